Context: an optimization exercise on an open-source flow, tuned for small area, a short achievable clock period and few clock cycles per item. The choices shown serve that exercise and are no tape-out recipe. At most, simulation tests tie the RTL to the original design; equivalence was not proved. Order is by start time. A run may have started before the one above it ended, and the first run may already hold edits. Some runs may be left out. An edit can pass the tests and still lose a function that they never use. Only the layout flow was run in runs 1 to 4, 9, 10, 12, 15 to 18 and 21; the RTL was not checked for function there. Power and IR drop assume default switching activity.

==> design/flow/run.sh <==
#!/bin/bash
# synth_recipe.tcl (not shown) runs the flow's synth.tcl, then flattens the netlist and writes it again
# the make line also repeats each setting of config.mk as NAME=value (left out here)
make -C /OpenROAD-flow-scripts/flow DESIGN_CONFIG=/design/flow/config.mk WORK_HOME=/design/flow/orfs CLKGATE_MAP_FILE= SYNTH_SCRIPT=/design/flow/synth_recipe.tcl finish
==> design/flow/config.mk <==
export PLATFORM = sky130hd
export DESIGN_NAME = prince_top
export DESIGN_NICKNAME = prince_top
export VERILOG_FILES = /design/flow/design.v
export SDC_FILE = /design/flow/constraint.sdc
export NUM_CORES = 4
export LEC_CHECK = 0
export CAP_MARGIN = 20
export CORE_MARGIN = 2
export CORE_UTILIZATION = 25
export SETUP_SLACK_MARGIN = 0.4
export SLEW_MARGIN = 20
==> design/flow/constraint.sdc <==
create_clock -name core_clock -period 6.5 [get_ports {clk}]
set_input_delay 1.3000 -clock core_clock [delete_from_list [all_inputs] [get_ports {clk}]]
set_output_delay 1.3000 -clock core_clock [all_outputs]
set_load 0.01 [all_outputs]
==> design/flow/design.v <==
module Share_1_A1(
	input wire [3:0] data_in,
	output wire [3:0] data_out
);
assign data_out[3] = 1'b1 ^ data_in[3] ^ data_in[1];
assign data_out[2] = 1'b1 ^ data_in[2];
assign data_out[1] = data_in[1] ^ data_in[0];
assign data_out[0] = data_in[1];
endmodule 
module Affine_1(
	input wire [3:0] x1,	 
	input wire [3:0] x2,
	input wire [3:0] x3,
	output wire [3:0] y1,	 
	output wire [3:0] y2, 
	output wire [3:0] y3 
);
Share_1_A1 i_share_1_A1 (x1, y1);
Share_1_A1 i_share_2_A1 (x2, y2);
Share_1_A1 i_share_3_A1 (x3, y3);
endmodule 
module Share_1_A2(
	input wire [3:0] data_in,
	output wire [3:0] data_out
);
assign data_out[3]   = data_in[3] ^ data_in[1] ^ data_in[0];
assign data_out[2] = 1'b1 ^ data_in[3] ^ data_in[1];
assign data_out[1] = 1'b1 ^ data_in[2] ^ data_in[1] ^ data_in[0];
assign data_out[0] = data_in[3] ^ data_in[2] ^ data_in[1] ^ data_in[0];
endmodule 
module Affine_2(
	input wire [3:0] x1,	 
	input wire [3:0] x2,
	input wire [3:0] x3,
	output wire [3:0] y1,	 
	output wire [3:0] y2,
	output wire [3:0] y3
);
Share_1_A2 i_share_1_A2 (x1, y1);
Share_1_A2 i_share_2_A2 (x2, y2);
Share_1_A2 i_share_3_A2 (x3, y3);
endmodule 
module Share_1_A3(
	input wire [3:0] data_in,
	output wire [3:0] data_out
);
assign data_out[3]   = data_in[0];
assign data_out[2] = data_in[1];
assign data_out[1] = data_in[2];
assign data_out[0] = data_in[3];
endmodule 
module Affine_3(
	input wire [3:0] x1,	 
	input wire [3:0] x2,
	input wire [3:0] x3,
	output wire [3:0] y1,	 
	output wire [3:0] y2,
	output wire [3:0] y3
);
Share_1_A3 i_share_1_A3 (x1, y1);
Share_1_A3 i_share_2_A3 (x2, y2);
Share_1_A3 i_share_3_A3 (x3, y3);
endmodule 
module Share_1_A4(
	input wire [3:0] data_in,
	output wire [3:0] data_out
);
assign data_out[3]   = 1'b1 ^ data_in[3] ^ data_in[2] ^ data_in[1] ^ data_in[0];
assign data_out[2] = data_in[3];
assign data_out[1] = 1'b1 ^ data_in[3] ^ data_in[1] ^ data_in[0];
assign data_out[0] = data_in[0];
endmodule 
module Affine_4(
	input wire [3:0] x1,	 
	input wire [3:0] x2,
	input wire [3:0] x3,
	output wire [3:0] y1,	 
	output wire [3:0] y2,
	output wire [3:0] y3
);
Share_1_A4 i_share_1_A4 (x1, y1);
Share_1_A4 i_share_2_A4 (x2, y2);
Share_1_A4 i_share_3_A4 (x3, y3);
endmodule 
module Share_1_A5(
	input wire [3:0] data_in,
	output wire [3:0] data_out
);
assign data_out[3] = 1'b1 ^ data_in[2];
assign data_out[2] = data_in[3] ^ data_in[1];
assign data_out[1] = 1'b1 ^ data_in[2] ^ data_in[0];
assign data_out[0] = 1'b1 ^ data_in[1] ^ data_in[0];
endmodule 
module Affine_5(
	input wire [3:0] x1,	 
	input wire [3:0] x2,
	input wire [3:0] x3,
	output wire [3:0] y1,	 
	output wire [3:0] y2,
	output wire [3:0] y3
);
Share_1_A5 i_share_1_A5 (x1, y1);
Share_1_A5 i_share_2_A5 (x2, y2);
Share_1_A5 i_share_3_A5 (x3, y3);
endmodule 
module Share_1_A6(
	input wire [3:0] data_in,
	output wire [3:0] data_out
);
assign data_out[3]   = 1'b1 ^ (data_in[3] ^ data_in[0]);
assign data_out[2] = data_in[2];
assign data_out[1] = data_in[0];
assign data_out[0] = 1'b1 ^ data_in[1];
endmodule 
module Affine_6(
	input wire [3:0] x1,	 
	input wire [3:0] x2,
	input wire [3:0] x3,
	output wire [3:0] y1,	 
	output wire [3:0] y2,
	output wire [3:0] y3
);
Share_1_A6 i_share_1_A6 (x1, y1);
Share_1_A6 i_share_2_A6 (x2, y2);
Share_1_A6 i_share_3_A6 (x3, y3);
endmodule 
module Share_1_Q294(
	input wire [3:0] data_in_i,
	input wire [3:0] data_in_i_plus_1,
	output wire [3:0] data_out
);
assign data_out[3] = data_in_i[3];
assign data_out[2] = data_in_i[2];
assign data_out[1] = data_in_i[1] ^ (data_in_i[3]&data_in_i[2]) ^ (data_in_i[3]&data_in_i_plus_1[2]) ^ (data_in_i_plus_1[3]&data_in_i[2]);
assign data_out[0] = data_in_i[0] ^ (data_in_i[3]&data_in_i[1]) ^ (data_in_i[3]&data_in_i_plus_1[1]) ^ (data_in_i_plus_1[3]&data_in_i[1]);
endmodule 
module Quadratic_294(
	input wire [3:0] x1,	 
	input wire [3:0] x2,
	input wire [3:0] x3,
	output wire [3:0] y1,	 
	output wire [3:0] y2,
	output wire [3:0] y3
);
Share_1_Q294 i_share_1_Q294 (x1, x2, y1);
Share_1_Q294 i_share_2_Q294 (x2, x3, y2);
Share_1_Q294 i_share_3_Q294 (x3, x1, y3);
endmodule 
module linear_m(
  input [63:0] data_in,
  output wire [63:0] data_out
);
assign data_out[63:60] = data_in[63:60];
assign data_out[59:56] = data_in[43:40];
assign data_out[55:52] = data_in[23:20];
assign data_out[51:48] = data_in[3:0];
assign data_out[47:44] = data_in[47:44];
assign data_out[43:40] = data_in[27:24];
assign data_out[39:36] = data_in[7:4];
assign data_out[35:32] = data_in[51:48];
assign data_out[31:28] = data_in[31:28];
assign data_out[27:24] = data_in[11:8];
assign data_out[23:20] = data_in[55:52];
assign data_out[19:16] = data_in[35:32];
assign data_out[15:12] = data_in[15:12];
assign data_out[11:8] = data_in[59:56];
assign data_out[7:4] = data_in[39:36];
assign data_out[3:0] = data_in[19:16];
endmodule
module linear_mprime(
  input [63:0] data_in,
  output wire [63:0] data_out
);
assign data_out[63] = data_in[59] ^ data_in[55] ^ data_in[51];
assign data_out[62] = data_in[62] ^ data_in[54] ^ data_in[50];
assign data_out[61] = data_in[61] ^ data_in[57] ^ data_in[49];
assign data_out[60] = data_in[60] ^ data_in[56] ^ data_in[52];
assign data_out[59] = data_in[63] ^ data_in[59] ^ data_in[55];
assign data_out[58] = data_in[58] ^ data_in[54] ^ data_in[50];
assign data_out[57] = data_in[61] ^ data_in[53] ^ data_in[49];
assign data_out[56] = data_in[60] ^ data_in[56] ^ data_in[48];
assign data_out[55] = data_in[63] ^ data_in[59] ^ data_in[51];
assign data_out[54] = data_in[62] ^ data_in[58] ^ data_in[54];
assign data_out[53] = data_in[57] ^ data_in[53] ^ data_in[49];
assign data_out[52] = data_in[60] ^ data_in[52] ^ data_in[48];
assign data_out[51] = data_in[63] ^ data_in[55] ^ data_in[51];
assign data_out[50] = data_in[62] ^ data_in[58] ^ data_in[50];
assign data_out[49] = data_in[61] ^ data_in[57] ^ data_in[53];
assign data_out[48] = data_in[56] ^ data_in[52] ^ data_in[48];
assign data_out[47] = data_in[47] ^ data_in[43] ^ data_in[39];
assign data_out[46] = data_in[42] ^ data_in[38] ^ data_in[34];
assign data_out[45] = data_in[45] ^ data_in[37] ^ data_in[33];
assign data_out[44] = data_in[44] ^ data_in[40] ^ data_in[32];
assign data_out[43] = data_in[47] ^ data_in[43] ^ data_in[35];
assign data_out[42] = data_in[46] ^ data_in[42] ^ data_in[38];
assign data_out[41] = data_in[41] ^ data_in[37] ^ data_in[33];
assign data_out[40] = data_in[44] ^ data_in[36] ^ data_in[32];
assign data_out[39] = data_in[47] ^ data_in[39] ^ data_in[35];
assign data_out[38] = data_in[46] ^ data_in[42] ^ data_in[34];
assign data_out[37] = data_in[45] ^ data_in[41] ^ data_in[37];
assign data_out[36] = data_in[40] ^ data_in[36] ^ data_in[32];
assign data_out[35] = data_in[43] ^ data_in[39] ^ data_in[35];
assign data_out[34] = data_in[46] ^ data_in[38] ^ data_in[34];
assign data_out[33] = data_in[45] ^ data_in[41] ^ data_in[33];
assign data_out[32] = data_in[44] ^ data_in[40] ^ data_in[36];
assign data_out[31] = data_in[31] ^ data_in[27] ^ data_in[23];
assign data_out[30] = data_in[26] ^ data_in[22] ^ data_in[18];
assign data_out[29] = data_in[29] ^ data_in[21] ^ data_in[17];
assign data_out[28] = data_in[28] ^ data_in[24] ^ data_in[16];
assign data_out[27] = data_in[31] ^ data_in[27] ^ data_in[19];
assign data_out[26] = data_in[30] ^ data_in[26] ^ data_in[22];
assign data_out[25] = data_in[25] ^ data_in[21] ^ data_in[17];
assign data_out[24] = data_in[28] ^ data_in[20] ^ data_in[16];
assign data_out[23] = data_in[31] ^ data_in[23] ^ data_in[19];
assign data_out[22] = data_in[30] ^ data_in[26] ^ data_in[18];
assign data_out[21] = data_in[29] ^ data_in[25] ^ data_in[21];
assign data_out[20] = data_in[24] ^ data_in[20] ^ data_in[16];
assign data_out[19] = data_in[27] ^ data_in[23] ^ data_in[19];
assign data_out[18] = data_in[30] ^ data_in[22] ^ data_in[18];
assign data_out[17] = data_in[29] ^ data_in[25] ^ data_in[17];
assign data_out[16] = data_in[28] ^ data_in[24] ^ data_in[20];
assign data_out[15] = data_in[11] ^ data_in[7] ^ data_in[3];
assign data_out[14] = data_in[14] ^ data_in[6] ^ data_in[2];
assign data_out[13] = data_in[13] ^ data_in[9] ^ data_in[1];
assign data_out[12] = data_in[12] ^ data_in[8] ^ data_in[4];
assign data_out[11] = data_in[15] ^ data_in[11] ^ data_in[7];
assign data_out[10] = data_in[10] ^ data_in[6] ^ data_in[2];
assign data_out[9] = data_in[13] ^ data_in[5] ^ data_in[1];
assign data_out[8] = data_in[12] ^ data_in[8] ^ data_in[0];
assign data_out[7] = data_in[15] ^ data_in[11] ^ data_in[3];
assign data_out[6] = data_in[14] ^ data_in[10] ^ data_in[6];
assign data_out[5] = data_in[9] ^ data_in[5] ^ data_in[1];
assign data_out[4] = data_in[12] ^ data_in[4] ^ data_in[0];
assign data_out[3] = data_in[15] ^ data_in[7] ^ data_in[3];
assign data_out[2] = data_in[14] ^ data_in[10] ^ data_in[2];
assign data_out[1] = data_in[13] ^ data_in[9] ^ data_in[5];
assign data_out[0] = data_in[8] ^ data_in[4] ^ data_in[0];
endmodule
module linear_m_inv (
  input [63:0] data_in,
  output wire [63:0] data_out
);
assign data_out[63:60] = data_in[63:60];
assign data_out[59:56] = data_in[11:8];
assign data_out[55:52] = data_in[23:20];
assign data_out[51:48] = data_in[35:32];
assign data_out[47:44] = data_in[47:44];
assign data_out[43:40] = data_in[59:56];
assign data_out[39:36] = data_in[7:4];
assign data_out[35:32] = data_in[19:16];
assign data_out[31:28] = data_in[31:28];
assign data_out[27:24] = data_in[43:40];
assign data_out[23:20] = data_in[55:52];
assign data_out[19:16] = data_in[3:0];
assign data_out[15:12] = data_in[15:12];
assign data_out[11:8] = data_in[27:24];
assign data_out[7:4] = data_in[39:36];
assign data_out[3:0] = data_in[51:48];
endmodule
module prince_core_data (
    input       [191:0] data_in      ,
    input       [  5:0] counter      ,
    input       [191:0] key_1        ,
    output wire [191:0] o_from_Abox_5,
    output wire [191:0] o_from_Q294
);
    localparam SBOX_NUMBER = 16;
    genvar j;
    wire [64-1:0] rcs_0 ;
    wire [64-1:0] rcs_1 ;
    wire [64-1:0] rcs_2 ;
    wire [64-1:0] rcs_3 ;
    wire [64-1:0] rcs_4 ;
    wire [64-1:0] rcs_5 ;
    wire [64-1:0] rcs_6 ;
    wire [64-1:0] rcs_7 ;
    wire [64-1:0] rcs_8 ;
    wire [64-1:0] rcs_9 ;
    wire [64-1:0] rcs_10;
    wire [64-1:0] rcs_11;
    assign rcs_0  = 64'h0000000000000000;
    assign rcs_1  = 64'h13198A2E03707344;
    assign rcs_2  = 64'hA4093822299F31D0;
    assign rcs_3  = 64'h082EFA98EC4E6C89;
    assign rcs_4  = 64'h452821E638D01377;
    assign rcs_5  = 64'hBE5466CF34E90C6C;
    assign rcs_6  = 64'h7EF84F78FD955CB1;
    assign rcs_7  = 64'h85840851F1AC43AA;
    assign rcs_8  = 64'hC882D32F25323C54;
    assign rcs_9  = 64'h64A51195E0E3610D;
    assign rcs_10 = 64'hD3B5A399CA0C2399;
    assign rcs_11 = 64'hC0AC29B7C97C50DD;
    reg [191:0] alpha ;
    reg [191:0] beta  ;
    reg [191:0] gamma ;
    reg [191:0] delta ;
    reg [191:0] rcs_k1;  
    wire [191:0] to_A4;
    wire [191:0] to_A6;
    wire [191:0] from_Abox_1;
    wire [191:0] from_Abox_2;
    wire [191:0] from_Abox_3;
    wire [191:0] from_Abox_4;
    wire [191:0] from_Abox_5;
    wire [191:0] from_Abox_6;
    wire [191:0] from_M     ;
    wire [191:0] to_M       ;
    wire [191:0] from_SR    ;
    wire [191:0] to_SR      ;
    wire [191:0] from_Q294  ;
    always @(*) begin: alpha_mux
        if (counter == 6'h4 || counter == 6'h7 || counter == 6'hA || counter == 6'hD || counter == 6'h10 || counter == 6'h13)
            alpha = from_Abox_1;
        else if (counter == 6'h16 || counter == 6'h19 || counter == 6'h1C || counter == 6'h1F || counter == 6'h22 || counter == 6'h25)
            alpha = from_Abox_5;
        else
            alpha = data_in;
    end
    always @(*) begin: beta_mux
        if ((counter == 6'h4 || counter == 6'h7 || counter == 6'hA || counter == 6'hD || counter == 6'h10) ||
				(counter == 6'd12 || counter == 6'd34))
            beta = from_M;
        else if (counter == 6'd1 || counter == 6'd3 || counter == 6'd15 || counter == 6'd33)
            beta = alpha;
		  else 
				beta = alpha;
    end
    assign to_A4 = rcs_k1 ^ beta;
    always @(*) begin: round_constant
        if (counter >= 6'd1 && counter < 6'd4)
            rcs_k1 <= {{64{1'b0}}, {64{1'b0}}, rcs_0} ^ key_1;
        else if (counter >= 6'd4 && counter < 6'd7)
            rcs_k1 <= {{64{1'b0}}, {64{1'b0}}, rcs_1} ^ key_1;
        else if (counter >= 6'd7 && counter < 6'd10)
            rcs_k1 <= {{64{1'b0}}, {64{1'b0}}, rcs_2} ^ key_1;
        else if (counter >= 6'd10 && counter < 6'd13)
            rcs_k1 <= {{64{1'b0}}, {64{1'b0}}, rcs_3} ^ key_1;
        else if (counter >= 6'd13 && counter < 6'd16)
            rcs_k1 <= {{64{1'b0}}, {64{1'b0}}, rcs_4} ^ key_1;
        else if (counter >= 6'd16 && counter < 6'd19)
            rcs_k1 <= {{64{1'b0}}, {64{1'b0}}, rcs_5} ^ key_1;
        else if (counter >= 6'd22 && counter < 6'd25)
            rcs_k1 <= {{64{1'b0}}, {64{1'b0}}, rcs_6} ^ key_1;
        else if (counter >= 6'd25 && counter < 6'd28)
            rcs_k1 <= {{64{1'b0}}, {64{1'b0}}, rcs_7} ^ key_1;
        else if (counter >= 6'd28 && counter < 6'd31)
            rcs_k1 <= {{64{1'b0}}, {64{1'b0}}, rcs_8} ^ key_1;
        else if (counter >= 6'd31 && counter < 6'd34)
            rcs_k1 <= {{64{1'b0}}, {64{1'b0}}, rcs_9} ^ key_1;
        else if (counter >= 6'd34 && counter < 6'd37)
            rcs_k1 <= {{64{1'b0}}, {64{1'b0}}, rcs_10} ^ key_1;
        else if (counter == 6'd37)
            rcs_k1 <= {{64{1'b0}}, {64{1'b0}}, rcs_11} ^ key_1;
        else
            rcs_k1 <= {{64{1'b0}}, {64{1'b0}}, rcs_0};
    end
    generate
        for (j = 0 ; j <= (SBOX_NUMBER-1) ; j = j + 1) begin: A1_box
            Affine_1 A1 (
                .x1(data_in[191 - 4*j : 191 - 4*j - 3]),
                .x2(data_in[191 - 4*j - 64 : 191 - 4*j - 3 - 64]),
                .x3(data_in[191 - 4*j - 128 : 191 - 4*j - 3 - 128]),
                .y1(from_Abox_1[191 - 4*j : 191 - 4*j - 3]),
                .y2(from_Abox_1[191 - 4*j - 64 : 191 - 4*j - 3 - 64]),
                .y3(from_Abox_1[191 - 4*j - 128 : 191 - 4*j - 3 - 128])
            );
        end
    endgenerate
    generate
        for (j = 0 ; j <= (SBOX_NUMBER-1) ; j = j + 1) begin: A5_box
            Affine_5 A5 (
                .x1(data_in[191 - 4*j : 191 - 4*j - 3]),
                .x2(data_in[191 - 4*j - 64 : 191 - 4*j - 3 - 64]),
                .x3(data_in[191 - 4*j - 128 : 191 - 4*j - 3 - 128]),
                .y1(from_Abox_5[191 - 4*j : 191 - 4*j - 3]),
                .y2(from_Abox_5[191 - 4*j - 64 : 191 - 4*j - 3 - 64]),
                .y3(from_Abox_5[191 - 4*j - 128 : 191 - 4*j - 3 - 128])
            );
        end
    endgenerate
    generate
        for (j = 0 ; j <= (SBOX_NUMBER-1) ; j = j + 1) begin: A4_box
            Affine_4 A4 (
                .x1(to_A4[191 - 4*j : 191 - 4*j - 3]),
                .x2(to_A4[191 - 4*j - 64 : 191 - 4*j - 3 - 64]),
                .x3(to_A4[191 - 4*j - 128 : 191 - 4*j - 3 - 128]),
                .y1(from_Abox_4[191 - 4*j : 191 - 4*j - 3]),
                .y2(from_Abox_4[191 - 4*j - 64 : 191 - 4*j - 3 - 64]),
                .y3(from_Abox_4[191 - 4*j - 128 : 191 - 4*j - 3 - 128])
            );
        end
    endgenerate
    generate
        for (j = 0 ; j <= (SBOX_NUMBER-1) ; j = j + 1) begin: A3_box
            Affine_3 A3 (
                .x1(alpha[191 - 4*j : 191 - 4*j - 3]),
                .x2(alpha[191 - 4*j - 64 : 191 - 4*j - 3 - 64]),
                .x3(alpha[191 - 4*j - 128 : 191 - 4*j - 3 - 128]),
                .y1(from_Abox_3[191 - 4*j : 191 - 4*j - 3]),
                .y2(from_Abox_3[191 - 4*j - 64 : 191 - 4*j - 3 - 64]),
                .y3(from_Abox_3[191 - 4*j - 128 : 191 - 4*j - 3 - 128])
            );
        end
    endgenerate
    generate
        for (j = 0 ; j <= (SBOX_NUMBER-1) ; j = j + 1) begin: A2_box
            Affine_2 A2 (
                .x1(alpha[191 - 4*j : 191 - 4*j - 3]),
                .x2(alpha[191 - 4*j - 64 : 191 - 4*j - 3 - 64]),
                .x3(alpha[191 - 4*j - 128 : 191 - 4*j - 3 - 128]),
                .y1(from_Abox_2[191 - 4*j : 191 - 4*j - 3]),
                .y2(from_Abox_2[191 - 4*j - 64 : 191 - 4*j - 3 - 64]),
                .y3(from_Abox_2[191 - 4*j - 128 : 191 - 4*j - 3 - 128])
            );
        end
    endgenerate
    generate
        for (j = 0 ; j <= (SBOX_NUMBER-1) ; j = j + 1) begin: A6_box
            Affine_6 A6 (
                .x1(to_A6[191 - 4*j : 191 - 4*j - 3]),
                .x2(to_A6[191 - 4*j - 64 : 191 - 4*j - 3 - 64]),
                .x3(to_A6[191 - 4*j - 128 : 191 - 4*j - 3 - 128]),
                .y1(from_Abox_6[191 - 4*j : 191 - 4*j - 3]),
                .y2(from_Abox_6[191 - 4*j - 64 : 191 - 4*j - 3 - 64]),
                .y3(from_Abox_6[191 - 4*j - 128 : 191 - 4*j - 3 - 128])
            );
        end
    endgenerate
    always @(*) begin: delta_mux
        if (counter == 6'd1 || counter == 6'd4 || counter == 6'd7 || counter == 6'd10 || counter == 6'd13 || counter == 6'd16)
            delta = from_Abox_4;
        else if ((counter == 6'd2 || counter == 6'd5 || counter == 6'd8 || counter == 6'd11 || counter == 6'd14 || counter == 6'd17) ||
            (counter == 6'd20 || counter == 6'd23 || counter == 6'd26 || counter == 6'd29 || counter == 6'd32 || counter == 6'd35))
        delta = from_Abox_3;
        else if ((counter == 6'd3 || counter == 6'd6 || counter == 6'd9 || counter == 6'd12 || counter == 6'd15 || counter == 6'd18) ||
            (counter == 6'd21 || counter == 6'd24 || counter == 6'd27 || counter == 6'd30 || counter == 6'd33 || counter == 6'd36))
        delta = from_Abox_2;
        else if (counter == 6'd19 || counter == 6'd22 || counter == 6'd25 || counter == 6'd28 || counter == 6'd31 || counter == 6'd34)
            delta = from_Abox_6;
        else
            delta = from_Abox_6;
    end
    always @(*) begin: gamma_mux
        if (counter == 6'd19 || counter == 6'd4 || counter == 6'd15 || counter == 6'd16 || counter == 6'd33)
            gamma = alpha;
        else if ((counter == 6'd22 || counter == 6'd25 || counter == 6'd28 || counter == 6'd31 || counter == 6'd34) ||
					(counter == 6'd3 || counter == 6'd12 || counter == 6'd13))
            gamma = from_SR;
		  else 
				gamma = alpha;
    end
    generate
        for (j = 0 ; j < 3; j = j + 1) begin: linear_mprime_inverse_box
            linear_mprime i_linear_mprime_inverse (
                .data_in (gamma[191 - 64*j : 191 - 64*j - 63]),
                .data_out(to_A6[191 - 64*j : 191 - 64*j - 63])
            );
        end
    endgenerate
    generate
        for (j = 0 ; j < 3; j = j + 1) begin: linear_mprime_box
            linear_mprime i_linear_mprime (
                .data_in(alpha[191 - 64*j : 191 - 64*j - 63]),
                .data_out(to_M[191 - 64*j : 191 - 64*j - 63])
            );
        end
    endgenerate
    generate
        for (j = 0 ; j < 3; j = j + 1) begin: linear_m_box
            linear_m i_linear_m (
                .data_in (to_M[191 - 64*j : 191 - 64*j - 63]),
                .data_out(from_M[191 - 64*j : 191 - 64*j - 63])
            );
        end
    endgenerate
    assign to_SR = alpha ^ rcs_k1;
    generate
        for (j = 0 ; j < 3; j = j + 1) begin: linear_m_inv_box
            linear_m_inv i_linear_m_inv (
                .data_in (to_SR[191 - 64*j : 191 - 64*j - 63]  ),
                .data_out(from_SR[191 - 64*j : 191 - 64*j - 63])
            );
        end
    endgenerate
    generate
        for (j = 0 ; j <= (SBOX_NUMBER-1) ; j = j + 1) begin: Q294_box
            Quadratic_294 Q294(
                .x1(delta[191 - 4*j : 191 - 4*j - 3]),
                .x2(delta[191 - 4*j - 64 : 191 - 4*j - 3 - 64]),
                .x3(delta[191 - 4*j - 128 : 191 - 4*j - 3 - 128]),
                .y1(from_Q294[191 - 4*j : 191 - 4*j - 3]),
                .y2(from_Q294[191 - 4*j - 64 : 191 - 4*j - 3 - 64]),
                .y3(from_Q294[191 - 4*j - 128 : 191 - 4*j - 3 - 128])
            );
        end
    endgenerate
    assign o_from_Abox_5 = from_Abox_5 ^ {{64{1'b0}}, {64{1'b0}}, rcs_11} ^ key_1;
    assign o_from_Q294   = from_Q294;
endmodule 
module prince_top (
    input  wire         clk       ,
    input  wire         reset     ,
    input  wire         start     ,
    input  wire [191:0] plaintext ,
    input  wire [383:0] key       ,
    output reg          done      ,
    output wire [191:0] ciphertext
);
    wire [191:0] k0_start         ;
    wire [191:0] k0_end           ;
    wire [191:0] k1               ;
    reg  [  5:0] counter          ;  
    reg  [191:0] shared_state     ;
    wire [191:0] o_from_Abox_5    ;
    wire [191:0] o_from_Q294      ;
	reg 		 clk_en;
    wire [191:0] in_core;
    assign k0_start = {key[383:320], key[255:192], key[127:64]};
    assign k0_end   = {{key[320],key[383:322],(key[321] ^ key[383])},
        {key[192],key[255:194],(key[193] ^ key[255])},
        {key[64],key[127:66],(key[65] ^ key[127])}};	 
    assign k1 = {key[319:256], key[191:128], key[63:0]};	 
    assign ciphertext = k0_end ^ o_from_Abox_5;
    assign in_core = (counter == 1) ? (plaintext ^ k0_start): shared_state;
    prince_core_data d_prince_core (
        .data_in      (in_core      ),
        .counter      (counter      ),
        .key_1        (k1           ),
        .o_from_Abox_5(o_from_Abox_5),
        .o_from_Q294  (o_from_Q294  )
    );
    reg [1:0]  state                  ;
    localparam STATE_IDLE = 2'h0      ;
    localparam STATE_ENC  = 2'h1      ;
    localparam STATE_DONE = 2'h2      ;
    always @(posedge clk) begin
        if (reset) begin
            state   <= STATE_IDLE;
            done    <= 1'b0;
            clk_en  <= 1'b0;
            counter <= 6'b0;
        end else begin
            case (state)
                STATE_IDLE : begin
                    done    <= 1'b0;
                    clk_en  <= 1'b0;
                    counter <= 6'b0;
                    if (start) begin
                        state   <= STATE_ENC;
                        counter <= counter + 1;
                        clk_en  <= 1'b1;
                    end
                end
                STATE_ENC : begin
                    if (counter == 36) begin
                        state   <= STATE_DONE;
                        clk_en  <= 1'b0;
                        counter <= counter;
                    end else begin
                        counter <= counter + 1;
                        clk_en  <= 1'b1;
                    end
                end
                STATE_DONE : begin
                    done   <= 1'b1;
                    clk_en <= 1'b0;
                    state  <= STATE_IDLE;
                end
            endcase
        end
    end
    always @(posedge clk) begin
        if (clk_en)
            shared_state <= o_from_Q294;
        else
            shared_state <= shared_state;
    end
endmodule 
==> results.cfg, run 1 <==
[final_layout]
seqCellArea_sq_um = 5973
drive_above_1_share = 0.2478
n_fill_cell = 23100
mostFrequentLayoutCells = 1754 x buf_4, 1349 x xnor2_1, 770 x xor2_1, 770 x clkdlybuf4s50_1, 701 x a21oi_1
multi_input_area_sq_um = 47200
post-route-util = 0.3714
finalInstanceArea_sq_um = 82730
num-nets-final = 10010
area_growth_pct = 47.52
final_common_cell = buf_4

[drt]
first_iter_violations = 10370
detail_route.vias_per_cell = 5.677
drc_errors = 0
avgRoutedWirePerCell_um = 35.68
ant_nets = 0
wirelength_um = 444200
dr_total_vias = 70690
drtPass1Iterations = 8

[worst_setup_path]
cp_data_required_time_ns = 5.20
path_max_fanout = 10
crit_path_end_kind = primary output
regToRegStartpoint = counter[5]$_SDFFE_PP0P_
rr_worst_depth = 21
critPathArrivalTime_ns = 4.73
criticalPathCategory = reg -> out
regToRegSetupSlack_ns = 0.50
worst_setup_path_start_kind = register
reg2reg_to = shared_state[152]$_DFFE_PP_

[yosys]
synthMuxAreaShare = 0.06336
synth_top_cell_by_area = xnor2_1
ys_types = 140
ys_ff_latch = 202
synth_compound_area_frac = 0.2237
synth_xor_area_frac = 0.3758
synth_fa_ha_area_frac = 0.002008
ys.flop_type = edfxtp_1
async_flop_share = 0
synth-simple-area-share = 0.1710
synthesis.instances = 7226
synth_top_family_by_area = XOR/XNOR gates
syn_avg_cell_area_sq_um = 7.761
synth-edff-count = 192
syn_area_sq_um = 56080
synth_nets = 7814
ys_top_cells_by_area = xnor2_1 21%, xor2_1 12%, edfxtp_1 10%, a21oi_1 6.3%, mux2i_1 5.0%
synth-seq-area-share = 0.1064
yosysTopAreaCellShare = 0.2108
ys_warn_count = 2

[floorplanning]
dieArea_sq_um = 228100
dieWidth_um = 477.6
io_pins = 772
coreArea_sq_um = 222700
rows = 173
die_h_um = 477.6
start_util = 0.2518

[clock_tree]
cts_buffer_depth = 3
cts_tree = yes
clockRootBuffer = clkbuf_16
clkSlewWorstSetupHoldPaths_ns = 0.07
numCtsBuffers = 34
cts_sinks = 202
cts_hold_buf = 0
clk_latency_ns = 0.66
htreeDepth = 2

[timing]
rsz0062_at_grt = true
hold_viol = 0
finalCriticalPeriod_ns = 6.034
tightest_slew_ns = 1.194
fin_setup_tns_ns = 0
fin_crit_sh = 0.9283
skew_ns = 0.04549
max_freq_ghz = 0.1657
setup_viol = 0
timing.final.ws_setup_ns = 0.4660
drv_slew = 0
slew_headroom = 0.2013

[min_path]
min_path_cells = 2
hold_class = reg -> reg
min_to = done$_SDFFE_PP0P_
worst_hold_startpoint = done$_SDFFE_PP0P_

[run_status]
status = finished clean

[placement]
io_buffers = 771
place_congestion = 1.073
dp_slack_ns = -0.1342
dpl.hpwl_um = 375900
dpl_cell_area_sq_um = 81350

[flow_run]
drv_cap = 0

[global_routing]
met3_usage = 0.1040
met2_usage = 0.5101
track_usage = 0.3707
gr-usage-met1 = 0.4993
antenna_found_initial = 69
overflow = 0
grt_pass1_wl_um = 581600
grt-busiest-layer = met2
grt_pass1_vias = 65050
grt_max_degree = 69
-- worst max path at each step --
stage | depth (start not counted) | startpoint | end
finish | 10 | counter[1]$_SDFFE_PP0P_ | ciphertext[91]
global route | 26 | counter[1]$_SDFFE_PP0P_ | shared_state[92]$_DFFE_PP_
CTS | 25 | counter[0]$_SDFFE_PP0P_ | shared_state[32]$_DFFE_PP_
detailed placement | 20 | key[69] | shared_state[32]$_DFFE_PP_
global placement | 20 | key[69] | shared_state[32]$_DFFE_PP_
floorplan | 21 | counter[1]$_SDFFE_PP0P_ | shared_state[44]$_DFFE_PP_
-- critical path, stage by stage, from the launching register on --
cell and delay (ns):
dfxtp_1 0.30, inv_1 0.11, ha_1 0.30, or3b_4 0.57
nor2_8 0.23, buf_4 0.29, buf_4 0.31, mux2i_1 0.14
buf_4 0.17, xnor2_1 0.85, clkdlybuf4s50_1 0.79
-- stage by stage --
step           cells  hold WS (ns)
2_1_floorplan   7226        0.4643
3_3_place_gp   12360        0.4665
3_5_place_dp   12360        0.4804
4_1_cts        12420        0.4965
5_1_grt        12430        0.5358
6_report       12450        0.4884
-- metal layers --
| metal | up-vias | wire, um | part of all wire |
|---|---|---|---|
| met4 | 56 | 33860 | 0.076 |
| met3 | 928 | 53350 | 0.12 |
| met2 | 4928 | 172900 | 0.39 |
| li1 | 30020 | - | - |
| met1 | 34770 | 183800 | 0.41 |
| met5 | - | 378 | 0.00085 |
-- Yosys cell counts (64+ instances only) --
| cell | instances |
|---|---|
| clkbuf_1 | 149 |
| nand2_1 | 598 |
| nand3_1 | 164 |
| nor3_1 | 213 |
| xnor3_1 | 87 |
| a21oi_1 | 701 |
| buf_2 | 222 |
| o21ai_1 | 71 |
| edfxtp_1 | 192 |
| nor2_1 | 520 |
| xor2_1 | 773 |
| xnor2_1 | 1350 |
| o21ai_0 | 311 |
| nand4_1 | 64 |
| mux2i_1 | 282 |
-- flip-flops by register name, summed over array words and instances (netlist names) --
name and flops:
clk_en 1, shared_state 192, done 1, state 2, counter 6
-- timing repair --
action,in CTS,in global routing
setup endpoints to repair,40,38
buffers inserted,0,1
pin swaps,1,3
gates resized for setup,7,22
-- area by class of cell --
type / instances / area share
Multi-Input combinational cell: 6414 / 0.5705
Timing Repair Buffer: 2696 / 0.2938
Antenna cell: 32 / 0.0009679
Inverter: 74 / 0.003357
Tap cell: 2975 / 0.04499
Clock inverter: 23 / 0.003766
Sequential cell: 202 / 0.07220
Clock buffer: 36 / 0.01037
-- cells by family after synthesis --
| logic type | Yosys count |
|---|---|
| simple gates | 1990 |
| buf+inv | 610 |
| compound gates | 1833 |
| flops | 202 |
| fa+ha+maj | 9 |
| xor+xnor | 2237 |
| mux | 345 |
Power of run 1 is not shown: default switching activity piles up to over one toggle a cycle in this logic, so the estimate is an artifact.
==> inputs of run 2 (changes only) <==
==> design/flow/design.v (replaced) <==
module Share_1_A1(
	input wire [3:0] data_in,
	output wire [3:0] data_out
);
assign data_out[3] = 1'b1 ^ data_in[3] ^ data_in[1];
assign data_out[2] = 1'b1 ^ data_in[2];
assign data_out[1] = data_in[1] ^ data_in[0];
assign data_out[0] = data_in[1];
endmodule 
module Affine_1(
	input wire [3:0] x1,	 
	input wire [3:0] x2,
	input wire [3:0] x3,
	output wire [3:0] y1,	 
	output wire [3:0] y2, 
	output wire [3:0] y3 
);
Share_1_A1 i_share_1_A1 (x1, y1);
Share_1_A1 i_share_2_A1 (x2, y2);
Share_1_A1 i_share_3_A1 (x3, y3);
endmodule 
module Share_1_A2(
	input wire [3:0] data_in,
	output wire [3:0] data_out
);
assign data_out[3]   = data_in[3] ^ data_in[1] ^ data_in[0];
assign data_out[2] = 1'b1 ^ data_in[3] ^ data_in[1];
assign data_out[1] = 1'b1 ^ data_in[2] ^ data_in[1] ^ data_in[0];
assign data_out[0] = data_in[3] ^ data_in[2] ^ data_in[1] ^ data_in[0];
endmodule 
module Affine_2(
	input wire [3:0] x1,	 
	input wire [3:0] x2,
	input wire [3:0] x3,
	output wire [3:0] y1,	 
	output wire [3:0] y2,
	output wire [3:0] y3
);
Share_1_A2 i_share_1_A2 (x1, y1);
Share_1_A2 i_share_2_A2 (x2, y2);
Share_1_A2 i_share_3_A2 (x3, y3);
endmodule 
module Share_1_A3(
	input wire [3:0] data_in,
	output wire [3:0] data_out
);
assign data_out[3]   = data_in[0];
assign data_out[2] = data_in[1];
assign data_out[1] = data_in[2];
assign data_out[0] = data_in[3];
endmodule 
module Affine_3(
	input wire [3:0] x1,	 
	input wire [3:0] x2,
	input wire [3:0] x3,
	output wire [3:0] y1,	 
	output wire [3:0] y2,
	output wire [3:0] y3
);
Share_1_A3 i_share_1_A3 (x1, y1);
Share_1_A3 i_share_2_A3 (x2, y2);
Share_1_A3 i_share_3_A3 (x3, y3);
endmodule 
module Share_1_A4(
	input wire [3:0] data_in,
	output wire [3:0] data_out
);
assign data_out[3]   = 1'b1 ^ data_in[3] ^ data_in[2] ^ data_in[1] ^ data_in[0];
assign data_out[2] = data_in[3];
assign data_out[1] = 1'b1 ^ data_in[3] ^ data_in[1] ^ data_in[0];
assign data_out[0] = data_in[0];
endmodule 
module Affine_4(
	input wire [3:0] x1,	 
	input wire [3:0] x2,
	input wire [3:0] x3,
	output wire [3:0] y1,	 
	output wire [3:0] y2,
	output wire [3:0] y3
);
Share_1_A4 i_share_1_A4 (x1, y1);
Share_1_A4 i_share_2_A4 (x2, y2);
Share_1_A4 i_share_3_A4 (x3, y3);
endmodule 
module Share_1_A5(
	input wire [3:0] data_in,
	output wire [3:0] data_out
);
assign data_out[3] = 1'b1 ^ data_in[2];
assign data_out[2] = data_in[3] ^ data_in[1];
assign data_out[1] = 1'b1 ^ data_in[2] ^ data_in[0];
assign data_out[0] = 1'b1 ^ data_in[1] ^ data_in[0];
endmodule 
module Affine_5(
	input wire [3:0] x1,	 
	input wire [3:0] x2,
	input wire [3:0] x3,
	output wire [3:0] y1,	 
	output wire [3:0] y2,
	output wire [3:0] y3
);
Share_1_A5 i_share_1_A5 (x1, y1);
Share_1_A5 i_share_2_A5 (x2, y2);
Share_1_A5 i_share_3_A5 (x3, y3);
endmodule 
module Share_1_A6(
	input wire [3:0] data_in,
	output wire [3:0] data_out
);
assign data_out[3]   = 1'b1 ^ (data_in[3] ^ data_in[0]);
assign data_out[2] = data_in[2];
assign data_out[1] = data_in[0];
assign data_out[0] = 1'b1 ^ data_in[1];
endmodule 
module Affine_6(
	input wire [3:0] x1,	 
	input wire [3:0] x2,
	input wire [3:0] x3,
	output wire [3:0] y1,	 
	output wire [3:0] y2,
	output wire [3:0] y3
);
Share_1_A6 i_share_1_A6 (x1, y1);
Share_1_A6 i_share_2_A6 (x2, y2);
Share_1_A6 i_share_3_A6 (x3, y3);
endmodule 
module Share_1_Q294(
	input wire [3:0] data_in_i,
	input wire [3:0] data_in_i_plus_1,
	output wire [3:0] data_out
);
assign data_out[3] = data_in_i[3];
assign data_out[2] = data_in_i[2];
assign data_out[1] = data_in_i[1] ^ (data_in_i[3]&data_in_i[2]) ^ (data_in_i[3]&data_in_i_plus_1[2]) ^ (data_in_i_plus_1[3]&data_in_i[2]);
assign data_out[0] = data_in_i[0] ^ (data_in_i[3]&data_in_i[1]) ^ (data_in_i[3]&data_in_i_plus_1[1]) ^ (data_in_i_plus_1[3]&data_in_i[1]);
endmodule 
module Quadratic_294(
	input wire [3:0] x1,	 
	input wire [3:0] x2,
	input wire [3:0] x3,
	output wire [3:0] y1,	 
	output wire [3:0] y2,
	output wire [3:0] y3
);
Share_1_Q294 i_share_1_Q294 (x1, x2, y1);
Share_1_Q294 i_share_2_Q294 (x2, x3, y2);
Share_1_Q294 i_share_3_Q294 (x3, x1, y3);
endmodule 
module linear_m(
  input [63:0] data_in,
  output wire [63:0] data_out
);
assign data_out[63:60] = data_in[63:60];
assign data_out[59:56] = data_in[43:40];
assign data_out[55:52] = data_in[23:20];
assign data_out[51:48] = data_in[3:0];
assign data_out[47:44] = data_in[47:44];
assign data_out[43:40] = data_in[27:24];
assign data_out[39:36] = data_in[7:4];
assign data_out[35:32] = data_in[51:48];
assign data_out[31:28] = data_in[31:28];
assign data_out[27:24] = data_in[11:8];
assign data_out[23:20] = data_in[55:52];
assign data_out[19:16] = data_in[35:32];
assign data_out[15:12] = data_in[15:12];
assign data_out[11:8] = data_in[59:56];
assign data_out[7:4] = data_in[39:36];
assign data_out[3:0] = data_in[19:16];
endmodule
module linear_mprime(
  input [63:0] data_in,
  output wire [63:0] data_out
);
assign data_out[63] = data_in[59] ^ data_in[55] ^ data_in[51];
assign data_out[62] = data_in[62] ^ data_in[54] ^ data_in[50];
assign data_out[61] = data_in[61] ^ data_in[57] ^ data_in[49];
assign data_out[60] = data_in[60] ^ data_in[56] ^ data_in[52];
assign data_out[59] = data_in[63] ^ data_in[59] ^ data_in[55];
assign data_out[58] = data_in[58] ^ data_in[54] ^ data_in[50];
assign data_out[57] = data_in[61] ^ data_in[53] ^ data_in[49];
assign data_out[56] = data_in[60] ^ data_in[56] ^ data_in[48];
assign data_out[55] = data_in[63] ^ data_in[59] ^ data_in[51];
assign data_out[54] = data_in[62] ^ data_in[58] ^ data_in[54];
assign data_out[53] = data_in[57] ^ data_in[53] ^ data_in[49];
assign data_out[52] = data_in[60] ^ data_in[52] ^ data_in[48];
assign data_out[51] = data_in[63] ^ data_in[55] ^ data_in[51];
assign data_out[50] = data_in[62] ^ data_in[58] ^ data_in[50];
assign data_out[49] = data_in[61] ^ data_in[57] ^ data_in[53];
assign data_out[48] = data_in[56] ^ data_in[52] ^ data_in[48];
assign data_out[47] = data_in[47] ^ data_in[43] ^ data_in[39];
assign data_out[46] = data_in[42] ^ data_in[38] ^ data_in[34];
assign data_out[45] = data_in[45] ^ data_in[37] ^ data_in[33];
assign data_out[44] = data_in[44] ^ data_in[40] ^ data_in[32];
assign data_out[43] = data_in[47] ^ data_in[43] ^ data_in[35];
assign data_out[42] = data_in[46] ^ data_in[42] ^ data_in[38];
assign data_out[41] = data_in[41] ^ data_in[37] ^ data_in[33];
assign data_out[40] = data_in[44] ^ data_in[36] ^ data_in[32];
assign data_out[39] = data_in[47] ^ data_in[39] ^ data_in[35];
assign data_out[38] = data_in[46] ^ data_in[42] ^ data_in[34];
assign data_out[37] = data_in[45] ^ data_in[41] ^ data_in[37];
assign data_out[36] = data_in[40] ^ data_in[36] ^ data_in[32];
assign data_out[35] = data_in[43] ^ data_in[39] ^ data_in[35];
assign data_out[34] = data_in[46] ^ data_in[38] ^ data_in[34];
assign data_out[33] = data_in[45] ^ data_in[41] ^ data_in[33];
assign data_out[32] = data_in[44] ^ data_in[40] ^ data_in[36];
assign data_out[31] = data_in[31] ^ data_in[27] ^ data_in[23];
assign data_out[30] = data_in[26] ^ data_in[22] ^ data_in[18];
assign data_out[29] = data_in[29] ^ data_in[21] ^ data_in[17];
assign data_out[28] = data_in[28] ^ data_in[24] ^ data_in[16];
assign data_out[27] = data_in[31] ^ data_in[27] ^ data_in[19];
assign data_out[26] = data_in[30] ^ data_in[26] ^ data_in[22];
assign data_out[25] = data_in[25] ^ data_in[21] ^ data_in[17];
assign data_out[24] = data_in[28] ^ data_in[20] ^ data_in[16];
assign data_out[23] = data_in[31] ^ data_in[23] ^ data_in[19];
assign data_out[22] = data_in[30] ^ data_in[26] ^ data_in[18];
assign data_out[21] = data_in[29] ^ data_in[25] ^ data_in[21];
assign data_out[20] = data_in[24] ^ data_in[20] ^ data_in[16];
assign data_out[19] = data_in[27] ^ data_in[23] ^ data_in[19];
assign data_out[18] = data_in[30] ^ data_in[22] ^ data_in[18];
assign data_out[17] = data_in[29] ^ data_in[25] ^ data_in[17];
assign data_out[16] = data_in[28] ^ data_in[24] ^ data_in[20];
assign data_out[15] = data_in[11] ^ data_in[7] ^ data_in[3];
assign data_out[14] = data_in[14] ^ data_in[6] ^ data_in[2];
assign data_out[13] = data_in[13] ^ data_in[9] ^ data_in[1];
assign data_out[12] = data_in[12] ^ data_in[8] ^ data_in[4];
assign data_out[11] = data_in[15] ^ data_in[11] ^ data_in[7];
assign data_out[10] = data_in[10] ^ data_in[6] ^ data_in[2];
assign data_out[9] = data_in[13] ^ data_in[5] ^ data_in[1];
assign data_out[8] = data_in[12] ^ data_in[8] ^ data_in[0];
assign data_out[7] = data_in[15] ^ data_in[11] ^ data_in[3];
assign data_out[6] = data_in[14] ^ data_in[10] ^ data_in[6];
assign data_out[5] = data_in[9] ^ data_in[5] ^ data_in[1];
assign data_out[4] = data_in[12] ^ data_in[4] ^ data_in[0];
assign data_out[3] = data_in[15] ^ data_in[7] ^ data_in[3];
assign data_out[2] = data_in[14] ^ data_in[10] ^ data_in[2];
assign data_out[1] = data_in[13] ^ data_in[9] ^ data_in[5];
assign data_out[0] = data_in[8] ^ data_in[4] ^ data_in[0];
endmodule
module linear_m_inv (
  input [63:0] data_in,
  output wire [63:0] data_out
);
assign data_out[63:60] = data_in[63:60];
assign data_out[59:56] = data_in[11:8];
assign data_out[55:52] = data_in[23:20];
assign data_out[51:48] = data_in[35:32];
assign data_out[47:44] = data_in[47:44];
assign data_out[43:40] = data_in[59:56];
assign data_out[39:36] = data_in[7:4];
assign data_out[35:32] = data_in[19:16];
assign data_out[31:28] = data_in[31:28];
assign data_out[27:24] = data_in[43:40];
assign data_out[23:20] = data_in[55:52];
assign data_out[19:16] = data_in[3:0];
assign data_out[15:12] = data_in[15:12];
assign data_out[11:8] = data_in[27:24];
assign data_out[7:4] = data_in[39:36];
assign data_out[3:0] = data_in[51:48];
endmodule
module prince_core_data (
    input  wire [191:0] state   ,
    input  wire [191:0] pt      ,
    input  wire [383:0] key     ,
    input  wire         s_i     ,
    input  wire         s_a3    ,
    input  wire         s_a2    ,
    input  wire         s_d     ,
    input  wire         s_e     ,
    input  wire         s_f     ,
    input  wire         s_o     ,
    input  wire [ 63:0] rc      ,
    output wire [191:0] nxt
);
    localparam SBOX_NUMBER = 16;
    genvar j;
    wire [191:0] k0 = {key[383:320], key[255:192], key[127:64]};
    wire [191:0] k1 = {key[319:256], key[191:128], key[63:0]};
    wire [191:0] k0_end = {{key[320],key[383:322],(key[321] ^ key[383])},
        {key[192],key[255:194],(key[193] ^ key[255])},
        {key[64],key[127:66],(key[65] ^ key[127])}};
    wire [191:0] rck1 = {128'b0, rc} ^ k1;
    wire [191:0] q, a1, a2, a3, a5, f_in, f_sr, t, m, m_sr, d_in, d_out, e_out;
    generate
        for (j = 0; j < SBOX_NUMBER; j = j + 1) begin: nib
            Quadratic_294 Q (
                .x1(state[191-4*j -: 4]), .x2(state[127-4*j -: 4]), .x3(state[63-4*j -: 4]),
                .y1(q[191-4*j -: 4]), .y2(q[127-4*j -: 4]), .y3(q[63-4*j -: 4]));
            Affine_1 A1 (
                .x1(q[191-4*j -: 4]), .x2(q[127-4*j -: 4]), .x3(q[63-4*j -: 4]),
                .y1(a1[191-4*j -: 4]), .y2(a1[127-4*j -: 4]), .y3(a1[63-4*j -: 4]));
            Affine_2 A2 (
                .x1(q[191-4*j -: 4]), .x2(q[127-4*j -: 4]), .x3(q[63-4*j -: 4]),
                .y1(a2[191-4*j -: 4]), .y2(a2[127-4*j -: 4]), .y3(a2[63-4*j -: 4]));
            Affine_3 A3 (
                .x1(q[191-4*j -: 4]), .x2(q[127-4*j -: 4]), .x3(q[63-4*j -: 4]),
                .y1(a3[191-4*j -: 4]), .y2(a3[127-4*j -: 4]), .y3(a3[63-4*j -: 4]));
            Affine_5 A5 (
                .x1(q[191-4*j -: 4]), .x2(q[127-4*j -: 4]), .x3(q[63-4*j -: 4]),
                .y1(a5[191-4*j -: 4]), .y2(a5[127-4*j -: 4]), .y3(a5[63-4*j -: 4]));
            Affine_4 A4 (
                .x1(d_in[191-4*j -: 4]), .x2(d_in[127-4*j -: 4]), .x3(d_in[63-4*j -: 4]),
                .y1(d_out[191-4*j -: 4]), .y2(d_out[127-4*j -: 4]), .y3(d_out[63-4*j -: 4]));
            Affine_6 A6 (
                .x1(m[191-4*j -: 4]), .x2(m[127-4*j -: 4]), .x3(m[63-4*j -: 4]),
                .y1(e_out[191-4*j -: 4]), .y2(e_out[127-4*j -: 4]), .y3(e_out[63-4*j -: 4]));
        end
        for (j = 0; j < 3; j = j + 1) begin: sh
            linear_m_inv  SRI (.data_in(f_in[191-64*j -: 64]), .data_out(f_sr[191-64*j -: 64]));
            linear_mprime MP  (.data_in(t[191-64*j -: 64]), .data_out(m[191-64*j -: 64]));
            linear_m      SR  (.data_in(m[191-64*j -: 64]), .data_out(m_sr[191-64*j -: 64]));
        end
    endgenerate
    assign f_in = a5 ^ rck1;
    assign t    = ({192{s_d | s_e}} & a1) | ({192{s_f}} & f_sr);
    assign d_in = (({192{s_d}} & m_sr) ^ ({192{s_i}} & (pt ^ k0))) ^ rck1;
    assign nxt = ({192{s_a3}} & a3) | ({192{s_a2}} & a2) |
                 ({192{s_d | s_i}} & d_out) | ({192{s_e | s_f}} & e_out) |
                 ({192{s_o}} & (f_in ^ k0_end));
endmodule
module prince_top (
    input  wire         clk       ,
    input  wire         reset     ,
    input  wire         start     ,
    input  wire [191:0] plaintext ,
    input  wire [383:0] key       ,
    output reg          done      ,
    output wire [191:0] ciphertext
);
    reg  [191:0] shared_state;
    reg          busy;
    reg  [  2:0] pos;     
    reg  [  3:0] layer;   
    wire [191:0] nxt;
    wire [ 63:0] rc;
    assign rc = !busy ? 64'h0 :
                (layer == 4'd0) ? 64'h13198A2E03707344 :
                (layer == 4'd1) ? 64'hA4093822299F31D0 :
                (layer == 4'd2) ? 64'h082EFA98EC4E6C89 :
                (layer == 4'd3) ? 64'h452821E638D01377 :
                (layer == 4'd4) ? 64'hBE5466CF34E90C6C :
                (layer == 4'd6) ? 64'h7EF84F78FD955CB1 :
                (layer == 4'd7) ? 64'h85840851F1AC43AA :
                (layer == 4'd8) ? 64'hC882D32F25323C54 :
                (layer == 4'd9) ? 64'h64A51195E0E3610D :
                (layer == 4'd10) ? 64'hD3B5A399CA0C2399 :
                (layer == 4'd11) ? 64'hC0AC29B7C97C50DD :
                64'h0;
    wire s_x = busy & pos[2];
    prince_core_data d_prince_core (
        .state(shared_state),
        .pt   (plaintext   ),
        .key  (key         ),
        .s_i  (~busy       ),
        .s_a3 (busy & pos[0]),
        .s_a2 (busy & pos[1]),
        .s_d  (s_x & (layer < 4'd5)),
        .s_e  (s_x & (layer == 4'd5)),
        .s_f  (s_x & (layer > 4'd5) & (layer < 4'd11)),
        .s_o  (s_x & (layer == 4'd11)),
        .rc   (rc          ),
        .nxt  (nxt         )
    );
    assign ciphertext = shared_state;
    wire last = pos[2] && (layer == 4'd11);
    always @(posedge clk) begin
        shared_state <= nxt;
    end
    always @(posedge clk) begin
        if (reset) begin
            busy  <= 1'b0;
            done  <= 1'b0;
            pos   <= 3'b001;
            layer <= 4'd0;
        end else begin
            done <= busy && last;
            if (!busy) begin
                busy  <= start;
                pos   <= 3'b001;
                layer <= 4'd0;
            end else begin
                pos <= {pos[1:0], pos[2]};
                if (pos[2])
                    layer <= layer + 4'd1;
                if (last)
                    busy <= 1'b0;
            end
        end
    end
endmodule
==> run 2 against run 1 <==
Effect of this change: die area down 25%; worst hold slack better by 0.10 ns; non-clock buffer count decreased by 1753; utilization is 5.0 points lower; first-iteration DRC count down 43%; worst setup slack gained 0.49 ns; global-route usage decreased by 6.7 points; clock-buffer cell count up 11; critical path type is now reg -> reg; highest routed layer unchanged.
==> results.cfg, run 2 <==
[yosys]
synth_compound_area_frac = 0.2321
ys_ff_latch = 201
ys_top_cells_by_area = xnor2_1 24%, xor2_1 13%, dfxtp_1 9.6%, xnor3_1 4.8%, o21ai_0 4.3%
ys.flop_type = dfxtp_1
async_flop_share = 0
synth_xor_area_frac = 0.4429
ys_warn_count = 1
synth.most_common_cell = xnor2_1
synth_nets = 6124
synth-edff-count = 0
synthesis.instances = 5492
synth-seq-area-share = 0.09570
syn_area_sq_um = 42050
syn_avg_cell_area_sq_um = 7.656
synth_common_cells = 1145 x xnor2_1, 627 x xor2_1, 474 x nand2_1
synth-simple-area-share = 0.1474
synthMuxAreaShare = 0.02702
synth_fa_ha_area_frac = 0.01577
synth_top_cell_by_area = xnor2_1
yosysTopAreaCellShare = 0.2385
ys_types = 102
synth_top_family_by_area = XOR/XNOR gates

[worst_setup_path]
critPathTopFamily = compound AO/OA/AOI/OAI gates
rr_worst_depth = 15
crit_path_end_kind = register
worst_path_largest_cell_delay_ns = 0.80
crit_path_top_delay_cell = ha_1
worst_setup_path_start_kind = register
reg2reg_to = shared_state[19]$_DFF_P_
critPathArrivalTime_ns = 6.02
cp_cell_sequence = inv_1 -> ha_1 -> nor3b_1 -> o2bb2ai_1 -> nand2_1 -> xnor2_1 -> xor2_1 -> o21ai_1 -> a221oi_1 -> xor2_1 -> mux2i_1 -> xnor2_2 -> o21a_1 -> a2111oi_0 -> nand3_1
cp_data_required_time_ns = 6.98
path_buf_inv = 1
path_common_cell = xor2_1
regToRegStartpoint = layer[0]$_SDFFE_PP0P_
cp.depth = 15
endpoint = shared_state[19]$_DFF_P_
critPathLaunch = layer[0]$_SDFFE_PP0P_
criticalPathCategory = reg -> reg
path_max_fanout = 27
regToRegSetupSlack_ns = 0.95

[drt]
ant_nets = 0
dr_total_vias = 47380
avgRoutedWirePerCell_um = 32.76
detail_route.vias_per_cell = 5.677
first_iter_violations = 5906
drtPass1Iterations = 9
drc_errors = 0
wirelength_um = 273500

[flow_run]
drv_cap = 0

[clock_tree]
clkSlewWorstSetupHoldPaths_ns = 0.06
cts_buffer_depth = 3
cts_resized = 0
cts_tree = yes
clk_latency_ns = 0.64
clockRootBuffer = clkbuf_16
cts_hold_buf = 0
htreeDepth = 2
post_cts_buffers = 0
cts_sinks = 201
numCtsBuffers = 35

[timing]
setup_viol = 0
rsz0062_at_grt = false
drv_slew = 0
max_freq_ghz = 0.1803
finalCriticalPeriod_ns = 5.546
fin_setup_tns_ns = 0
fin_crit_sh = 0.8532
hold_viol = 0
slew_headroom = 0.2117
skew_ns = 0.04302
tightest_slew_ns = 1.182

[final_layout]
mostFrequentLayoutCells = 1144 x xnor2_1, 771 x clkdlybuf4s50_1, 627 x xor2_1, 470 x nand2_1, 441 x nor2_1
largest_register_ff_count = 192
final_common_cell = xnor2_1
num-nets-final = 6735
top_register = shared_state
drive_above_1_share = 0.06286
area_growth_pct = 27.80
largestRegisters = shared_state: 192 flops, layer: 4 flops, pos: 3 flops

[min_path]
hold_class = reg -> reg

[placement]
io_buffers = 771
place_congestion = 1.032
dpl.hpwl_um = 219300

[floorplanning]
dieWidth_um = 414.1
die_h_um = 414.1
coreArea_sq_um = 167000
start_util = 0.2517
rows = 150
dieArea_sq_um = 171500
io_pins = 772

[global_routing]
grt_pass1_vias = 45080
track_usage = 0.3034
grt_pass1_wl_um = 367900
grt_max_degree = 91
overflow = 0
antenna_found_initial = 30

[run_status]
status = finished clean
-- run 2: stage by stage --
stage	util	instance area, sq um	setup slack, ns	hold WS, ns	cells
after floorplan	-	42050	2.287	0.5332	5492
after global placement	0.3148	52580	1.037	0.5668	8270
after detailed placement	0.3148	52590	1.059	0.5850	8270
after CTS	0.3214	53690	1.030	0.5934	8329
after global routing	0.3217	53730	0.5834	0.6312	8345
final	0.3217	53730	0.9539	0.5918	8346
-- run 2: how the worst min path moves through the flow --
stage / startpoint / to / slack (ns) / cells past startpoint
6_report: layer[1]$_SDFFE_PP0P_ / layer[1]$_SDFFE_PP0P_ / 0.59 / 2
5_1_grt: busy$_SDFF_PP0_ / busy$_SDFF_PP0_ / 0.63 / 2
4_1_cts: layer[1]$_SDFFE_PP0P_ / layer[1]$_SDFFE_PP0P_ / 0.59 / 2
3_5_place_dp: busy$_SDFF_PP0_ / busy$_SDFF_PP0_ / 0.59 / 2
3_3_place_gp: layer[1]$_SDFFE_PP0P_ / layer[1]$_SDFFE_PP0P_ / 0.57 / 2
2_1_floorplan: layer[1]$_SDFFE_PP0P_ / layer[1]$_SDFFE_PP0P_ / 0.53 / 2
-- run 2: final cells by class --
class                           instances  area [sq um]
Clock buffer                           47         991.0
Tap cell                             2204          2758
Sequential cell                       201          4030
Multi-Input combinational cell       4888         36490
Antenna cell                           17         42.54
Inverter                               34         130.1
Fill cell                           17920        113300
Timing Repair Buffer                  943          9184
Clock inverter                         12         110.1
-- run 2: cell families after synthesis --
family,Yosys count
compound gates,1446
xor+xnor,1913
fa+ha+maj,53
buf+inv,403
flops,201
mux,107
simple gates,1369
-- run 2: per-layer routing --
metal,up-vias,GRT usage,part of all wire
li1,20610,-,-
met1,22950,0.3387,0.35
met2,3057,0.4988,0.46
met3,763,0.04594,0.081
met4,10,0.2771,0.11
met5,-,0,0.00021
-- run 2: tightest hold or removal path, cell delays in order, from the launching register on --
cell,delay [ns]
dfxtp_1,0.35
mux2i_1,0.14
nor2_1,0.06
Power of run 2 is not shown: the default activity estimate is doubtful for this run.
==> inputs of run 3 (changes only) <==
--- a/design/flow/design.v
+++ b/design/flow/design.v
@@ -263,12 +263,13 @@
     input  wire [383:0] key     ,
     input  wire         s_i     ,
-    input  wire         s_a3    ,
-    input  wire         s_a2    ,
-    input  wire         s_d     ,
-    input  wire         s_e     ,
+    input  wire         s_p0    ,
+    input  wire         s_p1    ,
+    input  wire         s_de    ,
     input  wire         s_f     ,
-    input  wire         s_o     ,
+    input  wire         s_d     ,
+    input  wire         s_ef    ,
     input  wire [ 63:0] rc      ,
-    output wire [191:0] nxt
+    output wire [191:0] nxt     ,
+    output wire [191:0] ct
 );
     localparam SBOX_NUMBER = 16;
@@ -280,41 +281,67 @@
         {key[64],key[127:66],(key[65] ^ key[127])}};
     wire [191:0] rck1 = {128'b0, rc} ^ k1;
-    wire [191:0] q, a1, a2, a3, a5, f_in, f_sr, t, m, m_sr, d_in, d_out, e_out;
+    wire [191:0] h, p0, p1, u1, u5, w, w_sr, t, m, m_sr, v, d, e;
     generate
         for (j = 0; j < SBOX_NUMBER; j = j + 1) begin: nib
             Quadratic_294 Q (
                 .x1(state[191-4*j -: 4]), .x2(state[127-4*j -: 4]), .x3(state[63-4*j -: 4]),
-                .y1(q[191-4*j -: 4]), .y2(q[127-4*j -: 4]), .y3(q[63-4*j -: 4]));
-            Affine_1 A1 (
-                .x1(q[191-4*j -: 4]), .x2(q[127-4*j -: 4]), .x3(q[63-4*j -: 4]),
-                .y1(a1[191-4*j -: 4]), .y2(a1[127-4*j -: 4]), .y3(a1[63-4*j -: 4]));
-            Affine_2 A2 (
-                .x1(q[191-4*j -: 4]), .x2(q[127-4*j -: 4]), .x3(q[63-4*j -: 4]),
-                .y1(a2[191-4*j -: 4]), .y2(a2[127-4*j -: 4]), .y3(a2[63-4*j -: 4]));
-            Affine_3 A3 (
-                .x1(q[191-4*j -: 4]), .x2(q[127-4*j -: 4]), .x3(q[63-4*j -: 4]),
-                .y1(a3[191-4*j -: 4]), .y2(a3[127-4*j -: 4]), .y3(a3[63-4*j -: 4]));
-            Affine_5 A5 (
-                .x1(q[191-4*j -: 4]), .x2(q[127-4*j -: 4]), .x3(q[63-4*j -: 4]),
-                .y1(a5[191-4*j -: 4]), .y2(a5[127-4*j -: 4]), .y3(a5[63-4*j -: 4]));
-            Affine_4 A4 (
-                .x1(d_in[191-4*j -: 4]), .x2(d_in[127-4*j -: 4]), .x3(d_in[63-4*j -: 4]),
-                .y1(d_out[191-4*j -: 4]), .y2(d_out[127-4*j -: 4]), .y3(d_out[63-4*j -: 4]));
-            Affine_6 A6 (
-                .x1(m[191-4*j -: 4]), .x2(m[127-4*j -: 4]), .x3(m[63-4*j -: 4]),
-                .y1(e_out[191-4*j -: 4]), .y2(e_out[127-4*j -: 4]), .y3(e_out[63-4*j -: 4]));
+                .y1(h[191-4*j -: 4]), .y2(h[127-4*j -: 4]), .y3(h[63-4*j -: 4]));
+        end
+        for (j = 0; j < 3*SBOX_NUMBER; j = j + 1) begin: nsh
+            nib_p0 P0 (.x(h[4*j +: 4]), .y(p0[4*j +: 4]));
+            nib_p1 P1 (.x(h[4*j +: 4]), .y(p1[4*j +: 4]));
+            nib_u1 U1 (.x(h[4*j +: 4]), .y(u1[4*j +: 4]));
+            nib_u5 U5 (.x(h[4*j +: 4]), .y(u5[4*j +: 4]));
+            nib_d4 D4 (.x(v[4*j +: 4]), .y(d[4*j +: 4]));
+            nib_e6 E6 (.x(m[4*j +: 4]), .y(e[4*j +: 4]));
         end
         for (j = 0; j < 3; j = j + 1) begin: sh
-            linear_m_inv  SRI (.data_in(f_in[191-64*j -: 64]), .data_out(f_sr[191-64*j -: 64]));
+            linear_m_inv  SRI (.data_in(w[191-64*j -: 64]), .data_out(w_sr[191-64*j -: 64]));
             linear_mprime MP  (.data_in(t[191-64*j -: 64]), .data_out(m[191-64*j -: 64]));
             linear_m      SR  (.data_in(m[191-64*j -: 64]), .data_out(m_sr[191-64*j -: 64]));
         end
     endgenerate
-    assign f_in = a5 ^ rck1;
-    assign t    = ({192{s_d | s_e}} & a1) | ({192{s_f}} & f_sr);
-    assign d_in = (({192{s_d}} & m_sr) ^ ({192{s_i}} & (pt ^ k0))) ^ rck1;
-    assign nxt = ({192{s_a3}} & a3) | ({192{s_a2}} & a2) |
-                 ({192{s_d | s_i}} & d_out) | ({192{s_e | s_f}} & e_out) |
-                 ({192{s_o}} & (f_in ^ k0_end));
+    assign w  = u5 ^ rck1;
+    assign ct = w ^ k0_end;
+    assign t  = ({192{s_de}} & u1) | ({192{s_f}} & w_sr);
+    assign v  = m_sr ^ ({192{s_i}} & (pt ^ k0)) ^ rck1;
+    assign nxt = ({192{s_p0}} & p0) | ({192{s_p1}} & p1) |
+                 ({192{s_d}} & d) | ({192{s_ef}} & e);
+endmodule
+module nib_p0 (input wire [3:0] x, output wire [3:0] y);
+    assign y[3] = x[3] ^ x[0];
+    assign y[2] = x[1] ^ x[0];
+    assign y[1] = x[2];
+    assign y[0] = x[3];
+endmodule
+module nib_p1 (input wire [3:0] x, output wire [3:0] y);
+    assign y[3] = x[1] ^ x[0];
+    assign y[2] = ~(x[1]);
+    assign y[1] = x[2] ^ x[0];
+    assign y[0] = ~(x[3]);
+endmodule
+module nib_u1 (input wire [3:0] x, output wire [3:0] y);
+    assign y[3] = ~(x[3] ^ x[2] ^ x[1]);
+    assign y[2] = ~(x[2]);
+    assign y[1] = x[0];
+    assign y[0] = x[2] ^ x[1];
+endmodule
+module nib_u5 (input wire [3:0] x, output wire [3:0] y);
+    assign y[3] = ~(x[2]);
+    assign y[2] = x[3] ^ x[2] ^ x[1];
+    assign y[1] = ~(x[1] ^ x[0]);
+    assign y[0] = ~(x[0]);
+endmodule
+module nib_d4 (input wire [3:0] x, output wire [3:0] y);
+    assign y[3] = ~(x[3] ^ x[2] ^ x[1] ^ x[0]);
+    assign y[2] = x[3];
+    assign y[1] = x[2];
+    assign y[0] = x[0];
+endmodule
+module nib_e6 (input wire [3:0] x, output wire [3:0] y);
+    assign y[3] = ~(x[3] ^ x[0]);
+    assign y[2] = x[2];
+    assign y[1] = ~(x[3]);
+    assign y[0] = ~(x[1]);
 endmodule
 module prince_top (
@@ -329,22 +356,24 @@
     reg  [191:0] shared_state;
     reg          busy;
-    reg  [  2:0] pos;     
-    reg  [  3:0] layer;   
+    reg  [  2:0] pos;      
+    reg  [ 11:0] layer;    
+    reg          s_p0, s_p1, s_de, s_f, s_d, s_ef;
     wire [191:0] nxt;
     wire [ 63:0] rc;
-    assign rc = !busy ? 64'h0 :
-                (layer == 4'd0) ? 64'h13198A2E03707344 :
-                (layer == 4'd1) ? 64'hA4093822299F31D0 :
-                (layer == 4'd2) ? 64'h082EFA98EC4E6C89 :
-                (layer == 4'd3) ? 64'h452821E638D01377 :
-                (layer == 4'd4) ? 64'hBE5466CF34E90C6C :
-                (layer == 4'd6) ? 64'h7EF84F78FD955CB1 :
-                (layer == 4'd7) ? 64'h85840851F1AC43AA :
-                (layer == 4'd8) ? 64'hC882D32F25323C54 :
-                (layer == 4'd9) ? 64'h64A51195E0E3610D :
-                (layer == 4'd10) ? 64'hD3B5A399CA0C2399 :
-                (layer == 4'd11) ? 64'hC0AC29B7C97C50DD :
-                64'h0;
-    wire s_x = busy & pos[2];
+    localparam [64*12-1:0] RCS = {
+        64'hC0AC29B7C97C50DD, 64'hD3B5A399CA0C2399, 64'h64A51195E0E3610D,
+        64'hC882D32F25323C54, 64'h85840851F1AC43AA, 64'h7EF84F78FD955CB1,
+        64'h0000000000000000, 64'hBE5466CF34E90C6C, 64'h452821E638D01377,
+        64'h082EFA98EC4E6C89, 64'hA4093822299F31D0, 64'h13198A2E03707344};
+    genvar b, l;
+    generate
+        for (b = 0; b < 64; b = b + 1) begin: rcb
+            wire [11:0] sel;
+            for (l = 0; l < 12; l = l + 1) begin: rcl
+                assign sel[l] = RCS[64*l + b] & layer[l];
+            end
+            assign rc[b] = |sel;
+        end
+    endgenerate
     prince_core_data d_prince_core (
         .state(shared_state),
@@ -352,18 +381,23 @@
         .key  (key         ),
         .s_i  (~busy       ),
-        .s_a3 (busy & pos[0]),
-        .s_a2 (busy & pos[1]),
-        .s_d  (s_x & (layer < 4'd5)),
-        .s_e  (s_x & (layer == 4'd5)),
-        .s_f  (s_x & (layer > 4'd5) & (layer < 4'd11)),
-        .s_o  (s_x & (layer == 4'd11)),
+        .s_p0 (s_p0        ),
+        .s_p1 (s_p1        ),
+        .s_de (s_de        ),
+        .s_f  (s_f         ),
+        .s_d  (s_d         ),
+        .s_ef (s_ef        ),
         .rc   (rc          ),
-        .nxt  (nxt         )
+        .nxt  (nxt         ),
+        .ct   (ciphertext  )
     );
-    assign ciphertext = shared_state;
-    wire last = pos[2] && (layer == 4'd11);
     always @(posedge clk) begin
         shared_state <= nxt;
     end
+    wire        last    = busy & pos[2] & layer[11];
+    wire        busy_n  = busy ? ~last : start;
+    wire [ 2:0] pos_n   = busy ? {pos[1:0], pos[2]} : 3'b001;
+    wire [11:0] layer_n = ~busy  ? {11'b0, start} :
+                          last   ? 12'b0 :
+                          pos[2] ? {layer[10:0], 1'b0} : layer;
     always @(posedge clk) begin
         if (reset) begin
@@ -371,18 +405,22 @@
             done  <= 1'b0;
             pos   <= 3'b001;
-            layer <= 4'd0;
+            layer <= 12'b0;
+            s_p0  <= 1'b0;
+            s_p1  <= 1'b0;
+            s_de  <= 1'b0;
+            s_f   <= 1'b0;
+            s_d   <= 1'b1;
+            s_ef  <= 1'b0;
         end else begin
-            done <= busy && last;
-            if (!busy) begin
-                busy  <= start;
-                pos   <= 3'b001;
-                layer <= 4'd0;
-            end else begin
-                pos <= {pos[1:0], pos[2]};
-                if (pos[2])
-                    layer <= layer + 4'd1;
-                if (last)
-                    busy <= 1'b0;
-            end
+            busy  <= busy_n;
+            done  <= busy & pos[1] & layer[11];
+            pos   <= pos_n;
+            layer <= layer_n;
+            s_p0  <= busy_n & pos_n[0];
+            s_p1  <= busy_n & pos_n[1];
+            s_de  <= busy_n & pos_n[2] & (|layer_n[5:0]);
+            s_f   <= busy_n & pos_n[2] & (|layer_n[11:6]);
+            s_d   <= ~busy_n | (pos_n[2] & (|layer_n[4:0]));
+            s_ef  <= busy_n & pos_n[2] & (|layer_n[10:5]);
         end
     end
==> run 3 against run 2 <==
Effect of this change: still clean on timing, DRC and antenna; wire length shrank 21%; cell count is 15% lower; fmax decreased by 1.1%; die area shrank 9.2%; clock-buffer cell count grew 1; sequential share of layout area is 1.3 points higher; via count decreased by 22%; synthesized cell count is 19% lower; worst hold slack got worse by 0.14 ns; sequential cell count up 14; first-iteration DRC count decreased by 20%; worst setup slack worse by 0.061 ns; highest routed layer unchanged.
==> results.cfg, run 3 <==
[final_layout]
seqCellArea_sq_um = 4330
n_fill_cell = 16010
largestRegisters = shared_state: 192 flops, layer: 12 flops, pos: 3 flops
area_growth_pct = 28.41
multi_input_area_sq_um = 32230
mostFrequentLayoutCells = 1147 x xnor2_1, 771 x clkdlybuf4s50_1, 473 x xor2_1, 291 x nor2_1, 261 x nand2_1
drive_above_1_share = 0.04511
num-nets-final = 5635
largest_register_ff_count = 192
top_register = shared_state
final_common_cell = xnor2_1

[floorplanning]
start_util = 0.2513
rows = 143
die_h_um = 394.6
dieWidth_um = 394.6
coreArea_sq_um = 151700
dieArea_sq_um = 155700
io_pins = 772

[placement]
dpl.hpwl_um = 179500
io_buffers = 771
place_congestion = 0.9892

[yosys]
ys_top_cells_by_area = xnor2_1 26%, xnor3_1 13%, dfxtp_1 11%, xor2_1 11%, a21oi_1 2.9%
ys_types = 97
synth_top_cell_by_area = xnor2_1
ys.flop_type = dfxtp_1
ys_warn_count = 1
syn_area_sq_um = 38140
syn_avg_cell_area_sq_um = 8.608
yosysTopAreaCellShare = 0.2643
synth_nets = 5057
synth-edff-count = 0
synth-seq-area-share = 0.1129
async_flop_share = 0
synth_common_cells = 1151 x xnor2_1, 474 x xor2_1, 291 x nor2_1
ys_ff_latch = 215
synth.most_common_cell = xnor2_1
synthesis.instances = 4430

[timing]
setup_viol = 0
skew_ns = 0.03100
drv_slew = 0
fin_setup_tns_ns = 0
hold_viol = 0
slew_headroom = 0.2064
max_freq_ghz = 0.1783
rsz0062_at_grt = false
tightest_slew_ns = 1.185
fin_crit_sh = 0.8627
finalCriticalPeriod_ns = 5.607

[clock_tree]
numCtsBuffers = 34
cts_sinks = 215
htreeDepth = 2
cts_hold_buf = 0
post_cts_buffers = 0
clk_latency_ns = 0.58
clkSlewWorstSetupHoldPaths_ns = 0.06
cts_buffer_depth = 3
cts_tree = yes
clockRootBuffer = clkbuf_16
cts_resized = 0

[global_routing]
track_usage = 0.2652
overflow = 0
antenna_found_initial = 34
grt_pass1_wl_um = 291700
grt_max_degree = 167
grt_pass1_vias = 35980

[worst_setup_path]
path_max_fanout = 8
worst_setup_path_start_kind = register
critPathArrivalTime_ns = 4.31
criticalPathCategory = reg -> out
cp_data_required_time_ns = 5.20
crit_path_end_kind = primary output

[drt]
drc_errors = 0
wirelength_um = 215800
avgRoutedWirePerCell_um = 30.53
ant_nets = 0
drtPass1Iterations = 9
first_iter_violations = 4745
dr_total_vias = 37110
detail_route.vias_per_cell = 5.249

[min_path]
hold_class = reg -> reg

[flow_run]
drv_cap = 0

[run_status]
status = finished clean
-- run 3: cell count changes in the layout (fill, tap and decap cells not counted), sizes merged, moves of 88 or more --
| cell | change |
|---|---|
| o22ai | -88 |
| o221ai | -101 |
| buf | -98 |
| xor2 | -150 |
| xnor3 | +126 |
| o21ai | -221 |
| nand2 | -213 |
| nor2 | -154 |
-- run 3: per-stage QoR --
step	setup WS (ns)	cell area [sq um]	instances	hold WS [ns]	util
after floorplan	2.634	38140	4430	0.4210	-
after global placement	1.010	47840	7002	0.4293	0.3153
after detailed placement	1.359	47860	7002	0.4386	0.3155
after CTS	0.9611	48940	7062	0.4556	0.3226
after global routing	0.7837	48960	7065	0.4573	0.3227
final	0.8926	48970	7070	0.4522	0.3228
-- run 3: final timing paths --
| check | from | to | slack, ns | cells after the start |
|---|---|---|---|---|
| setup reg to reg | shared_state[34]$_DFF_P_ | shared_state[35]$_DFF_P_ | 1.65 | 10 |
| setup / recovery | shared_state[178]$_DFF_P_ | ciphertext[177] | 0.89 | 7 |
| hold / removal | pos[0]$_SDFF_PP1_ | pos[1]$_SDFF_PP0_ | 0.45 | 1 |
| hold reg to reg | pos[0]$_SDFF_PP1_ | pos[1]$_SDFF_PP0_ | 0.45 | 1 |
-- run 3: critical path: stages (launching register included) --
cell and delay [ns]:
dfxtp_1 0.68, ha_1 0.25, xor2_1 0.22, xor3_2 0.55
xnor3_1 0.43, xnor2_1 0.73, xor2_1 0.27, clkdlybuf4s50_1 0.58
-- run 3: kinds of logic (layout without fill, tap and decap cells) --
| family | count (synthesis) | after routing | synth area share |
|---|---|---|---|
| adders and majority gates | 48 | 48 | 0.01575 |
| xor gates and xnor gates | 1885 | 1885 | 0.5266 |
| muxes | 59 | 59 | 0.01667 |
| and+or+nand+nor | 898 | 898 | 0.1139 |
| DFF | 215 | 215 | 0.1129 |
| buffers and inverters | 417 | 1019 | 0.04311 |
| AOI/OAI and AO/OA | 908 | 908 | 0.1711 |
| other | 0 | 8 | 0 |
-- run 3: metal layers --
| metal | wire [um] | GRT usage |
|---|---|---|
| met3 | 20630 | 0.05421 |
| met1 | 84790 | 0.3345 |
| met5 | 172 | 0 |
| met4 | 11340 | 0.1187 |
| met2 | 98890 | 0.4341 |
-- run 3: cell type report --
| type | count | share of cell area |
|---|---|---|
| Antenna cell | 8 | 0.0004088 |
| Clock buffer | 48 | 0.01970 |
| Clock inverter | 12 | 0.002325 |
| Inverter | 114 | 0.008841 |
| Multi-Input combinational cell | 3798 | 0.6582 |
| Sequential cell | 215 | 0.08843 |
| Tap cell | 2030 | 0.05187 |
| Timing Repair Buffer | 845 | 0.1702 |
Power of run 3 is not shown: the default activity estimate is doubtful for this run.
==> inputs of run 4 (changes only) <==
--- a/design/flow/config.mk
+++ b/design/flow/config.mk
@@ -8,5 +8,5 @@
 export CAP_MARGIN = 20
 export CORE_MARGIN = 2
-export CORE_UTILIZATION = 25
+export CORE_UTILIZATION = 55
 export SETUP_SLACK_MARGIN = 0.4
 export SLEW_MARGIN = 20
==> run 4 against run 3 <==
Effect of this change: utilization increased by 36 points; still clean on timing, DRC and antenna; critical endpoint is now ciphertext[25]; die area fell by 54%; wire length decreased by 23%; worst setup slack gained 0.17 ns; final area decreased by 3.7%; sequential cell count unchanged; non-clock buffer count down 39; clock skew fell by 0.0082 ns.
==> results.cfg, run 4 <==
[clock_tree]
clkSlewWorstSetupHoldPaths_ns = 0.06
post_cts_buffers = 0
htreeDepth = 1
cts_hold_buf = 0
cts_buffer_depth = 3
clk_latency_ns = 0.60
clockRootBuffer = clkbuf_16
numCtsBuffers = 30
cts_sinks = 215
cts_tree = yes
cts_resized = 0

[final_layout]
stdcell_count = 5926
drive_above_1_share = 0.03528
largest_register_ff_count = 192
largestRegisters = shared_state: 192 flops, layer: 12 flops, pos: 3 flops
top_register = shared_state
final_common_cell = xnor2_1
mostFrequentLayoutCells = 1151 x xnor2_1, 771 x clkdlybuf4s50_1, 474 x xor2_1, 291 x nor2_1, 261 x nand2_1
num-nets-final = 5592
area_growth_pct = 23.69

[yosys]
synth.most_common_cell = xnor2_1
synth-seq-area-share = 0.1129
ys_ff_latch = 215
ys_types = 97
synthesis.instances = 4430
synth-edff-count = 0
yosysTopAreaCellShare = 0.2643
async_flop_share = 0
synth_top_cell_by_area = xnor2_1
ys_warn_count = 1
ys_top_cells_by_area = xnor2_1 26%, xnor3_1 13%, dfxtp_1 11%, xor2_1 11%, a21oi_1 2.9%
syn_avg_cell_area_sq_um = 8.608
synth_common_cells = 1151 x xnor2_1, 474 x xor2_1, 291 x nor2_1
synth_nets = 5057
ys.flop_type = dfxtp_1
syn_area_sq_um = 38140

[global_routing]
grt_max_degree = 161
antenna_found_initial = 12
grt_pass1_vias = 35360
overflow = 0
grt_pass1_wl_um = 236700
track_usage = 0.4498
met2_usage = 0.7111
gr-usage-met1 = 0.5598
met3_usage = 0.09388
grt-busiest-layer = met2

[run_status]
status = finished clean

[floorplanning]
rows = 96
start_util = 0.5560
die_h_um = 267.3
coreArea_sq_um = 68590
dieArea_sq_um = 71460
dieWidth_um = 267.3
io_pins = 772

[drt]
wirelength_um = 167100
drtPass1Iterations = 10
first_iter_violations = 5979
drc_errors = 0
dr_total_vias = 37210
avgRoutedWirePerCell_um = 28.20
detail_route.vias_per_cell = 6.278
ant_nets = 0

[timing]
fin_crit_sh = 0.8360
drv_slew = 0
fin_setup_tns_ns = 0
rsz0062_at_grt = false
max_freq_ghz = 0.1840
hold_viol = 0
tightest_slew_ns = 1.193
finalCriticalPeriod_ns = 5.434
slew_headroom = 0.1979
setup_viol = 0
skew_ns = 0.02283

[placement]
dpl.hpwl_um = 134100
place_congestion = 1.029
place_inst = 5864
io_buffers = 771

[worst_setup_path]
regToRegSetupSlack_ns = 1.68
cp_cell_sequence = ha_1 -> xnor2_1 -> xnor3_1 -> xnor3_1 -> xnor2_1 -> xor2_1 -> clkdlybuf4s50_1
cp_data_required_time_ns = 5.20
path_max_fanout = 11
reg2reg_to = shared_state[35]$_DFF_P_
criticalPathCategory = reg -> out
worst_setup_path_start_kind = register
crit_path_end_kind = primary output
critPathArrivalTime_ns = 4.13
rr_worst_depth = 11
crit_path_top_delay_cell = dfxtp_1
regToRegStartpoint = shared_state[10]$_DFF_P_
worst_path_largest_cell_delay_ns = 1.00

[min_path]
worst_hold_startpoint = pos[0]$_SDFF_PP1_
min_path_cells = 1
min_to = pos[1]$_SDFF_PP0_
hold_class = reg -> reg

[flow_run]
drv_cap = 0
==> run 4: how the worst max path moves through the flow <==
stage                                   start                  endpoint
finish               shared_state[26]$_DFF_P_            ciphertext[25]
global route         shared_state[31]$_DFF_P_            ciphertext[30]
CTS                 shared_state[130]$_DFF_P_           ciphertext[129]
detailed placement                    key[33]            ciphertext[33]
global placement                      key[33]            ciphertext[33]
floorplan                              key[8]  shared_state[35]$_DFF_P_
==> run 4: kinds of logic after synthesis <==
family,count (synthesis),share of synthesized area
XOR/XNOR,1885,0.5266
AO/OA/AOI/OAI,908,0.1711
AND/OR/NAND/NOR,898,0.1139
buffers and inverters,417,0.04311
flip-flops,215,0.1129
multiplexers,59,0.01667
adder cells (fa/ha/maj),48,0.01575
==> run 4: per-stage QoR <==
step	util	hold slack (ns)	setup WS (ns)	instance area (sq um)
after floorplan	-	0.4210	2.634	38140
after global placement	0.6730	0.4294	1.436	46160
after detailed placement	0.6730	0.4412	1.490	46160
after CTS	0.6875	0.4551	1.148	47150
after global routing	0.6877	0.4800	1.026	47170
final	0.6877	0.4573	1.066	47170
==> run 4: per-layer routing <==
metal / vias up / routed length [um]
li1: 16370 / -
met1: 17410 / 60580
met2: 2855 / 74410
met3: 565 / 20030
met4: 6 / 12080
met5: - / 27
==> run 4: area by class of cell <==
class,instances,area [sq um]
multi-input combinational,3798,32190
fill,5831,21420
timing repair buffer,806,8043
sequential,215,4330
tap,931,1165
clock buffer,42,827.0
inverter,114,431.7
clock inverter,13,167.7
antenna,7,17.52
==> run 4: worst max-delay path, delay by kind of cell, from the launching register on <==
family	cells	cell delay (ns)
buffers and inverters	1	0.57
XOR/XNOR	5	1.65
adder cells (fa/ha/maj)	1	0.34
flip-flops	1	1.00
Power of run 4 is not shown: the default activity estimate is doubtful for this run.
==> inputs of run 5 (changes only) <==
--- a/design/flow/design.v
+++ b/design/flow/design.v
@@ -269,4 +269,5 @@
     input  wire         s_d     ,
     input  wire         s_ef    ,
+    input  wire         s_o     ,
     input  wire [ 63:0] rc      ,
     output wire [191:0] nxt     ,
@@ -307,5 +308,5 @@
     assign v  = m_sr ^ ({192{s_i}} & (pt ^ k0)) ^ rck1;
     assign nxt = ({192{s_p0}} & p0) | ({192{s_p1}} & p1) |
-                 ({192{s_d}} & d) | ({192{s_ef}} & e);
+                 ({192{s_d}} & d) | ({192{s_ef}} & e) | ({192{s_o}} & ct);
 endmodule
 module nib_p0 (input wire [3:0] x, output wire [3:0] y);
@@ -358,5 +359,5 @@
     reg  [  2:0] pos;      
     reg  [ 11:0] layer;    
-    reg          s_p0, s_p1, s_de, s_f, s_d, s_ef;
+    reg          s_p0, s_p1, s_de, s_f, s_d, s_ef, s_o;
     wire [191:0] nxt;
     wire [ 63:0] rc;
@@ -387,8 +388,10 @@
         .s_d  (s_d         ),
         .s_ef (s_ef        ),
+        .s_o  (s_o         ),
         .rc   (rc          ),
         .nxt  (nxt         ),
-        .ct   (ciphertext  )
+        .ct   (            )
     );
+    assign ciphertext = shared_state;
     always @(posedge clk) begin
         shared_state <= nxt;
@@ -412,7 +415,8 @@
             s_d   <= 1'b1;
             s_ef  <= 1'b0;
+            s_o   <= 1'b0;
         end else begin
             busy  <= busy_n;
-            done  <= busy & pos[1] & layer[11];
+            done  <= last;
             pos   <= pos_n;
             layer <= layer_n;
@@ -423,4 +427,5 @@
             s_d   <= ~busy_n | (pos_n[2] & (|layer_n[4:0]));
             s_ef  <= busy_n & pos_n[2] & (|layer_n[10:5]);
+            s_o   <= busy_n & pos_n[2] & layer_n[11];
         end
     end
==> run 5 against run 4 <==
Effect of this change: still clean; clock-buffer cell count shrank 3; worst setup slack gained 0.42 ns; first-iteration DRC count grew 9.6%; utilization shrank 0.64 points; register-to-register slack lost 0.19 ns; wire length grew 11%; sequential share of layout area shrank 0.24 points; global-route usage grew 2.7 points; die area grew 4.2%; clock skew shrank 0.0028 ns.
==> results.cfg, run 5 <==
[clock_tree]
cts_resized = 0
cts_sinks = 216
clockRootBuffer = clkbuf_16
cts_buffer_depth = 3
cts_tree = yes
htreeDepth = 1
cts_hold_buf = 0
clk_latency_ns = 0.63
numCtsBuffers = 31
post_cts_buffers = 0
clkSlewWorstSetupHoldPaths_ns = 0.06

[placement]
io_buffers = 771
place_inst = 6050
dpl.hpwl_um = 146400
place_congestion = 1.066
dp_slack_ns = 1.739

[worst_setup_path]
path_buf_inv = 0
crit_path_top_delay_cell = o21ai_0
worst_setup_path_start_kind = register
rr_worst_depth = 11
crit_path_end_kind = register
cp.depth = 11
regToRegSetupSlack_ns = 1.49
cp_data_required_time_ns = 6.95
path_max_fanout = 14
reg2reg_to = shared_state[183]$_DFF_P_
endpoint = shared_state[183]$_DFF_P_
regToRegStartpoint = shared_state[151]$_DFF_P_
critPathArrivalTime_ns = 5.47
critPathTopFamily = XOR/XNOR gates
criticalPathCategory = reg -> reg
critPathLaunch = shared_state[151]$_DFF_P_
worst_path_largest_cell_delay_ns = 0.90
cp_cell_sequence = ha_1 -> xor2_1 -> xor3_2 -> xnor2_1 -> o21ai_0 -> xnor2_1 -> xnor3_1 -> xnor2_1 -> xnor3_1 -> xnor2_1 -> o221ai_1
path_common_cell = xnor2_1

[floorplanning]
coreArea_sq_um = 71490
dieArea_sq_um = 74490
dieWidth_um = 272.9
start_util = 0.5564
rows = 98
die_h_um = 272.9
io_pins = 772

[drt]
drc_errors = 0
first_iter_violations = 6553
ant_nets = 0
drtPass1Iterations = 10
dr_total_vias = 39830
wirelength_um = 185400
detail_route.vias_per_cell = 6.521
avgRoutedWirePerCell_um = 30.35

[run_status]
status = finished clean

[timing]
max_freq_ghz = 0.1995
fin_crit_sh = 0.7712
fin_setup_tns_ns = 0
drv_slew = 0
hold_viol = 0
timing.final.ws_setup_ns = 1.488
skew_ns = 0.02003
setup_viol = 0
tightest_slew_ns = 1.163
slew_headroom = 0.2162
rsz0062_at_grt = false
finalCriticalPeriod_ns = 5.012

[pwr]
ir_drop_v = 0.0003840
power.leakage_nw = 19.13
power-per-cell-area_nw_per_um2 = 574.8
p_seq_frac = 0.146
pwr-share-clk = 0.067
p_int_mw = 13.37
power_switching_mw = 14.63
combPwrFrac = 0.787
p_sw_frac = 0.5226

[yosys]
synth_top_cell_by_area = xnor2_1
async_flop_share = 0
synth_common_cells = 1250 x xnor2_1, 480 x xor2_1, 371 x nand2_1
syn_avg_cell_area_sq_um = 8.595
ys_ff_latch = 216
synthesis.instances = 4628
synth-seq-area-share = 0.1087
yosysTopAreaCellShare = 0.2752
synth.most_common_cell = xnor2_1
ys_warn_count = 1
ys_top_cells_by_area = xnor2_1 28%, dfxtp_1 11%, xor2_1 11%, xnor3_1 9.6%, nand2_1 3.5%
synth_nets = 5255
synth-edff-count = 0
ys_types = 91
ys.flop_type = dfxtp_1
syn_area_sq_um = 39780

[global_routing]
grt_max_degree = 136
grt_pass1_wl_um = 260200
antenna_found_initial = 12
grt_pass1_vias = 37740
track_usage = 0.4763
overflow = 0

[final_layout]
largestRegisters = shared_state: 192 flops, layer: 12 flops, pos: 3 flops
drive_above_1_share = 0.04541
stdcell_count = 6108
final_common_cell = xnor2_1
mostFrequentLayoutCells = 1250 x xnor2_1, 771 x clkdlybuf4s50_1, 480 x xor2_1, 371 x nand2_1, 300 x nor2_1
num-nets-final = 5760
largest_register_ff_count = 192
n_fill_cell = 6148
post-route-util = 0.6814
top_register = shared_state
area_growth_pct = 22.46

[flow_run]
drv_cap = 0

[min_path]
hold_class = reg -> reg
-- run 5: area by class of cell --
| cell class | instances | area [sq um] | share of cell area |
|---|---|---|---|
| well taps | 950 | 1189 | 0.02440 |
| inverters | 66 | 251.5 | 0.005163 |
| clock buffers | 39 | 855.8 | 0.01757 |
| multi-input cells | 3996 | 33730 | 0.6925 |
| clock inverters | 14 | 176.4 | 0.003622 |
| flip-flops and latches | 216 | 4354 | 0.08939 |
| diodes | 5 | 12.51 | 0.0002569 |
| repair buffers | 822 | 8138 | 0.1671 |
-- run 5: logic make-up after synthesis --
kind of cell	Yosys count	synth area share
flip-flops	216	0.1087
AND/OR/NAND/NOR	1031	0.1235
XOR/XNOR	1990	0.5246
AO/OA/AOI/OAI	870	0.1698
multiplexers	57	0.01488
adder cells (fa/ha/maj)	48	0.01510
buffers and inverters	416	0.04344
-- run 5: power by group through the flow --
stage	combinational [mW]	clock, mW	sequential (mW)
after floorplan	16.6	0	2.58
after global placement	21.1	0	3.90
after detailed placement	21.4	0	3.92
after CTS	21.5	1.84	3.90
after global routing	23.2	1.89	4.08
final	22.0	1.87	4.09
-- run 5: how the worst min path moves through the flow --
stage	endpoint	from	depth (start not counted)
after global placement	pos[1]$_SDFF_PP0_	pos[0]$_SDFF_PP1_	1
after floorplan	pos[1]$_SDFF_PP0_	pos[0]$_SDFF_PP1_	1
after global routing	pos[1]$_SDFF_PP0_	pos[0]$_SDFF_PP1_	1
final	pos[1]$_SDFF_PP0_	pos[0]$_SDFF_PP1_	1
after CTS	pos[1]$_SDFF_PP0_	pos[0]$_SDFF_PP1_	1
after detailed placement	pos[1]$_SDFF_PP0_	pos[0]$_SDFF_PP1_	1
-- run 5: routing by layer --
layer	track usage	up-vias	wire, um
met5	0	-	76
met3	0.1062	706	23340
met2	0.7361	3125	80360
li1	-	17120	-
met1	0.5811	18870	65040
met4	0.3525	12	16570
-- run 5: metrics by stage --
step	total power, mW	hold slack (ns)	cell area, sq um
after detailed placement	25.29	0.4330	47660
after CTS	27.26	0.4475	48700
after floorplan	19.21	0.4210	39780
after global placement	24.97	0.4272	47660
after global routing	29.20	0.4688	48710
final	28.00	0.4444	48710
Testbench counts for the RTL of run 5, summed over its fixed seeds: cycles 7,296, items 192.
==> inputs of run 6 (changes only) <==
--- a/design/flow/config.mk
+++ b/design/flow/config.mk
@@ -9,4 +9,4 @@
 export CORE_MARGIN = 2
 export CORE_UTILIZATION = 55
-export SETUP_SLACK_MARGIN = 0.4
+export SETUP_SLACK_MARGIN = 2.5
 export SLEW_MARGIN = 20
==> run 6 against run 5 <==
Effect of this change: clock power hardly changed; combinational power increased by 4%; utilization increased by 2.0 points; synthesized area unchanged; clock skew shrank 0.0029 ns; final area is 2.9% higher; largest cell class unchanged; synthesized cell count unchanged; critical endpoint is now shared_state[11]$_DFF_P_.
==> results.cfg, run 6 <==
[final_layout]
mostFrequentLayoutCells = 1201 x xnor2_1, 771 x clkdlybuf4s50_1, 451 x xor2_1, 371 x nand2_1, 295 x nor2_1
largestRegisters = shared_state: 192 flops, layer: 12 flops, pos: 3 flops
n_fill_cell = 5951
top_register = shared_state
area_growth_pct = 26.00
final_common_cell = xnor2_1
post-route-util = 0.7011
largest_register_ff_count = 192
drive_above_1_share = 0.09791
num-nets-final = 5785

[clock_tree]
cts_buffer_depth = 3
numCtsBuffers = 31
cts_tree = yes
clk_latency_ns = 0.63
clkSlewWorstSetupHoldPaths_ns = 0.06
cts_hold_buf = 0
clockRootBuffer = clkbuf_16
htreeDepth = 1
cts_sinks = 216

[pwr]
power-per-cell-area_nw_per_um2 = 578.0
power.leakage_nw = 19.65
pwr-share-clk = 0.065
p_sw_frac = 0.5198
combPwrFrac = 0.789
p_int_mw = 13.91
power_switching_mw = 15.06
ir_drop_v = 0.0004445
p_seq_frac = 0.146

[yosys]
synth_nets = 5255
syn_area_sq_um = 39780
synth-seq-area-share = 0.1087
ys_top_cells_by_area = xnor2_1 28%, dfxtp_1 11%, xor2_1 11%, xnor3_1 9.6%, nand2_1 3.5%
async_flop_share = 0
synth.most_common_cell = xnor2_1
synthesis.instances = 4628
ys_ff_latch = 216
ys_warn_count = 1
yosysTopAreaCellShare = 0.2752
synth_common_cells = 1250 x xnor2_1, 480 x xor2_1, 371 x nand2_1
ys.flop_type = dfxtp_1
synth_top_cell_by_area = xnor2_1
syn_avg_cell_area_sq_um = 8.595
synth-edff-count = 0
ys_types = 91

[worst_setup_path]
criticalPathCategory = reg -> reg
cp_data_required_time_ns = 7.03
path_max_fanout = 9
cp_cell_sequence = ha_1 -> xor2_1 -> xnor3_1 -> xnor3_1 -> xnor2_1 -> a22o_1 -> xnor3_1 -> xnor3_1 -> xnor3_1 -> o221ai_1
crit_path_top_delay_cell = dfxtp_2
critPathArrivalTime_ns = 4.51
crit_path_end_kind = register
worst_path_largest_cell_delay_ns = 0.57
path_common_cell = xnor3_1
worst_setup_path_start_kind = register

[timing]
slew_headroom = 0.3436
finalCriticalPeriod_ns = 3.987
skew_ns = 0.01708
drv_slew = 0
max_freq_ghz = 0.2508
setup_viol = 0
fin_crit_sh = 0.6133
fin_setup_tns_ns = 0
hold_viol = 0
tightest_slew_ns = 0.9845
rsz0062_at_grt = true

[drt]
avgRoutedWirePerCell_um = 30.51
first_iter_violations = 6598
detail_route.vias_per_cell = 6.532
drtPass1Iterations = 10
wirelength_um = 187300
dr_total_vias = 40100
ant_nets = 0
drc_errors = 0

[floorplanning]
die_h_um = 272.9
io_pins = 772
dieWidth_um = 272.9
coreArea_sq_um = 71490
dieArea_sq_um = 74490
rows = 98
start_util = 0.5564

[min_path]
hold_class = reg -> reg

[placement]
io_buffers = 771
dpl.hpwl_um = 146400
place_congestion = 1.066

[global_routing]
grt_max_degree = 136
track_usage = 0.4781
overflow = 0
antenna_found_initial = 14
grt_pass1_vias = 37860
grt_pass1_wl_um = 261200

[flow_run]
drv_cap = 0

[run_status]
status = finished clean
[run 6: path summary, 6_finish.rpt]
path / cells past startpoint / from / to / slack, ns
hold reg to reg: 1 / pos[0]$_SDFF_PP1_ / pos[1]$_SDFF_PP0_ / 0.45
hold / removal: 1 / pos[0]$_SDFF_PP1_ / pos[1]$_SDFF_PP0_ / 0.45
setup / recovery: 10 / shared_state[34]$_DFF_P_ / shared_state[11]$_DFF_P_ / 2.51
setup reg to reg: 10 / shared_state[34]$_DFF_P_ / shared_state[11]$_DFF_P_ / 2.51
[run 6: cells by family (layout without fill, tap and decap cells)]
group           count (synthesis)  count (layout)  share of synthesized area
xor+xnor                     1990            1990                     0.5246
buf+inv                       416             966                    0.04344
mux                            57              57                    0.01488
compound gates                870             870                     0.1698
other cells                     0              11                          0
simple gates                 1031            1031                     0.1235
fa+ha+maj                      48              48                    0.01510
flops                         216             216                     0.1087
[run 6: worst max-delay path, delay by kind of cell, from the launching register on]
kind | cells | cell delay [ns]
adder cells (fa/ha/maj) | 1 | 0.23
flip-flops | 1 | 0.57
XOR/XNOR | 7 | 2.56
AO/OA/AOI/OAI | 2 | 0.52
[run 6: per-stage QoR]
step	power, mW	worst slack (ns)	cell area [sq um]	hold WS (ns)	std cells
finish	28.97	2.513	50120	0.4450	6139
CTS	27.54	2.457	49150	0.4475	6112
global placement	24.97	1.794	47660	0.4272	6050
floorplan	19.21	2.598	39780	0.4210	4628
global route	30.16	2.465	50100	0.4693	6132
detailed placement	25.29	1.739	47660	0.4330	6050
[run 6: power groups by stage]
stage | Combinational (mW) | Sequential, mW | Clock [mW]
6_report | 22.9 | 4.23 | 1.87
5_1_grt | 24.0 | 4.22 | 1.89
4_1_cts | 21.7 | 3.96 | 1.84
3_5_place_dp | 21.4 | 3.92 | 0
3_3_place_gp | 21.1 | 3.90 | 0
2_1_floorplan | 16.6 | 2.58 | 0
[run 6: repair_timing]
| item | CTS | global route |
|---|---|---|
| gates resized for setup | 123 | 171 |
| buffers inserted | 9 | 16 |
| setup endpoints to repair | 52 | 46 |
| hold endpoints to repair | 0 | 0 |
| pin swaps | 5 | 12 |
[run 6: routing by layer]
| layer | vias up | wire length [um] | GRT usage |
|---|---|---|---|
| li1 | 17140 | - | - |
| met1 | 18980 | 64840 | 0.5819 |
| met2 | 3231 | 80840 | 0.7362 |
| met3 | 744 | 24020 | 0.1061 |
| met4 | 8 | 17570 | 0.3647 |
| met5 | - | 56 | 0 |
[run 6: cell type report]
cell class | count | area [sq um] | share of cell area
clock buffers | 39 | 855.8 | 0.01708
multi-input cells | 3996 | 34690 | 0.6922
inverters | 66 | 257.7 | 0.005143
well taps | 950 | 1189 | 0.02372
clock inverters | 14 | 176.4 | 0.003520
flip-flops and latches | 216 | 4554 | 0.09087
diodes | 11 | 27.53 | 0.0005492
repair buffers | 847 | 8366 | 0.1669
==> inputs of run 7 (changes only) <==
--- a/design/flow/config.mk
+++ b/design/flow/config.mk
@@ -9,4 +9,4 @@
 export CORE_MARGIN = 2
 export CORE_UTILIZATION = 55
-export SETUP_SLACK_MARGIN = 2.5
+export SETUP_SLACK_MARGIN = 3.5
 export SLEW_MARGIN = 20
==> run 7 against run 6 <==
Effect of this change: the flow now stops in global routing; synthesized area did not move; synthesized cell count did not move.
==> results.cfg, run 7 <==
[yosys]
ys.flop_type = dfxtp_1
yosysTopAreaCellShare = 0.2752
synth_common_cells = 1250 x xnor2_1, 480 x xor2_1, 371 x nand2_1
synth-edff-count = 0
syn_area_sq_um = 39780
async_flop_share = 0
ys_warn_count = 1
synthesis.instances = 4628
synth-seq-area-share = 0.1087
synth_top_cell_by_area = xnor2_1
ys_top_cells_by_area = xnor2_1 28%, dfxtp_1 11%, xor2_1 11%, xnor3_1 9.6%, nand2_1 3.5%
ys_types = 91
synth.most_common_cell = xnor2_1
ys_ff_latch = 216
syn_avg_cell_area_sq_um = 8.595
synth_nets = 5255

[run_status]
firstError = [ERROR GRT-0232] Routing congestion too high. Check the congestion heatmap in the GUI.
haltStage = global routing
status = did not finish

[global_routing]
grt_max_degree = 129
overflow = 1168
track_usage = 0.9130

[floorplanning]
die_h_um = 272.9
dieWidth_um = 272.9
start_util = 0.5564
rows = 98
io_pins = 772

[placement]
place_congestion = 1.052
dpl.hpwl_um = 145600
io_buffers = 771

[clock_tree]
htreeDepth = 1
cts_hold_buf = 0
numCtsBuffers = 31
clockRootBuffer = clkbuf_16
cts_buffer_depth = 3
cts_sinks = 216

[timing]
worst-ep-kind = register data pin
postGrtWorstEndpoint = shared_state[171]$_DFF_P_/D
run 7: logic make-up after synthesis:
kind of cell | Yosys count | synth area share
and+or+nand+nor | 1031 | 0.1235
AOI/OAI and AO/OA | 870 | 0.1698
xor gates and xnor gates | 1990 | 0.5246
muxes | 57 | 0.01488
adders and majority gates | 48 | 0.01510
DFF | 216 | 0.1087
buffers and inverters | 416 | 0.04344
run 7: worst min path at each step:
stage	from	end	slack, ns
2_1_floorplan	pos[0]$_SDFF_PP1_	pos[1]$_SDFF_PP0_	0.42
3_3_place_gp	pos[0]$_SDFF_PP1_	pos[1]$_SDFF_PP0_	0.43
3_5_place_dp	pos[0]$_SDFF_PP1_	pos[1]$_SDFF_PP0_	0.44
4_1_cts	pos[0]$_SDFF_PP1_	pos[1]$_SDFF_PP0_	0.45
run 7: what timing repair did:
action,4_1_cts
cloned,4
setup endpoints to repair,364
resized for setup,1434
buffers inserted,737
pin swaps,539
run 7: routing by layer:
metal  track usage  GRT overflow
met4        0.9748           430
met2         1.029           652
met5        0.5809             2
met3        0.8360            47
met1        0.8702            37
run 7: per-stage QoR:
| step | hold WS, ns | worst slack, ns | instances | utilization | area (sq um) |
|---|---|---|---|---|---|
| after floorplan | 0.4210 | 2.922 | 4628 | - | 41430 |
| after global placement | 0.4347 | 2.035 | 6041 | 0.6874 | 49140 |
| after detailed placement | 0.4401 | 2.038 | 6041 | 0.6874 | 49140 |
| after CTS | 0.4511 | 3.051 | 6836 | 0.8682 | 62070 |
==> inputs of run 8 (changes only) <==
==> design/flow/flow/run.sh (new file) <==
#!/bin/bash
# Standard ORFS layout with two changes:
#  - synthesis maps the logic with flow/area.abc, an area-oriented ABC script,
#    in place of ORFS's speed script (everything else in the standard
#    synthesis, synth_recipe.tcl, is unchanged, so the registers are the same);
#  - the port buffers that buffer_ports inserts are the smallest plain buffer
#    (repair may still resize them).
set -euo pipefail
work=$(pwd)
{
  echo "proc abc {args} {"
  echo "  set i [lsearch -exact \$args -script]"
  echo "  if {\$i >= 0} { lset args [expr {\$i + 1}] $work/flow/area.abc }"
  echo "  yosys abc {*}\$args"
  echo "}"
  cat synth_recipe.tcl
} > own_synth.tcl
export BUFFER_PORTS_ARGS="-buffer_cell sky130_fd_sc_hd__buf_1"
bash standard.sh SYNTH_SCRIPT="$work/own_synth.tcl" finish > standard_flow.log 2>&1
==> design/flow/flow/area.abc (new file) <==
&get -n
&st
&dch
&nf
&put
==> design/flow/standard.sh (new file) <==
#!/bin/bash
# synth_recipe.tcl (not shown) runs the flow's synth.tcl, then flattens the netlist and writes it again
# the make line also repeats each setting of config.mk as NAME=value (left out here)
make -C /OpenROAD-flow-scripts/flow DESIGN_CONFIG=/design/flow/config.mk WORK_HOME=/design/flow/orfs CLKGATE_MAP_FILE= SYNTH_SCRIPT=/design/flow/synth_recipe.tcl "${@:-finish}"
--- a/design/flow/config.mk
+++ b/design/flow/config.mk
@@ -9,4 +9,4 @@
 export CORE_MARGIN = 2
 export CORE_UTILIZATION = 55
-export SETUP_SLACK_MARGIN = 3.5
+export SETUP_SLACK_MARGIN = 2.5
 export SLEW_MARGIN = 20
removed: design/flow/run.sh
==> run 8 against run 7 <==
Effect of this change: the run now finishes clean; synthesized cell count down 18%; synthesized area down 15%.
==> results.cfg, run 8 <==
[run_status]
status = finished clean

[global_routing]
grt_pass1_wl_um = 225900
grt_max_degree = 132
track_usage = 0.4893
overflow = 0
antenna_found_initial = 21
grt_pass1_vias = 33080

[final_layout]
mostFrequentLayoutCells = 843 x xnor2_1, 771 x buf_1, 414 x xor2_1, 401 x o21ai_0, 356 x nand2_1
final_common_cell = xnor2_1
largestRegisters = shared_state: 192 flops, layer: 12 flops, pos: 3 flops
area_growth_pct = 18.35
num-nets-final = 5247
largest_register_ff_count = 192
top_register = shared_state
drive_above_1_share = 0.05944
post-route-util = 0.6617

[worst_setup_path]
regToRegSetupSlack_ns = 2.43
critPathTopFamily = XOR/XNOR gates
criticalPathCategory = reg -> reg
path_common_cell = xnor2_1
cp.depth = 10
worst_path_largest_cell_delay_ns = 0.58
reg2reg_to = shared_state[47]$_DFF_P_
cp_data_required_time_ns = 6.99
regToRegStartpoint = layer[0]$_SDFF_PP0_
path_max_fanout = 13
crit_path_end_kind = register
crit_path_top_delay_cell = or4_1
path_buf_inv = 0
worst_setup_path_start_kind = register
cp_cell_sequence = or4_1 -> or3_1 -> xor2_1 -> xnor2_1 -> a2bb2oi_2 -> xnor3_1 -> xnor2_1 -> xnor2_1 -> xnor3_1 -> o21ai_0
critPathArrivalTime_ns = 4.56
rr_worst_depth = 10

[yosys]
synth_nets = 4403
ys_top_cells_by_area = xnor2_1 22%, xnor3_1 14%, dfxtp_1 13%, xor2_1 11%, o21ai_0 6.0%
ys.flop_type = dfxtp_1
synth-seq-area-share = 0.1277
ys_types = 53
ys_ff_latch = 216
syn_avg_cell_area_sq_um = 8.971
ys_warn_count = 1
yosysTopAreaCellShare = 0.2239
async_flop_share = 0
synth_common_cells = 866 x xnor2_1, 435 x xor2_1, 403 x o21ai_0
synthesis.instances = 3776
synth.most_common_cell = xnor2_1
synth_top_cell_by_area = xnor2_1
synth-edff-count = 0
syn_area_sq_um = 33870

[pwr]
power-per-cell-area_nw_per_um2 = 603.2
ir_drop_v = 0.0003340
power.leakage_nw = 15.91

[clock_tree]
clk_latency_ns = 0.57
cts_buffer_depth = 3
clkSlewWorstSetupHoldPaths_ns = 0.06
htreeDepth = 2
clockRootBuffer = clkbuf_16
cts_sinks = 216
cts_tree = yes
numCtsBuffers = 34
cts_hold_buf = 0

[min_path]
min_to = pos[1]$_SDFF_PP0_
hold_class = reg -> reg
min_path_cells = 2
worst_hold_startpoint = pos[0]$_SDFF_PP1_

[placement]
dpl.hpwl_um = 126500
place_congestion = 1.074
dp_slack_ns = 2.030
io_buffers = 771

[timing]
drv_slew = 0
setup_viol = 0
max_freq_ghz = 0.2454
hold_viol = 0
rsz0062_at_grt = true
tightest_slew_ns = 1.153
fin_setup_tns_ns = 0
fin_crit_sh = 0.6269
timing.final.ws_setup_ns = 2.425
finalCriticalPeriod_ns = 4.075
slew_headroom = 0.2316
skew_ns = 0.02268

[floorplanning]
coreArea_sq_um = 60580
rows = 90
dieArea_sq_um = 63590
io_pins = 772
die_h_um = 252.2
dieWidth_um = 252.2
start_util = 0.5591

[drt]
drtPass1Iterations = 8
first_iter_violations = 4953
drc_errors = 0
detail_route.vias_per_cell = 6.527
wirelength_um = 162000
dr_total_vias = 35520
ant_nets = 0
avgRoutedWirePerCell_um = 29.77

[flow_run]
drv_cap = 0
==> run 8: cell count changes after synthesis, sizes merged, moves of 46 or more <==
cell and change:
a21oi +214, a221oi +49, a222oi -65, buf -134, clkbuf -216, inv -63
nor2 -169, nor2b -46, o21ai +267, xnor2 -408, xor2 -58
==> run 8: stage by stage <==
stage | total power, mW | hold WS, ns | instance area [sq um] | cells
3_5_place_dp | 21.03 | 0.4485 | 38070 | 5361
2_1_floorplan | 16.83 | 0.4261 | 33890 | 3776
6_report | 24.18 | 0.4519 | 40090 | 5442
5_1_grt | 25.33 | 0.4901 | 40070 | 5435
3_3_place_gp | 20.93 | 0.4399 | 38070 | 5361
4_1_cts | 23.33 | 0.4570 | 39510 | 5422
==> run 8: timing repair <==
item / in CTS / in global routing
buffers inserted: 2 / 3
pin swaps: 1 / 3
setup endpoints to repair: 35 / 54
resized for setup: 56 / 126
==> run 8: kinds of logic after synthesis <==
kind of cell / share of synthesized area
compound gates: 0.2306
xor+xnor: 0.5333
fa+ha+maj: 0.01773
buf+inv: 0.003768
flops: 0.1277
mux: 0.007461
simple gates: 0.07953
==> run 8: worst max-delay path by stage <==
stage	slack [ns]	endpoint	start
floorplan	2.76	shared_state[27]$_DFF_P_	key[26]
finish	2.43	shared_state[47]$_DFF_P_	layer[0]$_SDFF_PP0_
global route	2.39	shared_state[47]$_DFF_P_	shared_state[6]$_DFF_P_
global placement	2.13	shared_state[27]$_DFF_P_	key[26]
detailed placement	2.03	shared_state[27]$_DFF_P_	key[26]
CTS	2.39	shared_state[27]$_DFF_P_	shared_state[27]$_DFF_P_
==> run 8: layout make-up <==
| type | count | area (sq um) |
|---|---|---|
| inverter | 34 | 148.9 |
| timing repair buffer | 808 | 3209 |
| sequential | 216 | 4439 |
| fill | 5435 | 20490 |
| antenna | 17 | 42.54 |
| tap | 782 | 978.4 |
| multi-input combinational | 3526 | 30130 |
| clock buffer | 49 | 1011 |
| clock inverter | 10 | 131.4 |
==> run 8: worst register-to-register path: cells and delay by family (launching register included) <==
family / cells / cell delay (ns)
XOR/XNOR: 6 / 1.95
AND/OR/NAND/NOR: 2 / 0.96
AO/OA/AOI/OAI: 2 / 0.60
flip-flops: 1 / 0.49
==> run 8: power by group <==
group	leakage (nW)	total [mW]	switching [mW]	internal [mW]
clock network	0.561	2.01	0.807	1.20
registers	1.82	3.71	1.79	1.92
logic	13.5	18.5	9.48	8.99
==> run 8: routing by layer <==
layer	global-route usage	part of all wire	wire, um	vias to the layer above
met5	0	0.00040	65	-
met4	0.3817	0.090	14640	10
met3	0.1130	0.13	21150	620
met2	0.7388	0.43	69850	2821
met1	0.6040	0.35	56330	16530
li1	-	-	-	15550
==> inputs of run 9 (changes only) <==
--- a/design/flow/design.v
+++ b/design/flow/design.v
@@ -281,5 +281,5 @@
         {key[192],key[255:194],(key[193] ^ key[255])},
         {key[64],key[127:66],(key[65] ^ key[127])}};
-    wire [191:0] rck1 = {128'b0, rc} ^ k1;
+    wire [191:0] kk = k1 ^ {128'b0, rc} ^ ({192{s_i}} & (pt ^ k0)) ^ ({192{s_o}} & k0_end);
     wire [191:0] h, p0, p1, u1, u5, w, w_sr, t, m, m_sr, v, d, e;
     generate
@@ -303,10 +303,10 @@
         end
     endgenerate
-    assign w  = u5 ^ rck1;
-    assign ct = w ^ k0_end;
+    assign w  = u5 ^ kk;
+    assign ct = w;
     assign t  = ({192{s_de}} & u1) | ({192{s_f}} & w_sr);
-    assign v  = m_sr ^ ({192{s_i}} & (pt ^ k0)) ^ rck1;
+    assign v  = m_sr ^ kk;
     assign nxt = ({192{s_p0}} & p0) | ({192{s_p1}} & p1) |
-                 ({192{s_d}} & d) | ({192{s_ef}} & e) | ({192{s_o}} & ct);
+                 ({192{s_d}} & d) | ({192{s_ef}} & e);
 endmodule
 module nib_p0 (input wire [3:0] x, output wire [3:0] y);
@@ -391,7 +391,6 @@
         .rc   (rc          ),
         .nxt  (nxt         ),
-        .ct   (            )
+        .ct   (ciphertext  )
     );
-    assign ciphertext = shared_state;
     always @(posedge clk) begin
         shared_state <= nxt;
@@ -418,5 +417,5 @@
         end else begin
             busy  <= busy_n;
-            done  <= last;
+            done  <= busy & pos[1] & layer[11];
             pos   <= pos_n;
             layer <= layer_n;
==> run 9 against run 8 <==
Effect of this change: critical path depth is 4 lower; non-clock buffer count grew 82; first-iteration DRC count grew 6.8%; synthesized cell count grew 0.82%; wire length down 8.3%; cell count grew 1.9%; via count fell by 3.1%; clock skew is 0.0028 ns lower; register-to-register slack better by 0.09 ns; sequential cell count stayed put.
==> results.cfg, run 9 <==
[yosys]
ys.flop_type = dfxtp_1
ys_types = 49
syn_area_sq_um = 32890
synth_common_cells = 1025 x xnor2_1, 518 x nand2_1, 413 x xor2_1
async_flop_share = 0
synth_top_cell_by_area = xnor2_1
synthMuxAreaShare = 0.003423
synth_fa_ha_area_frac = 0.01826
synth-seq-area-share = 0.1315
yosysTopAreaCellShare = 0.2729
ys_top_cells_by_area = xnor2_1 27%, dfxtp_1 13%, xnor3_1 13%, xor2_1 11%, nand2_1 5.9%
ys_warn_count = 1
synthesis.instances = 3807
synth_xor_area_frac = 0.5361
synth_top_family_by_area = XOR/XNOR gates
synth-edff-count = 0
syn_avg_cell_area_sq_um = 8.640
ys_ff_latch = 216
synth.most_common_cell = xnor2_1
synth_compound_area_frac = 0.2033
synth-simple-area-share = 0.1034
synth_nets = 4434

[clock_tree]
clk_latency_ns = 0.59
cts_sinks = 216
cts_hold_buf = 0
cts_tree = yes
cts_buffer_depth = 3
htreeDepth = 1
clockRootBuffer = clkbuf_16
numCtsBuffers = 29
clkSlewWorstSetupHoldPaths_ns = 0.06

[floorplanning]
dieWidth_um = 248.6
rows = 89
io_pins = 772
die_h_um = 248.6
start_util = 0.5573
dieArea_sq_um = 61780
coreArea_sq_um = 59020

[flow_run]
drv_cap = 0

[timing]
setup_viol = 0
skew_ns = 0.01989
fin_crit_sh = 0.6383
finalCriticalPeriod_ns = 4.149
slew_headroom = 0.2217
max_freq_ghz = 0.2410
fin_setup_tns_ns = 0
drv_slew = 0
rsz0062_at_grt = true
tightest_slew_ns = 1.168
whs_ns = 0.4526
hold_viol = 0

[worst_setup_path]
worst_setup_path_start_kind = register
path_max_fanout = 6
crit_path_end_kind = primary output
critPathArrivalTime_ns = 2.85
criticalPathCategory = reg -> out
cp_data_required_time_ns = 5.20

[final_layout]
final_common_cell = xnor2_1
num-nets-final = 5355
area_growth_pct = 25.63
largestRegisters = shared_state: 192 flops, layer: 12 flops, pos: 3 flops
drive_above_1_share = 0.1368
finalInstanceArea_sq_um = 41320
top_register = shared_state
mostFrequentLayoutCells = 917 x xnor2_1, 715 x buf_1, 517 x nand2_1, 350 x xor2_1, 316 x o21ai_0
largest_register_ff_count = 192

[global_routing]
grt_pass1_vias = 31740
overflow = 0
antenna_found_initial = 24
grt_max_degree = 119
track_usage = 0.4493
grt_pass1_wl_um = 209700

[drt]
dr_total_vias = 34400
detail_route.vias_per_cell = 6.207
wirelength_um = 148600
drtPass1Iterations = 8
first_iter_violations = 5290
ant_nets = 0
avgRoutedWirePerCell_um = 26.81
drc_errors = 0

[placement]
io_buffers = 771
dpl_cell_area_sq_um = 37130
place_congestion = 1.009
dpl.hpwl_um = 113800

[run_status]
status = finished clean

[min_path]
hold_class = reg -> reg
run 9: cell count changes after synthesis, moves of 27 or more:
cell	change
nor2_1	-33
xor3_1	-42
o2111ai_1	+27
a21oi_1	-31
nor2b_1	+54
o21ai_0	-75
xnor2_1	+159
xnor3_1	-28
o211ai_1	-33
nand2_1	+162
a222oi_1	+35
a221oi_1	-57
a2bb2oi_1	-58
run 9: logic make-up (layout without fill, tap and decap cells):
group                    after synthesis  in the layout
multiplexers                          11             11
buffers and inverters                 36            979
other                                  0             20
adder cells (fa/ha/maj)               48             48
XOR/XNOR                            1660           1660
AO/OA/AOI/OAI                       1044           1044
AND/OR/NAND/NOR                      792            792
flip-flops                           216            216
run 9: through the flow:
step | setup WS [ns] | instances | util
floorplan | 2.511 | 3807 | -
global placement | 1.764 | 5381 | 0.6290
detailed placement | 1.765 | 5381 | 0.6291
CTS | 2.349 | 5481 | 0.6749
global route | 2.323 | 5543 | 0.7002
finish | 2.351 | 5543 | 0.7002
run 9: critical path, stage by stage (launching register included):
cell and delay, ns:
dfxtp_4 0.36, or4_4 0.61, or4_4 0.47, o211a_1 0.15, or3_4 0.37, and2_4 0.17, buf_6 0.12
run 9: timing repair:
action | CTS | global route
buffers inserted | 45 | 40
gates resized for setup | 339 | 230
pin swaps | 45 | 60
setup endpoints to repair | 259 | 143
gates cloned | 2 | 2
run 9: final timing paths:
| path | from | to | slack [ns] | depth (start not counted) |
|---|---|---|---|---|
| setup / recovery | layer[8]$_SDFF_PP0_ | ciphertext[2] | 2.35 | 6 |
| hold / removal | pos[0]$_SDFF_PP1_ | pos[1]$_SDFF_PP0_ | 0.45 | 2 |
| setup reg to reg | shared_state[6]$_DFF_P_ | shared_state[19]$_DFF_P_ | 2.52 | 12 |
| hold reg to reg | pos[0]$_SDFF_PP1_ | pos[1]$_SDFF_PP0_ | 0.45 | 2 |
run 9: final cells by class:
cell class / count / area, sq um
timing repair buffer: 890 / 4244
antenna: 20 / 50.05
sequential: 216 / 4543
fill: 5079 / 17690
inverter: 36 / 136.4
tap: 773 / 967.2
multi-input combinational: 3555 / 30430
clock inverter: 17 / 191.4
clock buffer: 36 / 762.0
run 9: metal layers:
layer  wire, um  GRT usage  up-vias
met4      12430     0.3126        6
met3      15370    0.06113      461
met2      65730     0.7053     2443
met1      55040     0.5722    16050
li1           -          -    15450
met5         34          0        -
Power of run 9 is not shown: the default activity estimate is doubtful for this run.
==> inputs of run 10 (changes only) <==
--- a/design/flow/design.v
+++ b/design/flow/design.v
@@ -269,5 +269,4 @@
     input  wire         s_d     ,
     input  wire         s_ef    ,
-    input  wire         s_o     ,
     input  wire [ 63:0] rc      ,
     output wire [191:0] nxt     ,
@@ -281,5 +280,5 @@
         {key[192],key[255:194],(key[193] ^ key[255])},
         {key[64],key[127:66],(key[65] ^ key[127])}};
-    wire [191:0] kk = k1 ^ {128'b0, rc} ^ ({192{s_i}} & (pt ^ k0)) ^ ({192{s_o}} & k0_end);
+    wire [191:0] rck1 = {128'b0, rc} ^ k1;
     wire [191:0] h, p0, p1, u1, u5, w, w_sr, t, m, m_sr, v, d, e;
     generate
@@ -303,8 +302,8 @@
         end
     endgenerate
-    assign w  = u5 ^ kk;
-    assign ct = w;
+    assign w  = u5 ^ rck1;
+    assign ct = w ^ k0_end;
     assign t  = ({192{s_de}} & u1) | ({192{s_f}} & w_sr);
-    assign v  = m_sr ^ kk;
+    assign v  = m_sr ^ ({192{s_i}} & (pt ^ k0)) ^ rck1;
     assign nxt = ({192{s_p0}} & p0) | ({192{s_p1}} & p1) |
                  ({192{s_d}} & d) | ({192{s_ef}} & e);
@@ -359,5 +358,5 @@
     reg  [  2:0] pos;      
     reg  [ 11:0] layer;    
-    reg          s_p0, s_p1, s_de, s_f, s_d, s_ef, s_o;
+    reg          s_p0, s_p1, s_de, s_f, s_d, s_ef;
     wire [191:0] nxt;
     wire [ 63:0] rc;
@@ -388,5 +387,4 @@
         .s_d  (s_d         ),
         .s_ef (s_ef        ),
-        .s_o  (s_o         ),
         .rc   (rc          ),
         .nxt  (nxt         ),
@@ -414,5 +412,4 @@
             s_d   <= 1'b1;
             s_ef  <= 1'b0;
-            s_o   <= 1'b0;
         end else begin
             busy  <= busy_n;
@@ -426,5 +423,4 @@
             s_d   <= ~busy_n | (pos_n[2] & (|layer_n[4:0]));
             s_ef  <= busy_n & pos_n[2] & (|layer_n[10:5]);
-            s_o   <= busy_n & pos_n[2] & layer_n[11];
         end
     end
==> run 10 against run 9 <==
Effect of this change: sequential cell count shrank 1; non-clock buffer count grew 15; cell count shrank 3.3%; critical path type is now in -> out.
==> results.cfg, run 10 <==
[run_status]
status = finished clean

[flow_run]
drv_cap = 0

[drt]
drtPass1Iterations = 9
wirelength_um = 149700
dr_total_vias = 33460
avgRoutedWirePerCell_um = 27.91
ant_nets = 0
detail_route.vias_per_cell = 6.240
first_iter_violations = 4401
drc_errors = 0

[placement]
dpl.hpwl_um = 116500
dp_slack_ns = 1.909
place_congestion = 1.041
io_buffers = 771
place_inst = 5201

[final_layout]
mostFrequentLayoutCells = 799 x xnor2_1, 758 x buf_1, 487 x xor2_1, 343 x o21ai_0, 340 x nand2_1
post-route-util = 0.6819
num-nets-final = 5185
largest_register_ff_count = 192
seqCellArea_sq_um = 4574
stdcell_count = 5362
top_register = shared_state
drive_above_1_share = 0.1175
final_common_cell = xnor2_1
n_fill_cell = 5119
area_growth_pct = 22.71
multi_input_area_sq_um = 29470
largestRegisters = shared_state: 192 flops, layer: 12 flops, pos: 3 flops

[worst_setup_path]
path_buf_inv = 2
path_common_cell = buf_1
critPathTopFamily = XOR/XNOR gates
cp_data_required_time_ns = 5.20
worst_setup_path_start_kind = input port
cp_cell_sequence = buf_1 -> xnor2_1 -> xor2_1 -> buf_1
path_max_fanout = 2
regToRegSetupSlack_ns = 2.47
worst_path_largest_cell_delay_ns = 0.66
criticalPathCategory = in -> out
critPathArrivalTime_ns = 2.79
crit_path_top_delay_cell = xnor2_1
crit_path_end_kind = primary output

[min_path]
hold_class = reg -> reg

[floorplanning]
start_util = 0.5557
dieArea_sq_um = 61480
io_pins = 772
dieWidth_um = 248.0
coreArea_sq_um = 58910
rows = 89
die_h_um = 248.0

[global_routing]
grt_max_degree = 105
overflow = 0
met3_usage = 0.1002
antenna_found_initial = 12
gr-usage-met1 = 0.5882
grt-busiest-layer = met2
met2_usage = 0.6915
grt_pass1_wl_um = 206600
grt_pass1_vias = 30760
track_usage = 0.4648

[clock_tree]
cts_tree = yes
clk_latency_ns = 0.60
numCtsBuffers = 29
clkSlewWorstSetupHoldPaths_ns = 0.06
cts_hold_buf = 0
cts_sinks = 215
clockRootBuffer = clkbuf_16
cts_buffer_depth = 3
htreeDepth = 1

[yosys]
synth-seq-area-share = 0.1315
async_flop_share = 0
syn_area_sq_um = 32730
synth_nets = 4249
ys_ff_latch = 215
ys_top_cells_by_area = xnor2_1 23%, xnor3_1 15%, xor2_1 14%, dfxtp_1 13%, o21ai_0 5.4%
ys_types = 48
synthesis.instances = 3622
synth-edff-count = 0
syn_avg_cell_area_sq_um = 9.038
ys.flop_type = dfxtp_1
synth_common_cells = 844 x xnor2_1, 530 x xor2_1, 351 x o21ai_0
ys_warn_count = 1
synth.most_common_cell = xnor2_1
synth_top_cell_by_area = xnor2_1
yosysTopAreaCellShare = 0.2258

[timing]
finalCriticalPeriod_ns = 4.093
timing.final.ws_setup_ns = 2.407
tightest_slew_ns = 1.171
fin_crit_sh = 0.6297
hold_viol = 0
drv_slew = 0
slew_headroom = 0.2193
setup_viol = 0
fin_setup_tns_ns = 0
max_freq_ghz = 0.2443
skew_ns = 0.01498
rsz0062_at_grt = true
## run 10: cell types whose count changed after synthesis, sizes merged, moves of 23 or more
cell	change
a2bb2oi	+53
a22oi	-27
a21oi	+23
xor2	+117
o21ai	+23
xnor2	-181
xor3	+31
nor2b	-52
nand2	-172
a222oi	-44
## run 10: worst paths after layout
check / start / end / depth (start not counted)
max reg2reg: layer[11]$_SDFF_PP0_ / shared_state[3]$_DFF_P_ / 10
min: pos[0]$_SDFF_PP1_ / pos[1]$_SDFF_PP0_ / 2
max: key[267] / ciphertext[139] / 4
min reg2reg: pos[0]$_SDFF_PP1_ / pos[1]$_SDFF_PP0_ / 2
## run 10: per-stage QoR
stage	hold WS (ns)	instance area [sq um]
2_1_floorplan	0.4261	32750
3_3_place_gp	0.4403	36910
3_5_place_dp	0.4396	36910
4_1_cts	0.4487	39130
5_1_grt	0.4760	40160
6_report	0.4470	40170
## run 10: kinds of logic (layout without fill, tap and decap cells)
| group | count (synthesis) | in the layout | synth area share |
|---|---|---|---|
| AO/OA/AOI/OAI | 1096 | 1096 | 0.2104 |
| XOR/XNOR | 1649 | 1649 | 0.5592 |
| adder cells (fa/ha/maj) | 48 | 48 | 0.01835 |
| buffers and inverters | 40 | 998 | 0.004587 |
| flip-flops | 215 | 215 | 0.1315 |
| multiplexers | 11 | 11 | 0.003440 |
| other | 0 | 9 | 0 |
| AND/OR/NAND/NOR | 563 | 563 | 0.07247 |
## run 10: what timing repair did
item | 4_1_cts | 5_1_grt
cloned | 0 | 0
resized for setup | 302 | 125
pin swaps | 51 | 47
setup endpoints to repair | 178 | 107
buffers inserted | 37 | 62
## run 10: layout make-up
cell class,instances,area share
Antenna cell,9,0.0005607
Clock buffer,33,0.01844
Clock inverter,20,0.007258
Inverter,40,0.004018
Multi-Input combinational cell,3367,0.7337
Sequential cell,215,0.1139
Tap cell,773,0.02408
Timing Repair Buffer,905,0.09806
## run 10: per-layer routing
layer  vias up  wire [um]
met4        10      13370
met1     15530      54030
met3       544      18290
met2      2448      63910
li1      14930          -
met5         -         64
## run 10: worst reg2reg max path, stage by stage, from the launching register on
cell and delay (ns):
dfxtp_4 0.39, or4_4 0.55, or3_4 0.42, xnor3_2 0.30, buf_4 0.17, a22oi_1 0.45
xnor2_1 0.22, xnor2_1 0.68, xnor2_1 0.25, xnor3_1 0.38, o21ai_0 0.14
Power of run 10 is not shown: the default activity estimate is doubtful for this run.
==> inputs of run 11 (changes only) <==
--- a/design/flow/design.v
+++ b/design/flow/design.v
@@ -269,4 +269,5 @@
     input  wire         s_d     ,
     input  wire         s_ef    ,
+    input  wire         s_o     ,
     input  wire [ 63:0] rc      ,
     output wire [191:0] nxt     ,
@@ -307,5 +308,5 @@
     assign v  = m_sr ^ ({192{s_i}} & (pt ^ k0)) ^ rck1;
     assign nxt = ({192{s_p0}} & p0) | ({192{s_p1}} & p1) |
-                 ({192{s_d}} & d) | ({192{s_ef}} & e);
+                 ({192{s_d}} & d) | ({192{s_ef}} & e) | ({192{s_o}} & ct);
 endmodule
 module nib_p0 (input wire [3:0] x, output wire [3:0] y);
@@ -358,5 +359,5 @@
     reg  [  2:0] pos;      
     reg  [ 11:0] layer;    
-    reg          s_p0, s_p1, s_de, s_f, s_d, s_ef;
+    reg          s_p0, s_p1, s_de, s_f, s_d, s_ef, s_o;
     wire [191:0] nxt;
     wire [ 63:0] rc;
@@ -387,8 +388,10 @@
         .s_d  (s_d         ),
         .s_ef (s_ef        ),
+        .s_o  (s_o         ),
         .rc   (rc          ),
         .nxt  (nxt         ),
-        .ct   (ciphertext  )
+        .ct   (            )
     );
+    assign ciphertext = shared_state;
     always @(posedge clk) begin
         shared_state <= nxt;
@@ -412,7 +415,8 @@
             s_d   <= 1'b1;
             s_ef  <= 1'b0;
+            s_o   <= 1'b0;
         end else begin
             busy  <= busy_n;
-            done  <= busy & pos[1] & layer[11];
+            done  <= last;
             pos   <= pos_n;
             layer <= layer_n;
@@ -423,4 +427,5 @@
             s_d   <= ~busy_n | (pos_n[2] & (|layer_n[4:0]));
             s_ef  <= busy_n & pos_n[2] & (|layer_n[10:5]);
+            s_o   <= busy_n & pos_n[2] & layer_n[11];
         end
     end
--- a/design/flow/config.mk
+++ b/design/flow/config.mk
@@ -9,4 +9,4 @@
 export CORE_MARGIN = 2
 export CORE_UTILIZATION = 55
-export SETUP_SLACK_MARGIN = 2.5
+export SETUP_SLACK_MARGIN = 3.0
 export SLEW_MARGIN = 20
==> run 11 against run 10 <==
Effect of this change: die area rose by 3.4%; clock-buffer cell count rose by 11; non-clock buffer count rose by 79; fmax rose by 14%; final area rose by 9.0%; cell count rose by 4.6%; worst setup slack improved by 0.50 ns; sequential cell count rose by 1; highest routed layer unchanged.
==> results.cfg, run 11 <==
[floorplanning]
coreArea_sq_um = 60580
die_h_um = 252.2
rows = 90
dieArea_sq_um = 63590
dieWidth_um = 252.2
io_pins = 772
start_util = 0.5591

[yosys]
ys_types = 53
async_flop_share = 0
ys_top_cells_by_area = xnor2_1 22%, xnor3_1 14%, dfxtp_1 13%, xor2_1 11%, o21ai_0 6.0%
synth_common_cells = 866 x xnor2_1, 435 x xor2_1, 403 x o21ai_0
synth.most_common_cell = xnor2_1
ys.flop_type = dfxtp_1
ys_warn_count = 1
yosysTopAreaCellShare = 0.2239
synth-seq-area-share = 0.1277
synth_top_cell_by_area = xnor2_1
synthesis.instances = 3776
syn_area_sq_um = 33870
ys_ff_latch = 216
syn_avg_cell_area_sq_um = 8.971
synth-edff-count = 0
synth_nets = 4403

[final_layout]
drive_above_1_share = 0.1700
area_growth_pct = 29.29
mostFrequentLayoutCells = 771 x buf_1, 761 x xnor2_1, 396 x o21ai_0, 373 x xor2_1, 355 x nand2_1
largestRegisters = shared_state: 192 flops, layer: 12 flops, pos: 3 flops
finalInstanceArea_sq_um = 43800
stdcell_count = 5609
top_register = shared_state
largest_register_ff_count = 192
final_common_cell = buf_1
n_fill_cell = 4910
num-nets-final = 5420
post-route-util = 0.7229

[worst_setup_path]
critPathArrivalTime_ns = 4.12
crit_path_end_kind = register
worst_path_largest_cell_delay_ns = 0.62
criticalPathCategory = reg -> reg
worst_setup_path_start_kind = register
cp_cell_sequence = or4_1 -> or3_4 -> xor2_4 -> xnor2_1 -> a2bb2oi_2 -> xnor3_1 -> xnor2_1 -> xnor2_1 -> xnor3_1 -> o21ai_0
crit_path_top_delay_cell = or4_1
path_common_cell = xnor2_1
rr_worst_depth = 10
cp_data_required_time_ns = 7.03
path_max_fanout = 12

[pwr]
p_seq_frac = 0.145
ir_drop_v = 0.0003557
p_sw_frac = 0.4998
power_mw = 26.80
p_int_mw = 13.41
combPwrFrac = 0.788
power.leakage_nw = 17.48
power_switching_mw = 13.40
pwr-share-clk = 0.067
power-per-cell-area_nw_per_um2 = 612.0

[clock_tree]
clockRootBuffer = clkbuf_16
numCtsBuffers = 31
cts_sinks = 216
cts_tree = yes
cts_hold_buf = 0
cts_buffer_depth = 3
clkSlewWorstSetupHoldPaths_ns = 0.06
clk_latency_ns = 0.63
htreeDepth = 1

[drt]
first_iter_violations = 5455
dr_total_vias = 37280
detail_route.vias_per_cell = 6.647
ant_nets = 0
drtPass1Iterations = 10
avgRoutedWirePerCell_um = 30.61
wirelength_um = 171700
drc_errors = 0

[min_path]
min_path_cells = 2
hold_class = reg -> reg

[timing]
whs_ns = 0.4514
hold_viol = 0
timing.final.ws_setup_ns = 2.908
finalCriticalPeriod_ns = 3.592
fin_crit_sh = 0.5526
skew_ns = 0.02433
drv_slew = 0
slew_headroom = 0.2253
fin_setup_tns_ns = 0
rsz0062_at_grt = true
setup_viol = 0
max_freq_ghz = 0.2784
tightest_slew_ns = 1.150

[placement]
dp_slack_ns = 2.016
place_congestion = 1.092
dpl.hpwl_um = 128600
dpl_cell_area_sq_um = 38210
io_buffers = 771
place_inst = 5363

[run_status]
status = finished clean

[global_routing]
track_usage = 0.5133
antenna_found_initial = 7
grt_pass1_vias = 34740
grt_max_degree = 119
overflow = 0
grt_pass1_wl_um = 237700

[flow_run]
drv_cap = 0
run 11: cell count changes after synthesis, moves of 11 or more:
| cell | previous run | this run |
|---|---|---|
| a221oi_1 | 28 | 71 |
| mux2i_1 | 9 | 23 |
| nand3_1 | 11 | 43 |
| nor2_1 | 114 | 132 |
| o2111ai_1 | 27 | 1 |
| o211ai_1 | 44 | 69 |
| o21ai_0 | 351 | 403 |
| o22ai_1 | 17 | 6 |
| xnor2_1 | 844 | 866 |
| xor2_1 | 530 | 435 |
| xor3_1 | 63 | 74 |
run 11: power groups by stage:
stage | Sequential, mW | Clock, mW | Combinational, mW
3_3_place_gp | 3.51 | 0 | 17.5
3_5_place_dp | 3.53 | 0 | 17.6
2_1_floorplan | 3.06 | 0 | 13.8
5_1_grt | 3.90 | 1.83 | 22.2
4_1_cts | 3.67 | 1.77 | 19.2
6_report | 3.90 | 1.79 | 21.1
run 11: routing by layer:
metal / track usage / part of all wire / vias up / wire [um]
met1: 0.6247 / 0.34 / 17230 / 57590
met4: 0.4516 / 0.11 / 2 / 19580
met3: 0.1303 / 0.14 / 882 / 23500
li1: - / - / 15870 / -
met2: 0.7534 / 0.41 / 3295 / 71010
met5: 0 / 0.000082 / - / 14
run 11: final cells by class:
| type | instances | area (sq um) | area share |
|---|---|---|---|
| clock inverter | 13 | 97.59 | 0.002228 |
| inverter | 34 | 148.9 | 0.003400 |
| sequential | 216 | 4742 | 0.1083 |
| clock buffer | 44 | 914.6 | 0.02088 |
| multi-input combinational | 3526 | 32280 | 0.7370 |
| tap | 782 | 978.4 | 0.02234 |
| timing repair buffer | 984 | 4613 | 0.1053 |
| antenna | 10 | 25.02 | 0.0005714 |
run 11: final timing paths:
path	from	endpoint	slack, ns
min reg2reg	pos[0]$_SDFF_PP1_	s_p1$_SDFF_PP0_	0.45
max reg2reg	layer[1]$_SDFF_PP0_	shared_state[47]$_DFF_P_	2.91
max	layer[1]$_SDFF_PP0_	shared_state[47]$_DFF_P_	2.91
min	pos[0]$_SDFF_PP1_	s_p1$_SDFF_PP0_	0.45
run 11: cell families (layout without fill, tap and decap cells):
family                     after synthesis  count (layout)  synth area share
buffers and inverters                   34            1075          0.003768
other                                    0              10                 0
DFF                                    216             216            0.1277
and+or+nand+nor                        630             630           0.07953
AOI/OAI and AO/OA                     1230            1230            0.2306
xor gates and xnor gates              1593            1593            0.5333
adders and majority gates               48              48           0.01773
muxes                                   25              25          0.007461
run 11: worst max-delay path, delay by kind of cell, from the launching register on:
kind	cells	cell delay, ns
compound gates	2	0.44
xor+xnor	6	1.59
simple gates	2	1.06
flops	1	0.41
run 11: timing repair:
action | 4_1_cts | 5_1_grt
resized for setup | 491 | 205
setup endpoints to repair | 157 | 64
buffers inserted | 79 | 100
pin swaps | 78 | 83
Testbench counts for the RTL of run 11, summed over its fixed seeds: cycles 7,296, items 192.
==> inputs of run 12 (changes only) <==
--- a/design/flow/design.v
+++ b/design/flow/design.v
@@ -362,4 +362,10 @@
     wire [191:0] nxt;
     wire [ 63:0] rc;
+    wire        last    = busy & pos[2] & layer[11];
+    wire        busy_n  = busy ? ~last : start;
+    wire [ 2:0] pos_n   = busy ? {pos[1:0], pos[2]} : 3'b001;
+    wire [11:0] layer_n = ~busy  ? {11'b0, start} :
+                          last   ? 12'b0 :
+                          pos[2] ? {layer[10:0], 1'b0} : layer;
     localparam [64*12-1:0] RCS = {
         64'hC0AC29B7C97C50DD, 64'hD3B5A399CA0C2399, 64'h64A51195E0E3610D,
@@ -367,4 +373,6 @@
         64'h0000000000000000, 64'hBE5466CF34E90C6C, 64'h452821E638D01377,
         64'h082EFA98EC4E6C89, 64'hA4093822299F31D0, 64'h13198A2E03707344};
+    reg  [63:0] rc_r;
+    wire [63:0] rc_n;
     genvar b, l;
     generate
@@ -372,9 +380,10 @@
             wire [11:0] sel;
             for (l = 0; l < 12; l = l + 1) begin: rcl
-                assign sel[l] = RCS[64*l + b] & layer[l];
+                assign sel[l] = RCS[64*l + b] & layer_n[l];
             end
-            assign rc[b] = |sel;
+            assign rc_n[b] = |sel;
         end
     endgenerate
+    assign rc = rc_r;
     prince_core_data d_prince_core (
         .state(shared_state),
@@ -397,10 +406,4 @@
         shared_state <= nxt;
     end
-    wire        last    = busy & pos[2] & layer[11];
-    wire        busy_n  = busy ? ~last : start;
-    wire [ 2:0] pos_n   = busy ? {pos[1:0], pos[2]} : 3'b001;
-    wire [11:0] layer_n = ~busy  ? {11'b0, start} :
-                          last   ? 12'b0 :
-                          pos[2] ? {layer[10:0], 1'b0} : layer;
     always @(posedge clk) begin
         if (reset) begin
@@ -416,4 +419,5 @@
             s_ef  <= 1'b0;
             s_o   <= 1'b0;
+            rc_r  <= 64'b0;
         end else begin
             busy  <= busy_n;
@@ -428,4 +432,5 @@
             s_ef  <= busy_n & pos_n[2] & (|layer_n[10:5]);
             s_o   <= busy_n & pos_n[2] & layer_n[11];
+            rc_r  <= rc_n;
         end
     end
--- a/design/flow/config.mk
+++ b/design/flow/config.mk
@@ -9,4 +9,4 @@
 export CORE_MARGIN = 2
 export CORE_UTILIZATION = 55
-export SETUP_SLACK_MARGIN = 3.0
+export SETUP_SLACK_MARGIN = 2.5
 export SLEW_MARGIN = 20
==> run 12 against run 11 <==
Effect of this change: final area decreased by 6.5%; clock power rose by 26%; largest cell class unchanged; synthesized cell count grew 0.11%; wire length down 5.1%; worst setup slack got worse by 0.49 ns; critical path type unchanged; still clean on timing, DRC and antenna; highest routed layer unchanged; first-iteration DRC count increased by 4.3%.
==> results.cfg, run 12 <==
[run_status]
status = finished clean

[yosys]
async_flop_share = 0
syn_area_sq_um = 34690
ys.flop_type = dfxtp_1
ys_top_cells_by_area = xnor2_1 23%, xnor3_1 16%, dfxtp_1 15%, xor2_1 11%, o21ai_0 5.2%
synth-seq-area-share = 0.1471
synthMuxAreaShare = 0.01410
synth_top_cell_by_area = xnor2_1
synth_fa_ha_area_frac = 0.01731
synth_common_cells = 907 x xnor2_1, 420 x xor2_1, 362 x o21ai_0
ys_ff_latch = 255
synth-edff-count = 0
synthesis.instances = 3780
synth-simple-area-share = 0.06524
ys_types = 43
syn_avg_cell_area_sq_um = 9.178
synth_xor_area_frac = 0.5306
synth_nets = 4407
synth.most_common_cell = xnor2_1
ys_warn_count = 1
synth_compound_area_frac = 0.2184
synth_top_family_by_area = XOR/XNOR gates
yosysTopAreaCellShare = 0.2290

[drt]
dr_total_vias = 35690
avgRoutedWirePerCell_um = 29.55
first_iter_violations = 5688
drc_errors = 0
drtPass1Iterations = 15
ant_nets = 0
wirelength_um = 162900
detail_route.vias_per_cell = 6.475

[worst_setup_path]
regToRegSetupSlack_ns = 2.42
path_buf_inv = 0
worst_path_largest_cell_delay_ns = 0.66
cp_data_required_time_ns = 6.95
critPathArrivalTime_ns = 4.53
rr_worst_depth = 11
criticalPathCategory = reg -> reg
worst_setup_path_start_kind = register
path_max_fanout = 8
cp_cell_sequence = ha_1 -> xnor2_1 -> xnor3_1 -> xnor2_1 -> a22oi_1 -> xnor3_1 -> xor2_1 -> xor3_1 -> xor3_1 -> nand2_1 -> nand4_1
crit_path_top_delay_cell = dfxtp_1
regToRegStartpoint = shared_state[63]$_DFF_P_
critPathTopFamily = XOR/XNOR gates
critPathLaunch = shared_state[63]$_DFF_P_
reg2reg_to = shared_state[23]$_DFF_P_
crit_path_end_kind = register

[clock_tree]
cts_hold_buf = 0
htreeDepth = 2
clockRootBuffer = clkbuf_16
cts_sinks = 255
clk_latency_ns = 0.58
numCtsBuffers = 35
clkSlewWorstSetupHoldPaths_ns = 0.06
cts_buffer_depth = 3
cts_tree = yes

[pwr]
power-per-cell-area_nw_per_um2 = 605.5
power.leakage_nw = 16.21
ir_drop_v = 0.0004707

[final_layout]
mostFrequentLayoutCells = 888 x xnor2_1, 770 x buf_1, 401 x xor2_1, 359 x o21ai_0, 336 x nand2_1
finalInstanceArea_sq_um = 40940
drive_above_1_share = 0.05322
num-nets-final = 5244
top_register = shared_state
area_growth_pct = 18.01
n_fill_cell = 5633
largest_register_ff_count = 192
seqCellArea_sq_um = 5200
final_common_cell = xnor2_1
largestRegisters = shared_state: 192 flops, rc_r: 39 flops, layer: 12 flops
multi_input_area_sq_um = 29920

[timing]
finalCriticalPeriod_ns = 4.077
drv_slew = 0
hold_viol = 0
slew_headroom = 0.1230
rsz0062_at_grt = true
tightest_slew_ns = 1.315
setup_viol = 0
fin_setup_tns_ns = 0
max_freq_ghz = 0.2453
fin_crit_sh = 0.6273
skew_ns = 0.02014

[global_routing]
antenna_found_initial = 28
grt_pass1_wl_um = 223200
overflow = 0
grt_max_degree = 192
grt_pass1_vias = 32420
track_usage = 0.4776

[floorplanning]
rows = 92
io_pins = 772
dieArea_sq_um = 65100
start_util = 0.5530
coreArea_sq_um = 62740
dieWidth_um = 255.2
die_h_um = 255.2

[min_path]
min_path_cells = 2
worst_hold_startpoint = pos[0]$_SDFF_PP1_
hold_class = reg -> reg
min_to = s_p1$_SDFF_PP0_

[placement]
place_congestion = 1.040
dpl_cell_area_sq_um = 38930
io_buffers = 771
dpl.hpwl_um = 127000

[flow_run]
drv_cap = 0
==> run 12: cell count changes in the layout (fill, tap and decap cells not counted), sizes merged, moves of 29 or more <==
| cell | previous run | this run |
|---|---|---|
| buf | 984 | 799 |
| o21ai | 403 | 362 |
| xnor2 | 866 | 907 |
| dfxtp | 216 | 255 |
| a222oi | 56 | 90 |
| clkinv | 42 | 71 |
==> run 12: cell type report <==
cell class,instances,share of cell area
multi-input cells,3458,0.7308
flip-flops and latches,255,0.1270
repair buffers,800,0.07735
well taps,846,0.02586
clock buffers,46,0.02466
inverters,67,0.006571
clock inverters,15,0.006235
diodes,24,0.001467
==> run 12: timing repair <==
action | in CTS | in global routing
setup endpoints to repair | 34 | 51
resized for setup | 40 | 115
endpoints found under the hold margin | 0 | 0
gates cloned | 0 | 0
setup buffers | 0 | 2
pin swaps | 0 | 2
==> run 12: where the power goes <==
group | internal (mW) | leakage [nW] | switching, mW
Sequential | 2.14 | 2.14 | 1.69
Combinational | 9.13 | 13.4 | 9.59
Clock | 1.37 | 0.619 | 0.876
Total | 12.6 | 16.2 | 12.2
==> run 12: worst max path at each step <==
stage	to	cells after the start
after floorplan	shared_state[23]$_DFF_P_	8
after global placement	shared_state[23]$_DFF_P_	10
after detailed placement	shared_state[23]$_DFF_P_	10
after CTS	shared_state[23]$_DFF_P_	11
after global routing	shared_state[143]$_DFF_P_	11
final	shared_state[23]$_DFF_P_	11
==> run 12: cells by family (layout without fill, tap and decap cells) <==
logic type	after synthesis	count (layout)
XOR/XNOR	1625	1625
multiplexers	46	46
flip-flops	255	255
other	0	24
buffers and inverters	67	928
AND/OR/NAND/NOR	550	550
AO/OA/AOI/OAI	1189	1189
adder cells (fa/ha/maj)	48	48
==> run 12: per-layer routing <==
layer	routed length, um	vias to the layer above	track usage
li1	-	15470	-
met1	60940	16860	0.6229
met2	69190	2793	0.7142
met3	22140	545	0.1365
met4	10470	13	0.2573
met5	118	-	0
==> run 12: through the flow <==
step                      worst slack [ns]  hold WS [ns]  utilization  instances  total power, mW
after floorplan                      2.379        0.4261            -       3780            17.31
after global placement               2.023        0.4344       0.6206       5424            21.48
after detailed placement             1.969        0.4415       0.6206       5424            21.58
after CTS                            2.367        0.4494       0.6433       5485            23.99
after global routing                 2.353        0.4712       0.6524       5507            25.93
final                                2.423        0.4475       0.6526       5511            24.79
==> run 12: worst reg2reg max path: stages (launching register included) <==
cell and delay, ns:
dfxtp_1 0.66, ha_1 0.26, xnor2_1 0.12, xnor3_1 0.57, xnor2_1 0.19, a22oi_1 0.46
xnor3_1 0.43, xor2_1 0.28, xor3_1 0.47, xor3_1 0.35, nand2_1 0.08, nand4_1 0.08
==> inputs of run 13 (changes only) <==
--- a/design/flow/design.v
+++ b/design/flow/design.v
@@ -269,5 +269,4 @@
     input  wire         s_d     ,
     input  wire         s_ef    ,
-    input  wire         s_o     ,
     input  wire [ 63:0] rc      ,
     output wire [191:0] nxt     ,
@@ -308,5 +307,5 @@
     assign v  = m_sr ^ ({192{s_i}} & (pt ^ k0)) ^ rck1;
     assign nxt = ({192{s_p0}} & p0) | ({192{s_p1}} & p1) |
-                 ({192{s_d}} & d) | ({192{s_ef}} & e) | ({192{s_o}} & ct);
+                 ({192{s_d}} & d) | ({192{s_ef}} & e);
 endmodule
 module nib_p0 (input wire [3:0] x, output wire [3:0] y);
@@ -359,5 +358,5 @@
     reg  [  2:0] pos;      
     reg  [ 11:0] layer;    
-    reg          s_p0, s_p1, s_de, s_f, s_d, s_ef, s_o;
+    reg          s_p0, s_p1, s_de, s_f, s_d, s_ef;
     wire [191:0] nxt;
     wire [ 63:0] rc;
@@ -397,10 +396,8 @@
         .s_d  (s_d         ),
         .s_ef (s_ef        ),
-        .s_o  (s_o         ),
         .rc   (rc          ),
         .nxt  (nxt         ),
-        .ct   (            )
+        .ct   (ciphertext  )
     );
-    assign ciphertext = shared_state;
     always @(posedge clk) begin
         shared_state <= nxt;
@@ -418,9 +415,8 @@
             s_d   <= 1'b1;
             s_ef  <= 1'b0;
-            s_o   <= 1'b0;
             rc_r  <= 64'b0;
         end else begin
             busy  <= busy_n;
-            done  <= last;
+            done  <= busy & pos[1] & layer[11];
             pos   <= pos_n;
             layer <= layer_n;
@@ -431,5 +427,4 @@
             s_d   <= ~busy_n | (pos_n[2] & (|layer_n[4:0]));
             s_ef  <= busy_n & pos_n[2] & (|layer_n[10:5]);
-            s_o   <= busy_n & pos_n[2] & layer_n[11];
             rc_r  <= rc_n;
         end
--- a/design/flow/config.mk
+++ b/design/flow/config.mk
@@ -9,4 +9,4 @@
 export CORE_MARGIN = 2
 export CORE_UTILIZATION = 55
-export SETUP_SLACK_MARGIN = 2.5
+export SETUP_SLACK_MARGIN = 3.0
 export SLEW_MARGIN = 20
==> run 13 against run 12 <==
Effect of this change: the layout now fails its checks (capacitance limit, slew limit); utilization up 19 points; clock skew up 0.0074 ns; global-route usage up 3.8 points; first-iteration DRC count up 12%; synthesized area down 3.7%; synthesized cell count down 3.7%; critical endpoint is now ciphertext[186].
==> results.cfg, run 13 <==
[drt]
drtPass1Iterations = 9
drc_errors = 0
ant_nets = 0
detail_route.vias_per_cell = 6.569
first_iter_violations = 6374
wirelength_um = 180400
avgRoutedWirePerCell_um = 30.44
dr_total_vias = 38930

[yosys]
synth_common_cells = 885 x xnor2_1, 533 x xor2_1, 357 x nand2_1
synth_xor_area_frac = 0.5598
synth-seq-area-share = 0.1521
synth_compound_area_frac = 0.2035
async_flop_share = 0
synth-simple-area-share = 0.05904
synth.most_common_cell = xnor2_1
syn_avg_cell_area_sq_um = 9.184
synthMuxAreaShare = 0.003519
ys_warn_count = 1
yosysTopAreaCellShare = 0.2319
synth_fa_ha_area_frac = 0.01797
syn_area_sq_um = 33420
ys_top_cells_by_area = xnor2_1 23%, dfxtp_1 15%, xnor3_1 15%, xor2_1 14%, a21oi_1 5.1%
synth_nets = 4266
ys_types = 38
ys.flop_type = dfxtp_1
synth-edff-count = 0
synth_top_family_by_area = XOR/XNOR gates
ys_ff_latch = 254
synth_top_cell_by_area = xnor2_1
synthesis.instances = 3639

[global_routing]
antenna_found_initial = 9
grt_max_degree = 77
overflow = 0
grt_pass1_vias = 35550
track_usage = 0.5154
grt_pass1_wl_um = 237300

[worst_setup_path]
critPathArrivalTime_ns = 2.57
cp_data_required_time_ns = 5.20
worst_setup_path_start_kind = register
criticalPathCategory = reg -> out
crit_path_end_kind = primary output
path_max_fanout = 3

[timing]
skew_ns = 0.02752
hold_viol = 0
rsz0062_at_grt = true
max_freq_ghz = 0.2587
fin_setup_tns_ns = 0
setup_viol = 0
drv_slew = 2
finalCriticalPeriod_ns = 3.865
tightest_slew_ns = 1.598
slew_headroom = -0.07691
fin_crit_sh = 0.5946

[run_status]
so_faults = capacitance limit, slew limit
status = complete, but fails checks

[final_layout]
largest_register_ff_count = 192
largestRegisters = shared_state: 192 flops, rc_r: 39 flops, layer: 12 flops
n_fill_cell = 3481
mostFrequentLayoutCells = 653 x xnor2_1, 563 x buf_4, 558 x buf_1, 411 x xor2_1, 299 x nand2_1
top_register = shared_state
final_common_cell = xnor2_1
area_growth_pct = 51.83
num-nets-final = 5734
drive_above_1_share = 0.3622

[clock_tree]
htreeDepth = 2
clockRootBuffer = clkbuf_16
cts_sinks = 254
cts_tree = yes
clk_latency_ns = 0.59
clkSlewWorstSetupHoldPaths_ns = 0.06
numCtsBuffers = 36
cts_buffer_depth = 3

[floorplanning]
start_util = 0.5547
rows = 90
dieArea_sq_um = 62750
coreArea_sq_um = 60250
die_h_um = 250.5
dieWidth_um = 250.5
io_pins = 772

[min_path]
hold_class = reg -> reg

[placement]
io_buffers = 771
place_congestion = 1.071
dpl.hpwl_um = 119100

[flow_run]
drv_cap = 1
==> run 13: cell count changes after synthesis, sizes merged, moves of 27 or more <==
cell and change:
clkinv -32, a222oi -46, xor2 +113, a221oi -35, o21ai -34, nand3 -27
==> run 13: through the flow <==
stage	instance area [sq um]	worst slack [ns]	std cells	utilization	hold WS, ns
after floorplan	33590	2.798	3639	-	0.4249
after global placement	37650	2.127	5214	0.6249	0.4408
after detailed placement	37650	2.129	5214	0.6249	0.4492
after CTS	47460	2.705	5765	0.7878	0.4765
after global routing	50730	2.634	5920	0.8420	0.5084
final	50740	2.635	5926	0.8423	0.4873
==> run 13: cells by family (layout without fill, tap and decap cells) <==
family,count (synthesis),in the layout
adders and majority gates,48,48
and+or+nand+nor,507,507
xor gates and xnor gates,1694,1694
other,0,12
AOI/OAI and AO/OA,1090,1090
DFF,254,254
muxes,11,11
buffers and inverters,35,1528
==> run 13: path summary, 6_finish.rpt <==
| path | from | endpoint | slack, ns | depth (start not counted) |
|---|---|---|---|---|
| worst max-delay path | shared_state[186]$_DFF_P_ | ciphertext[186] | 2.63 | 6 |
| worst min-delay path | pos[1]$_SDFF_PP0_ | s_d$_SDFF_PP1_ | 0.49 | 2 |
| worst max register to register | shared_state[35]$_DFF_P_ | shared_state[19]$_DFF_P_ | 2.70 | 12 |
| worst min register to register | pos[1]$_SDFF_PP0_ | s_d$_SDFF_PP1_ | 0.49 | 2 |
==> run 13: layout make-up <==
class | count | area [sq um] | area share
multi-input cells | 3350 | 33770 | 0.6655
repair buffers | 1430 | 9045 | 0.1782
flip-flops and latches | 254 | 5634 | 0.1110
clock buffers | 59 | 1079 | 0.02125
well taps | 782 | 978.4 | 0.01928
inverters | 35 | 180.2 | 0.003551
diodes | 12 | 30.03 | 0.0005918
clock inverters | 4 | 27.53 | 0.0005425
==> run 13: critical path: stages (launching register included) <==
cell and delay (ns):
dfxtp_4 0.36, ha_4 0.16, xnor2_2 0.15, xnor3_2 0.34
xor3_2 0.48, xor2_4 0.33, buf_6 0.16
==> run 13: repair_timing <==
item,CTS,global route
endpoints found under the setup margin,290,226
pin swaps,345,201
hold buffers,0,0
gates resized for setup,1239,424
buffers inserted,487,149
gates cloned,1,0
==> run 13: layer usage <==
layer,GRT usage,wire length (um)
met5,0,0
met2,0.7794,75170
met3,0.1204,25530
met1,0.6313,59330
met4,0.4133,20330
Testbench counts for the RTL of run 13, summed over its fixed seeds: cycles 7,104, items 192.
Power of run 13 is not shown: the default activity estimate is doubtful for this run.
==> inputs of run 14 (changes only) <==
--- a/design/flow/config.mk
+++ b/design/flow/config.mk
@@ -9,4 +9,4 @@
 export CORE_MARGIN = 2
 export CORE_UTILIZATION = 55
-export SETUP_SLACK_MARGIN = 3.0
+export SETUP_SLACK_MARGIN = 2.5
 export SLEW_MARGIN = 20
==> run 14 against run 13 <==
Effect of this change: now clean on timing, DRC and antenna; clock skew grew 0.0038 ns; critical path depth is the same; global-route usage decreased by 5.6 points; sequential share of layout area increased by 2.1 points; cell count fell by 10%; synthesized area unchanged; synthesized cell count stayed put; first-iteration DRC count decreased by 27%; die area unchanged; utilization fell by 18 points; sequential cell count unchanged; worst hold slack lost 0.034 ns; critical path type unchanged; highest routed layer is now met5.
==> results.cfg, run 14 <==
[drt]
wirelength_um = 150100
first_iter_violations = 4655
dr_total_vias = 33010
drtPass1Iterations = 10
drc_errors = 0
detail_route.vias_per_cell = 6.195
avgRoutedWirePerCell_um = 28.17
ant_nets = 0

[clock_tree]
numCtsBuffers = 36
cts_buffer_depth = 3
clockRootBuffer = clkbuf_16
cts_tree = yes
clk_latency_ns = 0.58
htreeDepth = 2
clkSlewWorstSetupHoldPaths_ns = 0.06
cts_sinks = 254

[min_path]
hold_class = reg -> reg

[final_layout]
drive_above_1_share = 0.08572
num-nets-final = 5138
top_register = shared_state
final_common_cell = xnor2_1
mostFrequentLayoutCells = 852 x xnor2_1, 769 x buf_1, 495 x xor2_1, 357 x nand2_1, 327 x a21oi_1
largestRegisters = shared_state: 192 flops, rc_r: 39 flops, layer: 12 flops
post-route-util = 0.6658
largest_register_ff_count = 192
area_growth_pct = 20.02

[worst_setup_path]
cp_data_required_time_ns = 5.20
criticalPathCategory = reg -> out
worst_setup_path_start_kind = register
path_max_fanout = 6
critPathArrivalTime_ns = 2.70
crit_path_end_kind = primary output

[timing]
hold_viol = 0
finalCriticalPeriod_ns = 4.005
tightest_slew_ns = 1.068
slew_headroom = 0.2880
drv_slew = 0
max_freq_ghz = 0.2497
fin_crit_sh = 0.6161
rsz0062_at_grt = true
fin_setup_tns_ns = 0
setup_viol = 0
skew_ns = 0.03131

[global_routing]
grt_pass1_wl_um = 211100
track_usage = 0.4598
grt_max_degree = 118
overflow = 0
grt_pass1_vias = 31100
antenna_found_initial = 9

[placement]
dpl.hpwl_um = 118300
io_buffers = 771
place_congestion = 1.064

[run_status]
status = finished clean

[yosys]
ys_ff_latch = 254
syn_avg_cell_area_sq_um = 9.184
async_flop_share = 0
synth-seq-area-share = 0.1521
synth-edff-count = 0
ys_types = 38
synth_common_cells = 885 x xnor2_1, 533 x xor2_1, 357 x nand2_1
synth_top_cell_by_area = xnor2_1
ys.flop_type = dfxtp_1
synth_nets = 4266
synth.most_common_cell = xnor2_1
ys_top_cells_by_area = xnor2_1 23%, dfxtp_1 15%, xnor3_1 15%, xor2_1 14%, a21oi_1 5.1%
yosysTopAreaCellShare = 0.2319
ys_warn_count = 1
synthesis.instances = 3639
syn_area_sq_um = 33420

[floorplanning]
die_h_um = 250.5
start_util = 0.5547
coreArea_sq_um = 60250
dieArea_sq_um = 62750
io_pins = 772
rows = 90
dieWidth_um = 250.5

[flow_run]
drv_cap = 0
==> run 14: cell counts after synthesis <==
No cell type changed its count.
==> run 14: timing repair <==
item                                    CTS  global route
hold endpoints to repair                  0             0
endpoints found under the setup margin  132            66
pin swaps                                27            41
buffers inserted                          6            34
resized for setup                       232            65
hold buffers                              0             0
==> run 14: logic make-up (layout without fill, tap and decap cells) <==
| logic type | Yosys count | after routing | synth area share |
|---|---|---|---|
| simple gates | 507 | 507 | 0.05904 |
| flops | 254 | 254 | 0.1521 |
| xor+xnor | 1694 | 1694 | 0.5598 |
| buf+inv | 35 | 934 | 0.003931 |
| other cells | 0 | 8 | 0 |
| compound gates | 1090 | 1090 | 0.2035 |
| fa+ha+maj | 48 | 48 | 0.01797 |
| mux | 11 | 11 | 0.003519 |
==> run 14: area by class of cell <==
type                            count  area, sq um
Antenna cell                        8        20.02
Sequential cell                   254         5309
Multi-Input combinational cell   3350        28960
Tap cell                          782        978.4
Inverter                           35        137.6
Timing Repair Buffer              834         3438
Clock buffer                       52         1085
Fill cell                        5284        20130
Clock inverter                     13        183.9
==> run 14: per-layer routing <==
metal | global-route usage | vias to the layer above | part of all wire | routed length (um)
met2 | 0.7064 | 2407 | 0.44 | 65400
met1 | 0.5918 | 15380 | 0.37 | 55620
met4 | 0.3059 | 4 | 0.079 | 11900
li1 | - | 14770 | - | -
met5 | 0 | - | 0.00015 | 22
met3 | 0.08480 | 448 | 0.11 | 17160
==> run 14: stage by stage <==
stage	hold WS, ns	instances	instance area, sq um	worst slack, ns
after global placement	0.4349	5215	37550	1.971
after CTS	0.4474	5286	39570	2.501
final	0.4535	5328	40110	2.495
after floorplan	0.4249	3639	33440	2.397
after global routing	0.4934	5324	40100	2.479
after detailed placement	0.4363	5215	37550	1.942
==> run 14: worst max-delay path, cell delays in order, from the launching register on <==
cell and delay, ns:
dfxtp_1 0.55, a21boi_0 0.15, o21ai_1 0.24, xor2_2 0.41
xnor3_1 0.33, xor2_1 0.27, buf_1 0.18
==> run 14: path summary, 6_finish.rpt <==
check,from,end,slack (ns),cells after the start
max,shared_state[41]$_DFF_P_,ciphertext[105],2.50,6
min,pos[0]$_SDFF_PP1_,s_p1$_SDFF_PP0_,0.45,2
min reg2reg,pos[0]$_SDFF_PP1_,s_p1$_SDFF_PP0_,0.45,2
max reg2reg,s_de$_SDFF_PP0_,shared_state[19]$_DFF_P_,2.56,9
Power of run 14 is not shown: the default activity estimate is doubtful for this run.
==> inputs of run 15 (changes only) <==
--- a/design/flow/design.v
+++ b/design/flow/design.v
@@ -262,11 +262,11 @@
     input  wire [191:0] pt      ,
     input  wire [383:0] key     ,
-    input  wire         s_i     ,
-    input  wire         s_p0    ,
-    input  wire         s_p1    ,
-    input  wire         s_de    ,
-    input  wire         s_f     ,
-    input  wire         s_d     ,
-    input  wire         s_ef    ,
+    input  wire [  2:0] s_i     ,  
+    input  wire [  2:0] s_p0    ,  
+    input  wire [  2:0] s_p1    ,  
+    input  wire [  2:0] s_de    ,  
+    input  wire [  2:0] s_f     ,  
+    input  wire [  2:0] s_d     ,  
+    input  wire [  2:0] s_ef    ,  
     input  wire [ 63:0] rc      ,
     output wire [191:0] nxt     ,
@@ -304,8 +304,8 @@
     assign w  = u5 ^ rck1;
     assign ct = w ^ k0_end;
-    assign t  = ({192{s_de}} & u1) | ({192{s_f}} & w_sr);
-    assign v  = m_sr ^ ({192{s_i}} & (pt ^ k0)) ^ rck1;
-    assign nxt = ({192{s_p0}} & p0) | ({192{s_p1}} & p1) |
-                 ({192{s_d}} & d) | ({192{s_ef}} & e);
+    assign t  = ({{64{s_de[2]}}, {64{s_de[1]}}, {64{s_de[0]}}} & u1) | ({{64{s_f[2]}}, {64{s_f[1]}}, {64{s_f[0]}}} & w_sr);
+    assign v  = m_sr ^ ({{64{s_i[2]}}, {64{s_i[1]}}, {64{s_i[0]}}} & (pt ^ k0)) ^ rck1;
+    assign nxt = ({{64{s_p0[2]}}, {64{s_p0[1]}}, {64{s_p0[0]}}} & p0) | ({{64{s_p1[2]}}, {64{s_p1[1]}}, {64{s_p1[0]}}} & p1) |
+                 ({{64{s_d[2]}}, {64{s_d[1]}}, {64{s_d[0]}}} & d) | ({{64{s_ef[2]}}, {64{s_ef[1]}}, {64{s_ef[0]}}} & e);
 endmodule
 module nib_p0 (input wire [3:0] x, output wire [3:0] y);
@@ -358,5 +358,5 @@
     reg  [  2:0] pos;      
     reg  [ 11:0] layer;    
-    reg          s_p0, s_p1, s_de, s_f, s_d, s_ef;
+    reg  [  2:0] s_i, s_p0, s_p1, s_de, s_f, s_d, s_ef;
     wire [191:0] nxt;
     wire [ 63:0] rc;
@@ -389,5 +389,5 @@
         .pt   (plaintext   ),
         .key  (key         ),
-        .s_i  (~busy       ),
+        .s_i  (s_i         ),
         .s_p0 (s_p0        ),
         .s_p1 (s_p1        ),
@@ -409,10 +409,11 @@
             pos   <= 3'b001;
             layer <= 12'b0;
-            s_p0  <= 1'b0;
-            s_p1  <= 1'b0;
-            s_de  <= 1'b0;
-            s_f   <= 1'b0;
-            s_d   <= 1'b1;
-            s_ef  <= 1'b0;
+            s_i   <= 3'b111;
+            s_p0  <= 3'b000;
+            s_p1  <= 3'b000;
+            s_de  <= 3'b000;
+            s_f   <= 3'b000;
+            s_d   <= 3'b111;
+            s_ef  <= 3'b000;
             rc_r  <= 64'b0;
         end else begin
@@ -421,10 +422,15 @@
             pos   <= pos_n;
             layer <= layer_n;
-            s_p0  <= busy_n & pos_n[0];
-            s_p1  <= busy_n & pos_n[1];
-            s_de  <= busy_n & pos_n[2] & (|layer_n[5:0]);
-            s_f   <= busy_n & pos_n[2] & (|layer_n[11:6]);
-            s_d   <= ~busy_n | (pos_n[2] & (|layer_n[4:0]));
-            s_ef  <= busy_n & pos_n[2] & (|layer_n[10:5]);
+            s_i   <= {~busy_n, ~(|layer_n), ~busy_n & pos_n[0]};
+            s_p0  <= {busy_n & pos_n[0], (|layer_n) & pos_n[0], busy_n & ~pos_n[1] & ~pos_n[2]};
+            s_p1  <= {busy_n & pos_n[1], (|layer_n) & pos_n[1], busy_n & ~pos_n[0] & ~pos_n[2]};
+            s_de  <= {busy_n & pos_n[2] & (|layer_n[5:0]), pos_n[2] & (|layer_n[5:0]),
+                      busy_n & pos_n[2] & ~(|layer_n[11:6])};
+            s_f   <= {busy_n & pos_n[2] & (|layer_n[11:6]), pos_n[2] & (|layer_n[11:6]),
+                      busy_n & pos_n[2] & ~(|layer_n[5:0])};
+            s_d   <= {~busy_n | (pos_n[2] & (|layer_n[4:0])), ~(|layer_n) | (pos_n[2] & (|layer_n[4:0])),
+                      ~busy_n | (~pos_n[0] & ~pos_n[1] & (|layer_n[4:0]))};
+            s_ef  <= {busy_n & pos_n[2] & (|layer_n[10:5]), pos_n[2] & (|layer_n[10:5]),
+                      busy_n & ~pos_n[0] & ~pos_n[1] & (|layer_n[10:5])};
             rc_r  <= rc_n;
         end
==> design/flow/flow/area.abc (replaced) <==
&get -n
&st
&dch -f
&nf -R 1000
&put
==> run 15 against run 14 <==
Effect of this change: clock-buffer cell count is 3 higher; critical path type unchanged; sequential share of layout area is 0.72 points higher; first-iteration DRC count is 13% higher; final area is 0.19% higher.
==> results.cfg, run 15 <==
[timing]
fin_setup_tns_ns = 0
rsz0062_at_grt = true
tightest_slew_ns = 1.105
drv_slew = 0
slew_headroom = 0.2587
setup_viol = 0
max_freq_ghz = 0.2443
finalCriticalPeriod_ns = 4.094
skew_ns = 0.03013
fin_crit_sh = 0.6298
whs_ns = 0.4561
hold_viol = 0

[global_routing]
grt_pass1_vias = 31730
grt_pass1_wl_um = 207000
track_usage = 0.4690
grt_max_degree = 65
antenna_found_initial = 4
overflow = 0

[yosys]
synth-edff-count = 0
synth-seq-area-share = 0.1732
ys.flop_type = dfxtp_1
synth_compound_area_frac = 0.2000
synth_fa_ha_area_frac = 0.01932
yosysTopAreaCellShare = 0.3304
ys_top_cells_by_area = xnor2_1 33%, xor2_1 19%, dfxtp_1 17%, o21ai_0 5.7%, a21oi_1 5.2%
syn_area_sq_um = 31090
synth-simple-area-share = 0.06551
synthesis.instances = 3736
async_flop_share = 0
synth_top_family_by_area = XOR/XNOR gates
synth.most_common_cell = xnor2_1
synth_common_cells = 1173 x xnor2_1, 668 x xor2_1, 354 x o21ai_0
ys_ff_latch = 269
synth_nets = 4363
ys_types = 35
synth_xor_area_frac = 0.5222
ys_warn_count = 1
synthMuxAreaShare = 0.01505
syn_avg_cell_area_sq_um = 8.322
synth_top_cell_by_area = xnor2_1

[min_path]
hold_class = reg -> reg

[drt]
detail_route.vias_per_cell = 6.160
first_iter_violations = 5237
drtPass1Iterations = 10
drc_errors = 0
ant_nets = 0
wirelength_um = 146700
avgRoutedWirePerCell_um = 26.66
dr_total_vias = 33890

[final_layout]
top_register = shared_state
largest_register_ff_count = 192
area_growth_pct = 29.26
num-nets-final = 5343
drive_above_1_share = 0.1398
final_common_cell = xnor2_1
largestRegisters = shared_state: 192 flops, rc_r: 39 flops, layer: 12 flops
mostFrequentLayoutCells = 993 x xnor2_1, 755 x buf_1, 576 x xor2_1, 350 x o21ai_0

[worst_setup_path]
crit_path_end_kind = primary output
endpoint = ciphertext[45]
rr_worst_depth = 14
cp_cell_sequence = o21ai_0 -> a21oi_1 -> xor2_2 -> xor2_2 -> xnor2_2 -> xnor2_1 -> buf_2
reg2reg_to = shared_state[7]$_DFF_P_
regToRegSetupSlack_ns = 2.55
worst_path_largest_cell_delay_ns = 0.63
path_common_cell = xor2_2
critPathLaunch = shared_state[173]$_DFF_P_
cp_data_required_time_ns = 5.20
crit_path_top_delay_cell = dfxtp_1
path_max_fanout = 6
regToRegStartpoint = shared_state[38]$_DFF_P_
criticalPathCategory = reg -> out
critPathArrivalTime_ns = 2.79
worst_setup_path_start_kind = register

[clock_tree]
clockRootBuffer = clkbuf_16
cts_tree = yes
clkSlewWorstSetupHoldPaths_ns = 0.06
clk_latency_ns = 0.58
htreeDepth = 2
cts_buffer_depth = 3
cts_sinks = 269
numCtsBuffers = 37
cts_hold_buf = 0

[floorplanning]
coreArea_sq_um = 56170
start_util = 0.5536
dieWidth_um = 241.8
io_pins = 772
rows = 87
die_h_um = 241.8
dieArea_sq_um = 58450

[placement]
io_buffers = 771
place_congestion = 1.046
dpl.hpwl_um = 114200

[flow_run]
drv_cap = 0

[run_status]
status = finished clean
[run 15: cell count changes in the layout (fill, tap and decap cells not counted), moves of 63 or more]
cell,before,now
a22oi_1,128,65
buf_4,58,165
xor2_1,495,576
xnor3_1,160,5
xnor2_2,33,157
xnor2_1,852,993
[run 15: timing repair]
item	in CTS	in global routing
resized for setup	303	189
buffers inserted	65	71
pin swaps	62	67
endpoints found under the setup margin	149	108
[run 15: per-layer routing]
layer | global-route usage | routed length (um) | vias up
li1 | - | - | 14850
met1 | 0.5946 | 53680 | 15880
met2 | 0.7364 | 64860 | 2619
met3 | 0.08302 | 16910 | 540
met4 | 0.2990 | 11220 | 0
met5 | 0 | 0 | -
[run 15: critical path, delay by kind of cell (launching register included)]
kind / cells / cell delay, ns
xor gates and xnor gates: 4 / 1.02
DFF: 1 / 0.63
AOI/OAI and AO/OA: 2 / 0.43
buffers and inverters: 1 / 0.15
[run 15: final cells by class]
| cell class | instances | area [sq um] |
|---|---|---|
| multi-input cells | 3428 | 28080 |
| flip-flops and latches | 269 | 5609 |
| fillers | 4704 | 15980 |
| diodes | 3 | 7.507 |
| repair buffers | 941 | 4235 |
| clock buffers | 55 | 1094 |
| well taps | 756 | 945.9 |
| inverters | 39 | 146.4 |
| clock inverters | 10 | 67.56 |
[run 15: cells by family (layout without fill, tap and decap cells)]
kind of cell               Yosys count  after routing
muxes                               43             43
xor gates and xnor gates          1846           1846
buffers and inverters               39           1045
DFF                                269            269
AOI/OAI and AO/OA                 1002           1002
and+or+nand+nor                    489            489
adders and majority gates           48             48
other                                0              3
[run 15: per-stage QoR]
step / instance area (sq um) / std cells / util / setup slack, ns
after floorplan: 31090 / 3736 / - / 2.917
after global placement: 35210 / 5297 / 0.6268 / 1.772
after detailed placement: 35210 / 5297 / 0.6268 / 1.841
after CTS: 38500 / 5427 / 0.6855 / 2.428
after global routing: 40190 / 5501 / 0.7155 / 2.337
final: 40190 / 5501 / 0.7155 / 2.406
[run 15: worst min-delay path by stage]
stage | to | slack, ns | startpoint | depth (start not counted)
floorplan | s_p1[0]$_SDFF_PP0_ | 0.41 | pos[1]$_SDFF_PP0_ | 1
global placement | s_p1[0]$_SDFF_PP0_ | 0.44 | pos[1]$_SDFF_PP0_ | 1
detailed placement | s_p1[0]$_SDFF_PP0_ | 0.43 | pos[1]$_SDFF_PP0_ | 1
CTS | s_p1[0]$_SDFF_PP0_ | 0.45 | pos[1]$_SDFF_PP0_ | 1
global route | s_p1[0]$_SDFF_PP0_ | 0.46 | pos[1]$_SDFF_PP0_ | 1
finish | s_p1[0]$_SDFF_PP0_ | 0.46 | pos[1]$_SDFF_PP0_ | 1
Power of run 15 is not shown: the default activity estimate is doubtful for this run.
==> inputs of run 16 (changes only) <==
--- a/design/flow/design.v
+++ b/design/flow/design.v
@@ -269,4 +269,5 @@
     input  wire [  2:0] s_d     ,  
     input  wire [  2:0] s_ef    ,  
+    input  wire [  2:0] s_o     ,  
     input  wire [ 63:0] rc      ,
     output wire [191:0] nxt     ,
@@ -307,5 +308,5 @@
     assign v  = m_sr ^ ({{64{s_i[2]}}, {64{s_i[1]}}, {64{s_i[0]}}} & (pt ^ k0)) ^ rck1;
     assign nxt = ({{64{s_p0[2]}}, {64{s_p0[1]}}, {64{s_p0[0]}}} & p0) | ({{64{s_p1[2]}}, {64{s_p1[1]}}, {64{s_p1[0]}}} & p1) |
-                 ({{64{s_d[2]}}, {64{s_d[1]}}, {64{s_d[0]}}} & d) | ({{64{s_ef[2]}}, {64{s_ef[1]}}, {64{s_ef[0]}}} & e);
+                 ({{64{s_d[2]}}, {64{s_d[1]}}, {64{s_d[0]}}} & d) | ({{64{s_ef[2]}}, {64{s_ef[1]}}, {64{s_ef[0]}}} & e) | ({{64{s_o[2]}}, {64{s_o[1]}}, {64{s_o[0]}}} & ct);
 endmodule
 module nib_p0 (input wire [3:0] x, output wire [3:0] y);
@@ -358,5 +359,5 @@
     reg  [  2:0] pos;      
     reg  [ 11:0] layer;    
-    reg  [  2:0] s_i, s_p0, s_p1, s_de, s_f, s_d, s_ef;
+    reg  [  2:0] s_i, s_p0, s_p1, s_de, s_f, s_d, s_ef, s_o;
     wire [191:0] nxt;
     wire [ 63:0] rc;
@@ -396,8 +397,10 @@
         .s_d  (s_d         ),
         .s_ef (s_ef        ),
+        .s_o  (s_o         ),
         .rc   (rc          ),
         .nxt  (nxt         ),
-        .ct   (ciphertext  )
+        .ct   (            )
     );
+    assign ciphertext = shared_state;
     always @(posedge clk) begin
         shared_state <= nxt;
@@ -416,8 +419,9 @@
             s_d   <= 3'b111;
             s_ef  <= 3'b000;
+            s_o   <= 3'b000;
             rc_r  <= 64'b0;
         end else begin
             busy  <= busy_n;
-            done  <= busy & pos[1] & layer[11];
+            done  <= last;
             pos   <= pos_n;
             layer <= layer_n;
@@ -433,4 +437,6 @@
             s_ef  <= {busy_n & pos_n[2] & (|layer_n[10:5]), pos_n[2] & (|layer_n[10:5]),
                       busy_n & ~pos_n[0] & ~pos_n[1] & (|layer_n[10:5])};
+            s_o   <= {busy_n & pos_n[2] & layer_n[11], pos_n[2] & layer_n[11],
+                      busy_n & ~pos_n[0] & ~pos_n[1] & layer_n[11]};
             rc_r  <= rc_n;
         end
--- a/design/flow/config.mk
+++ b/design/flow/config.mk
@@ -9,4 +9,4 @@
 export CORE_MARGIN = 2
 export CORE_UTILIZATION = 55
-export SETUP_SLACK_MARGIN = 2.5
+export SETUP_SLACK_MARGIN = 3.0
 export SLEW_MARGIN = 20
==> run 16 against run 15 <==
Effect of this change: still clean; fmax rose by 13%; sequential share of layout area fell by 0.78 points; via count increased by 9.7%; final area is 10% higher; utilization up 5.1 points; synthesized cell count increased by 3.9%; critical path type is now reg -> reg; critical endpoint is now shared_state[11]$_DFF_P_; highest routed layer is now met5.
==> results.cfg, run 16 <==
[worst_setup_path]
path_common_cell = xnor2_1
crit_path_end_kind = register
criticalPathCategory = reg -> reg
cp_data_required_time_ns = 6.96
endpoint = shared_state[11]$_DFF_P_
crit_path_top_delay_cell = dfxtp_4
cp_cell_sequence = ha_4 -> xnor2_1 -> xnor2_1 -> buf_4 -> xnor2_4 -> xnor2_4 -> o21ai_4 -> xor2_4 -> xnor2_4 -> xnor2_2 -> xnor2_1 -> xor2_1 -> xnor2_1 -> a222oi_1 -> nand3_1
critPathLaunch = shared_state[58]$_DFF_P_
worst_setup_path_start_kind = register
regToRegStartpoint = shared_state[58]$_DFF_P_
reg2reg_to = shared_state[11]$_DFF_P_
regToRegSetupSlack_ns = 2.89
path_max_fanout = 8
critPathArrivalTime_ns = 4.06
rr_worst_depth = 15
worst_path_largest_cell_delay_ns = 0.41

[final_layout]
num-nets-final = 5591
finalInstanceArea_sq_um = 44310
seqCellArea_sq_um = 5837
multi_input_area_sq_um = 31150
largestRegisters = shared_state: 192 flops, rc_r: 39 flops, layer: 12 flops
drive_above_1_share = 0.2043
largest_register_ff_count = 192
area_growth_pct = 37.61
mostFrequentLayoutCells = 855 x xnor2_1, 770 x buf_1, 665 x xor2_1, 609 x nand2_1, 266 x xnor2_2
top_register = shared_state
n_fill_cell = 4288
final_common_cell = xnor2_1
post-route-util = 0.7665

[clock_tree]
cts_hold_buf = 0
numCtsBuffers = 38
clk_latency_ns = 0.60
cts_buffer_depth = 3
clkSlewWorstSetupHoldPaths_ns = 0.06
htreeDepth = 2
cts_tree = yes
cts_sinks = 272
clockRootBuffer = clkbuf_16

[placement]
dpl.hpwl_um = 125700
io_buffers = 771
dpl_cell_area_sq_um = 36420
dp_slack_ns = 2.124
place_congestion = 1.080

[yosys]
ys_ff_latch = 272
synth_top_cell_by_area = xnor2_1
synthesis.instances = 3881
synth-seq-area-share = 0.1691
yosysTopAreaCellShare = 0.3142
synth_nets = 4508
syn_area_sq_um = 32200
syn_avg_cell_area_sq_um = 8.296
ys_top_cells_by_area = xnor2_1 31%, xor2_1 21%, dfxtp_1 17%, nand2_1 7.1%, a222oi_1 3.4%
async_flop_share = 0
ys_types = 39
ys.flop_type = dfxtp_1
synth.most_common_cell = xnor2_1
synth-edff-count = 0
ys_warn_count = 1
synth_common_cells = 1155 x xnor2_1, 790 x xor2_1, 613 x nand2_1

[floorplanning]
io_pins = 772
dieArea_sq_um = 60490
start_util = 0.5570
die_h_um = 245.9
dieWidth_um = 245.9
coreArea_sq_um = 57810
rows = 88

[flow_run]
drv_cap = 0

[global_routing]
grt_pass1_vias = 33700
grt_max_degree = 65
grt_pass1_wl_um = 228400
overflow = 0
track_usage = 0.5144
antenna_found_initial = 12

[timing]
slew_headroom = 0.2640
fin_crit_sh = 0.5552
setup_viol = 0
tightest_slew_ns = 1.097
rsz0062_at_grt = true
max_freq_ghz = 0.2771
timing.final.ws_setup_ns = 2.891
finalCriticalPeriod_ns = 3.609
drv_slew = 0
fin_setup_tns_ns = 0
skew_ns = 0.02777
hold_viol = 0

[drt]
wirelength_um = 169500
drc_errors = 0
ant_nets = 0
avgRoutedWirePerCell_um = 29.39
detail_route.vias_per_cell = 6.446
drtPass1Iterations = 13
first_iter_violations = 6622
dr_total_vias = 37170

[min_path]
min_path_cells = 1
hold_class = reg -> reg

[run_status]
status = finished clean
[run 16: changes by cell type in the layout (fill, tap and decap cells not counted), moves of 89 or more]
cell	previous run	this run
a21oi_1	321	96
xor2_1	576	665
xnor2_2	157	266
nand2_1	321	609
o21ai_0	350	120
buf_4	165	264
xnor2_1	993	855
[run 16: critical path: cells and delay by family, from the launching register on]
| family | cells | cell delay, ns |
|---|---|---|
| xor+xnor | 10 | 1.92 |
| compound gates | 2 | 0.64 |
| flops | 1 | 0.41 |
| fa+ha+maj | 1 | 0.19 |
| buf+inv | 1 | 0.17 |
| simple gates | 1 | 0.14 |
[run 16: final cells by class]
| type | count | area share |
|---|---|---|
| Multi-Input combinational cell | 3587 | 0.7030 |
| Sequential cell | 272 | 0.1317 |
| Timing Repair Buffer | 1043 | 0.1125 |
| Clock buffer | 51 | 0.02395 |
| Tap cell | 765 | 0.02160 |
| Clock inverter | 17 | 0.004716 |
| Inverter | 22 | 0.002005 |
| Antenna cell | 9 | 0.0005083 |
[run 16: stage by stage]
stage | instances | hold WS, ns
global route | 5763 | 0.4699
CTS | 5582 | 0.4334
finish | 5766 | 0.4465
floorplan | 3881 | 0.4132
global placement | 5456 | 0.4257
detailed placement | 5456 | 0.4254
[run 16: what timing repair did]
action                                  in CTS  in global routing
resized for setup                          406                440
endpoints found under the hold margin        0                  0
endpoints found under the setup margin     117                 65
buffers inserted                            58                175
cloned                                       0                  0
pin swaps                                   79                209
[run 16: worst min-delay path by stage]
stage                      startpoint                  to  slack, ns
CTS                 pos[1]$_SDFF_PP0_  s_p1[0]$_SDFF_PP0_       0.43
finish              pos[1]$_SDFF_PP0_  s_p1[0]$_SDFF_PP0_       0.45
global route        pos[1]$_SDFF_PP0_  s_p1[0]$_SDFF_PP0_       0.47
detailed placement  pos[1]$_SDFF_PP0_  s_p1[0]$_SDFF_PP0_       0.43
floorplan           pos[1]$_SDFF_PP0_  s_p1[0]$_SDFF_PP0_       0.41
global placement    pos[1]$_SDFF_PP0_  s_p1[0]$_SDFF_PP0_       0.43
[run 16: layer usage]
layer	global-route usage	vias to the layer above	share of wire
li1	-	15520	-
met1	0.6376	17320	0.34
met2	0.7616	3489	0.42
met3	0.1372	836	0.15
met4	0.3834	8	0.091
met5	0	-	0.00029
[run 16: cell families (layout without fill, tap and decap cells)]
logic type,count (synthesis),count (layout),share of synthesized area
buf+inv,22,1133,0.002565
compound gates,715,715,0.1601
xor+xnor,1947,1947,0.5305
fa+ha+maj,48,48,0.01865
flops,272,272,0.1691
mux,45,45,0.01453
simple gates,832,832,0.1045
other cells,0,9,0
Power of run 16 is not shown: the default activity estimate is doubtful for this run.
==> inputs of run 17 (changes only) <==
==> design/flow/design.v: back to that of run 12 <==
==> design/flow/flow/area.abc (replaced) <==
&get -n
&st
&dch
&nf
&put
==> run 17 against run 16 <==
Effect of this change: sequential cell count fell by 17; utilization fell by 5.6 points; cell count fell by 1.5%; largest cell class unchanged; final area rose by 0.65%; sequential share of layout area fell by 0.95 points; register-to-register slack improved by 0.02 ns; synthesized area rose by 7.8%; first-iteration DRC count fell by 6.6%; non-clock buffer count fell by 90.
==> results.cfg, run 17 <==
[clock_tree]
cts_hold_buf = 0
cts_tree = yes
clockRootBuffer = clkbuf_16
numCtsBuffers = 38
htreeDepth = 2
clk_latency_ns = 0.60
cts_sinks = 255
cts_buffer_depth = 3
clkSlewWorstSetupHoldPaths_ns = 0.06

[timing]
slew_headroom = 0.1792
max_freq_ghz = 0.2786
drv_slew = 0
finalCriticalPeriod_ns = 3.589
whs_ns = 0.4607
skew_ns = 0.03620
fin_setup_tns_ns = 0
setup_viol = 0
tightest_slew_ns = 1.218
fin_crit_sh = 0.5522
hold_viol = 0
rsz0062_at_grt = true

[placement]
io_buffers = 771
place_congestion = 1.057
dpl.hpwl_um = 129800

[worst_setup_path]
worst_setup_path_start_kind = register
cp_cell_sequence = a21oi_1 -> xnor2_2 -> xnor2_1 -> a22oi_1 -> xor2_1 -> xor2_1 -> xnor2_1 -> a221o_1 -> a21o_1
path_max_fanout = 7
crit_path_end_kind = register
crit_path_top_delay_cell = dfxtp_1
critPathArrivalTime_ns = 4.05
path_buf_inv = 0
criticalPathCategory = reg -> reg
critPathTopFamily = XOR/XNOR gates
regToRegStartpoint = shared_state[89]$_DFF_P_
critPathLaunch = shared_state[89]$_DFF_P_
worst_path_largest_cell_delay_ns = 0.60
cp_data_required_time_ns = 6.96

[floorplanning]
dieWidth_um = 255.2
die_h_um = 255.2
start_util = 0.5530
io_pins = 772
rows = 92
dieArea_sq_um = 65100
coreArea_sq_um = 62740

[global_routing]
grt_pass1_wl_um = 234300
grt_pass1_vias = 33350
overflow = 0
antenna_found_initial = 27
track_usage = 0.5025
grt_max_degree = 192

[drt]
detail_route.vias_per_cell = 6.555
dr_total_vias = 37250
first_iter_violations = 6182
avgRoutedWirePerCell_um = 30.54
ant_nets = 0
drtPass1Iterations = 11
drc_errors = 0
wirelength_um = 173500

[yosys]
synth_top_cell_by_area = xnor2_1
syn_area_sq_um = 34690
synthesis.instances = 3780
synth_nets = 4407
ys_warn_count = 1
ys_types = 43
async_flop_share = 0
synth-seq-area-share = 0.1471
yosysTopAreaCellShare = 0.2290
ys_top_cells_by_area = xnor2_1 23%, xnor3_1 16%, dfxtp_1 15%, xor2_1 11%, o21ai_0 5.2%
ys_ff_latch = 255
ys.flop_type = dfxtp_1
syn_avg_cell_area_sq_um = 9.178
synth-edff-count = 0
synth_common_cells = 907 x xnor2_1, 420 x xor2_1, 362 x o21ai_0
synth.most_common_cell = xnor2_1

[final_layout]
drive_above_1_share = 0.1657
post-route-util = 0.7109
seqCellArea_sq_um = 5453
multi_input_area_sq_um = 32080
largest_register_ff_count = 192
final_common_cell = xnor2_1
largestRegisters = shared_state: 192 flops, rc_r: 39 flops, layer: 12 flops
num-nets-final = 5401
n_fill_cell = 5091
area_growth_pct = 28.55
mostFrequentLayoutCells = 782 x xnor2_1, 770 x buf_1, 362 x xor2_1, 351 x o21ai_0, 336 x nand2_1
top_register = shared_state

[flow_run]
drv_cap = 0

[pwr]
ir_drop_v = 0.0003902
power.leakage_nw = 17.76
power-per-cell-area_nw_per_um2 = 612.2

[min_path]
worst_hold_startpoint = pos[0]$_SDFF_PP1_
hold_class = reg -> reg

[run_status]
status = finished clean
==> run 17: cell types whose count changed after synthesis, sizes merged, moves of 18 or more <==
cell	previous run	this run
xor2	790	420
nand2	613	336
xnor2	1155	907
xnor3	2	240
a21oi	114	339
o21ai	148	362
xor3	0	58
clkinv	22	67
nor2	90	124
a22o	53	20
nand3	62	29
a221oi	42	60
a222oi	108	90
==> run 17: kinds of logic after synthesis <==
family                     share of synthesized area
AOI/OAI and AO/OA                             0.2184
muxes                                        0.01410
DFF                                           0.1471
xor gates and xnor gates                      0.5306
adders and majority gates                    0.01731
and+or+nand+nor                              0.06524
buffers and inverters                       0.007249
==> run 17: timing repair <==
action,4_1_cts,5_1_grt
resized for setup,436,222
endpoints found under the setup margin,147,61
cloned,0,1
pin swaps,47,110
setup buffers,38,117
==> run 17: cell type report <==
| type | instances | share of cell area |
|---|---|---|
| repair inverters | 1 | 0.0002525 |
| clock buffers | 54 | 0.02472 |
| clock inverters | 16 | 0.004124 |
| well taps | 846 | 0.02374 |
| flip-flops and latches | 255 | 0.1223 |
| inverters | 67 | 0.006257 |
| diodes | 32 | 0.001796 |
| repair buffers | 953 | 0.09758 |
| multi-input cells | 3458 | 0.7193 |
==> run 17: metrics by stage <==
stage | cells | total power [mW] | worst slack [ns] | cell area, sq um
global placement | 5424 | 21.62 | 1.975 | 39010
global route | 5674 | 28.34 | 2.899 | 44580
CTS | 5532 | 25.18 | 2.886 | 42390
floorplan | 3780 | 17.33 | 2.518 | 34790
finish | 5682 | 27.30 | 2.911 | 44600
detailed placement | 5424 | 21.72 | 1.944 | 39010
==> run 17: worst paths after layout <==
| kind | end | slack [ns] | depth (start not counted) |
|---|---|---|---|
| max | shared_state[143]$_DFF_P_ | 2.91 | 9 |
| min | s_p1$_SDFF_PP0_ | 0.46 | 2 |
| max reg2reg | shared_state[143]$_DFF_P_ | 2.91 | 9 |
| min reg2reg | s_p1$_SDFF_PP0_ | 0.46 | 2 |
==> run 17: tightest hold or removal path: stages, from the launching register on <==
cell,delay [ns]
dfxtp_1,0.30
nand2_1,0.08
nor3_1,0.05
==> run 17: power breakdown <==
group	internal [mW]	total (mW)	switching [mW]
Sequential	2.29	4.14	1.85
Combinational	10.2	20.9	10.7
Clock	1.31	2.23	0.926
==> run 17: metal layers <==
metal / wire, um / track usage
met3: 24420 / 0.1331
met1: 62170 / 0.6485
met2: 72850 / 0.7318
met5: 130 / 0.01203
met4: 13940 / 0.3475
==> inputs of run 18 (changes only) <==
--- a/design/flow/design.v
+++ b/design/flow/design.v
@@ -269,5 +269,4 @@
     input  wire         s_d     ,
     input  wire         s_ef    ,
-    input  wire         s_o     ,
     input  wire [ 63:0] rc      ,
     output wire [191:0] nxt     ,
@@ -304,9 +303,9 @@
     endgenerate
     assign w  = u5 ^ rck1;
-    assign ct = w ^ k0_end;
+    assign ct = u5 ^ (rck1 ^ k0_end);
     assign t  = ({192{s_de}} & u1) | ({192{s_f}} & w_sr);
     assign v  = m_sr ^ ({192{s_i}} & (pt ^ k0)) ^ rck1;
     assign nxt = ({192{s_p0}} & p0) | ({192{s_p1}} & p1) |
-                 ({192{s_d}} & d) | ({192{s_ef}} & e) | ({192{s_o}} & ct);
+                 ({192{s_d}} & d) | ({192{s_ef}} & e);
 endmodule
 module nib_p0 (input wire [3:0] x, output wire [3:0] y);
@@ -359,5 +358,5 @@
     reg  [  2:0] pos;      
     reg  [ 11:0] layer;    
-    reg          s_p0, s_p1, s_de, s_f, s_d, s_ef, s_o;
+    reg          s_p0, s_p1, s_de, s_f, s_d, s_ef;
     wire [191:0] nxt;
     wire [ 63:0] rc;
@@ -397,10 +396,8 @@
         .s_d  (s_d         ),
         .s_ef (s_ef        ),
-        .s_o  (s_o         ),
         .rc   (rc          ),
         .nxt  (nxt         ),
-        .ct   (            )
+        .ct   (ciphertext  )
     );
-    assign ciphertext = shared_state;
     always @(posedge clk) begin
         shared_state <= nxt;
@@ -418,9 +415,8 @@
             s_d   <= 1'b1;
             s_ef  <= 1'b0;
-            s_o   <= 1'b0;
             rc_r  <= 64'b0;
         end else begin
             busy  <= busy_n;
-            done  <= last;
+            done  <= busy & pos[1] & layer[11];
             pos   <= pos_n;
             layer <= layer_n;
@@ -431,5 +427,4 @@
             s_d   <= ~busy_n | (pos_n[2] & (|layer_n[4:0]));
             s_ef  <= busy_n & pos_n[2] & (|layer_n[10:5]);
-            s_o   <= busy_n & pos_n[2] & layer_n[11];
             rc_r  <= rc_n;
         end
--- a/design/flow/config.mk
+++ b/design/flow/config.mk
@@ -9,4 +9,4 @@
 export CORE_MARGIN = 2
 export CORE_UTILIZATION = 55
-export SETUP_SLACK_MARGIN = 3.0
+export SETUP_SLACK_MARGIN = 2.5
 export SLEW_MARGIN = 20
==> run 18 against run 17 <==
Effect of this change: register-to-register slack worse by 0.40 ns; sequential cell count decreased by 1; critical endpoint is now ciphertext[139]; fmax is 11% lower; wire length is 13% lower; via count is 11% lower; worst setup slack lost 0.44 ns; worst hold slack better by 0.0016 ns; synthesized cell count decreased by 3.4%; sequential share of layout area up 0.97 points.
==> results.cfg, run 18 <==
[run_status]
status = finished clean

[worst_setup_path]
crit_path_top_delay_cell = xor2_1
criticalPathCategory = in -> out
path_common_cell = buf_1
worst_setup_path_start_kind = input port
crit_path_end_kind = primary output
critPathArrivalTime_ns = 2.73
path_max_fanout = 2
cp_cell_sequence = buf_1 -> xnor2_1 -> xor2_1 -> buf_1
worst_path_largest_cell_delay_ns = 0.58
cp_data_required_time_ns = 5.20

[yosys]
async_flop_share = 0
synth-seq-area-share = 0.1517
ys_warn_count = 1
syn_avg_cell_area_sq_um = 9.178
synth-edff-count = 0
ys_ff_latch = 254
synth_nets = 4280
synthesis.instances = 3653
ys_types = 41
synth.most_common_cell = xnor2_1
synth_common_cells = 904 x xnor2_1, 510 x xor2_1, 362 x nand2_1
synth_top_cell_by_area = xnor2_1
yosysTopAreaCellShare = 0.2361
ys_top_cells_by_area = xnor2_1 24%, dfxtp_1 15%, xnor3_1 15%, xor2_1 13%, o21ai_0 5.0%
ys.flop_type = dfxtp_1
syn_area_sq_um = 33530

[timing]
max_freq_ghz = 0.2484
fin_setup_tns_ns = 0
finalCriticalPeriod_ns = 4.026
slew_headroom = 0.1997
drv_slew = 0
hold_viol = 0
fin_crit_sh = 0.6195
tightest_slew_ns = 1.201
setup_viol = 0
skew_ns = 0.01796
rsz0062_at_grt = true

[global_routing]
grt_pass1_wl_um = 211600
met2_usage = 0.7110
antenna_found_initial = 16
gr-usage-met1 = 0.5920
grt_max_degree = 144
track_usage = 0.4604
grt-busiest-layer = met2
met3_usage = 0.09060
grt_pass1_vias = 30870
overflow = 0

[clock_tree]
numCtsBuffers = 34
clk_latency_ns = 0.57
htreeDepth = 2
cts_hold_buf = 0
clkSlewWorstSetupHoldPaths_ns = 0.06
cts_sinks = 254
cts_buffer_depth = 3
clockRootBuffer = clkbuf_16
cts_tree = yes

[floorplanning]
io_pins = 772
die_h_um = 250.9
dieWidth_um = 250.9
coreArea_sq_um = 60360
rows = 90
start_util = 0.5555
dieArea_sq_um = 62950

[min_path]
hold_class = reg -> reg

[drt]
first_iter_violations = 4803
dr_total_vias = 33250
avgRoutedWirePerCell_um = 28.13
wirelength_um = 150500
ant_nets = 0
drc_errors = 0
detail_route.vias_per_cell = 6.214
drtPass1Iterations = 7

[flow_run]
drv_cap = 0

[placement]
dpl.hpwl_um = 118200
place_congestion = 1.006
io_buffers = 771

[final_layout]
drive_above_1_share = 0.08337
area_growth_pct = 19.41
top_register = shared_state
largest_register_ff_count = 192
largestRegisters = shared_state: 192 flops, rc_r: 39 flops, layer: 12 flops
final_common_cell = xnor2_1
num-nets-final = 5159
mostFrequentLayoutCells = 858 x xnor2_1, 769 x buf_1, 487 x xor2_1, 362 x nand2_1, 329 x o21ai_0
run 18: worst max-delay path, delay by kind of cell:
| kind | cells | cell delay (ns) |
|---|---|---|
| xor+xnor | 2 | 0.81 |
| buf+inv | 2 | 0.61 |
run 18: per-layer routing:
| layer | share of wire | wire [um] |
|---|---|---|
| met5 | 0.00041 | 62 |
| met4 | 0.077 | 11610 |
| met3 | 0.11 | 17170 |
| met2 | 0.44 | 65620 |
| met1 | 0.37 | 56030 |
run 18: logic make-up after synthesis:
logic type / Yosys count / synth area share
buf+inv: 43 / 0.004814
compound gates: 1085 / 0.2027
simple gates: 519 / 0.05978
mux: 9 / 0.002873
flops: 254 / 0.1517
xor+xnor: 1695 / 0.5602
fa+ha+maj: 48 / 0.01791
run 18: path summary, 6_finish.rpt:
path,cells past startpoint,to,startpoint,slack [ns]
setup / recovery,4,ciphertext[139],key[267],2.47
hold / removal,2,pos[1]$_SDFF_PP0_,pos[0]$_SDFF_PP1_,0.46
setup reg to reg,9,shared_state[83]$_DFF_P_,s_de$_SDFF_PP0_,2.51
hold reg to reg,2,pos[1]$_SDFF_PP0_,pos[0]$_SDFF_PP1_,0.46
run 18: layout make-up:
class	count	area, sq um
multi-input combinational	3356	28920
fill	5349	20320
sequential	254	5285
timing repair buffer	843	3478
clock buffer	51	1069
tap	782	978.4
inverter	43	168.9
clock inverter	11	105.1
antenna	11	27.53
run 18: stage by stage:
step	hold slack [ns]	utilization	cells	worst slack [ns]	cell area, sq um
after floorplan	0.4249	-	3653	2.654	33550
after global placement	0.4341	0.6233	5227	2.016	37620
after detailed placement	0.4386	0.6233	5227	2.024	37620
after CTS	0.4486	0.6554	5307	2.348	39560
after global routing	0.4844	0.6631	5347	2.471	40030
final	0.4623	0.6633	5351	2.474	40040
run 18: what timing repair did:
action / 4_1_cts / 5_1_grt
gates resized for setup: 219 / 46
endpoints found under the setup margin: 140 / 70
pin swaps: 33 / 35
buffers inserted: 18 / 33
Power of run 18 is not shown: the default activity estimate is doubtful for this run.
==> inputs of run 19 (changes only) <==
==> design/flow/design.v: back to that of run 5 <==
--- a/design/flow/config.mk
+++ b/design/flow/config.mk
@@ -8,5 +8,5 @@
 export CAP_MARGIN = 20
 export CORE_MARGIN = 2
-export CORE_UTILIZATION = 55
-export SETUP_SLACK_MARGIN = 2.5
+export CORE_UTILIZATION = 45
+export SETUP_SLACK_MARGIN = 3.3
 export SLEW_MARGIN = 20
==> run 19 against run 18 <==
Effect of this change: critical endpoint is now shared_state[27]$_DFF_P_; cell count grew 17%; still clean on timing, DRC and antenna; largest cell class unchanged; sequential share of layout area decreased by 3.8 points; global-route usage about the same; critical path depth rose by 6; utilization grew 2.6 points; wire length grew 27%; clock-buffer cell count grew 3; die area is 23% higher; clock skew is 0.0066 ns higher; worst hold slack worse by 0.0061 ns; register-to-register slack better by 0.59 ns.
==> results.cfg, run 19 <==
[final_layout]
final_common_cell = buf_1
top_register = shared_state
drive_above_1_share = 0.3143
seqCellArea_sq_um = 4813
multi_input_area_sq_um = 35250
largest_register_ff_count = 192
area_growth_pct = 51.51
num-nets-final = 5903
finalInstanceArea_sq_um = 51320
mostFrequentLayoutCells = 764 x buf_1, 620 x xnor2_1, 614 x buf_4, 376 x o21ai_0, 352 x nand2_1
largestRegisters = shared_state: 192 flops, layer: 12 flops, pos: 3 flops
n_fill_cell = 5968

[drt]
ant_nets = 0
avgRoutedWirePerCell_um = 30.50
first_iter_violations = 5187
dr_total_vias = 39540
detail_route.vias_per_cell = 6.291
wirelength_um = 191700
drc_errors = 0
drtPass1Iterations = 10

[global_routing]
overflow = 0
track_usage = 0.4606
grt_max_degree = 103
grt_pass1_wl_um = 257900
antenna_found_initial = 22
grt_pass1_vias = 36170

[clock_tree]
numCtsBuffers = 34
clkSlewWorstSetupHoldPaths_ns = 0.06
cts_hold_buf = 0
clk_latency_ns = 0.57
cts_buffer_depth = 3
htreeDepth = 2
cts_sinks = 216
cts_tree = yes
clockRootBuffer = clkbuf_16

[pwr]
power-per-cell-area_nw_per_um2 = 619.9
power.leakage_nw = 21.15
ir_drop_v = 0.0002714
power_mw = 31.81

[timing]
fin_setup_tns_ns = 0
finalCriticalPeriod_ns = 3.405
slew_headroom = 0.2113
setup_viol = 0
fin_crit_sh = 0.5238
rsz0062_at_grt = true
tightest_slew_ns = 1.183
hold_viol = 0
skew_ns = 0.02455
max_freq_ghz = 0.2937
drv_slew = 0

[placement]
dpl_cell_area_sq_um = 39130
place_congestion = 1.022
io_buffers = 771
dpl.hpwl_um = 137700

[yosys]
syn_area_sq_um = 33870
synth.most_common_cell = xnor2_1
synth_top_cell_by_area = xnor2_1
ys_types = 53
syn_avg_cell_area_sq_um = 8.971
synth_nets = 4403
synth-edff-count = 0
async_flop_share = 0
ys_warn_count = 1
ys_top_cells_by_area = xnor2_1 22%, xnor3_1 14%, dfxtp_1 13%, xor2_1 11%, o21ai_0 6.0%
ys.flop_type = dfxtp_1
yosysTopAreaCellShare = 0.2239
synth-seq-area-share = 0.1277
synth_common_cells = 866 x xnor2_1, 435 x xor2_1, 403 x o21ai_0
ys_ff_latch = 216
synthesis.instances = 3776

[worst_setup_path]
critPathArrivalTime_ns = 3.86
crit_path_end_kind = register
cp_data_required_time_ns = 6.95
worst_setup_path_start_kind = register
path_max_fanout = 5
criticalPathCategory = reg -> reg

[floorplanning]
io_pins = 772
dieArea_sq_um = 77480
start_util = 0.4550
die_h_um = 278.4
rows = 100
dieWidth_um = 278.4
coreArea_sq_um = 74450

[flow_run]
drv_cap = 0

[min_path]
hold_class = reg -> reg

[run_status]
status = finished clean
-- run 19: changes by cell type after synthesis, sizes merged, moves of 14 or more --
cell / before / now
xor2: 510 / 435
o21ai: 333 / 403
nand3: 3 / 43
a221oi: 32 / 71
dfxtp: 254 / 216
xnor2: 904 / 866
o2111ai: 32 / 1
mux2i: 4 / 23
xor3: 56 / 74
o211ai: 53 / 69
a22oi: 128 / 114
and2: 4 / 18
-- run 19: final timing paths --
check,startpoint,slack [ns],to,cells after the start
setup / recovery,shared_state[48]$_DFF_P_,3.10,shared_state[27]$_DFF_P_,10
hold / removal,pos[1]$_SDFF_PP0_,0.46,pos[2]$_SDFF_PP0_,2
setup reg to reg,shared_state[48]$_DFF_P_,3.10,shared_state[27]$_DFF_P_,10
hold reg to reg,pos[1]$_SDFF_PP0_,0.46,pos[2]$_SDFF_PP0_,2
-- run 19: critical path: stages (launching register included) --
cell and delay [ns]:
dfxtp_1 0.43, and3b_1 0.21, or4_1 0.53, and2_4 0.24, xor3_2 0.45, a2bb2oi_4 0.24
xnor2_2 0.12, xnor2_2 0.29, xnor3_1 0.47, xnor2_1 0.14, a21o_1 0.18
-- run 19: where the power goes --
group | leakage (nW) | switching (mW) | internal (mW) | total (mW)
Clock | 0.550 | 0.825 | 1.14 | 1.96
Sequential | 1.87 | 1.58 | 2.10 | 3.68
Combinational | 18.7 | 12.6 | 13.6 | 26.2
-- run 19: timing repair --
item,CTS,global route
gates cloned,2,1
pin swaps,285,294
buffers inserted,326,337
endpoints found under the setup margin,186,87
gates resized for setup,715,346
-- run 19: logic make-up after synthesis --
family | share of synthesized area
adder cells (fa/ha/maj) | 0.01773
flip-flops | 0.1277
XOR/XNOR | 0.5333
multiplexers | 0.007461
buffers and inverters | 0.003768
AND/OR/NAND/NOR | 0.07953
AO/OA/AOI/OAI | 0.2306
-- run 19: metrics by stage --
stage	setup WS (ns)	std cells	util	hold WS [ns]
2_1_floorplan	3.100	3776	-	0.4261
3_3_place_gp	1.807	5543	0.5255	0.4444
3_5_place_dp	1.860	5543	0.5255	0.4468
5_1_grt	3.032	6280	0.6892	0.4721
6_report	3.096	6285	0.6894	0.4562
4_1_cts	3.140	5931	0.6261	0.4554
-- run 19: metal layers --
layer | global-route usage | part of all wire
met5 | 0 | 0.00048
met4 | 0.3545 | 0.096
met3 | 0.09856 | 0.12
met2 | 0.7088 | 0.43
met1 | 0.5635 | 0.35
-- run 19: cell type report --
class	count	share of cell area
well taps	969	0.02362
flip-flops and latches	216	0.09379
repair buffers	1463	0.1694
repair inverters	1	0.0005851
clock buffers	54	0.02104
multi-input cells	3526	0.6868
diodes	16	0.0007802
inverters	34	0.003364
clock inverters	6	0.0006339
Testbench counts for the RTL of run 19, summed over its fixed seeds: cycles 7,296, items 192.
==> inputs of run 20 (changes only) <==
==> design/flow/design.v: back to that of run 13 <==
--- a/design/flow/config.mk
+++ b/design/flow/config.mk
@@ -8,5 +8,5 @@
 export CAP_MARGIN = 20
 export CORE_MARGIN = 2
-export CORE_UTILIZATION = 45
-export SETUP_SLACK_MARGIN = 3.3
+export CORE_UTILIZATION = 62
+export SETUP_SLACK_MARGIN = 2.5
 export SLEW_MARGIN = 20
==> run 20 against run 19 <==
Effect of this change: global-route usage grew 4.8 points; critical path depth is 4 lower; still clean on timing, DRC and antenna; fmax shrank 17%; utilization increased by 5.4 points; first-iteration DRC count down 2.4%; wire length is 23% lower; die area decreased by 28%; via count is 14% lower; synthesized cell count fell by 3.6%.
==> results.cfg, run 20 <==
[worst_setup_path]
critPathArrivalTime_ns = 2.80
path_max_fanout = 6
worst_path_largest_cell_delay_ns = 0.61
crit_path_top_delay_cell = dfxtp_1
regToRegStartpoint = shared_state[114]$_DFF_P_
cp_cell_sequence = o21ai_0 -> a21oi_1 -> xnor2_2 -> xnor2_1 -> xor2_1 -> buf_1
cp_data_required_time_ns = 5.20
crit_path_end_kind = primary output
path_buf_inv = 1
critPathLaunch = shared_state[5]$_DFF_P_
criticalPathCategory = reg -> out
worst_setup_path_start_kind = register
critPathTopFamily = XOR/XNOR gates

[final_layout]
n_fill_cell = 4219
final_common_cell = xnor2_1
top_register = shared_state
num-nets-final = 5142
area_growth_pct = 19.26
drive_above_1_share = 0.08306
largest_register_ff_count = 192
mostFrequentLayoutCells = 851 x xnor2_1, 768 x buf_1, 502 x xor2_1, 357 x nand2_1
largestRegisters = shared_state: 192 flops, rc_r: 39 flops, layer: 12 flops
post-route-util = 0.7436

[timing]
timing.final.ws_setup_ns = 2.399
slew_headroom = 0.2112
tightest_slew_ns = 1.183
drv_slew = 0
setup_viol = 0
hold_viol = 0
fin_crit_sh = 0.6309
rsz0062_at_grt = true
finalCriticalPeriod_ns = 4.101
skew_ns = 0.03923
fin_setup_tns_ns = 0
max_freq_ghz = 0.2438

[yosys]
async_flop_share = 0
synth-seq-area-share = 0.1521
synthesis.instances = 3639
ys_top_cells_by_area = xnor2_1 23%, dfxtp_1 15%, xnor3_1 15%, xor2_1 14%, a21oi_1 5.1%
synth.most_common_cell = xnor2_1
ys.flop_type = dfxtp_1
yosysTopAreaCellShare = 0.2319
synth_top_cell_by_area = xnor2_1
ys_types = 38
synth_nets = 4266
synth-edff-count = 0
syn_avg_cell_area_sq_um = 9.184
ys_warn_count = 1
syn_area_sq_um = 33420
synth_common_cells = 885 x xnor2_1, 533 x xor2_1, 357 x nand2_1
ys_ff_latch = 254

[clock_tree]
htreeDepth = 2
cts_tree = yes
cts_sinks = 254
cts_buffer_depth = 3
clkSlewWorstSetupHoldPaths_ns = 0.06
clockRootBuffer = clkbuf_16
clk_latency_ns = 0.59
numCtsBuffers = 35

[drt]
avgRoutedWirePerCell_um = 28.21
dr_total_vias = 34020
detail_route.vias_per_cell = 6.480
wirelength_um = 148100
drtPass1Iterations = 10
first_iter_violations = 5065
ant_nets = 0
drc_errors = 0

[global_routing]
grt_max_degree = 131
overflow = 0
antenna_found_initial = 17
grt_pass1_vias = 31740
grt_pass1_wl_um = 208500
track_usage = 0.5087

[floorplanning]
start_util = 0.6235
coreArea_sq_um = 53600
rows = 85
dieWidth_um = 236.2
die_h_um = 236.2
dieArea_sq_um = 55780
io_pins = 772

[min_path]
worst_hold_startpoint = pos[0]$_SDFF_PP1_
hold_class = reg -> reg

[placement]
dpl.hpwl_um = 115100
io_buffers = 771
dp_slack_ns = 2.050
place_congestion = 1.103

[run_status]
status = finished clean

[flow_run]
drv_cap = 0
==> run 20: cell count changes in the layout (fill, tap and decap cells not counted), moves of 48 or more <==
cell,previous run,this run
buf_4,614,65
a2bb2oi_1,1,51
dfxtp_1,59,150
xor2_1,328,502
dfxtp_4,117,27
xnor2_1,620,851
a2bb2oi_4,48,0
xor2_2,80,29
a22oi_1,37,131
xnor2_2,204,34
o21ai_0,376,326
a22oi_2,77,0
==> run 20: repair_timing <==
| action | in CTS | in global routing |
|---|---|---|
| setup buffers | 4 | 43 |
| hold buffers | 0 | 0 |
| gates resized for setup | 214 | 51 |
| pin swaps | 26 | 36 |
| endpoints found under the setup margin | 122 | 69 |
==> run 20: path summary, 6_finish.rpt <==
path	to	slack [ns]	depth (start not counted)
worst min-delay path	s_p1$_SDFF_PP0_	0.45	2
worst min register to register	s_p1$_SDFF_PP0_	0.45	2
worst max register to register	shared_state[115]$_DFF_P_	2.50	11
worst max-delay path	ciphertext[4]	2.40	6
==> run 20: layer usage <==
layer  vias to the layer above  global-route usage  wire length (um)
met4                        10              0.3999             14370
met3                       633              0.1100             19160
met5                         -                   0                67
li1                      14780                   -                 -
met2                      2789              0.7663             62700
met1                     15810              0.6345             51750
==> run 20: through the flow <==
stage / hold WS [ns] / cell area [sq um] / std cells
4_1_cts: 0.4493 / 39240 / 5192
6_report: 0.4516 / 39860 / 5249
2_1_floorplan: 0.4249 / 33440 / 3639
3_3_place_gp: 0.4323 / 37400 / 5127
3_5_place_dp: 0.4375 / 37400 / 5127
5_1_grt: 0.4794 / 39850 / 5245
==> run 20: layout make-up <==
class	instances	area, sq um	area share
Sequential cell	254	5283	0.1325
Clock buffer	48	1026	0.02574
Timing Repair Buffer	839	3437	0.08623
Inverter	35	137.6	0.003453
Clock inverter	13	211.5	0.005305
Multi-Input combinational cell	3350	28860	0.7240
Tap cell	696	870.8	0.02185
Antenna cell	14	35.03	0.0008790
==> run 20: worst register-to-register path, stage by stage (launching register included) <==
cell       delay (ns)
dfxtp_2          0.40
ha_1             0.24
xnor2_1          0.22
xnor3_2          0.41
xor3_1           0.32
a2bb2oi_1        0.49
xnor2_1          0.24
xor2_1           0.52
xnor2_1          0.26
xnor3_1          0.42
xnor2_1          0.20
o21ai_0          0.10
==> run 20: kinds of logic after synthesis <==
group / after synthesis / share of synthesized area
muxes: 11 / 0.003519
DFF: 254 / 0.1521
xor gates and xnor gates: 1694 / 0.5598
buffers and inverters: 35 / 0.003931
AOI/OAI and AO/OA: 1090 / 0.2035
adders and majority gates: 48 / 0.01797
and+or+nand+nor: 507 / 0.05904
Testbench counts for the RTL of run 20, summed over its fixed seeds: cycles 7,104, items 192.
Power of run 20 is not shown: the default activity estimate is doubtful for this run.
==> inputs of run 21 (changes only) <==
==> design/flow/design.v: back to that of run 15 <==
--- a/design/flow/config.mk
+++ b/design/flow/config.mk
@@ -8,5 +8,5 @@
 export CAP_MARGIN = 20
 export CORE_MARGIN = 2
-export CORE_UTILIZATION = 62
+export CORE_UTILIZATION = 55
 export SETUP_SLACK_MARGIN = 2.5
 export SLEW_MARGIN = 20
==> run 21 against run 20 <==
Effect of this change: worst hold slack improved by 0.0022 ns; worst setup slack improved by 0.086 ns; sequential cell count rose by 15; register-to-register slack improved by 0.07 ns; sequential share of layout area rose by 0.55 points; utilization fell by 7.8 points; wire length rose by 1.9%; non-clock buffer count rose by 19; critical path type is now in -> out; largest cell class unchanged.
==> results.cfg, run 21 <==
[run_status]
status = finished clean

[yosys]
synth_nets = 4312
ys_warn_count = 1
syn_area_sq_um = 34130
synth_top_family_by_area = XOR/XNOR gates
synth-simple-area-share = 0.06880
ys_types = 42
synth_compound_area_frac = 0.1832
ys_top_cells_by_area = xnor2_1 23%, dfxtp_1 16%, xor2_1 14%, xnor3_1 14%, xor3_1 4.9%
synth_xor_area_frac = 0.5613
syn_avg_cell_area_sq_um = 9.263
synth-edff-count = 0
synth.most_common_cell = xnor2_1
async_flop_share = 0
synth_common_cells = 903 x xnor2_1, 562 x xor2_1, 375 x nand2_1
ys.flop_type = dfxtp_1
ys_ff_latch = 269
synth_top_cell_by_area = xnor2_1
yosysTopAreaCellShare = 0.2317
synthesis.instances = 3685
synthMuxAreaShare = 0.007075
synth_fa_ha_area_frac = 0.01759
synth-seq-area-share = 0.1578

[worst_setup_path]
worst_setup_path_start_kind = input port
path_max_fanout = 2
criticalPathCategory = in -> out
critPathArrivalTime_ns = 2.72
cp_data_required_time_ns = 5.20
crit_path_end_kind = primary output

[timing]
max_freq_ghz = 0.2490
finalCriticalPeriod_ns = 4.015
tightest_slew_ns = 1.022
skew_ns = 0.03014
fin_crit_sh = 0.6177
slew_headroom = 0.3147
fin_setup_tns_ns = 0
rsz0062_at_grt = true
setup_viol = 0
hold_viol = 0
drv_slew = 0

[placement]
dpl.hpwl_um = 120600
io_buffers = 771
place_congestion = 1.017

[floorplanning]
rows = 91
start_util = 0.5552
dieArea_sq_um = 64070
io_pins = 772
dieWidth_um = 253.1
die_h_um = 253.1
coreArea_sq_um = 61480

[final_layout]
top_register = shared_state
drive_above_1_share = 0.08941
area_growth_pct = 19.96
largest_register_ff_count = 192
n_fill_cell = 5454
final_common_cell = xnor2_1
mostFrequentLayoutCells = 876 x xnor2_1, 767 x buf_1, 524 x xor2_1, 375 x nand2_1, 304 x a21oi_1
num-nets-final = 5208
largestRegisters = shared_state: 192 flops, rc_r: 39 flops, layer: 12 flops

[global_routing]
grt_pass1_vias = 31180
track_usage = 0.4524
grt_max_degree = 65
grt_pass1_wl_um = 210300
overflow = 0
antenna_found_initial = 4

[clock_tree]
cts_sinks = 269
cts_buffer_depth = 3
cts_tree = yes
clk_latency_ns = 0.58
numCtsBuffers = 36
clockRootBuffer = clkbuf_16
clkSlewWorstSetupHoldPaths_ns = 0.07
cts_hold_buf = 0
htreeDepth = 2

[drt]
detail_route.vias_per_cell = 6.176
wirelength_um = 150900
drc_errors = 0
avgRoutedWirePerCell_um = 27.94
first_iter_violations = 4481
dr_total_vias = 33370
ant_nets = 0
drtPass1Iterations = 8

[flow_run]
drv_cap = 0

[min_path]
hold_class = reg -> reg
## run 21: cell types whose count changed after synthesis, moves of 18 or more
cell and change:
xnor2_1 +18, a22oi_1 -19, xor2_1 +29, nand2_1 +18, nor2b_1 +42, a21oi_1 -24, o21ai_0 -35
## run 21: final cells by class
type | instances | area [sq um] | share of cell area
antenna | 4 | 10.01 | 0.0002445
tap | 790 | 988.4 | 0.02414
sequential | 269 | 5652 | 0.1380
clock buffer | 43 | 989.7 | 0.02417
clock inverter | 22 | 281.5 | 0.006875
multi-input combinational | 3377 | 29310 | 0.7159
timing repair buffer | 858 | 3565 | 0.08706
inverter | 39 | 146.4 | 0.003575
## run 21: final timing paths
| path | from | endpoint | slack, ns | cells after the start |
|---|---|---|---|---|
| worst max-delay path | key[256] | ciphertext[128] | 2.48 | 4 |
| worst max register to register | shared_state[22]$_DFF_P_ | shared_state[23]$_DFF_P_ | 2.57 | 10 |
| worst min-delay path | pos[1]$_SDFF_PP0_ | s_p1[0]$_SDFF_PP0_ | 0.45 | 1 |
| worst min register to register | pos[1]$_SDFF_PP0_ | s_p1[0]$_SDFF_PP0_ | 0.45 | 1 |
## run 21: critical path: stages
cell	delay (ns)
buf_1	0.24
xor3_1	0.64
xnor2_1	0.32
buf_1	0.21
## run 21: per-layer routing
layer | GRT usage | wire length, um
met2 | 0.7082 | 67580
met1 | 0.5743 | 56450
met4 | 0.2852 | 10850
met3 | 0.08645 | 16050
met5 | 0 | 0
## run 21: per-stage QoR
step	hold slack (ns)	setup WS, ns	utilization	std cells	area (sq um)
detailed placement	0.4345	1.842	0.6231	5283	38310
global route	0.4502	2.478	0.6660	5402	40950
floorplan	0.4132	2.673	-	3685	34130
global placement	0.4262	1.775	0.6231	5283	38310
finish	0.4539	2.485	0.6660	5402	40950
CTS	0.4435	2.439	0.6563	5362	40360
## run 21: logic make-up after synthesis
kind of cell,count (synthesis)
and+or+nand+nor,569
adders and majority gates,48
buffers and inverters,39
DFF,269
xor gates and xnor gates,1742
AOI/OAI and AO/OA,996
muxes,22
## run 21: timing repair
item / in CTS / in global routing
setup buffers: 14 / 36
setup endpoints to repair: 144 / 64
pin swaps: 33 / 24
gates resized for setup: 246 / 65
Power of run 21 is not shown: the default activity estimate is doubtful for this run.
==> inputs of run 22 (changes only) <==
==> design/flow/design.v: back to that of run 13 <==
--- a/design/flow/config.mk
+++ b/design/flow/config.mk
@@ -9,4 +9,4 @@
 export CORE_MARGIN = 2
 export CORE_UTILIZATION = 55
-export SETUP_SLACK_MARGIN = 2.5
+export SETUP_SLACK_MARGIN = 2.2
 export SLEW_MARGIN = 20
==> run 22 against run 21 <==
Effect of this change: fmax fell by 6.9%; clock skew is 0.011 ns lower; synthesized cell count fell by 1.2%; register-to-register slack got worse by 0.38 ns; final area shrank 4.6%; via count fell by 1.4%; critical path type is now reg -> reg.
==> results.cfg, run 22 <==
[worst_setup_path]
worst_path_largest_cell_delay_ns = 0.70
path_common_cell = xnor2_1
path_buf_inv = 0
cp_data_required_time_ns = 6.91
critPathTopFamily = XOR/XNOR gates
worst_setup_path_start_kind = register
criticalPathCategory = reg -> reg
critPathArrivalTime_ns = 4.72
crit_path_top_delay_cell = a22oi_1
crit_path_end_kind = register
cp_cell_sequence = ha_1 -> xnor2_1 -> xnor3_1 -> xnor2_1 -> a22oi_1 -> xnor3_1 -> xnor2_1 -> xnor2_1 -> xnor3_1 -> xor2_1 -> o21ai_0
path_max_fanout = 8

[final_layout]
mostFrequentLayoutCells = 870 x xnor2_1, 770 x buf_1, 521 x xor2_1, 357 x nand2_1, 339 x a21oi_1
n_fill_cell = 5397
multi_input_area_sq_um = 28430
largestRegisters = shared_state: 192 flops, rc_r: 39 flops, layer: 12 flops
drive_above_1_share = 0.03956
area_growth_pct = 16.86
num-nets-final = 5099
seqCellArea_sq_um = 5175
post-route-util = 0.6483
largest_register_ff_count = 192
final_common_cell = xnor2_1
top_register = shared_state

[drt]
wirelength_um = 148500
ant_nets = 0
dr_total_vias = 32910
detail_route.vias_per_cell = 6.221
avgRoutedWirePerCell_um = 28.08
drtPass1Iterations = 12
drc_errors = 0
first_iter_violations = 4422

[timing]
slew_headroom = 0.2895
fin_crit_sh = 0.6635
tightest_slew_ns = 1.055
skew_ns = 0.01885
finalCriticalPeriod_ns = 4.313
rsz0062_at_grt = true
hold_viol = 0
drv_slew = 0
max_freq_ghz = 0.2319
fin_setup_tns_ns = 0
setup_viol = 0

[floorplanning]
coreArea_sq_um = 60250
start_util = 0.5547
dieArea_sq_um = 62750
io_pins = 772
rows = 90
die_h_um = 250.5
dieWidth_um = 250.5

[clock_tree]
numCtsBuffers = 36
clk_latency_ns = 0.58
htreeDepth = 2
cts_buffer_depth = 3
cts_tree = yes
clockRootBuffer = clkbuf_16
clkSlewWorstSetupHoldPaths_ns = 0.06
cts_sinks = 254

[yosys]
syn_area_sq_um = 33420
async_flop_share = 0
synth-edff-count = 0
synth_nets = 4266
synth_common_cells = 885 x xnor2_1, 533 x xor2_1, 357 x nand2_1
synthesis.instances = 3639
ys_warn_count = 1
synth-seq-area-share = 0.1521
ys_ff_latch = 254
synth.most_common_cell = xnor2_1
syn_avg_cell_area_sq_um = 9.184
ys.flop_type = dfxtp_1
ys_top_cells_by_area = xnor2_1 23%, dfxtp_1 15%, xnor3_1 15%, xor2_1 14%, a21oi_1 5.1%
ys_types = 38
synth_top_cell_by_area = xnor2_1
yosysTopAreaCellShare = 0.2319

[placement]
io_buffers = 771
place_congestion = 1.033
dpl.hpwl_um = 118000

[global_routing]
grt_pass1_wl_um = 208900
overflow = 0
grt_max_degree = 204
track_usage = 0.4537
grt_pass1_vias = 31070
antenna_found_initial = 13

[flow_run]
drv_cap = 0

[run_status]
status = finished clean

[min_path]
hold_class = reg -> reg
[run 22: cell families (layout without fill, tap and decap cells)]
logic type / count (synthesis) / count (layout) / share of synthesized area
AOI/OAI and AO/OA: 1090 / 1090 / 0.2035
xor gates and xnor gates: 1694 / 1694 / 0.5598
adders and majority gates: 48 / 48 / 0.01797
buffers and inverters: 35 / 895 / 0.003931
DFF: 254 / 254 / 0.1521
muxes: 11 / 11 / 0.003519
other: 0 / 9 / 0
and+or+nand+nor: 507 / 507 / 0.05904
[run 22: repair_timing]
| item | in CTS | in global routing |
|---|---|---|
| pin swaps | 0 | 2 |
| hold buffers | 0 | 0 |
| resized for setup | 22 | 65 |
| setup endpoints to repair | 18 | 50 |
| setup buffers | 0 | 2 |
[run 22: worst min-delay path: cells and delay by family, from the launching register on]
| family | cells | cell delay (ns) |
|---|---|---|
| flops | 1 | 0.29 |
| simple gates | 2 | 0.12 |
[run 22: stage by stage]
| stage | area (sq um) | hold WS [ns] | cells | worst slack (ns) |
|---|---|---|---|---|
| floorplan | 33440 | 0.4249 | 3639 | 2.220 |
| global placement | 37520 | 0.4314 | 5214 | 1.813 |
| detailed placement | 37520 | 0.4411 | 5214 | 1.873 |
| CTS | 38800 | 0.4464 | 5279 | 2.088 |
| global route | 39040 | 0.4859 | 5286 | 2.170 |
| finish | 39060 | 0.4490 | 5290 | 2.187 |
[run 22: path summary, 6_finish.rpt]
check	from	end	slack [ns]	cells after the start
worst max-delay path	shared_state[35]$_DFF_P_	shared_state[19]$_DFF_P_	2.19	11
worst min-delay path	pos[0]$_SDFF_PP1_	s_p1$_SDFF_PP0_	0.45	2
worst max register to register	shared_state[35]$_DFF_P_	shared_state[19]$_DFF_P_	2.19	11
worst min register to register	pos[0]$_SDFF_PP1_	s_p1$_SDFF_PP0_	0.45	2
[run 22: area by class of cell]
type | count | share of cell area
flip-flops and latches | 254 | 0.1325
repair buffers | 795 | 0.07939
clock inverters | 10 | 0.002819
multi-input cells | 3350 | 0.7279
diodes | 9 | 0.0005767
clock buffers | 55 | 0.02800
well taps | 782 | 0.02505
inverters | 35 | 0.003716
[run 22: per-layer routing]
layer	up-vias	share of wire	GRT usage
met2	2400	0.43	0.6944
met5	-	0.00030	0
li1	14720	-	-
met4	6	0.081	0.3121
met1	15320	0.37	0.5796
met3	471	0.11	0.08677
Testbench counts for the RTL of run 22, summed over its fixed seeds: cycles 7,104, items 192.
Power of run 22 is not shown: the default activity estimate is doubtful for this run.
==> inputs of run 23 (changes only) <==
--- a/design/flow/config.mk
+++ b/design/flow/config.mk
@@ -6,7 +6,7 @@
 export NUM_CORES = 4
 export LEC_CHECK = 0
-export CAP_MARGIN = 20
+export CAP_MARGIN = 5
 export CORE_MARGIN = 2
 export CORE_UTILIZATION = 55
-export SETUP_SLACK_MARGIN = 2.2
-export SLEW_MARGIN = 20
+export SETUP_SLACK_MARGIN = 2.5
+export SLEW_MARGIN = 5
==> run 23 against run 22 <==
Effect of this change: still clean; synthesized area unchanged; via count rose by 0.30%; critical path depth is 5 lower; utilization increased by 1.8 points; first-iteration DRC count increased by 5.3%; non-clock buffer count increased by 39; die area did not move; sequential cell count did not move; fmax up 7.7%; clock-buffer cell count decreased by 3; clock skew up 0.012 ns.
==> results.cfg, run 23 <==
[run_status]
status = finished clean

[floorplanning]
dieWidth_um = 250.5
io_pins = 772
coreArea_sq_um = 60250
die_h_um = 250.5
rows = 90
start_util = 0.5547
dieArea_sq_um = 62750

[yosys]
syn_area_sq_um = 33420
synth_common_cells = 885 x xnor2_1, 533 x xor2_1, 357 x nand2_1
ys_warn_count = 1
synth_top_cell_by_area = xnor2_1
synth_nets = 4266
ys_ff_latch = 254
synth-seq-area-share = 0.1521
synth-edff-count = 0
ys_top_cells_by_area = xnor2_1 23%, dfxtp_1 15%, xnor3_1 15%, xor2_1 14%, a21oi_1 5.1%
yosysTopAreaCellShare = 0.2319
async_flop_share = 0
syn_avg_cell_area_sq_um = 9.184
ys.flop_type = dfxtp_1
ys_types = 38
synth.most_common_cell = xnor2_1
synthesis.instances = 3639

[drt]
dr_total_vias = 33010
ant_nets = 0
drtPass1Iterations = 10
detail_route.vias_per_cell = 6.195
wirelength_um = 150100
avgRoutedWirePerCell_um = 28.17
first_iter_violations = 4655
drc_errors = 0

[timing]
fin_setup_tns_ns = 0
max_freq_ghz = 0.2497
skew_ns = 0.03131
hold_viol = 0
drv_slew = 0
tightest_slew_ns = 1.068
fin_crit_sh = 0.6161
finalCriticalPeriod_ns = 4.005
slew_headroom = 0.2880
setup_viol = 0
rsz0062_at_grt = true

[worst_setup_path]
rr_worst_depth = 9
worst_setup_path_start_kind = register
regToRegStartpoint = s_de$_SDFF_PP0_
criticalPathCategory = reg -> out
path_max_fanout = 6
reg2reg_to = shared_state[19]$_DFF_P_
cp_data_required_time_ns = 5.20
regToRegSetupSlack_ns = 2.56
crit_path_end_kind = primary output
critPathArrivalTime_ns = 2.70

[placement]
dpl.hpwl_um = 118300
place_congestion = 1.064
io_buffers = 771

[final_layout]
largestRegisters = shared_state: 192 flops, rc_r: 39 flops, layer: 12 flops
top_register = shared_state
mostFrequentLayoutCells = 852 x xnor2_1, 769 x buf_1, 495 x xor2_1, 357 x nand2_1, 327 x a21oi_1
num-nets-final = 5138
area_growth_pct = 20.02
final_common_cell = xnor2_1
n_fill_cell = 5284
drive_above_1_share = 0.08572
largest_register_ff_count = 192

[global_routing]
grt_pass1_wl_um = 211100
grt_max_degree = 118
antenna_found_initial = 9
track_usage = 0.4598
grt_pass1_vias = 31100
overflow = 0

[clock_tree]
clkSlewWorstSetupHoldPaths_ns = 0.06
clockRootBuffer = clkbuf_16
cts_sinks = 254
cts_tree = yes
numCtsBuffers = 36
cts_buffer_depth = 3
cts_hold_buf = 0
htreeDepth = 2
clk_latency_ns = 0.58

[min_path]
min_to = s_p1$_SDFF_PP0_
worst_hold_startpoint = pos[0]$_SDFF_PP1_
min_path_cells = 2
hold_class = reg -> reg

[flow_run]
drv_cap = 0
## run 23: cell counts after synthesis
No cell type changed its count.
## run 23: worst max-delay path: stages, from the launching register on
cell	delay, ns
dfxtp_1	0.55
a21boi_0	0.15
o21ai_1	0.24
xor2_2	0.41
xnor3_1	0.33
xor2_1	0.27
buf_1	0.18
## run 23: cell type report
type | instances | area (sq um) | share of cell area
Antenna cell | 8 | 20.02 | 0.0004991
Clock buffer | 52 | 1085 | 0.02704
Clock inverter | 13 | 183.9 | 0.004585
Inverter | 35 | 137.6 | 0.003431
Multi-Input combinational cell | 3350 | 28960 | 0.7220
Sequential cell | 254 | 5309 | 0.1323
Tap cell | 782 | 978.4 | 0.02439
Timing Repair Buffer | 834 | 3438 | 0.08572
## run 23: metal layers
layer	share of wire	up-vias	GRT usage
li1	-	14770	-
met4	0.079	4	0.3059
met3	0.11	448	0.08480
met2	0.44	2407	0.7064
met1	0.37	15380	0.5918
met5	0.00015	-	0
## run 23: cells by family after synthesis
group	synth area share
XOR/XNOR	0.5598
AO/OA/AOI/OAI	0.2035
AND/OR/NAND/NOR	0.05904
flip-flops	0.1521
adder cells (fa/ha/maj)	0.01797
buffers and inverters	0.003931
multiplexers	0.003519
## run 23: what timing repair did
item                                    in CTS  in global routing
endpoints found under the setup margin     132                 66
resized for setup                          232                 65
buffers inserted                             6                 34
pin swaps                                   27                 41
## run 23: worst max path at each step
stage	startpoint	cells after the start	slack [ns]	endpoint
2_1_floorplan	s_f$_SDFF_PP0_	8	2.40	shared_state[87]$_DFF_P_
3_3_place_gp	key[51]	10	1.97	shared_state[51]$_DFF_P_
3_5_place_dp	key[51]	10	1.94	shared_state[51]$_DFF_P_
4_1_cts	shared_state[189]$_DFF_P_	6	2.50	ciphertext[189]
5_1_grt	shared_state[173]$_DFF_P_	6	2.48	ciphertext[173]
6_report	shared_state[41]$_DFF_P_	6	2.50	ciphertext[105]
## run 23: stage by stage
step / setup slack (ns) / cell area, sq um / cells / util / hold slack (ns)
5_1_grt: 2.479 / 40100 / 5324 / 0.6656 / 0.4934
6_report: 2.495 / 40110 / 5328 / 0.6658 / 0.4535
3_3_place_gp: 1.971 / 37550 / 5215 / 0.6233 / 0.4349
4_1_cts: 2.501 / 39570 / 5286 / 0.6569 / 0.4474
3_5_place_dp: 1.942 / 37550 / 5215 / 0.6233 / 0.4363
2_1_floorplan: 2.397 / 33440 / 3639 / - / 0.4249
Power of run 23 is not shown: the default activity estimate is doubtful for this run.
==> inputs of run 24 (changes only) <==
--- a/design/flow/config.mk
+++ b/design/flow/config.mk
@@ -6,7 +6,7 @@
 export NUM_CORES = 4
 export LEC_CHECK = 0
-export CAP_MARGIN = 5
+export CAP_MARGIN = 20
 export CORE_MARGIN = 2
 export CORE_UTILIZATION = 55
-export SETUP_SLACK_MARGIN = 2.5
-export SLEW_MARGIN = 5
+export SETUP_SLACK_MARGIN = 2.65
+export SLEW_MARGIN = 20
==> run 24 against run 23 <==
Effect of this change: wire length up 0.61%; register-to-register slack gained 0.11 ns; worst hold slack improved by 0.00063 ns; worst setup slack better by 0.10 ns; fmax up 2.6%; die area is the same; sequential cell count is the same; sequential share of layout area shrank 0.27 points; largest cell class unchanged.
==> results.cfg, run 24 <==
[yosys]
synth_top_cell_by_area = xnor2_1
syn_avg_cell_area_sq_um = 9.184
synth_common_cells = 885 x xnor2_1, 533 x xor2_1, 357 x nand2_1
ys_ff_latch = 254
synth_fa_ha_area_frac = 0.01797
synth_xor_area_frac = 0.5598
synth-seq-area-share = 0.1521
synth_top_family_by_area = XOR/XNOR gates
synthMuxAreaShare = 0.003519
syn_area_sq_um = 33420
synth-simple-area-share = 0.05904
ys_types = 38
async_flop_share = 0
ys_warn_count = 1
yosysTopAreaCellShare = 0.2319
ys_top_cells_by_area = xnor2_1 23%, dfxtp_1 15%, xnor3_1 15%, xor2_1 14%, a21oi_1 5.1%
ys.flop_type = dfxtp_1
synth-edff-count = 0
synth.most_common_cell = xnor2_1
synth_nets = 4266
synthesis.instances = 3639
synth_compound_area_frac = 0.2035

[global_routing]
antenna_found_initial = 13
track_usage = 0.4578
grt_pass1_vias = 31350
grt_max_degree = 117
overflow = 0
grt_pass1_wl_um = 210800

[final_layout]
num-nets-final = 5264
top_register = shared_state
area_growth_pct = 24.43
drive_above_1_share = 0.1342
stdcell_count = 5454
largest_register_ff_count = 192
mostFrequentLayoutCells = 824 x xnor2_1, 750 x buf_1, 472 x xor2_1, 356 x nand2_1, 324 x o21ai_0
largestRegisters = shared_state: 192 flops, rc_r: 39 flops, layer: 12 flops
final_common_cell = xnor2_1
finalInstanceArea_sq_um = 41580

[flow_run]
drv_cap = 0

[timing]
finalCriticalPeriod_ns = 3.901
slew_headroom = 0.2994
max_freq_ghz = 0.2563
tightest_slew_ns = 1.040
drv_slew = 0
timing.final.ws_setup_ns = 2.599
fin_setup_tns_ns = 0
fin_crit_sh = 0.6002
rsz0062_at_grt = true
hold_viol = 0
setup_viol = 0
skew_ns = 0.03063

[clock_tree]
htreeDepth = 2
numCtsBuffers = 37
cts_buffer_depth = 3
clockRootBuffer = clkbuf_16
cts_tree = yes
cts_hold_buf = 0
clkSlewWorstSetupHoldPaths_ns = 0.06
clk_latency_ns = 0.58
cts_sinks = 254

[worst_setup_path]
crit_path_end_kind = register
cp_data_required_time_ns = 6.98
cp_cell_sequence = buf_1 -> xor2_1 -> xnor2_1 -> a22oi_1 -> xnor3_1 -> xnor2_1 -> xnor2_1 -> xnor3_1 -> xor2_1 -> o21ai_0
crit_path_top_delay_cell = xnor3_1
critPathTopFamily = XOR/XNOR gates
criticalPathCategory = in -> reg
worst_path_largest_cell_delay_ns = 0.66
critPathArrivalTime_ns = 4.38
path_max_fanout = 3
path_buf_inv = 1
worst_setup_path_start_kind = input port
path_common_cell = xnor2_1

[drt]
avgRoutedWirePerCell_um = 27.69
dr_total_vias = 33940
wirelength_um = 151000
drtPass1Iterations = 9
ant_nets = 0
drc_errors = 0
first_iter_violations = 5069
detail_route.vias_per_cell = 6.223

[floorplanning]
die_h_um = 250.5
rows = 90
dieWidth_um = 250.5
coreArea_sq_um = 60250
dieArea_sq_um = 62750
io_pins = 772
start_util = 0.5547

[run_status]
status = finished clean

[placement]
dpl.hpwl_um = 117500
io_buffers = 771
place_inst = 5218
dpl_cell_area_sq_um = 37540
place_congestion = 1.042
dp_slack_ns = 1.971

[min_path]
hold_class = reg -> reg
run 24: worst min-delay path, delay by kind of cell, from the launching register on:
family           cells  cell delay, ns
flip-flops           1            0.29
AND/OR/NAND/NOR      2            0.11
run 24: worst paths after layout:
check                      startpoint                       end  slack (ns)  cells past startpoint
max reg2reg  shared_state[13]$_DFF_P_  shared_state[27]$_DFF_P_        2.67                      8
min                 pos[0]$_SDFF_PP1_           s_p1$_SDFF_PP0_        0.45                      2
max                           key[19]  shared_state[19]$_DFF_P_        2.60                     10
min reg2reg         pos[0]$_SDFF_PP1_           s_p1$_SDFF_PP0_        0.45                      2
run 24: metrics by stage:
| step | hold slack, ns | utilization |
|---|---|---|
| 2_1_floorplan | 0.4249 | - |
| 3_3_place_gp | 0.4309 | 0.6231 |
| 3_5_place_dp | 0.4363 | 0.6231 |
| 4_1_cts | 0.4484 | 0.6667 |
| 5_1_grt | 0.4660 | 0.6901 |
| 6_report | 0.4542 | 0.6903 |
run 24: timing repair:
item,CTS,global route
setup endpoints to repair,165,103
pin swaps,85,48
endpoints found under the hold margin,0,0
resized for setup,300,153
setup buffers,59,103
run 24: cell type report:
class                   count  area (sq um)
fillers                  5152         18660
multi-input cells        3350         29470
inverters                  35         147.6
well taps                 782         978.4
repair buffers            959          4383
clock buffers              54          1082
flip-flops and latches    254          5391
clock inverters            11         108.9
diodes                      9         22.52
run 24: cells by family (layout without fill, tap and decap cells):
kind of cell | count (synthesis) | count (layout)
AO/OA/AOI/OAI | 1090 | 1090
buffers and inverters | 35 | 1059
adder cells (fa/ha/maj) | 48 | 48
multiplexers | 11 | 11
XOR/XNOR | 1694 | 1694
flip-flops | 254 | 254
AND/OR/NAND/NOR | 507 | 507
other | 0 | 9
run 24: layer usage:
layer / vias to the layer above / track usage / routed length (um)
met1: 15930 / 0.5860 / 55930
li1: 15000 / - / -
met2: 2485 / 0.6977 / 65800
met3: 515 / 0.08428 / 16820
met5: - / 0 / 56
met4: 10 / 0.3252 / 12400
Power of run 24 is not shown: the default activity estimate is doubtful for this run.
==> inputs of run 25 (changes only) <==
--- a/design/flow/config.mk
+++ b/design/flow/config.mk
@@ -9,4 +9,5 @@
 export CORE_MARGIN = 2
 export CORE_UTILIZATION = 55
-export SETUP_SLACK_MARGIN = 2.65
+export PLACE_DENSITY = 0.8
+export SETUP_SLACK_MARGIN = 2.5
 export SLEW_MARGIN = 20
==> run 25 against run 24 <==
Effect of this change: highest routed layer unchanged; sequential share of layout area rose by 0.29 points; critical path type is now reg -> out; critical path depth down 5; wire length is 0.48% higher; die area unchanged; worst setup slack worse by 0.23 ns; utilization decreased by 2.9 points; first-iteration DRC count shrank 2.4%.
==> results.cfg, run 25 <==
[run_status]
status = finished clean

[yosys]
synthesis.instances = 3639
syn_area_sq_um = 33420
yosysTopAreaCellShare = 0.2319
ys.flop_type = dfxtp_1
synth-edff-count = 0
ys_types = 38
synth-seq-area-share = 0.1521
synth_top_cell_by_area = xnor2_1
ys_ff_latch = 254
ys_warn_count = 1
async_flop_share = 0
synth_nets = 4266
synth_common_cells = 885 x xnor2_1, 533 x xor2_1, 357 x nand2_1
syn_avg_cell_area_sq_um = 9.184
ys_top_cells_by_area = xnor2_1 23%, dfxtp_1 15%, xnor3_1 15%, xor2_1 14%, a21oi_1 5.1%
synth.most_common_cell = xnor2_1

[floorplanning]
rows = 90
die_h_um = 250.5
io_pins = 772
coreArea_sq_um = 60250
start_util = 0.5547
dieArea_sq_um = 62750
dieWidth_um = 250.5

[final_layout]
largest_register_ff_count = 192
area_growth_pct = 19.29
top_register = shared_state
final_common_cell = xnor2_1
n_fill_cell = 5201
mostFrequentLayoutCells = 855 x xnor2_1, 769 x buf_1, 499 x xor2_1, 357 x nand2_1, 332 x a21oi_1
multi_input_area_sq_um = 28870
seqCellArea_sq_um = 5284
largestRegisters = shared_state: 192 flops, rc_r: 39 flops, layer: 12 flops
num-nets-final = 5130
drive_above_1_share = 0.07798

[worst_setup_path]
reg2reg_to = shared_state[87]$_DFF_P_
path_max_fanout = 8
critPathLaunch = shared_state[75]$_DFF_P_
worst_setup_path_start_kind = register
criticalPathCategory = reg -> out
crit_path_end_kind = primary output
rr_worst_depth = 9
regToRegStartpoint = shared_state[21]$_DFF_P_
cp_data_required_time_ns = 5.20
endpoint = ciphertext[73]
critPathArrivalTime_ns = 2.83
regToRegSetupSlack_ns = 2.57

[drt]
ant_nets = 0
wirelength_um = 151700
drtPass1Iterations = 10
dr_total_vias = 33830
avgRoutedWirePerCell_um = 28.49
first_iter_violations = 4948
drc_errors = 0
detail_route.vias_per_cell = 6.352

[placement]
dpl.hpwl_um = 119400
io_buffers = 771
place_congestion = 1.073

[clock_tree]
htreeDepth = 2
cts_tree = yes
cts_buffer_depth = 3
cts_sinks = 254
cts_hold_buf = 0
clk_latency_ns = 0.57
numCtsBuffers = 35
clkSlewWorstSetupHoldPaths_ns = 0.06
clockRootBuffer = clkbuf_16

[timing]
slew_headroom = 0.2595
skew_ns = 0.02834
drv_slew = 0
tightest_slew_ns = 1.111
fin_crit_sh = 0.6355
finalCriticalPeriod_ns = 4.131
fin_setup_tns_ns = 0
hold_viol = 0
setup_viol = 0
max_freq_ghz = 0.2421
rsz0062_at_grt = true

[global_routing]
grt_pass1_vias = 31500
grt_pass1_wl_um = 212500
overflow = 0
antenna_found_initial = 20
track_usage = 0.4620
grt_max_degree = 191

[flow_run]
drv_cap = 0

[min_path]
hold_class = reg -> reg
[run 25: repair_timing]
| action | 4_1_cts | 5_1_grt |
|---|---|---|
| pin swaps | 24 | 36 |
| resized for setup | 218 | 44 |
| setup endpoints to repair | 126 | 65 |
| setup buffers | 7 | 25 |
[run 25: worst min path at each step]
stage                            from                 to  cells past startpoint
finish              pos[0]$_SDFF_PP1_  pos[1]$_SDFF_PP0_                      2
global placement    pos[0]$_SDFF_PP1_  pos[1]$_SDFF_PP0_                      2
floorplan           pos[0]$_SDFF_PP1_    s_p1$_SDFF_PP0_                      2
global route        pos[0]$_SDFF_PP1_  pos[1]$_SDFF_PP0_                      2
detailed placement  pos[0]$_SDFF_PP1_  pos[1]$_SDFF_PP0_                      2
CTS                 pos[0]$_SDFF_PP1_  pos[1]$_SDFF_PP0_                      2
[run 25: logic make-up (layout without fill, tap and decap cells)]
logic type                 after synthesis  after routing  synth area share
AOI/OAI and AO/OA                     1090           1090            0.2035
xor gates and xnor gates              1694           1694            0.5598
adders and majority gates               48             48           0.01797
buffers and inverters                   35            923          0.003931
DFF                                    254            254            0.1521
muxes                                   11             11          0.003519
other                                    0             17                 0
and+or+nand+nor                        507            507           0.05904
[run 25: layout make-up]
type / count / share of cell area
Multi-Input combinational cell: 3350 / 0.7242
Inverter: 35 / 0.003641
Sequential cell: 254 / 0.1325
Antenna cell: 17 / 0.001067
Tap cell: 782 / 0.02454
Timing Repair Buffer: 827 / 0.08477
Clock inverter: 13 / 0.005021
Clock buffer: 48 / 0.02420
[run 25: layer usage]
| layer | global-route usage | share of wire | vias up |
|---|---|---|---|
| met4 | 0.3514 | 0.090 | 10 |
| met5 | 0 | 0.00044 | - |
| met3 | 0.09228 | 0.12 | 558 |
| met1 | 0.5762 | 0.36 | 15880 |
| met2 | 0.7057 | 0.43 | 2620 |
| li1 | - | - | 14770 |
[run 25: worst max-delay path, cell delays in order (launching register included)]
cell	delay, ns
dfxtp_2	0.49
nand2_1	0.25
xnor3_2	0.59
xnor3_1	0.43
xor2_1	0.31
buf_1	0.19
[run 25: stage by stage]
stage	worst slack (ns)	area, sq um	instances	hold WS [ns]	utilization
6_report	2.369	39870	5326	0.4451	0.6617
5_1_grt	2.365	39860	5323	0.4661	0.6616
4_1_cts	2.318	39410	5284	0.4423	0.6541
3_5_place_dp	2.052	37560	5216	0.4343	0.6234
3_3_place_gp	2.027	37560	5216	0.4328	0.6234
2_1_floorplan	2.397	33440	3639	0.4249	-
Power of run 25 is not shown: the default activity estimate is doubtful for this run.
==> inputs of run 26 (changes only) <==
==> design/flow/design.v: back to that of run 5 <==
--- a/design/flow/config.mk
+++ b/design/flow/config.mk
@@ -9,5 +9,4 @@
 export CORE_MARGIN = 2
 export CORE_UTILIZATION = 55
-export PLACE_DENSITY = 0.8
-export SETUP_SLACK_MARGIN = 2.5
+export SETUP_SLACK_MARGIN = 2.8
 export SLEW_MARGIN = 20
==> run 26 against run 25 <==
Effect of this change: still clean on timing, DRC and antenna; worst setup slack improved by 0.42 ns; clock skew shrank 0.0028 ns; first-iteration DRC count rose by 4.3%; die area is 1.3% higher; utilization is 2.6 points higher; largest cell class unchanged; highest routed layer unchanged.
==> results.cfg, run 26 <==
[worst_setup_path]
criticalPathCategory = reg -> reg
crit_path_end_kind = register
critPathArrivalTime_ns = 4.20
worst_setup_path_start_kind = register
rr_worst_depth = 11
path_max_fanout = 9
cp_data_required_time_ns = 6.99

[yosys]
ys_warn_count = 1
synth-edff-count = 0
synth_common_cells = 866 x xnor2_1, 435 x xor2_1, 403 x o21ai_0
ys.flop_type = dfxtp_1
synth_xor_area_frac = 0.5333
syn_avg_cell_area_sq_um = 8.971
synth_fa_ha_area_frac = 0.01773
ys_top_cells_by_area = xnor2_1 22%, xnor3_1 14%, dfxtp_1 13%, xor2_1 11%, o21ai_0 6.0%
synth-simple-area-share = 0.07953
yosysTopAreaCellShare = 0.2239
synth_nets = 4403
synth_compound_area_frac = 0.2306
async_flop_share = 0
synth_top_family_by_area = XOR/XNOR gates
synthesis.instances = 3776
synthMuxAreaShare = 0.007461
synth-seq-area-share = 0.1277
syn_area_sq_um = 33870
synth.most_common_cell = xnor2_1
synth_top_cell_by_area = xnor2_1
ys_types = 53
ys_ff_latch = 216

[timing]
fin_setup_tns_ns = 0
finalCriticalPeriod_ns = 3.713
setup_viol = 0
hold_viol = 0
drv_slew = 0
whs_ns = 0.4524
skew_ns = 0.02552
max_freq_ghz = 0.2694
timing.final.ws_setup_ns = 2.787
fin_crit_sh = 0.5712
tightest_slew_ns = 1.284
rsz0062_at_grt = true
slew_headroom = 0.1352

[final_layout]
largest_register_ff_count = 192
drive_above_1_share = 0.1193
final_common_cell = xnor2_1
num-nets-final = 5281
largestRegisters = shared_state: 192 flops, layer: 12 flops, pos: 3 flops
mostFrequentLayoutCells = 795 x xnor2_1, 771 x buf_1, 398 x o21ai_0, 394 x xor2_1, 356 x nand2_1
area_growth_pct = 22.92
top_register = shared_state
n_fill_cell = 5177
post-route-util = 0.6873

[drt]
detail_route.vias_per_cell = 6.609
drtPass1Iterations = 9
wirelength_um = 165400
first_iter_violations = 5160
ant_nets = 0
dr_total_vias = 36210
avgRoutedWirePerCell_um = 30.18
drc_errors = 0

[global_routing]
antenna_found_initial = 27
overflow = 0
track_usage = 0.4960
grt_max_degree = 94
grt_pass1_wl_um = 229900
grt_pass1_vias = 33330

[min_path]
min_path_cells = 2
hold_class = reg -> reg

[floorplanning]
coreArea_sq_um = 60580
rows = 90
start_util = 0.5591
die_h_um = 252.2
dieWidth_um = 252.2
io_pins = 772
dieArea_sq_um = 63590

[flow_run]
drv_cap = 0

[clock_tree]
clkSlewWorstSetupHoldPaths_ns = 0.06
htreeDepth = 1
cts_sinks = 216
clockRootBuffer = clkbuf_16
cts_buffer_depth = 3
numCtsBuffers = 31
cts_tree = yes
clk_latency_ns = 0.62
cts_hold_buf = 0

[placement]
dp_slack_ns = 2.111
io_buffers = 771
place_congestion = 1.046
dpl.hpwl_um = 128000

[pwr]
ir_drop_v = 0.0003294
power.leakage_nw = 16.48
power-per-cell-area_nw_per_um2 = 604.9

[run_status]
status = finished clean
## run 26: changes by cell type after synthesis, sizes merged, moves of 18 or more
| cell | before | now |
|---|---|---|
| xor2 | 533 | 435 |
| mux2i | 5 | 23 |
| a221oi | 25 | 71 |
| nand3 | 2 | 43 |
| xnor2 | 885 | 866 |
| dfxtp | 254 | 216 |
| o21ai | 328 | 403 |
| o2111ai | 23 | 1 |
## run 26: through the flow
stage	instance area [sq um]	instances	power [mW]
final	41640	5479	25.19
after detailed placement	38070	5358	21.04
after global routing	41620	5473	26.28
after floorplan	33900	3776	16.83
after CTS	40140	5420	23.56
after global placement	38060	5358	20.90
## run 26: timing repair
item | in CTS | in global routing
buffers inserted | 5 | 40
pin swaps | 8 | 40
hold endpoints to repair | 0 | 0
setup endpoints to repair | 95 | 65
resized for setup | 253 | 247
## run 26: worst paths after layout
kind / from / slack [ns] / end
worst min register to register: pos[1]$_SDFF_PP0_ / 0.45 / pos[2]$_SDFF_PP0_
worst max register to register: shared_state[154]$_DFF_P_ / 2.79 / shared_state[155]$_DFF_P_
worst max-delay path: shared_state[154]$_DFF_P_ / 2.79 / shared_state[155]$_DFF_P_
worst min-delay path: pos[1]$_SDFF_PP0_ / 0.45 / pos[2]$_SDFF_PP0_
## run 26: critical path, stage by stage, from the launching register on
cell and delay (ns):
dfxtp_2 0.56, ha_1 0.23, xnor2_1 0.13, xnor3_2 0.56, xor3_1 0.27, a2bb2oi_2 0.34
xnor3_1 0.46, xnor2_1 0.31, xor2_1 0.19, xnor3_1 0.40, nand2_1 0.07, nand4_1 0.07
## run 26: layout make-up
| class | instances | area, sq um | area share |
|---|---|---|---|
| diodes | 19 | 47.55 | 0.001142 |
| repair buffers | 845 | 3503 | 0.08414 |
| inverters | 34 | 148.9 | 0.003576 |
| multi-input cells | 3526 | 31380 | 0.7537 |
| clock inverters | 6 | 32.53 | 0.0007813 |
| flip-flops and latches | 216 | 4584 | 0.1101 |
| well taps | 782 | 978.4 | 0.02350 |
| clock buffers | 51 | 960.9 | 0.02308 |
## run 26: kinds of logic (layout without fill, tap and decap cells)
| kind of cell | after synthesis | count (layout) |
|---|---|---|
| buf+inv | 34 | 936 |
| compound gates | 1230 | 1230 |
| flops | 216 | 216 |
| mux | 25 | 25 |
| simple gates | 630 | 630 |
| other cells | 0 | 19 |
| fa+ha+maj | 48 | 48 |
| xor+xnor | 1593 | 1593 |
## run 26: where the power goes
part	internal (mW)	total, mW	switching [mW]	leakage (nW)
clock network	0.995	1.78	0.781	0.492
registers	2.00	3.85	1.85	1.84
logic	9.53	19.6	10.0	14.1
## run 26: metal layers
| metal | global-route usage | wire (um) | vias to the layer above |
|---|---|---|---|
| met2 | 0.7541 | 71210 | 2905 |
| li1 | - | - | 15610 |
| met1 | 0.6171 | 57420 | 17030 |
| met5 | 0 | 112 | - |
| met3 | 0.1091 | 21400 | 646 |
| met4 | 0.3723 | 15230 | 18 |
Testbench counts for the RTL of run 26, summed over its fixed seeds: cycles 7,296, items 192.

-- afterwards: timing with drivers on the ports --
The flow's constraints put no driver on any port. The routed layouts listed below were extracted and timed again, unchanged, in two steps.
Step 1, drivers: a clkbuf_16 drives clk and a buf_2 each remaining input, both assumed.
Step 2 moves the port delays by t, midway between the first and last clock arrival at a register: inputs arrive t later, outputs are due t later. That takes back most of the time a late clock gives input paths.
Slacks: no drivers / after step 1 / after step 2; pairs: no drivers / after step 1.
| run | shift t [ns] | setup WS [ns] | worst setup path after step 2 |
|---|---|---|---|
| run 1 | 0.726 | 0.466 / 0.374 / -0.158 | input to register |
| run 2 | 0.700 | 0.954 / 0.954 / 0.954 | register to register |
| run 3 | 0.641 | 0.893 / 0.818 / 1.247 | input to output |
| run 4 | 0.655 | 1.066 / 0.998 / 1.444 | input to output |
| run 5 | 0.690 | 1.488 / 1.488 / 1.488 | register to register |
| run 6 | 0.693 | 2.513 / 2.513 / 1.914 | input to register |
| run 8 | 0.626 | 2.425 / 2.425 / 2.224 | input to register |
| run 9 | 0.643 | 2.351 / 2.290 / 1.895 | input to register |
| run 10 | 0.657 | 2.407 / 2.388 / 2.029 | input to register |
| run 11 | 0.690 | 2.908 / 2.908 / 2.291 | input to register |
| run 12 | 0.635 | 2.423 / 2.423 / 2.011 | input to register |
| run 13 | 0.649 | 2.635 / 2.565 / 2.193 | input to register |
| run 14 | 0.628 | 2.495 / 2.431 / 1.997 | input to register |
| run 15 | 0.639 | 2.406 / 2.336 / 1.891 | input to register |
| run 16 | 0.652 | 2.891 / 2.891 / 2.370 | input to register |
| run 17 | 0.644 | 2.911 / 2.911 / 2.385 | input to register |
| run 18 | 0.628 | 2.474 / 2.434 / 2.018 | input to register |
| run 19 | 0.627 | 3.095 / 3.095 / 2.520 | input to register |
| run 20 | 0.633 | 2.399 / 2.334 / 2.055 | input to register |
| run 21 | 0.631 | 2.485 / 2.430 / 1.905 | input to register |
| run 22 | 0.633 | 2.187 / 2.143 / 1.991 | input to register |
| run 23 | 0.628 | 2.495 / 2.431 / 1.997 | input to register |
| run 24 | 0.636 | 2.599 / 2.577 / 1.995 | input to register |
| run 25 | 0.625 | 2.369 / 2.306 / 2.056 | input to register |
| run 26 | 0.679 | 2.787 / 2.787 / 2.391 | input to register |
With both steps, setup timing fails in run 1, where it was met with ideal ports. The setup slack of run 1, which loses most, moves by -0.092 ns with the drivers and by -0.624 ns with both steps.
